Source: an optimization exercise on an open RTL-to-GDS flow (aim: small area). Production flows keep margins and buffers that such runs may drop.
In this exercise RTL edits were held to simulation tests only and were not proved equivalent to the original.
Order is by start time. A run may have started before the one above it ended, and the first run may already hold edits.
Some runs may be left out. An edit can pass the tests and still lose a function that they never use.
The clock cells of runs 5 to 14 come from the design's own scripts or RTL, not from TritonCTS.
No driver is modelled on the clock port, so clock power and skew are understated where the tree is cut down; a real chip needs a root buffer or a tree.
No activity file was given, so power comes from the tool's default toggle rates.

### design.v
module Adder(
    input  wire [3:0] i_data,
    output wire [3:0] o_data 
);
assign o_data = (i_data > 4'h4) ? (i_data + 4'h3) : i_data;
endmodule
module Bin2bcd_6bit(
    input  wire [5:0] i_data,
    output wire [7:0] o_bcd
);
wire [3:0] o1, o2, o3, o4;
Adder Adder1(
    .i_data ({1'b0, i_data[5:3]}),
    .o_data  (o1)
);
Adder Adder2(
    .i_data ({o1[2:0], i_data[2]}),
    .o_data  (o2)
);
Adder Adder3(
    .i_data ({o2[2:0], i_data[1]}),
    .o_data (o3)
);
assign o_bcd = {1'b0, o1[3], o2[3], o3, i_data[0]};
endmodule
module UniversalCounter#(
    parameter MAX_NUM       =   10,     
    parameter COUNTER_BITS  =   31      
)
(
    input  wire                     clk,           
    input  wire                     rst,          
    input  wire                     en_in,         
    input  wire                     dir_in,         
    input  wire                     loadCmd_in,     
    input  wire [COUNTER_BITS:0]    loadValue_in,
    output reg  [COUNTER_BITS:0]    counter_out,    
    output wire                     tc_out          
);
localparam COUNTER_MODULE   =   MAX_NUM - 1'b1;
always@(posedge clk) begin
    if(rst)
        counter_out <= 'h0;
    else if(loadCmd_in) begin
        if(loadValue_in <= COUNTER_MODULE)
            counter_out <= loadValue_in;
    end else if(en_in) begin
        if(dir_in) begin
            if(counter_out == COUNTER_MODULE)
                counter_out <= 'h0;
            else counter_out <= counter_out + 1'b1;   
        end
        else begin
            if(counter_out == 0)
                counter_out <= COUNTER_MODULE;
            else counter_out <= counter_out - 1'b1;   
        end
    end
end
assign tc_out = en_in & (counter_out == COUNTER_MODULE);
endmodule
module FrequencyDivisionPulse#(
    parameter FREQUENCY_IN       = 100_000_000,
    parameter FREQUENCY_OUT      = 100        
)(
    input   wire        clk,    
    input   wire        rst,    
    output  reg         clk_out 
);
localparam  DIVISION_NUM = (FREQUENCY_IN / FREQUENCY_OUT) - 1'b1;
reg [31:0]  cnt;
always@(posedge clk) begin
    if(rst) begin
        cnt     <= 32'b0;
        clk_out <= 1'b0;
    end
    else if(cnt == DIVISION_NUM) begin
        cnt     <= 32'h0;
        clk_out <= 1'b1;
    end else begin
        cnt     <= cnt + 1'b1;
        clk_out <= 1'b0;
    end
end
endmodule
module FrequencyDivisionSquare #(
    parameter FREQUENCY_IN        = 100_000_000,
    parameter FREQUENCY_OUT       = 100
)
(
    input   wire         clk,
    input   wire         rst,
    output  reg          clk_out
);
    localparam      DIVISION_NUM = FREQUENCY_IN / FREQUENCY_OUT / 2;      
    reg [31:0]      cnt;
    always @(posedge clk) begin
        if(rst) begin
            cnt        <= 32'd0;
            clk_out    <= 1'b0;
        end
        else if(cnt < DIVISION_NUM) begin
            cnt        <= cnt + 1'b1;
        end
        else begin
            cnt        <= 32'h0;
            clk_out    <=  ~clk_out;
        end
    end
endmodule
module AdjustableTimerHMS #(
    parameter FREQUENCY_IN = 1000
)
(
    input  wire       clk,
    input  wire       rst,
    input  wire       en_in,
    input  wire       adjustCmd_in,
    input  wire [7:0] bcdSecond_in,
    input  wire [7:0] bcdMinute_in,
    input  wire [7:0] bcdHour_in,
    output wire [7:0] bcdSecond_out,
    output wire [7:0] bcdMinute_out,
    output wire [7:0] bcdHour_out
);  
wire clk1HzPulse;
FrequencyDivisionPulse #(
    .FREQUENCY_IN    (FREQUENCY_IN),
    .FREQUENCY_OUT   (32'd1)
)
To_1HzPulse_ISR0
(
    .clk     (clk),
    .rst     (rst),
    .clk_out (clk1HzPulse)
);
wire        tc_hour;
wire        tc_min;
wire [31:0] hours;
wire [31:0] minutes;
wire [31:0] seconds;
wire [7:0] hours_bcd;
wire [7:0] minutes_bcd;
wire [7:0] seconds_bcd;
wire [7:0] hourTmp;
wire [7:0] minuteTmp;
wire [7:0] secondTmp;
assign hourTmp   = {1'b0, bcdHour_in[7:4],   3'b0} + {3'b0, bcdHour_in[7:4],   1'b0} + bcdHour_in[3:0];
assign minuteTmp = {1'b0, bcdMinute_in[7:4], 3'b0} + {3'b0, bcdMinute_in[7:4], 1'b0} + bcdMinute_in[3:0];
assign secondTmp = {1'b0, bcdSecond_in[7:4], 3'b0} + {3'b0, bcdSecond_in[7:4], 1'b0} + bcdSecond_in[3:0];
UniversalCounter #(
    .MAX_NUM         (60)
)Counter_ISR0
(
    .clk             (clk),
    .rst             (rst),
    .en_in           (clk1HzPulse & en_in),
    .dir_in          (1'b1),
    .loadCmd_in      (adjustCmd_in),
    .loadValue_in    ({24'h0, secondTmp}),
    .counter_out     (seconds),
    .tc_out          (tc_min)
);
UniversalCounter #(
    .MAX_NUM         (60)
)Counter_ISR1
(
    .clk             (clk),
    .rst             (rst),
    .en_in           (tc_min & en_in),
    .dir_in          (1'b1),
    .loadCmd_in      (adjustCmd_in),
    .loadValue_in    ({24'h0, minuteTmp}),
    .counter_out     (minutes),
    .tc_out          (tc_hour)
);
UniversalCounter #(
    .MAX_NUM         (24)
)Counter_ISR2
(
    .clk             (clk),
    .rst             (rst),
    .en_in           (tc_hour & en_in),
    .dir_in          (1'b1),
    .loadCmd_in      (adjustCmd_in),
    .loadValue_in    ({24'h0, hourTmp}),
    .counter_out     (hours),
    .tc_out          ()
);
Bin2bcd_6bit Bin2bcd_6bit_ISR0
(
    .i_data  (seconds[5:0]),
    .o_bcd   (seconds_bcd)
);
Bin2bcd_6bit Bin2bcd_6bit_ISR1
(
    .i_data  (minutes[5:0]),
    .o_bcd   (minutes_bcd)
);
Bin2bcd_6bit Bin2bcd_6bit_ISR2
(
    .i_data  (hours[5:0]),
    .o_bcd   (hours_bcd)
);
assign bcdHour_out   = hours_bcd;
assign bcdMinute_out = minutes_bcd;
assign bcdSecond_out = seconds_bcd;
endmodule
module ClockWithBtn #(
    parameter FREQUENCY_IN = 1000
)(
    input  wire    clk,
    input  wire    rst,
    input  wire    en_in,
    input  wire    timerSetupBtn_in,
    input  wire    timerSelectBtn_in,
    input  wire    timerUpBtn_in,
    input  wire    timerDownBtn_in,
    output reg [7:0] bcdSecond_out,
    output reg [7:0] bcdMinute_out,
    output reg [7:0] bcdHour_out
);
reg [7:0] hour_setValue;
reg [7:0] minute_setValue;
reg [7:0] second_setValue;
wire [7:0] hours_cnt_bcd;
wire [7:0] minutes_cnt_bcd;
wire [7:0] seconds_cnt_bcd;
reg       setCmd;            
reg [1:0] selectCnt;         
localparam IDLE_STATE    = 3'b001,
           SETTING_STATE = 3'b010,
           END_STATE     = 3'b100;
reg [2:0] state;
always @(posedge clk) begin
    if(rst) begin
        hour_setValue   <= 8'h00;
        minute_setValue <= 8'h00;
        second_setValue <= 8'h00;
        setCmd          <= 1'b0;
        selectCnt       <= 2'h0;
        state           <= IDLE_STATE;
    end
    else begin
        case (state)
            IDLE_STATE:begin
                if(timerSetupBtn_in) begin
                    state <= SETTING_STATE;
                    hour_setValue   <= {1'b0, hours_cnt_bcd[7:4],   3'b0} + {3'b0, hours_cnt_bcd[7:4],   1'b0} + hours_cnt_bcd[3:0];
                    minute_setValue <= {1'b0, minutes_cnt_bcd[7:4], 3'b0} + {3'b0, minutes_cnt_bcd[7:4], 1'b0} + minutes_cnt_bcd[3:0];
                    second_setValue <= {1'b0, seconds_cnt_bcd[7:4], 3'b0} + {3'b0, seconds_cnt_bcd[7:4], 1'b0} + seconds_cnt_bcd[3:0];
                end
            end 
            SETTING_STATE: begin
                if(timerSetupBtn_in) begin
                    setCmd <= 1'b1;
                    state <= END_STATE;
                end
                else if(timerSelectBtn_in) begin
                    if(selectCnt == 2'h2)
                        selectCnt <= 2'h0;
                    else
                        selectCnt <= selectCnt + 1'b1;                    
                end
                else begin
                    if(timerUpBtn_in) begin
                        case (selectCnt)
                            2'h0: begin
                                if(second_setValue == 8'd59)
                                    second_setValue <= 8'd0;
                                else
                                    second_setValue <= second_setValue + 1'b1; 
                            end
                            2'h1: begin
                                if(minute_setValue == 8'd59)
                                    minute_setValue <= 8'd0;
                                else
                                    minute_setValue <= minute_setValue + 1'b1; 
                            end
                            2'h2: begin
                                if(hour_setValue == 8'd23)
                                    hour_setValue <= 8'd0;
                                else
                                    hour_setValue <= hour_setValue + 1'b1;
                            end
                            default: selectCnt <= 2'h0;
                        endcase
                    end
                    else if(timerDownBtn_in) begin
                        case (selectCnt)
                            2'h0: begin
                                if(second_setValue == 8'd0)
                                    second_setValue <= 8'd59;
                                else
                                    second_setValue <= second_setValue - 1'b1; 
                            end
                            2'h1: begin
                                if(minute_setValue == 8'd0)
                                    minute_setValue <= 8'd59;
                                else
                                    minute_setValue <= minute_setValue - 1'b1; 
                            end
                            2'h2: begin
                                if(hour_setValue == 8'd0)
                                    hour_setValue <= 8'd23;
                                else
                                    hour_setValue <= hour_setValue - 1'b1;
                            end
                            default: selectCnt <= 2'h0;
                        endcase                        
                    end
                end
            end
            END_STATE: begin
                setCmd <= 1'b0;
                selectCnt <= 2'h0;
                state <= IDLE_STATE;
            end
            default: state <= IDLE_STATE;
        endcase
    end
end
wire [7:0] secondSet_bcd;
wire [7:0] minuteSet_bcd;
wire [7:0] hourSet_bcd;
Bin2bcd_6bit Bin2bcd_6bit_ISR0
(
    .i_data (second_setValue[5:0]),
    .o_bcd  (secondSet_bcd)
);
Bin2bcd_6bit Bin2bcd_6bit_ISR1
(
    .i_data (minute_setValue[5:0]),
    .o_bcd  (minuteSet_bcd)
);
Bin2bcd_6bit Bin2bcd_6bit_ISR2
(
    .i_data (hour_setValue[5:0]),
    .o_bcd  (hourSet_bcd)
);
wire [7:0] timerHour_bcd;
wire [7:0] timerMinute_bcd;
wire [7:0] timerSecond_bcd;
assign hours_cnt_bcd   = (setCmd) ? hourSet_bcd   : timerHour_bcd;
assign minutes_cnt_bcd = (setCmd) ? minuteSet_bcd : timerMinute_bcd;
assign seconds_cnt_bcd = (setCmd) ? secondSet_bcd : timerSecond_bcd;
AdjustableTimerHMS #(
    .FREQUENCY_IN (FREQUENCY_IN)
)
AdjustableTimerHMS_ISR0
(
    .clk          (clk),
    .rst          (rst),
    .en_in        (en_in),
    .adjustCmd_in (setCmd),
    .bcdSecond_in (secondSet_bcd),
    .bcdMinute_in (minuteSet_bcd),
    .bcdHour_in   (hourSet_bcd),
    .bcdSecond_out(timerSecond_bcd),
    .bcdMinute_out(timerMinute_bcd),
    .bcdHour_out  (timerHour_bcd)
);
reg [7:0] bcdHourTmp;
reg [7:0] bcdMinuteTmp;
reg [7:0] bcdSecondTmp;
always @(*) begin
    if(state == IDLE_STATE) begin
        bcdHourTmp <= hours_cnt_bcd;
        bcdMinuteTmp <= minutes_cnt_bcd;
        bcdSecondTmp <= seconds_cnt_bcd;
    end
    else begin
        bcdHourTmp <= hourSet_bcd;
        bcdMinuteTmp <= minuteSet_bcd;
        bcdSecondTmp <= secondSet_bcd;
    end
end
wire twinklingTime;
FrequencyDivisionSquare #(
    .FREQUENCY_IN  (FREQUENCY_IN),
    .FREQUENCY_OUT (2)
)
FrequencyDivisionSquare_ISR0
(
    .clk     (clk),
    .rst     (rst),
    .clk_out (twinklingTime)
);
always @(*) begin
    if(state == SETTING_STATE) begin
        if(selectCnt == 2'h0) begin
            bcdSecond_out <= (twinklingTime) ? bcdSecondTmp : 8'hFF;
            bcdMinute_out <= bcdMinuteTmp;
            bcdHour_out <= bcdHourTmp;
        end
        else if(selectCnt == 2'h1) begin
            bcdSecond_out <= bcdSecondTmp;
            bcdMinute_out <= (twinklingTime) ? bcdMinuteTmp : 8'hFF;
            bcdHour_out <= bcdHourTmp;
        end
        else if(selectCnt == 2'h2) begin
            bcdSecond_out <= bcdSecondTmp;
            bcdMinute_out <= bcdMinuteTmp;
            bcdHour_out <= (twinklingTime) ? bcdHourTmp : 8'hFF;
        end
        else begin
            bcdSecond_out <= bcdSecondTmp;
            bcdMinute_out <= bcdMinuteTmp;
            bcdHour_out <= bcdHourTmp;
        end
    end
    else begin
        bcdSecond_out <= bcdSecondTmp;
        bcdMinute_out <= bcdMinuteTmp;
        bcdHour_out <= bcdHourTmp;
    end
end
endmodule
### config.mk
export PLATFORM = sky130hd
export DESIGN_NAME = ClockWithBtn
export DESIGN_NICKNAME = ClockWithBtn
export VERILOG_FILES = /design/flow/design.v
export SDC_FILE = /design/flow/constraint.sdc
export NUM_CORES = 4
export LEC_CHECK = 0
export CAP_MARGIN = 20
export CORE_MARGIN = 2
export CORE_UTILIZATION = 40
export PLACE_DENSITY = 0.6
export SLEW_MARGIN = 20
### constraint.sdc
create_clock -name core_clock -period 10.0 [get_ports {clk}]
set_input_delay 2.0000 -clock core_clock [delete_from_list [all_inputs] [get_ports {clk}]]
set_output_delay 2.0000 -clock core_clock [all_outputs]
set_load 0.01 [all_outputs]
### run.sh
#!/bin/bash
# synth_recipe.tcl (not shown) runs the flow's synth.tcl, then flattens the netlist and writes it again
# the make line also repeats each setting of config.mk as NAME=value (left out here)
make -C /OpenROAD-flow-scripts/flow DESIGN_CONFIG=/design/flow/config.mk WORK_HOME=/design/flow/orfs CLKGATE_MAP_FILE= SYNTH_SCRIPT=/design/flow/synth_recipe.tcl finish
==> qor.csv, run 1 <==
stage,metric,value,unit
detailed_routing,Avg WL per Cell,16.02,µm
synth,Synth Area in Simple Gates,25.24,%
clock_network,clock root cell,clkbuf_16,
critical_path,"slowest stage delay, CP",0.59,ns
die,FP Rows,68,
sta,Min Hold Slack,0.4533,ns
synth,Synth Area in XOR/XNOR,6.618,%
global_route,GRT Residual Overflow,0,
critical_path,Reg2Reg Depth,20,
detailed_routing,First-pass DRT Iterations,5,
synth,"EDFF count, synth",0,
sta,Layout Skew,0.01526,ns
synth,Syn Inst Count,1788,
place,routability cong.,0.9068,
critical_path,Reg2Reg Setup Slack,3.90,ns
global_route,met3 Track Usage GR,3.276,%
min_path,Min-Delay Path Class,register to register,
global_route,GR Util met2,33.38,%
final_layout,ANT cells,0,
synth,Synth Area per Inst,7.761,µm²
critical_path,Crit path buffers/inverters,5,
global_route,busiest grt layer,met2,
sta,Final Cycle Share,66.68,%
critical_path,"Req. time, crit path",8.00,ns
sta,Slew @ Worst Pin,1.131,ns
synth,sequential share of the synthesized area,27.70,%
critical_path,critical setup path kind,register to primary output,
die,Die Ht,190.3,µm
die,core area,34370,µm²
flow_run,max-cap violation count,0,
die,total die area,36200,µm²
final_layout,Layout area overhead,9.413,%
global_route,Tot GR Track Use,20.15,%
detailed_routing,Vias per Instance,5.765,
sta,Slew headroom,24.59,%
min_path,number of cells on the worst hold path,1,
power,Sw Share,30.10,%
power,total net switching power,513.8,µW
global_route,grt met1 use,26.98,%
power,Total Power,1707,µW
power,P_int,1193,µW
sta,worst setup margin,3.332,ns
clock_network,CTS tree,built,
sta,setup tns final,0,ns
synth,Synth async-reset ratio,0,%
die,Initial Util,40.37,%
place,"Cell Area, Placed",14600,µm²
synth,Synth Area in Adders,9.143,%
power,Comb power frac,12.9,%
power,worst vdd ir,0.0001180,V
sta,Max Slew Vio Count,0,
place,HPWL Detailed,25240,µm
sta,Fmax achieved,0.1500,GHz
die,# IOs,31,
detailed_routing,drt drc,0,
die,Die W,190.3,µm
final_layout,nets,1890,
critical_path,cell-by-cell trace of the critical path,inv_1 -> ha_1 -> inv_1 -> ha_1 -> xnor2_1 -> ha_1 -> inv_1 -> a31oi_1 -> xnor2_1 -> ha_1 -> inv_1 -> a21boi_0 -> mux2i_1 -> mux2_2 -> nand2_1 -> o211ai_1 -> clkdlybuf4s50_1,
sta,Final Hold Fails,0,
clock_network,CTS Buffer Depth,2,
synth,most used flip-flop cell after synthesis,dfxtp_1,
clock_network,"Reg clk slew, reported paths",0.08,ns
power,clock group share of total power,40.6,%
sta,# setup viols final,0,
synth,"Distinct cells, synth",95,
synth,"FF+latch count, synth",192,
critical_path,Levels on crit path,17,
detailed_routing,final WL,36130,µm
detailed_routing,via count,13000,
final_layout,Fillers,3456,
critical_path,"CP delay by family, top",adder cells,
global_route,initial antenna violation count,1,
outcome,status,no timing/DRC/antenna violations,
synth,Mapped Area,13880,µm²
power,register share of total power,46.5,%
synth,mux contribution to synthesized area,2.416,%
global_route,number of global-route vias before repair,12360,
sta,RSZ-0062 raised after global routing,false,
synth,largest family of logic cells by synthesized area,simple AND/OR/NAND/NOR gates,
clock_network,Worst-Skew Late Latency,0.45,ns
place,port buffer count,30,
critical_path,Worst path slowest cell,clkdlybuf4s50_1,
synth,Synth Area in Compound Gates,23.73,%
clock_network,H-Tree Depth,4,
detailed_routing,Final ANT Viol Nets,0,
clock_network,cts bufs inserted,17,
power,leakage power,0.005745,µW
clock_network,post-cts repair resize count,0,
critical_path,WP data arrival,4.67,ns
clock_network,total clock sinks,192,
final_layout,layout cells sized above 1,6.333,%
critical_path,Setup crit end kind,primary output,
global_route,pin count of the biggest net entering global routing,80,
critical_path,CP Max Fanout,8,
place,Place WS,3.906,ns
clock_network,"Setup Fix Bufs, Post-CTS",0,
synth,Synth warnings,5,
critical_path,CP startpoint kind,register,
clock_network,hold_buf cts,0,
global_route,wire length of the first global-routing pass,60750,µm
power,PD cells,112.4,nW/µm²
sta,minimum clock period,6.668,ns
detailed_routing,initial drt markers,916,
final_layout,final instance area,15180,µm²
worst paths after layout:
path	start	to
setup / recovery	minute_setValue[3]$_SDFFE_PP0P_	bcdMinute_out[2]
hold / removal	FrequencyDivisionSquare_ISR0.cnt[0]$_SDFF_PP0_	FrequencyDivisionSquare_ISR0.cnt[0]$_SDFF_PP0_
setup reg to reg	hour_setValue[4]$_SDFFE_PP0P_	register
hold reg to reg	FrequencyDivisionSquare_ISR0.cnt[0]$_SDFF_PP0_	FrequencyDivisionSquare_ISR0.cnt[0]$_SDFF_PP0_
cell usage after synthesis, drive strengths merged, types with 21 or more instances:
| master | count | area share, % |
|---|---|---|
| a211oi | 42 | 2.5 |
| xor2 | 55 | 3.5 |
| a21oi | 97 | 3.7 |
| mux2i | 21 | 1.6 |
| inv | 87 | 2.4 |
| nand4 | 36 | 1.7 |
| o21ai | 97 | 3.6 |
| dfxtp | 192 | 28 |
| ha | 87 | 7.8 |
| clkbuf | 71 | 1.9 |
| a31oi | 35 | 1.6 |
| a311oi | 33 | 2.4 |
| o211ai | 27 | 1.5 |
| nand3 | 77 | 2.8 |
| xnor2 | 49 | 3.1 |
| nor3 | 53 | 1.9 |
| and3 | 32 | 1.4 |
| nor4 | 44 | 2.0 |
| nor2 | 201 | 5.6 |
| nand2 | 176 | 4.8 |
area by class of cell:
type	instances	area, µm²	area share (%)
Multi-Input combinational cell	1441	9422	62.05
Sequential cell	192	3844	25.32
Tap cell	455	569.3	3.749
Timing Repair Buffer	47	429.2	2.827
Clock buffer	17	425.4	2.802
Inverter	88	331.6	2.184
Clock inverter	15	162.7	1.071
stage by stage:
stage | std cells | util [%]
after CTS | 2255 | 44.17
final | 2255 | 44.17
after detailed placement | 2223 | 42.46
after floorplan | 1811 | -
after global routing | 2255 | 44.17
after global placement | 2222 | 42.43
cells in the final DEF, fill, tap and decap left out, types with 24 or more instances in the layout:
cell type	netlist	final
nor2_1	198	198
nand3_1	77	77
xor2_1	54	54
o211ai_1	27	27
conb_1	1	24
a21oi_1	94	94
a311oi_1	25	25
xnor2_1	49	49
clkdlybuf4s50_1	0	29
inv_1	87	87
dfxtp_1	192	192
nand2_1	176	176
a31oi_1	35	35
a211oi_1	37	37
nand4_1	35	35
ha_1	87	87
and3_1	32	32
nor4_1	43	43
nor3_1	52	52
o21ai_0	89	89
metal layers:
metal / wire length [µm] / vias to the layer above
met1: 17120 / 6154
met4: 549 / 0
met2: 16810 / 294
li1: - / 6510
met3: 1647 / 42
met5: 0 / -
power groups by stage:
stage	Combinational [µW]	Sequential (µW)	Clock, µW
floorplan	163	802	0
global placement	214	811	0
detailed placement	217	812	0
CTS	218	794	712
global route	246	797	741
finish	220	794	693
logic make-up after synthesis:
kind of cell / after synthesis
xor+xnor: 104
simple gates: 719
flops: 192
other cells: 1
fa+ha+maj: 96
mux: 31
buf+inv: 178
compound gates: 467
registers in the layout (all words and copies together) (netlist names):
signal,cells
AdjustableTimerHMS_ISR0.To_1HzPulse_ISR0.cnt,32
minute_setValue,8
AdjustableTimerHMS_ISR0.Counter_ISR0.counter_out,32
second_setValue,8
setCmd,1
FrequencyDivisionSquare_ISR0.cnt,32
state,3
hour_setValue,8
AdjustableTimerHMS_ISR0.Counter_ISR2.counter_out,32
AdjustableTimerHMS_ISR0.Counter_ISR1.counter_out,32
FrequencyDivisionSquare_ISR0.clk_out,1
selectCnt,2
AdjustableTimerHMS_ISR0.To_1HzPulse_ISR0.clk_out,1
==> run 2: changes to the inputs <==
==> design.v (replaced) <==
module ClockWithBtn #(
    parameter FREQUENCY_IN = 1000
)(
    input  wire       clk,
    input  wire       rst,
    input  wire       en_in,
    input  wire       timerSetupBtn_in,
    input  wire       timerSelectBtn_in,
    input  wire       timerUpBtn_in,
    input  wire       timerDownBtn_in,
    output wire [7:0] bcdSecond_out,
    output wire [7:0] bcdMinute_out,
    output wire [7:0] bcdHour_out
);
reg  [9:0] dv;
reg        p;
wire       dv_term = (dv == 10'b0000111111);
wire       dv_clr  = rst | dv_term;
always @(posedge clk) begin
    dv <= dv_clr ? 10'd0 : {~dv[8:0], ~(dv[2] ^ dv[9])};
    p  <= ~rst & dv_term;
end
reg  [8:0] bk;
reg        w;
wire       bk_term = bk[1] & bk[3] & ~bk[4] & bk[5] & bk[7] & ~bk[8];
wire       bk_clr  = rst | bk_term;
always @(posedge clk) begin
    bk <= bk_clr ? 9'd0 : {~bk[7:0], ~(bk[3] ^ bk[8])};
    w  <= ~rst & (w ^ bk_term);
end
reg  act, s1, s0;
wire idle   = ~act & ~s0;
wire setact = act & ~timerSetupBtn_in & ~timerSelectBtn_in;
wire up     = setact & timerUpBtn_in;
wire dn     = setact & ~timerUpBtn_in & timerDownBtn_in;
wire selS   = ~s1 & ~s0;
wire selM   = s0;
wire selH   = s1;
always @(posedge clk) begin
    if (rst) begin
        act <= 1'b0; s1 <= 1'b0; s0 <= 1'b0;
    end else if (act) begin
        if (timerSetupBtn_in) begin
            act <= 1'b0; s1 <= 1'b1; s0 <= 1'b1;
        end else if (timerSelectBtn_in) begin
            s1 <= s0; s0 <= ~s1 & ~s0;
        end
    end else begin
        act <= idle & timerSetupBtn_in;
        s1  <= 1'b0;
        s0  <= 1'b0;
    end
end
reg  [3:0] su_n, mu_n, hu_n;
reg  [2:0] st_n, mt_n;
reg  [1:0] ht_n;
wire [3:0] su = ~su_n, mu = ~mu_n, hu = ~hu_n;
wire [2:0] st = ~st_n, mt = ~mt_n;
wire [1:0] ht = ~ht_n;
wire tick  = p & en_in & idle & ~timerSetupBtn_in;
wire sec59 = (su == 4'd9) & (st == 3'd5);
wire min59 = (mu == 4'd9) & (mt == 3'd5);
wire incS  = tick | (up & selS);
wire decS  = dn & selS;
wire incM  = (tick & sec59) | (up & selM);
wire decM  = dn & selM;
wire incH  = (tick & sec59 & min59) | (up & selH);
wire decH  = dn & selH;
reg [3:0] su_x, mu_x, hu_x;
reg [2:0] st_x, mt_x;
reg [1:0] ht_x;
always @(*) begin
    su_x = su; st_x = st;
    if (incS) begin
        su_x = (su == 4'd9) ? 4'd0 : su + 4'd1;
        if (su == 4'd9) st_x = (st == 3'd5) ? 3'd0 : st + 3'd1;
    end else if (decS) begin
        su_x = (su == 4'd0) ? 4'd9 : su - 4'd1;
        if (su == 4'd0) st_x = (st == 3'd0) ? 3'd5 : st - 3'd1;
    end
    mu_x = mu; mt_x = mt;
    if (incM) begin
        mu_x = (mu == 4'd9) ? 4'd0 : mu + 4'd1;
        if (mu == 4'd9) mt_x = (mt == 3'd5) ? 3'd0 : mt + 3'd1;
    end else if (decM) begin
        mu_x = (mu == 4'd0) ? 4'd9 : mu - 4'd1;
        if (mu == 4'd0) mt_x = (mt == 3'd0) ? 3'd5 : mt - 3'd1;
    end
    hu_x = hu; ht_x = ht;
    if (incH) begin
        if (ht == 2'd2 && hu == 4'd3) begin
            hu_x = 4'd0; ht_x = 2'd0;
        end else if (hu == 4'd9) begin
            hu_x = 4'd0; ht_x = ht + 2'd1;
        end else
            hu_x = hu + 4'd1;
    end else if (decH) begin
        if (ht == 2'd0 && hu == 4'd0) begin
            hu_x = 4'd3; ht_x = 2'd2;
        end else if (hu == 4'd0) begin
            hu_x = 4'd9; ht_x = ht - 2'd1;
        end else
            hu_x = hu - 4'd1;
    end
end
always @(posedge clk) begin
    su_n <= rst ? 4'hF : ~su_x;
    st_n <= rst ? 3'h7 : ~st_x;
    mu_n <= rst ? 4'hF : ~mu_x;
    mt_n <= rst ? 3'h7 : ~mt_x;
    hu_n <= rst ? 4'hF : ~hu_x;
    ht_n <= rst ? 2'h3 : ~ht_x;
end
wire bS = act & selS & ~w;
wire bM = act & selM & ~w;
wire bH = act & selH & ~w;
assign bcdSecond_out = {bS, ~(st_n & {3{~bS}}), ~(su_n & {4{~bS}})};
assign bcdMinute_out = {bM, ~(mt_n & {3{~bM}}), ~(mu_n & {4{~bM}})};
assign bcdHour_out   = {bH, bH, ~(ht_n & {2{~bH}}), ~(hu_n & {4{~bH}})};
endmodule
==> qor.csv, run 2 <==
stage,metric,value,unit
outcome,status,no timing/DRC/antenna violations,
clock_network,"Reg clk slew, reported paths",0.09,ns
synth,cell taking the most area after synthesis,dfxtp_1,
detailed_routing,Vias per Instance,5.244,
final_layout,nets,349,
critical_path,Setup crit end kind,primary output,
critical_path,"CP delay by family, top",simple AND/OR/NAND/NOR gates,
sta,Final Hold Fails,0,
min_path,worst hold endpoint,bk[3]$_SDFF_PP0_,
critical_path,Levels on crit path,4,
synth,Commonest cells post-synth,"nor2_1, dfxtp_1, nand2_1, clkbuf_1, nand3_1",
sta,Slew @ Worst Pin,0.7148,ns
detailed_routing,Avg WL per Cell,13.14,µm
detailed_routing,initial drt markers,138,
sta,Layout Skew,0.009582,ns
detailed_routing,Final ANT Viol Nets,0,
final_layout,Register Area,880.8,µm²
min_path,Min-Delay Path Class,register to register,
global_route,initial antenna violation count,0,
critical_path,CP Max Fanout,20,
final_layout,layout cells sized above 1,8.434,%
sta,Final Cycle Share,44.68,%
place,port buffer count,30,
power,leakage power,0.001328,µW
clock_network,post-cts repair resize count,0,
die,FP Rows,29,
critical_path,worst r2r src,act$_SDFF_PP0_,
detailed_routing,via count,2145,
sta,Max Slew Vio Count,0,
final_layout,Fillers,621,
sta,Slew headroom,52.28,%
clock_network,cts bufs inserted,5,
power,Total Power,375.0,µW
critical_path,Worst path slowest cell,dfxtp_1,
detailed_routing,final WL,5373,µm
critical_path,Reg2Reg Setup Slack,7.76,ns
min_path,hold_sp,bk[2]$_SDFF_PP0_,
clock_network,"Setup Fix Bufs, Post-CTS",0,
die,Die Ht,84.27,µm
synth,Synth Area per Inst,8.105,µm²
critical_path,Crit path buffers/inverters,1,
synth,Synth async-reset ratio,0,%
synth,Synth warnings,1,
detailed_routing,First-pass DRT Iterations,4,
clock_network,CTS Buffer Depth,2,
global_route,Tot GR Track Use,15.46,%
synth,sequential share of the synthesized area,34.17,%
critical_path,cell-by-cell trace of the critical path,nor3b_1 -> nand2b_1 -> nand2_1 -> clkdlybuf4s50_1,
clock_network,Worst-Skew Late Latency,0.30,ns
global_route,GRT Residual Overflow,0,
final_layout,final instance area,2975,µm²
power,PD cells,126.0,nW/µm²
final_layout,area occupied by multi-input gates,1516,µm²
clock_network,clock root cell,clkbuf_8,
clock_network,CTS tree,built,
final_layout,"most common cell after layout, fill and taps aside",nor2_1,
global_route,pin count of the biggest net entering global routing,23,
sta,minimum clock period,4.468,ns
die,total die area,7101,µm²
die,core area,6277,µm²
clock_network,hold_buf cts,0,
critical_path,CP startpoint kind,register,
global_route,number of global-route vias before repair,1997,
critical_path,"slowest stage delay, CP",0.79,ns
synth,Mapped Area,2577,µm²
place,routability cong.,0.8343,
die,# IOs,31,
synth,share of the synthesized area in the top cell type,34.17,%
synth,"EDFF count, synth",0,
critical_path,WP data arrival,2.47,ns
detailed_routing,drt drc,0,
place,"Cell Area, Placed",2854,µm²
sta,RSZ-0062 raised after global routing,false,
power,worst vdd ir,0.0001091,V
synth,most used flip-flop cell after synthesis,dfxtp_1,
synth,most area-consuming cells after synthesis,"dfxtp_1, nor2_1, nand2_1, ha_1, nand3_1",
critical_path,critical setup path kind,register to primary output,
synth,most common cell in the netlist,nor2_1,
synth,Syn Inst Count,318,
die,Die W,84.27,µm
flow_run,max-cap violation count,0,
final_layout,ANT cells,0,
critical_path,Reg2Reg Depth,5,
min_path,number of cells on the worst hold path,1,
sta,setup tns final,0,ns
clock_network,H-Tree Depth,2,
final_layout,most frequent cells in the layout,"nor2_1, dfxtp_1, nand2_1, clkdlybuf4s50_1, nand3_1",
place,HPWL Detailed,3780,µm
sta,# setup viols final,0,
synth,"Distinct cells, synth",60,
final_layout,Layout area overhead,15.44,%
synth,"FF+latch count, synth",44,
die,Initial Util,41.06,%
clock_network,total clock sinks,44,
critical_path,crit path from,act$_SDFF_PP0_,
critical_path,"Req. time, crit path",8.00,ns
global_route,wire length of the first global-routing pass,9280,µm
sta,Fmax achieved,0.2238,GHz
## run 2: cell count changes in the layout (fill, tap and decap cells not counted), sizes merged, moves of 63 or more
cell | before | now
a21oi | 97 | 6
dfxtp | 192 | 44
ha | 87 | 11
inv | 95 | 14
nand2 | 176 | 39
nand3 | 77 | 14
nor2 | 201 | 45
o21ai | 97 | 13
## run 2: routing by layer
metal	GRT usage, %	vias to the layer above	part of all wire [%]
li1	-	1128	-
met1	21.30	979	50
met2	25.54	31	47
met3	2.655	7	3.1
met4	3.079	0	0.82
met5	0	-	0
## run 2: layout make-up
cell class / count / share of cell area, %
clock inverters: 2 / 1.304
well taps: 77 / 3.238
clock buffers: 6 / 2.775
repair buffers: 31 / 10.34
inverters: 14 / 1.766
flip-flops and latches: 44 / 29.60
multi-input cells: 235 / 50.97
## run 2: how the worst max path moves through the flow
| stage | end |
|---|---|
| detailed placement | register |
| CTS | bcdSecond_out[6] |
| finish | bcdSecond_out[6] |
| global route | bcdSecond_out[0] |
| floorplan | register |
| global placement | register |
## run 2: logic make-up after synthesis
kind of cell,count (synthesis),share of synthesized area (%)
AOI/OAI and AO/OA,60,17.19
xor gates and xnor gates,11,3.738
adders and majority gates,11,5.340
buffers and inverters,39,6.990
DFF,44,34.17
muxes,8,3.301
and+or+nand+nor,145,29.27
## run 2: power breakdown
group          switching (µW)  internal [µW]  total, µW  leakage (µW)
registers                8.00            183        191      0.000362
clock network            63.1           81.7        145     0.0000614
logic                    19.2           20.1       39.4      0.000904
## run 2: stage by stage
step / setup WS [ns] / hold slack, ns / util [%] / cells
2_1_floorplan: 6.583 / 0.3682 / - / 318
3_3_place_gp: 5.582 / 0.3719 / 45.47 / 401
3_5_place_dp: 5.533 / 0.3746 / 45.47 / 401
4_1_cts: 5.526 / 0.3888 / 47.40 / 409
5_1_grt: 5.355 / 0.4101 / 47.40 / 409
6_report: 5.532 / 0.3863 / 47.40 / 409
==> run 3: changes to the inputs <==
--- a/design.v
+++ b/design.v
@@ -68,46 +68,45 @@
 wire decH  = dn & selH;
-reg [3:0] su_x, mu_x, hu_x;
-reg [2:0] st_x, mt_x;
-reg [1:0] ht_x;
-always @(*) begin
-    su_x = su; st_x = st;
-    if (incS) begin
-        su_x = (su == 4'd9) ? 4'd0 : su + 4'd1;
-        if (su == 4'd9) st_x = (st == 3'd5) ? 3'd0 : st + 3'd1;
-    end else if (decS) begin
-        su_x = (su == 4'd0) ? 4'd9 : su - 4'd1;
-        if (su == 4'd0) st_x = (st == 3'd0) ? 3'd5 : st - 3'd1;
-    end
-    mu_x = mu; mt_x = mt;
-    if (incM) begin
-        mu_x = (mu == 4'd9) ? 4'd0 : mu + 4'd1;
-        if (mu == 4'd9) mt_x = (mt == 3'd5) ? 3'd0 : mt + 3'd1;
-    end else if (decM) begin
-        mu_x = (mu == 4'd0) ? 4'd9 : mu - 4'd1;
-        if (mu == 4'd0) mt_x = (mt == 3'd0) ? 3'd5 : mt - 3'd1;
-    end
-    hu_x = hu; ht_x = ht;
-    if (incH) begin
-        if (ht == 2'd2 && hu == 4'd3) begin
-            hu_x = 4'd0; ht_x = 2'd0;
-        end else if (hu == 4'd9) begin
-            hu_x = 4'd0; ht_x = ht + 2'd1;
-        end else
-            hu_x = hu + 4'd1;
-    end else if (decH) begin
-        if (ht == 2'd0 && hu == 4'd0) begin
-            hu_x = 4'd3; ht_x = 2'd2;
-        end else if (hu == 4'd0) begin
-            hu_x = 4'd9; ht_x = ht - 2'd1;
-        end else
-            hu_x = hu - 4'd1;
-    end
-end
+wire su9 = su[0] & su[3];
+wire su0 = ~su[0] & ~su[1] & ~su[2] & ~su[3];
+wire mu9 = mu[0] & mu[3];
+wire mu0 = ~mu[0] & ~mu[1] & ~mu[2] & ~mu[3];
+wire hu9 = hu[0] & hu[3];
+wire hu0 = ~hu[0] & ~hu[1] & ~hu[2] & ~hu[3];
+wire h23 = ht[1] & hu[0] & hu[1];
+wire h00 = hu0 & ~ht[0] & ~ht[1];
+wire [3:0] su_t = {
+    incS & su[0] & ((su[1] & su[2]) | su[3]) | decS & ~su[0] & ~su[1] & ~su[2],
+    incS & su[0] & su[1] | decS & ~su[0] & ~su[1] & (su[2] | su[3]),
+    incS & su[0] & ~su[3] | decS & ~su[0] & (su[1] | su[2] | su[3]),
+    incS | decS};
+wire cS = incS & su9, bS_ = decS & su0;
+wire [2:0] st_t = {
+    cS & st[0] & (st[1] | st[2]) | bS_ & ~st[0] & ~st[1],
+    cS & st[0] & ~st[2] | bS_ & ~st[0] & (st[1] | st[2]),
+    cS | bS_};
+wire [3:0] mu_t = {
+    incM & mu[0] & ((mu[1] & mu[2]) | mu[3]) | decM & ~mu[0] & ~mu[1] & ~mu[2],
+    incM & mu[0] & mu[1] | decM & ~mu[0] & ~mu[1] & (mu[2] | mu[3]),
+    incM & mu[0] & ~mu[3] | decM & ~mu[0] & (mu[1] | mu[2] | mu[3]),
+    incM | decM};
+wire cM = incM & mu9, bM_ = decM & mu0;
+wire [2:0] mt_t = {
+    cM & mt[0] & (mt[1] | mt[2]) | bM_ & ~mt[0] & ~mt[1],
+    cM & mt[0] & ~mt[2] | bM_ & ~mt[0] & (mt[1] | mt[2]),
+    cM | bM_};
+wire [3:0] hu_t = {
+    incH & hu[0] & ((hu[1] & hu[2]) | hu[3]) | decH & ~hu[0] & ~hu[1] & ~hu[2] & (hu[3] | ht[0] | ht[1]),
+    incH & hu[0] & hu[1] & ~ht[1] | decH & ~hu[0] & ~hu[1] & (hu[2] | hu[3]),
+    incH & hu[0] & ~hu[3] | decH & ~hu[0] & (hu[1] | hu[2] | hu[3] | (~ht[0] & ~ht[1])),
+    incH | decH};
+wire [1:0] ht_t = {
+    incH & (hu9 & ht[0] | h23) | decH & hu0 & ~ht[0],
+    incH & hu9 | decH & hu0 & (ht[0] | ht[1])};
 always @(posedge clk) begin
-    su_n <= rst ? 4'hF : ~su_x;
-    st_n <= rst ? 3'h7 : ~st_x;
-    mu_n <= rst ? 4'hF : ~mu_x;
-    mt_n <= rst ? 3'h7 : ~mt_x;
-    hu_n <= rst ? 4'hF : ~hu_x;
-    ht_n <= rst ? 2'h3 : ~ht_x;
+    su_n <= rst ? 4'hF : su_n ^ su_t;
+    st_n <= rst ? 3'h7 : st_n ^ st_t;
+    mu_n <= rst ? 4'hF : mu_n ^ mu_t;
+    mt_n <= rst ? 3'h7 : mt_n ^ mt_t;
+    hu_n <= rst ? 4'hF : hu_n ^ hu_t;
+    ht_n <= rst ? 2'h3 : ht_n ^ ht_t;
 end
==> qor.csv, run 3 <==
stage,metric,value,unit
detailed_routing,via count,1934,
critical_path,Reg2Reg Depth,5,
global_route,GRT Residual Overflow,0,
place,HPWL Detailed,3295,µm
final_layout,Largest regs,"dv x10, bk x9",
die,FP Rows,27,
detailed_routing,drt drc,0,
synth,Synth Area per Inst,8.108,µm²
critical_path,"slowest stage delay, CP",0.53,ns
global_route,pin count of the biggest net entering global routing,22,
synth,most area-consuming cells after synthesis,"dfxtp_1, nand2_1, nor2_1, xnor2_1, inv_1",
sta,Layout Skew,0.005931,ns
detailed_routing,Vias per Instance,5.270,
final_layout,most flop-heavy register,dv,
clock_network,post-cts repair resize count,0,
sta,Max Slew Vio Count,0,
final_layout,Fillers,565,
clock_network,cts bufs inserted,5,
critical_path,critical setup path kind,register to primary output,
power,worst vdd ir,0.00008469,V
final_layout,"most common cell after layout, fill and taps aside",dfxtp_1,
critical_path,Setup crit end kind,primary output,
final_layout,nets,301,
sta,RSZ-0062 raised after global routing,false,
sta,setup tns final,0,ns
synth,Mapped Area,2246,µm²
die,# IOs,31,
clock_network,H-Tree Depth,2,
global_route,initial antenna violation count,0,
power,leakage power,0.001137,µW
critical_path,cell-by-cell trace of the critical path,nor2b_1 -> nand2_1 -> nand2_1 -> clkdlybuf4s50_1,
sta,Slew headroom,57.99,%
critical_path,Worst path slowest cell,clkdlybuf4s50_1,
global_route,wire length of the first global-routing pass,8211,µm
critical_path,"CP delay by family, top",simple AND/OR/NAND/NOR gates,
power,PD cells,143.0,nW/µm²
die,Die W,78.93,µm
synth,sequential share of the synthesized area,39.22,%
synth,share of the synthesized area in the top cell type,39.22,%
sta,Fmax achieved,0.2497,GHz
synth,Syn Inst Count,277,
critical_path,cell mode on critical path,nand2_1,
synth,Synth warnings,1,
sta,Slew @ Worst Pin,0.6263,ns
clock_network,CTS tree,built,
synth,"FF+latch count, synth",44,
final_layout,max reg flops,10,
final_layout,Layout area overhead,18.44,%
final_layout,layout cells sized above 1,6.780,%
sta,Final Cycle Share,40.05,%
synth,"Distinct cells, synth",60,
synth,most used flip-flop cell after synthesis,dfxtp_1,
detailed_routing,Final ANT Viol Nets,0,
die,Die Ht,78.93,µm
clock_network,"Setup Fix Bufs, Post-CTS",0,
min_path,Min-Delay Path Class,register to register,
clock_network,"Reg clk slew, reported paths",0.09,ns
critical_path,CP startpoint kind,register,
sta,minimum clock period,4.005,ns
clock_network,hold_buf cts,0,
critical_path,CP Max Fanout,8,
clock_network,CTS Buffer Depth,2,
synth,cell taking the most area after synthesis,dfxtp_1,
detailed_routing,initial drt markers,94,
final_layout,ANT cells,0,
min_path,number of cells on the worst hold path,1,
power,Total Power,380.5,µW
critical_path,WP data arrival,2.00,ns
global_route,number of global-route vias before repair,1803,
detailed_routing,final WL,4784,µm
critical_path,Crit path buffers/inverters,1,
place,port buffer count,30,
detailed_routing,Avg WL per Cell,13.04,µm
sta,Final Hold Fails,0,
clock_network,Worst-Skew Late Latency,0.30,ns
synth,most common cell in the netlist,dfxtp_1,
synth,Synth async-reset ratio,0,%
global_route,Tot GR Track Use,16.64,%
synth,"EDFF count, synth",0,
sta,# setup viols final,0,
die,total die area,6230,µm²
die,Initial Util,41.04,%
flow_run,max-cap violation count,0,
critical_path,"Req. time, crit path",8.00,ns
synth,Commonest cells post-synth,"dfxtp_1, nand2_1, nor2_1, inv_1, clkbuf_1",
outcome,status,no timing/DRC/antenna violations,
clock_network,clock root cell,clkbuf_8,
detailed_routing,First-pass DRT Iterations,4,
place,routability cong.,0.8657,
die,core area,5473,µm²
critical_path,Levels on crit path,4,
clock_network,total clock sinks,44,
final_layout,most frequent cells in the layout,"dfxtp_1, nand2_1, nor2_1, clkdlybuf4s50_1, inv_1",
run 3: cell types whose count changed after synthesis, moves of 4 or more:
cell | before | now
o311ai_1 | 0 | 5
clkbuf_1 | 15 | 11
o21ai_0 | 12 | 2
nand2_1 | 39 | 43
ha_1 | 11 | 0
nor2b_1 | 2 | 6
nor2_1 | 45 | 38
nand3_1 | 14 | 5
run 3: power breakdown:
| group | switching [µW] | internal [µW] | total, µW |
|---|---|---|---|
| Clock | 66.3 | 75.3 | 142 |
| Combinational | 20.9 | 24.2 | 45.1 |
| Sequential | 9.28 | 185 | 194 |
run 3: through the flow:
stage	util [%]	area, µm²	cells	hold slack (ns)	worst slack (ns)
final	48.61	2660	367	0.3860	5.995
after global placement	46.50	2545	359	0.3701	5.864
after CTS	48.61	2660	367	0.3885	5.939
after floorplan	-	2246	277	0.3682	6.596
after detailed placement	46.50	2545	359	0.3711	5.812
after global routing	48.61	2660	367	0.4210	5.790
run 3: cell type report:
| type | instances | area [µm²] | area share, % |
|---|---|---|---|
| inverters | 13 | 48.80 | 1.834 |
| repair buffers | 31 | 307.8 | 11.57 |
| clock buffers | 5 | 68.82 | 2.587 |
| well taps | 72 | 90.09 | 3.387 |
| multi-input cells | 199 | 1217 | 45.77 |
| clock inverters | 3 | 46.29 | 1.740 |
| flip-flops and latches | 44 | 880.8 | 33.11 |
run 3: cells by family (layout without fill, tap and decap cells):
| group | after synthesis | count (layout) | synth area share [%] |
|---|---|---|---|
| and+or+nand+nor | 134 | 134 | 30.81 |
| AOI/OAI and AO/OA | 50 | 50 | 17.33 |
| DFF | 44 | 44 | 39.22 |
| buffers and inverters | 34 | 52 | 6.573 |
| xor gates and xnor gates | 11 | 11 | 4.290 |
| muxes | 4 | 4 | 1.783 |
run 3: routing by layer:
| layer | share of wire (%) | up-vias | GRT usage (%) | wire, µm |
|---|---|---|---|---|
| met4 | 1.4 | 0 | 6.207 | 67 |
| met5 | 0 | - | 0 | 0 |
| li1 | - | 1006 | - | - |
| met2 | 45 | 36 | 26.58 | 2163 |
| met1 | 50 | 885 | 22.22 | 2379 |
| met3 | 3.6 | 7 | 3.409 | 173 |
run 3: path summary, 6_finish.rpt:
kind	startpoint	endpoint	slack [ns]
setup / recovery	act$_SDFF_PP0_	bcdMinute_out[4]	6.00
setup reg to reg	s0$_SDFFE_PP0P_	hu_n[2]$_SDFF_PP1_	7.88
hold / removal	bk[0]$_SDFF_PP0_	bk[1]$_SDFF_PP0_	0.39
hold reg to reg	bk[0]$_SDFF_PP0_	bk[1]$_SDFF_PP0_	0.39
run 3: worst register-to-register path, cell delays in order, from the launching register on:
cell     delay [ns]
dfxtp_1        0.44
nor4b_4        0.39
nand4_2        0.30
o31ai_1        0.55
and4_1         0.25
o21ai_1        0.06
==> run 4: changes to the inputs <==
==> flow/run.sh (new file) <==
#!/bin/bash
# Own layout flow: the standard flow, with two changes:
#  - synthesis maps the logic with an area-oriented ABC script (flow/area.abc);
#    everything else in synthesis is the standard flow's own script (synth_recipe.tcl)
#  - the port buffers are buf_1 cells
# Each tool's output goes to the logs under orfs/logs and to flow_make.log here.
set -euo pipefail
W=$(pwd)
export MY_WORK="$W"
export MY_ABC_SCRIPT="$W/flow/area.abc"
export BUFFER_PORTS_ARGS="-buffer_cell sky130_fd_sc_hd__buf_1"
sed -e "s#SYNTH_SCRIPT=[^ ]*#SYNTH_SCRIPT=$W/flow/my_synth.tcl#" standard.sh > my_standard.sh
grep -q "SYNTH_SCRIPT=$W/flow/my_synth.tcl" my_standard.sh
bash my_standard.sh finish > flow_make.log 2>&1
==> flow/area.abc (new file) <==
strash
 &get -n
 &deepsyn -T 20
 &put
 dch -f
 map -a
 topo
==> flow/my_synth.tcl (new file) <==
# The standard flow's synthesis script (synth_recipe.tcl), with ABC's technology mapping
# run with an area-oriented script and no delay target.
proc abc {args} {
  set i [lsearch -exact $args -script]
  if { $i >= 0 } { set args [lreplace $args $i [expr {$i + 1}] -script $::env(MY_ABC_SCRIPT)] }
  set j [lsearch -exact $args -D]
  if { $j >= 0 } { set args [lreplace $args $j [expr {$j + 1}]] }
  yosys abc {*}$args
}
source $::env(MY_WORK)/synth_recipe.tcl
==> standard.sh (new file) <==
#!/bin/bash
# synth_recipe.tcl (not shown) runs the flow's synth.tcl, then flattens the netlist and writes it again
# the make line also repeats each setting of config.mk as NAME=value (left out here)
make -C /OpenROAD-flow-scripts/flow DESIGN_CONFIG=/design/flow/config.mk WORK_HOME=/design/flow/orfs CLKGATE_MAP_FILE= SYNTH_SCRIPT=/design/flow/synth_recipe.tcl "${@:-finish}"
removed: run.sh
==> qor.csv, run 4 <==
stage,metric,value,unit
power,clock group share of total power,34.9,%
sta,# setup viols final,0,
synth,most area-consuming cells after synthesis,"dfxtp_1, nor2_1, nand2_1, clkinv_1, a21oi_1",
clock_network,hold_buf cts,0,
detailed_routing,Avg WL per Cell,10.22,µm
synth,Synth async-reset ratio,0,%
synth,"EDFF count, synth",0,
final_layout,most frequent cells in the layout,"nor2_1, nand2_1, dfxtp_1, clkinv_1, buf_1",
power,worst vdd ir,0.00008833,V
critical_path,CP Max Fanout,6,
global_route,number of global-route vias before repair,1411,
clock_network,total clock sinks,44,
die,# IOs,31,
place,port buffer count,30,
critical_path,Setup crit end kind,primary output,
synth,Commonest cells post-synth,"nor2_1, nand2_1, dfxtp_1, clkinv_1, a21oi_1",
place,HPWL Detailed,2714,µm
synth,Syn Inst Count,266,
power,PD cells,150.8,nW/µm²
clock_network,H-Tree Depth,2,
synth,sequential share of the synthesized area,47.28,%
synth,share of the synthesized area in the top cell type,47.28,%
outcome,status,no timing/DRC/antenna violations,
final_layout,"Core Util, Final",47.85,%
die,Die W,72.25,µm
sta,Fmax achieved,0.2641,GHz
critical_path,critical setup path kind,register to primary output,
sta,Min Hold Slack,0.3841,ns
min_path,number of cells on the worst hold path,1,
sta,setup tns final,0,ns
power,P_int,245.3,µW
synth,most used flip-flop cell after synthesis,dfxtp_1,
flow_run,max-cap violation count,0,
place,routability cong.,0.7740,
synth,cell taking the most area after synthesis,dfxtp_1,
detailed_routing,drt drc,0,
die,Die Ht,72.25,µm
final_layout,Largest regs,"dv x10, bk x9",
global_route,GRT Residual Overflow,0,
critical_path,Worst path slowest cell,dfxtp_1,
power,register share of total power,58.6,%
sta,RSZ-0062 raised after global routing,false,
clock_network,"Reg clk slew, reported paths",0.08,ns
clock_network,CTS Buffer Depth,2,
die,total die area,5219,µm²
power,Sw Share,23.01,%
clock_network,post-cts repair resize count,0,
critical_path,WP data arrival,1.79,ns
final_layout,layout cells sized above 1,2.658,%
power,Comb power frac,6.5,%
synth,"Distinct cells, synth",17,
critical_path,"Req. time, crit path",8.00,ns
sta,Slew headroom,61.09,%
clock_network,CTS tree,built,
synth,Synth warnings,1,
power,Total Power,318.6,µW
critical_path,cell mode on critical path,clkinv_1,
final_layout,Layout area overhead,13.36,%
clock_network,Worst-Skew Late Latency,0.29,ns
die,Initial Util,42.21,%
global_route,Tot GR Track Use,14.87,%
detailed_routing,Vias per Instance,4.782,
final_layout,max reg flops,10,
sta,Final Cycle Share,37.87,%
sta,Layout Skew,0.006079,ns
critical_path,cell-by-cell trace of the critical path,clkinv_1 -> nor3_1 -> clkinv_1 -> nand2_1 -> buf_1,
power,total net switching power,73.31,µW
min_path,Min-Delay Path Class,register to register,
synth,"FF+latch count, synth",44,
detailed_routing,via count,1688,
sta,minimum clock period,3.787,ns
detailed_routing,initial drt markers,51,
global_route,wire length of the first global-routing pass,6023,µm
detailed_routing,Final ANT Viol Nets,0,
sta,Final Hold Fails,0,
clock_network,"Setup Fix Bufs, Post-CTS",0,
critical_path,Reg2Reg Depth,12,
final_layout,most flop-heavy register,dv,
synth,Synth Area per Inst,7.004,µm²
final_layout,"most common cell after layout, fill and taps aside",nor2_1,
die,core area,4414,µm²
die,FP Rows,24,
critical_path,"slowest stage delay, CP",0.44,ns
final_layout,nets,307,
synth,Mapped Area,1863,µm²
global_route,initial antenna violation count,0,
critical_path,CP startpoint kind,register,
detailed_routing,final WL,3607,µm
global_route,pin count of the biggest net entering global routing,28,
sta,Slew @ Worst Pin,0.5776,ns
power,leakage power,0.0008925,µW
sta,Max Slew Vio Count,0,
final_layout,ANT cells,0,
clock_network,clock root cell,clkbuf_8,
synth,most common cell in the netlist,nor2_1,
detailed_routing,First-pass DRT Iterations,4,
clock_network,cts bufs inserted,5,
run 4: per-layer routing:
| metal | wire length [µm] | vias to the layer above | track usage (%) |
|---|---|---|---|
| met1 | 1760 | 724 | 18.67 |
| met5 | 0 | - | 0 |
| met3 | 163 | 4 | 4.861 |
| met4 | 36 | 0 | 6.080 |
| li1 | - | 935 | - |
| met2 | 1645 | 25 | 23.55 |
run 4: worst paths after layout:
| kind | start | endpoint | slack [ns] |
|---|---|---|---|
| worst max-delay path | s1$_SDFFE_PP0P_ | bcdHour_out[2] | 6.21 |
| worst min-delay path | bk[2]$_SDFF_PP0_ | bk[3]$_SDFF_PP0_ | 0.38 |
| worst max register to register | act$_SDFF_PP0_ | st_n[2]$_SDFF_PP1_ | 7.85 |
| worst min register to register | bk[2]$_SDFF_PP0_ | bk[3]$_SDFF_PP0_ | 0.38 |
run 4: logic make-up after synthesis:
| kind of cell | count (synthesis) | share of synthesized area, % |
|---|---|---|
| DFF | 44 | 47.28 |
| xor gates and xnor gates | 1 | 0.4702 |
| and+or+nand+nor | 115 | 24.92 |
| AOI/OAI and AO/OA | 62 | 17.66 |
| buffers and inverters | 44 | 9.671 |
run 4: layout make-up:
class	instances	area (µm²)
clock inverters	1	7.507
multi-input cells	178	802.0
flip-flops and latches	44	880.8
well taps	52	65.06
clock buffers	7	86.33
repair buffers	31	120.1
fillers	468	2302
inverters	40	150.1
run 4: power groups by stage:
| stage | Combinational (µW) | Sequential, µW | Clock [µW] |
|---|---|---|---|
| 6_report | 20.7 | 187 | 111 |
| 5_1_grt | 23.9 | 188 | 123 |
| 4_1_cts | 21.2 | 187 | 117 |
| 3_5_place_dp | 21.1 | 191 | 0 |
| 3_3_place_gp | 20.7 | 191 | 0 |
| 2_1_floorplan | 13.8 | 190 | 0 |
run 4: worst max-delay path, delay by kind of cell (launching register included):
kind | cells | cell delay [ns]
buf+inv | 3 | 0.58
simple gates | 2 | 0.48
flops | 1 | 0.44
run 4: per-stage QoR:
| stage | cell area, µm² | std cells | worst slack, ns |
|---|---|---|---|
| 2_1_floorplan | 1863 | 266 | 6.484 |
| 3_3_place_gp | 2018 | 345 | 6.210 |
| 3_5_place_dp | 2018 | 345 | 6.157 |
| 4_1_cts | 2112 | 353 | 6.180 |
| 5_1_grt | 2112 | 353 | 6.047 |
| 6_report | 2112 | 353 | 6.213 |
==> run 5: changes to the inputs <==
--- a/design.v
+++ b/design.v
@@ -33,4 +33,2 @@
 wire setact = act & ~timerSetupBtn_in & ~timerSelectBtn_in;
-wire up     = setact & timerUpBtn_in;
-wire dn     = setact & ~timerUpBtn_in & timerDownBtn_in;
 wire selS   = ~s1 & ~s0;
@@ -60,46 +58,40 @@
 wire tick  = p & en_in & idle & ~timerSetupBtn_in;
-wire sec59 = (su == 4'd9) & (st == 3'd5);
-wire min59 = (mu == 4'd9) & (mt == 3'd5);
-wire incS  = tick | (up & selS);
-wire decS  = dn & selS;
-wire incM  = (tick & sec59) | (up & selM);
-wire decM  = dn & selM;
-wire incH  = (tick & sec59 & min59) | (up & selH);
-wire decH  = dn & selH;
-wire su9 = su[0] & su[3];
-wire su0 = ~su[0] & ~su[1] & ~su[2] & ~su[3];
-wire mu9 = mu[0] & mu[3];
-wire mu0 = ~mu[0] & ~mu[1] & ~mu[2] & ~mu[3];
+wire sec59 = su[0] & su[3] & st[0] & st[2];
+wire min59 = mu[0] & mu[3] & mt[0] & mt[2];
+wire btn = setact & (timerUpBtn_in | timerDownBtn_in);
+wire d   = act & ~timerUpBtn_in & timerDownBtn_in;
+wire eS  = tick | (btn & selS);
+wire eM  = (tick & sec59) | (btn & selM);
+wire eH  = (tick & sec59 & min59) | (btn & selH);
+wire [3:0] su_t = {
+    eS & (d ? ~su[0] & ~su[1] & ~su[2] : su[0] & ((su[1] & su[2]) | su[3])),
+    eS & (d ? ~su[0] & ~su[1] & (su[2] | su[3]) : su[0] & su[1]),
+    eS & (d ? ~su[0] & (su[1] | su[2] | su[3]) : su[0] & ~su[3]),
+    eS};
+wire eST = eS & (d ? ~su[0] & ~su[1] & ~su[2] & ~su[3] : su[0] & su[3]);
+wire [2:0] st_t = {
+    eST & (d ? ~st[0] & ~st[1] : st[0] & (st[1] | st[2])),
+    eST & (d ? ~st[0] & (st[1] | st[2]) : st[0] & ~st[2]),
+    eST};
+wire [3:0] mu_t = {
+    eM & (d ? ~mu[0] & ~mu[1] & ~mu[2] : mu[0] & ((mu[1] & mu[2]) | mu[3])),
+    eM & (d ? ~mu[0] & ~mu[1] & (mu[2] | mu[3]) : mu[0] & mu[1]),
+    eM & (d ? ~mu[0] & (mu[1] | mu[2] | mu[3]) : mu[0] & ~mu[3]),
+    eM};
+wire eMT = eM & (d ? ~mu[0] & ~mu[1] & ~mu[2] & ~mu[3] : mu[0] & mu[3]);
+wire [2:0] mt_t = {
+    eMT & (d ? ~mt[0] & ~mt[1] : mt[0] & (mt[1] | mt[2])),
+    eMT & (d ? ~mt[0] & (mt[1] | mt[2]) : mt[0] & ~mt[2]),
+    eMT};
+wire hz = ~ht[0] & ~ht[1];
+wire [3:0] hu_t = {
+    eH & (d ? ~hu[0] & ~hu[1] & ~hu[2] & (hu[3] | ~hz) : hu[0] & ((hu[1] & hu[2]) | hu[3])),
+    eH & (d ? ~hu[0] & ~hu[1] & (hu[2] | hu[3]) : hu[0] & hu[1] & ~ht[1]),
+    eH & (d ? ~hu[0] & (hu[1] | hu[2] | hu[3] | hz) : hu[0] & ~hu[3]),
+    eH};
 wire hu9 = hu[0] & hu[3];
 wire hu0 = ~hu[0] & ~hu[1] & ~hu[2] & ~hu[3];
-wire h23 = ht[1] & hu[0] & hu[1];
-wire h00 = hu0 & ~ht[0] & ~ht[1];
-wire [3:0] su_t = {
-    incS & su[0] & ((su[1] & su[2]) | su[3]) | decS & ~su[0] & ~su[1] & ~su[2],
-    incS & su[0] & su[1] | decS & ~su[0] & ~su[1] & (su[2] | su[3]),
-    incS & su[0] & ~su[3] | decS & ~su[0] & (su[1] | su[2] | su[3]),
-    incS | decS};
-wire cS = incS & su9, bS_ = decS & su0;
-wire [2:0] st_t = {
-    cS & st[0] & (st[1] | st[2]) | bS_ & ~st[0] & ~st[1],
-    cS & st[0] & ~st[2] | bS_ & ~st[0] & (st[1] | st[2]),
-    cS | bS_};
-wire [3:0] mu_t = {
-    incM & mu[0] & ((mu[1] & mu[2]) | mu[3]) | decM & ~mu[0] & ~mu[1] & ~mu[2],
-    incM & mu[0] & mu[1] | decM & ~mu[0] & ~mu[1] & (mu[2] | mu[3]),
-    incM & mu[0] & ~mu[3] | decM & ~mu[0] & (mu[1] | mu[2] | mu[3]),
-    incM | decM};
-wire cM = incM & mu9, bM_ = decM & mu0;
-wire [2:0] mt_t = {
-    cM & mt[0] & (mt[1] | mt[2]) | bM_ & ~mt[0] & ~mt[1],
-    cM & mt[0] & ~mt[2] | bM_ & ~mt[0] & (mt[1] | mt[2]),
-    cM | bM_};
-wire [3:0] hu_t = {
-    incH & hu[0] & ((hu[1] & hu[2]) | hu[3]) | decH & ~hu[0] & ~hu[1] & ~hu[2] & (hu[3] | ht[0] | ht[1]),
-    incH & hu[0] & hu[1] & ~ht[1] | decH & ~hu[0] & ~hu[1] & (hu[2] | hu[3]),
-    incH & hu[0] & ~hu[3] | decH & ~hu[0] & (hu[1] | hu[2] | hu[3] | (~ht[0] & ~ht[1])),
-    incH | decH};
 wire [1:0] ht_t = {
-    incH & (hu9 & ht[0] | h23) | decH & hu0 & ~ht[0],
-    incH & hu9 | decH & hu0 & (ht[0] | ht[1])};
+    eH & (d ? hu0 & ~ht[0] : (hu9 & ht[0]) | (ht[1] & hu[0] & hu[1])),
+    eH & (d ? hu0 & ~hz : hu9)};
 always @(posedge clk) begin
--- a/flow/run.sh
+++ b/flow/run.sh
@@ -1,3 +1,3 @@
 #!/bin/bash
-# Own layout flow: the standard flow, with two changes:
+# Own layout flow: the standard flow, with these changes:
 #  - synthesis maps the logic with an area-oriented ABC script (flow/area.abc);
@@ -5,2 +5,5 @@
 #  - the port buffers are buf_1 cells
+#  - the clock tree is four buffers driven by the clock port, each feeding a
+#    cluster of about a quarter of the flip-flops (flow/cts_hook.tcl); each
+#    is a clkbuf_4, upsized while the estimated slew at its clock pins is high
 # Each tool's output goes to the logs under orfs/logs and to flow_make.log here.
@@ -11,2 +14,7 @@
 export BUFFER_PORTS_ARGS="-buffer_cell sky130_fd_sc_hd__buf_1"
+export PRE_CTS_TCL="$W/flow/cts_hook.tcl"
+export MY_CTS_GROUPS=4
+export MY_CTS_BUF=sky130_fd_sc_hd__clkbuf_4
+export MY_CTS_SIZES="sky130_fd_sc_hd__clkbuf_8 sky130_fd_sc_hd__clkbuf_16"
+export MY_CTS_SLEW=0.11
 sed -e "s#SYNTH_SCRIPT=[^ ]*#SYNTH_SCRIPT=$W/flow/my_synth.tcl#" standard.sh > my_standard.sh
==> flow/cts_hook.tcl (new file) <==
# Clock tree: the clock port drives MY_CTS_GROUPS buffers (MY_CTS_BUF)
# directly, each feeding one cluster of flip-flops (k-means on position).
proc clock_tree_synthesis {args} {
  set ng $::env(MY_CTS_GROUPS)
  set bc $::env(MY_CTS_BUF)
  set bufs {}
  set block [ord::get_db_block]
  set net [$block findNet clk]
  set sinks {}
  foreach it [$net getITerms] {
    if {[$it isInputSignal]} {
      set inst [$it getInst]
      set b [$inst getBBox]
      set x [expr {([$b xMin] + [$b xMax]) / 2.0}]
      set y [expr {([$b yMin] + [$b yMax]) / 2.0}]
      lappend sinks [list $x $y "[$inst getName]/[[$it getMTerm] getName]"]
    }
  }
  set sinks [lsort -real -index 0 $sinks]
  set n [llength $sinks]
  # initial centres: slabs in x
  set cen {}
  for {set g 0} {$g < $ng} {incr g} {
    set s [lindex $sinks [expr {(2 * $g + 1) * $n / (2 * $ng)}]]
    lappend cen [list [lindex $s 0] [lindex $s 1]]
  }
  # balanced k-means: each cluster takes at most ceil(n/ng) sinks
  set cap [expr {($n + $ng - 1) / $ng}]
  for {set it 0} {$it < 30} {incr it} {
    set pairs {}
    set i 0
    foreach s $sinks {
      set g 0
      foreach c $cen {
        set d [expr {abs([lindex $s 0] - [lindex $c 0]) + abs([lindex $s 1] - [lindex $c 1])}]
        lappend pairs [list $d $i $g]
        incr g
      }
      incr i
    }
    set pairs [lsort -real -index 0 $pairs]
    set asg [lrepeat $n -1]
    set cnt [lrepeat $ng 0]
    foreach p $pairs {
      lassign $p d i g
      if {[lindex $asg $i] >= 0 || [lindex $cnt $g] >= $cap} continue
      lset asg $i $g
      lset cnt $g [expr {[lindex $cnt $g] + 1}]
    }
    set newcen {}
    for {set g 0} {$g < $ng} {incr g} {
      set sx 0; set sy 0; set k 0
      for {set i 0} {$i < $n} {incr i} {
        if {[lindex $asg $i] == $g} {
          set s [lindex $sinks $i]
          set sx [expr {$sx + [lindex $s 0]}]; set sy [expr {$sy + [lindex $s 1]}]; incr k
        }
      }
      lappend newcen [list [expr {$sx / $k}] [expr {$sy / $k}]]
    }
    set cen $newcen
  }
  for {set g 0} {$g < $ng} {incr g} {
    set pins {}
    for {set i 0} {$i < $n} {incr i} {
      if {[lindex $asg $i] == $g} { lappend pins [get_pins [lindex [lindex $sinks $i] 2]] }
    }
    set c [lindex $cen $g]
    set buf [insert_buffer -buffer_cell $bc -net clk -load_pins $pins \
      -location [list [expr {[lindex $c 0] / 1000.0}] [expr {[lindex $c 1] / 1000.0}]] \
      -buffer_name clkbuf_$g -net_name clknet_$g]
    lappend bufs $buf
  }
  # upsize a buffer while the estimated slew at its flip-flops' clock pins
  # is above MY_CTS_SLEW (ns)
  set sizes $::env(MY_CTS_SIZES)
  set_propagated_clock [all_clocks]
  estimate_parasitics -placement
  foreach buf $bufs {
    set name [get_full_name $buf]
    foreach size $sizes {
      set worst 0
      foreach pin [get_pins -of_objects [get_nets -of_objects [get_pins $name/X]]] {
        if {[get_full_name $pin] eq "$name/X"} continue
        set worst [expr {max($worst, [get_property $pin slew_max])}]
      }
      puts "clock buffer $name [get_property $buf ref_name] slew $worst"
      if {$worst <= $::env(MY_CTS_SLEW)} break
      replace_cell $buf $size
      estimate_parasitics -placement
    }
  }
}
==> qor.csv, run 5 <==
stage,metric,value,unit
power,Total Power,279.3,µW
clock_network,Worst-Skew Late Latency,0.16,ns
critical_path,critical setup path kind,input port to register,
critical_path,Reg-to-Reg End,hu_n[1]$_SDFF_PP1_,
synth,most area-consuming cells after synthesis,"dfxtp_1, nor2_1, o21ai_0, nand2_1, a21oi_1",
die,Die W,72.89,µm
detailed_routing,initial drt markers,66,
min_path,Min-Delay Path Class,register to register,
synth,Commonest cells post-synth,"nor2_1, dfxtp_1, nand2_1, clkinv_1, o21ai_0",
place,"Cell Area, Placed",2056,µm²
die,core area,4661,µm²
final_layout,most frequent cells in the layout,"nor2_1, dfxtp_1, nand2_1, clkinv_1, o21ai_0",
global_route,Tot GR Track Use,14.45,%
place,routability cong.,0.8245,
detailed_routing,First-pass DRT Iterations,4,
final_layout,Register Area,880.8,µm²
global_route,GRT Residual Overflow,0,
synth,Mapped Area,1898,µm²
sta,minimum clock period,4.198,ns
min_path,worst hold endpoint,bk[3]$_SDFF_PP0_,
final_layout,max reg flops,10,
synth,"EDFF count, synth",0,
power,PD cells,133.1,nW/µm²
sta,Max Slew Vio Count,0,
outcome,status,no timing/DRC/antenna violations,
sta,Slew headroom,54.67,%
synth,most common cell in the netlist,nor2_1,
clock_network,"Reg clk slew, reported paths",0.10,ns
sta,setup tns final,0,ns
global_route,initial antenna violation count,0,
final_layout,"most common cell after layout, fill and taps aside",nor2_1,
final_layout,nets,307,
sta,# setup viols final,0,
die,Die Ht,72.89,µm
detailed_routing,final WL,3775,µm
final_layout,area occupied by multi-input gates,844.6,µm²
final_layout,final instance area,2098,µm²
final_layout,Largest regs,"dv x10, bk x9",
synth,Syn Inst Count,267,
sta,Slew @ Worst Pin,0.6775,ns
final_layout,most flop-heavy register,dv,
power,leakage power,0.0009073,µW
place,HPWL Detailed,2869,µm
die,total die area,5312,µm²
min_path,hold_sp,bk[2]$_SDFF_PP0_,
detailed_routing,drt drc,0,
power,worst vdd ir,0.00008281,V
place,port buffer count,30,
critical_path,Reg2Reg Depth,9,
final_layout,layout cells sized above 1,3.020,%
global_route,wire length of the first global-routing pass,6417,µm
sta,RSZ-0062 raised after global routing,false,
critical_path,worst r2r src,s0$_SDFFE_PP0P_,
critical_path,Reg2Reg Setup Slack,7.30,ns
clock_network,"Setup Fix Bufs, Post-CTS",0,
die,FP Rows,25,
sta,Final Cycle Share,41.98,%
min_path,number of cells on the worst hold path,1,
critical_path,WP data arrival,4.27,ns
detailed_routing,Final ANT Viol Nets,0,
detailed_routing,via count,1724,
clock_network,hold_buf cts,0,
detailed_routing,Avg WL per Cell,10.72,µm
synth,cell taking the most area after synthesis,dfxtp_1,
clock_network,post-cts repair resize count,0,
synth,most used flip-flop cell after synthesis,dfxtp_1,
final_layout,Fillers,491,
synth,"Distinct cells, synth",21,
synth,Synth async-reset ratio,0,%
synth,Synth warnings,1,
sta,Final Hold Fails,0,
synth,"FF+latch count, synth",44,
critical_path,CP startpoint kind,input port,
synth,Synth Area per Inst,7.109,µm²
global_route,pin count of the biggest net entering global routing,25,
critical_path,"Req. time, crit path",10.07,ns
sta,Fmax achieved,0.2382,GHz
synth,sequential share of the synthesized area,46.41,%
critical_path,CP Max Fanout,6,
synth,share of the synthesized area in the top cell type,46.41,%
final_layout,"Core Util, Final",45.02,%
detailed_routing,Vias per Instance,4.898,
critical_path,Setup crit end kind,register,
die,# IOs,31,
critical_path,crit path from,timerSetupBtn_in,
final_layout,Layout area overhead,10.55,%
die,Initial Util,40.72,%
sta,Layout Skew,0.02424,ns
global_route,number of global-route vias before repair,1490,
final_layout,ANT cells,0,
flow_run,max-cap violation count,0,
run 5: worst max-delay path by stage:
stage	slack, ns	depth (start not counted)	endpoint
floorplan	6.03	8	ht_n[1]$_SDFF_PP1_
global placement	5.72	13	mt_n[1]$_SDFF_PP1_
detailed placement	5.66	9	ht_n[1]$_SDFF_PP1_
CTS	5.82	9	ht_n[1]$_SDFF_PP1_
global route	5.48	12	st_n[2]$_SDFF_PP1_
finish	5.80	10	hu_n[1]$_SDFF_PP1_
run 5: cell families after synthesis:
family,after synthesis,share of synthesized area (%)
AOI/OAI and AO/OA,70,19.45
xor gates and xnor gates,3,1.385
buffers and inverters,42,9.097
DFF,44,46.41
and+or+nand+nor,108,23.67
run 5: metrics by stage:
stage | instances | hold WS [ns] | worst slack (ns)
3_5_place_dp | 348 | 0.3751 | 5.661
3_3_place_gp | 348 | 0.3700 | 5.723
5_1_grt | 352 | 0.3927 | 5.481
4_1_cts | 352 | 0.3910 | 5.815
2_1_floorplan | 267 | 0.3682 | 6.034
6_report | 352 | 0.3877 | 5.802
run 5: area by class of cell, clock buffers not listed:
class | instances | area share (%)
sequential | 44 | 41.98
multi-input combinational | 181 | 40.25
inverter | 38 | 6.798
timing repair buffer | 31 | 5.725
tap | 54 | 3.220
run 5: where the power goes:
group	internal, µW	switching (µW)
registers	182	3.88
clock network	27.9	42.4
logic	7.61	15.6
run 5: routing by layer:
metal / global-route usage [%] / up-vias / part of all wire [%]
met4: 1.852 / 0 / 1.1
met3: 1.796 / 3 / 4.6
met1: 19.02 / 751 / 49
met5: 0 / - / 0
met2: 25.96 / 31 / 46
li1: - / 939 / -
run 5: critical path: stages:
cell      delay [ns]
buf_1           0.13
clkinv_1        0.06
nand4_1         0.12
or4_2           0.57
or4_2           0.55
o21ai_0         0.25
o21ai_0         0.19
nor3_1          0.23
a21oi_1         0.09
o21ai_0         0.07
==> run 6: changes to the inputs <==
==> design.v: back to that of run 3 <==
--- a/flow/run.sh
+++ b/flow/run.sh
@@ -2,4 +2,5 @@
 # Own layout flow: the standard flow, with these changes:
-#  - synthesis maps the logic with an area-oriented ABC script (flow/area.abc);
-#    everything else in synthesis is the standard flow's own script (synth_recipe.tcl)
+#  - synthesis maps the logic with several area-oriented ABC scripts
+#    (flow/abc/*.abc) and keeps the smallest result; everything else in
+#    synthesis is the standard flow's own script (synth_recipe.tcl)
 #  - the port buffers are buf_1 cells
@@ -12,3 +13,4 @@
 export MY_WORK="$W"
-export MY_ABC_SCRIPT="$W/flow/area.abc"
+export MY_ABC_DIR="$W/flow/abc"
+export MY_ABC_TMP="$W"
 export BUFFER_PORTS_ARGS="-buffer_cell sky130_fd_sc_hd__buf_1"
@@ -18,3 +20,3 @@
 export MY_CTS_SIZES="sky130_fd_sc_hd__clkbuf_8 sky130_fd_sc_hd__clkbuf_16"
-export MY_CTS_SLEW=0.11
+export MY_CTS_SLEW=0.095
 sed -e "s#SYNTH_SCRIPT=[^ ]*#SYNTH_SCRIPT=$W/flow/my_synth.tcl#" standard.sh > my_standard.sh
==> flow/abc/a_ds.abc (new file) <==
strash
 &get -n
 &deepsyn -T 20
 &put
 dch -f
 map -a
 topo
==> flow/abc/b_m3.abc (new file) <==
strash
 &get -n
 &deepsyn -T 20
 &put
 dch -f
 map -a
 topo
 &get -n
 &nf -R 1000
 &put
==> flow/abc/c_F.abc (new file) <==
strash
 &get -n
 &dc2
 &dch -f
 &nf -R 1000
 &put
==> flow/abc/f_ds30nf.abc (new file) <==
strash
 &get -n
 &deepsyn -T 30 -S 7
 &put
 dch -f
 map -a
 topo
 &get -n
 &nf -R 1000
 &put
==> flow/abc/i_ds20s9.abc (new file) <==
strash
 &get -n
 &deepsyn -T 20 -S 9
 &put
 &dch -f
 &nf -R 1000
 &put
==> flow/my_synth.tcl (replaced) <==
# The standard flow's synthesis script (synth_recipe.tcl), with ABC's technology mapping
# run with several area-oriented scripts (flow/abc/*.abc) and no delay
# target; the smallest result is kept.
proc abc {args} {
  set j [lsearch -exact $args -D]
  if { $j >= 0 } { set args [lreplace $args $j [expr {$j + 1}]] }
  set i [lsearch -exact $args -script]
  if { $i >= 0 } { set args [lreplace $args $i [expr {$i + 1}]] }
  set lib [lindex $args [expr {[lsearch -exact $args -liberty] + 1}]]
  yosys design -save pre_abc
  set best ""
  set best_area 1e18
  foreach s [lsort [glob $::env(MY_ABC_DIR)/*.abc]] {
    yosys design -load pre_abc
    yosys abc {*}$args -script $s
    yosys tee -q -o $::env(MY_ABC_TMP)/abc_stat.txt stat -liberty $lib
    set f [open $::env(MY_ABC_TMP)/abc_stat.txt r]
    set txt [read $f]
    close $f
    regexp {Chip area for module[^:]*: ([0-9.eE+-]+)} $txt -> area
    puts "abc script [file tail $s]: area $area"
    if { $area < $best_area } { set best_area $area; set best $s }
  }
  yosys design -load pre_abc
  puts "abc script chosen: [file tail $best] (area $best_area)"
  yosys abc {*}$args -script $best
}
source $::env(MY_WORK)/synth_recipe.tcl
--- a/config.mk
+++ b/config.mk
@@ -8,5 +8,5 @@
 export CAP_MARGIN = 20
-export CORE_MARGIN = 2
-export CORE_UTILIZATION = 40
-export PLACE_DENSITY = 0.6
+export CORE_AREA = 2.3 2.72 64.86 64.6
+export DIE_AREA = 0 0 67.16 67.16
+export PLACE_DENSITY = 0.85
 export SLEW_MARGIN = 20
removed: flow/area.abc
==> qor.csv, run 6 <==
stage,metric,value,unit
outcome,status,no timing/DRC/antenna violations,
critical_path,worst r2r src,act$_SDFF_PP0_,
final_layout,"most common cell after layout, fill and taps aside",dfxtp_1,
final_layout,ANT cells,0,
sta,setup tns final,0,ns
synth,largest family of logic cells by synthesized area,simple AND/OR/NAND/NOR gates,
synth,mux contribution to synthesized area,0.5435,%
critical_path,CP Max Fanout,6,
global_route,wire length of the first global-routing pass,6092,µm
global_route,GRT Residual Overflow,0,
critical_path,cell-by-cell trace of the critical path,buf_1 -> nand2b_1 -> nor4b_1 -> and3_1 -> and2_0 -> nand3_1 -> a21o_1 -> and2_0 -> a21oi_1 -> o21ai_0,
sta,Final Cycle Share,42.14,%
place,Place WS,5.681,ns
synth,Syn Inst Count,234,
die,FP Rows,22,
synth,Mapped Area,1842,µm²
critical_path,Crit path buffers/inverters,1,
min_path,Min-Delay Path Class,register to register,
final_layout,Final Non-Filler Cells,313,
global_route,initial antenna violation count,0,
detailed_routing,Final ANT Viol Nets,0,
final_layout,max reg flops,10,
min_path,hold_sp,bk[2]$_SDFF_PP0_,
synth,sequential share of the synthesized area,47.83,%
final_layout,"Core Util, Final",54.68,%
critical_path,crit path from,timerSetupBtn_in,
synth,"FF+latch count, synth",44,
final_layout,Layout area overhead,11.14,%
die,Initial Util,49.20,%
min_path,number of cells on the worst hold path,1,
global_route,pin count of the biggest net entering global routing,32,
clock_network,hold_buf cts,0,
synth,Synth async-reset ratio,0,%
sta,Layout Skew,0.01458,ns
clock_network,Worst-Skew Late Latency,0.14,ns
final_layout,Largest regs,"dv x10, bk x9",
die,core area,3744,µm²
detailed_routing,Avg WL per Cell,11.48,µm
clock_network,"Setup Fix Bufs, Post-CTS",0,
critical_path,"CP delay by family, top",simple AND/OR/NAND/NOR gates,
sta,Slew @ Worst Pin,0.8654,ns
synth,Synth Area in XOR/XNOR,0.4755,%
detailed_routing,First-pass DRT Iterations,4,
detailed_routing,via count,1633,
sta,Min Hold Slack,0.3811,ns
place,HPWL Detailed,2562,µm
detailed_routing,initial drt markers,66,
synth,Synth Area per Inst,7.871,µm²
critical_path,cell mode on critical path,and2_0,
synth,most common cell in the netlist,dfxtp_1,
min_path,worst hold endpoint,bk[3]$_SDFF_PP0_,
sta,# setup viols final,0,
critical_path,Reg-to-Reg End,ht_n[0]$_SDFF_PP1_,
synth,Synth Area in Adders,0,%
sta,Fmax achieved,0.2373,GHz
sta,RSZ-0062 raised after global routing,false,
die,# IOs,31,
synth,Synth Area in Compound Gates,20.18,%
die,Die Ht,67.16,µm
final_layout,most flop-heavy register,dv,
clock_network,post-cts repair resize count,0,
critical_path,WP data arrival,4.25,ns
detailed_routing,final WL,3593,µm
synth,cell taking the most area after synthesis,dfxtp_1,
critical_path,"Req. time, crit path",10.04,ns
critical_path,Setup crit end kind,register,
sta,Slew headroom,41.50,%
global_route,number of global-route vias before repair,1400,
place,routability cong.,0.8173,
critical_path,Worst path slowest cell,nor4b_1,
place,dpl cells,309,
critical_path,Reg2Reg Setup Slack,7.40,ns
detailed_routing,drt drc,0,
critical_path,Reg2Reg Depth,9,
die,total die area,4510,µm²
synth,Commonest cells post-synth,"dfxtp_1, nor2_1, nand2_1, a21oi_1, o21ai_0",
sta,worst setup margin,5.786,ns
synth,"Distinct cells, synth",36,
final_layout,nets,274,
power,PD cells,141.1,nW/µm²
critical_path,CP startpoint kind,input port,
place,port buffer count,30,
synth,Synth warnings,1,
synth,share of the synthesized area in the top cell type,47.83,%
sta,Max Slew Vio Count,0,
final_layout,most frequent cells in the layout,"dfxtp_1, nor2_1, nand2_1, buf_1, a21oi_1",
final_layout,layout cells sized above 1,1.887,%
flow_run,max-cap violation count,0,
synth,most area-consuming cells after synthesis,"dfxtp_1, nor2_1, nand2_1, a21oi_1, o21ai_0",
synth,Synth Area in Simple Gates,26.70,%
sta,minimum clock period,4.214,ns
clock_network,"Reg clk slew, reported paths",0.08,ns
die,Die W,67.16,µm
detailed_routing,Vias per Instance,5.217,
critical_path,critical setup path kind,input port to register,
power,worst vdd ir,0.00009954,V
power,leakage power,0.0008622,µW
critical_path,"slowest stage delay, CP",0.77,ns
synth,"EDFF count, synth",0,
global_route,Tot GR Track Use,16.57,%
sta,Final Hold Fails,0,
synth,most used flip-flop cell after synthesis,dfxtp_1,
[run 6: cell count changes after synthesis, moves of 3 or more]
cell,delta
nand3b_1,+3
a21oi_1,-5
clkinv_1,-25
nand2_1,-7
nor2_1,-5
o21ai_0,-13
[run 6: worst max-delay path by stage]
stage                         end  slack [ns]  cells past startpoint
3_5_place_dp   ht_n[0]$_SDFF_PP1_        5.68                     10
5_1_grt        ht_n[0]$_SDFF_PP1_        5.56                     10
2_1_floorplan  ht_n[0]$_SDFF_PP1_        6.08                      9
6_report       ht_n[0]$_SDFF_PP1_        5.79                     10
4_1_cts        ht_n[0]$_SDFF_PP1_        5.85                     10
3_3_place_gp   ht_n[0]$_SDFF_PP1_        5.75                     10
[run 6: cells by family after synthesis]
kind of cell / count (synthesis)
and+or+nand+nor: 108
DFF: 44
AOI/OAI and AO/OA: 63
xor gates and xnor gates: 1
muxes: 1
buffers and inverters: 17
[run 6: per-layer routing]
metal	global-route usage (%)	vias up	wire, µm
li1	-	872	-
met2	29.33	24	1641
met5	0	-	0
met1	22.57	730	1766
met4	2.296	0	61
met3	1.333	7	123
[run 6: metrics by stage]
step / area (µm²) / power, µW
after CTS: 2047 / 291.0
after floorplan: 1842 / 203.1
after global placement: 1992 / 211.0
after detailed placement: 1992 / 211.9
after global routing: 2047 / 304.1
final: 2047 / 288.8
[run 6: report_power, final]
part / internal (µW) / switching (µW)
clock: 36.6 / 44.7
sequential: 182 / 4.98
combinational: 7.37 / 13.0
total: 226 / 62.6
[run 6: final cells by class, clock buffers not listed]
type                       instances  area [µm²]
fill                             379        1697
multi-input combinational        173       882.1
sequential                        44       880.8
timing repair buffer              31       120.1
tap                               48       60.06
inverter                          13       48.80
==> run 7: changes to the inputs <==
--- a/flow/run.sh
+++ b/flow/run.sh
@@ -6,5 +6,5 @@
 #  - the port buffers are buf_1 cells
-#  - the clock tree is four buffers driven by the clock port, each feeding a
-#    cluster of about a quarter of the flip-flops (flow/cts_hook.tcl); each
-#    is a clkbuf_4, upsized while the estimated slew at its clock pins is high
+#  - the clock tree is three buffers driven by the clock port, each feeding a
+#    cluster of about a third of the flip-flops (flow/cts_hook.tcl); each
+#    is a clkbuf_8, upsized while the estimated slew at its clock pins is high
 # Each tool's output goes to the logs under orfs/logs and to flow_make.log here.
@@ -17,6 +17,6 @@
 export PRE_CTS_TCL="$W/flow/cts_hook.tcl"
-export MY_CTS_GROUPS=4
-export MY_CTS_BUF=sky130_fd_sc_hd__clkbuf_4
-export MY_CTS_SIZES="sky130_fd_sc_hd__clkbuf_8 sky130_fd_sc_hd__clkbuf_16"
-export MY_CTS_SLEW=0.095
+export MY_CTS_GROUPS=3
+export MY_CTS_BUF=sky130_fd_sc_hd__clkbuf_8
+export MY_CTS_SIZES="sky130_fd_sc_hd__clkbuf_16"
+export MY_CTS_SLEW=0.10
 sed -e "s#SYNTH_SCRIPT=[^ ]*#SYNTH_SCRIPT=$W/flow/my_synth.tcl#" standard.sh > my_standard.sh
==> qor.csv, run 7 <==
stage,metric,value,unit
outcome,status,no timing/DRC/antenna violations,
detailed_routing,via count,1628,
sta,minimum clock period,4.212,ns
sta,Final Cycle Share,42.12,%
sta,Fmax achieved,0.2374,GHz
global_route,Tot GR Track Use,16.25,%
critical_path,CP Max Fanout,6,
critical_path,CP startpoint kind,input port,
synth,"FF+latch count, synth",44,
sta,Layout Skew,0.009263,ns
synth,Synth Area in Simple Gates,26.70,%
synth,Synth Area per Inst,7.871,µm²
die,FP Rows,22,
global_route,pin count of the biggest net entering global routing,32,
place,port buffer count,30,
detailed_routing,final WL,3540,µm
final_layout,"most common cell after layout, fill and taps aside",dfxtp_1,
detailed_routing,initial drt markers,97,
final_layout,most frequent cells in the layout,"dfxtp_1, nor2_1, nand2_1, buf_1, a21oi_1",
synth,Commonest cells post-synth,"dfxtp_1, nor2_1, nand2_1, a21oi_1, o21ai_0",
power,worst vdd ir,0.0001075,V
power,leakage power,0.0008550,µW
synth,mux contribution to synthesized area,0.5435,%
synth,Mapped Area,1842,µm²
detailed_routing,Avg WL per Cell,11.35,µm
synth,Synth warnings,1,
global_route,wire length of the first global-routing pass,5996,µm
min_path,Min-Delay Path Class,register to register,
global_route,initial antenna violation count,0,
global_route,GRT Residual Overflow,0,
synth,Synth Area in Adders,0,%
detailed_routing,drt drc,0,
place,routability cong.,0.8173,
die,total die area,4510,µm²
sta,Slew @ Worst Pin,0.8644,ns
die,core area,3744,µm²
synth,"EDFF count, synth",0,
synth,share of the synthesized area in the top cell type,47.83,%
final_layout,Largest regs,"dv x10, bk x9",
clock_network,"Reg clk slew, reported paths",0.09,ns
place,HPWL Detailed,2562,µm
detailed_routing,First-pass DRT Iterations,4,
critical_path,"Req. time, crit path",10.04,ns
detailed_routing,Vias per Instance,5.218,
global_route,number of global-route vias before repair,1388,
sta,setup tns final,0,ns
detailed_routing,Final ANT Viol Nets,0,
die,Die Ht,67.16,µm
final_layout,ANT cells,0,
die,Die W,67.16,µm
critical_path,critical setup path kind,input port to register,
sta,Slew headroom,41.56,%
sta,RSZ-0062 raised after global routing,false,
power,Total Power,277.6,µW
synth,largest family of logic cells by synthesized area,simple AND/OR/NAND/NOR gates,
critical_path,WP data arrival,4.26,ns
die,# IOs,31,
synth,Synth Area in Compound Gates,20.18,%
synth,"Distinct cells, synth",36,
synth,Synth Area in XOR/XNOR,0.4755,%
synth,sequential share of the synthesized area,47.83,%
synth,most used flip-flop cell after synthesis,dfxtp_1,
synth,Syn Inst Count,234,
clock_network,"Setup Fix Bufs, Post-CTS",0,
synth,Synth async-reset ratio,0,%
final_layout,most flop-heavy register,dv,
sta,Max Slew Vio Count,0,
critical_path,Setup crit end kind,register,
flow_run,max-cap violation count,0,
clock_network,hold_buf cts,0,
clock_network,Worst-Skew Late Latency,0.15,ns
synth,most area-consuming cells after synthesis,"dfxtp_1, nor2_1, nand2_1, a21oi_1, o21ai_0",
critical_path,Reg2Reg Setup Slack,7.39,ns
final_layout,"Core Util, Final",54.31,%
final_layout,nets,273,
power,PD cells,136.6,nW/µm²
final_layout,Layout area overhead,10.39,%
synth,cell taking the most area after synthesis,dfxtp_1,
synth,most common cell in the netlist,dfxtp_1,
final_layout,max reg flops,10,
final_layout,layout cells sized above 1,1.515,%
die,Initial Util,49.20,%
sta,Final Hold Fails,0,
sta,# setup viols final,0,
clock_network,post-cts repair resize count,0,
final_layout,final instance area,2033,µm²
place,"Cell Area, Placed",1992,µm²
[run 7: cell counts after synthesis]
Identical to the previous run, type by type.
[run 7: routing by layer]
| metal | track usage, % | part of all wire (%) | vias to the layer above |
|---|---|---|---|
| met5 | 0 | 0 | - |
| met1 | 21.84 | 48 | 725 |
| met4 | 1.276 | 0.56 | 0 |
| met3 | 1.500 | 3.8 | 2 |
| met2 | 29.46 | 47 | 29 |
| li1 | - | - | 872 |
[run 7: critical path: stages]
cell,delay (ns)
buf_1,0.11
nand2b_1,0.19
nor4b_1,0.77
and3_1,0.29
and2_0,0.19
nand3_1,0.11
a21o_1,0.18
and2_0,0.18
a21oi_1,0.15
o21ai_0,0.08
[run 7: cells by family after synthesis]
logic type / count (synthesis)
AO/OA/AOI/OAI: 63
XOR/XNOR: 1
buffers and inverters: 17
flip-flops: 44
multiplexers: 1
AND/OR/NAND/NOR: 108
[run 7: where the power goes]
| part | switching [µW] | internal, µW | leakage, µW |
|---|---|---|---|
| clock network | 42.5 | 27.7 | 0.0000216 |
| logic | 13.0 | 7.37 | 0.000471 |
| registers | 4.95 | 182 | 0.000362 |
| total | 60.4 | 217 | 0.000855 |
[run 7: final timing paths]
check / cells past startpoint / end / from
max: 10 / ht_n[0]$_SDFF_PP1_ / timerSetupBtn_in
min: 1 / bk[7]$_SDFF_PP0_ / bk[6]$_SDFF_PP0_
max reg2reg: 9 / ht_n[0]$_SDFF_PP1_ / act$_SDFF_PP0_
min reg2reg: 1 / bk[7]$_SDFF_PP0_ / bk[6]$_SDFF_PP0_
[run 7: cell type report, clock buffers not listed]
type / count / area, µm²
sequential: 44 / 880.8
inverter: 13 / 48.80
fill: 381 / 1710
tap: 48 / 60.06
multi-input combinational: 173 / 882.1
timing repair buffer: 31 / 120.1
[run 7: per-stage QoR]
step / hold WS (ns) / instances / setup WS [ns]
2_1_floorplan: 0.3682 / 234 / 6.084
3_5_place_dp: 0.3773 / 309 / 5.681
4_1_cts: 0.4018 / 312 / 5.854
6_report: 0.3948 / 312 / 5.788
3_3_place_gp: 0.3692 / 309 / 5.750
5_1_grt: 0.4123 / 312 / 5.573
==> run 8: changes to the inputs <==
==> flow/abc/j_ds_nf2.abc (new file) <==
strash
 &get -n
 &deepsyn -T 20
 &put
 dch -f
 map -a
 topo
 &get -n
 &nf -R 1000
 &put
 &get -n
 &dch -f
 &nf -R 1000
 &put
==> flow/abc/k_ds_nf4.abc (new file) <==
strash
 &get -n
 &deepsyn -T 20
 &put
 dch -f
 map -a
 topo
 &get -n
 &nf -R 1000
 &put
 &get -n
 &dch -f
 &nf -R 1000
 &put
 &get -n
 &dch -f
 &nf -R 1000
 &put
 &get -n
 &dch -f
 &nf -R 1000
 &put
==> flow/abc/l_ds_dc2nf.abc (new file) <==
strash
 &get -n
 &deepsyn -T 20
 &put
 dch -f
 map -a
 topo
 &get -n
 &nf -R 1000
 &put
 &get -n
 &dc2
 &dch -f
 &nf -R 1000
 &put
==> qor.csv, run 8 <==
stage,metric,value,unit
detailed_routing,drt drc,0,
final_layout,Register Area,880.8,µm²
final_layout,most flop-heavy register,dv,
detailed_routing,Vias per Instance,5.344,
global_route,number of global-route vias before repair,1436,
final_layout,Largest regs,"dv x10, bk x9",
power,Comb power frac,7.9,%
global_route,wire length of the first global-routing pass,5961,µm
final_layout,max reg flops,10,
final_layout,final instance area,2008,µm²
power,leakage power,0.0008307,µW
sta,Max Slew Vio Count,0,
synth,Synth warnings,1,
sta,Slew headroom,71.84,%
detailed_routing,Avg WL per Cell,11.44,µm
synth,"Distinct cells, synth",30,
sta,Final Hold Fails,0,
synth,Mapped Area,1817,µm²
detailed_routing,Final ANT Viol Nets,0,
die,Initial Util,48.53,%
detailed_routing,via count,1646,
die,Die W,67.16,µm
critical_path,critical setup path kind,input port to register,
synth,Syn Inst Count,230,
synth,Synth Area per Inst,7.899,µm²
power,Sw Share,22.06,%
synth,sequential share of the synthesized area,48.48,%
critical_path,"CP delay by family, top",simple AND/OR/NAND/NOR gates,
final_layout,"most common cell after layout, fill and taps aside",dfxtp_1,
critical_path,cell-by-cell trace of the critical path,buf_1 -> nor3b_1 -> and3b_1 -> and3_1 -> nand4_1 -> clkinv_1 -> a32oi_1 -> a21oi_1 -> o21ai_0,
outcome,status,no timing/DRC/antenna violations,
detailed_routing,initial drt markers,120,
final_layout,most frequent cells in the layout,"dfxtp_1, nand2_1, nor2_1, buf_1, a21oi_1",
clock_network,Worst-Skew Late Latency,0.15,ns
die,# IOs,31,
critical_path,"Req. time, crit path",10.04,ns
die,Die Ht,67.16,µm
power,clock group share of total power,25.0,%
detailed_routing,final WL,3523,µm
sta,Layout Skew,0.005127,ns
synth,most common cell in the netlist,dfxtp_1,
final_layout,nets,269,
synth,Synth async-reset ratio,0,%
sta,# setup viols final,0,
final_layout,layout cells sized above 1,1.538,%
synth,cell taking the most area after synthesis,dfxtp_1,
global_route,Tot GR Track Use,16.17,%
sta,Min Hold Slack,0.3892,ns
global_route,busiest grt layer,met2,
sta,minimum clock period,3.613,ns
final_layout,area occupied by multi-input gates,872.1,µm²
final_layout,Fillers,393,
flow_run,max-cap violation count,0,
min_path,Min-Delay Path Class,register to register,
critical_path,CP startpoint kind,input port,
sta,Slew @ Worst Pin,0.4224,ns
clock_network,post-cts repair resize count,0,
clock_network,hold_buf cts,0,
die,core area,3744,µm²
power,register share of total power,67.1,%
global_route,GRT Residual Overflow,0,
global_route,grt met1 use,20.25,%
global_route,pin count of the biggest net entering global routing,32,
critical_path,Crit path buffers/inverters,2,
critical_path,WP data arrival,3.65,ns
global_route,GR Util met2,31.06,%
global_route,initial antenna violation count,0,
power,PD cells,139.2,nW/µm²
clock_network,"Setup Fix Bufs, Post-CTS",0,
synth,"FF+latch count, synth",44,
place,routability cong.,0.8659,
power,P_int,217.8,µW
place,"Cell Area, Placed",1967,µm²
synth,most area-consuming cells after synthesis,"dfxtp_1, nand2_1, a21oi_1, nor2_1, o21ai_0",
place,HPWL Detailed,2668,µm
place,Place WS,6.223,ns
detailed_routing,First-pass DRT Iterations,4,
synth,share of the synthesized area in the top cell type,48.48,%
sta,RSZ-0062 raised after global routing,false,
critical_path,"slowest stage delay, CP",0.30,ns
die,total die area,4510,µm²
power,total net switching power,61.64,µW
sta,Final Cycle Share,36.13,%
sta,worst setup margin,6.387,ns
synth,Commonest cells post-synth,"dfxtp_1, nand2_1, nor2_1, a21oi_1, o21ai_0",
sta,Fmax achieved,0.2768,GHz
sta,setup tns final,0,ns
critical_path,Worst path slowest cell,and3b_1,
final_layout,ANT cells,0,
critical_path,CP Max Fanout,7,
synth,"EDFF count, synth",0,
place,port buffer count,30,
clock_network,"Reg clk slew, reported paths",0.09,ns
synth,most used flip-flop cell after synthesis,dfxtp_1,
power,worst vdd ir,0.0001628,V
final_layout,Layout area overhead,10.54,%
die,FP Rows,22,
critical_path,Setup crit end kind,register,
global_route,met3 Track Usage GR,1.500,%
[run 8: cell types whose count changed after synthesis, moves of 4 or more]
| cell | previous run | this run |
|---|---|---|
| a21oi_1 | 24 | 28 |
| clkinv_1 | 13 | 9 |
| nand4_1 | 2 | 7 |
| nor2_1 | 41 | 34 |
[run 8: worst paths after layout]
path	startpoint	slack [ns]	cells after the start	to
worst min-delay path	bk[0]$_SDFF_PP0_	0.39	1	bk[1]$_SDFF_PP0_
worst max register to register	su_n[1]$_SDFF_PP1_	7.87	9	ht_n[0]$_SDFF_PP1_
worst min register to register	bk[0]$_SDFF_PP0_	0.39	1	bk[1]$_SDFF_PP0_
worst max-delay path	timerSetupBtn_in	6.39	9	mt_n[1]$_SDFF_PP1_
[run 8: kinds of logic (layout without fill, tap and decap cells)]
group	after synthesis	after routing	share of synthesized area, %
AND/OR/NAND/NOR	112	112	28.58
AO/OA/AOI/OAI	59	59	18.39
buffers and inverters	13	43	3.512
flip-flops	44	44	48.48
XOR/XNOR	1	1	0.4822
multiplexers	1	1	0.5510
[run 8: cell type report, clock buffers not listed]
class                           count  area share (%)
Tap cell                           48           2.991
Inverter                            9           1.682
Multi-Input combinational cell    173           43.43
Sequential cell                    44           43.86
Timing Repair Buffer               31           5.981
[run 8: power by group through the flow]
| stage | combinational, µW | sequential (µW) | clock [µW] |
|---|---|---|---|
| after floorplan | 14.2 | 190 | 0 |
| after global placement | 21.4 | 191 | 0 |
| after detailed placement | 22.4 | 192 | 0 |
| after CTS | 22.4 | 187 | 72.2 |
| after global routing | 25.3 | 188 | 77.8 |
| final | 22.1 | 187 | 69.9 |
[run 8: per-stage QoR]
stage | utilization [%] | power (µW) | cells
finish | 53.64 | 279.4 | 308
global route | 53.64 | 291.6 | 308
CTS | 53.64 | 282.1 | 308
detailed placement | 52.54 | 213.9 | 305
global placement | 52.54 | 212.8 | 305
floorplan | - | 204.5 | 230
[run 8: routing by layer]
layer  part of all wire, %  routed length [µm]  up-vias
li1                      -                   -      871
met1                    46                1616      735
met2                    49                1725       36
met3                   4.6                 161        4
met4                  0.54                  19        0
met5                     0                   0        -
==> run 9: changes to the inputs <==
==> flow/abc/m_ds40_nf2.abc (new file) <==
strash
 &get -n
 &deepsyn -T 40 -S 2
 &put
 dch -f
 map -a
 topo
 &get -n
 &nf -R 1000
 &put
 &get -n
 &dch -f
 &nf -R 1000
 &put
--- a/config.mk
+++ b/config.mk
@@ -7,3 +7,3 @@
 export LEC_CHECK = 0
-export CAP_MARGIN = 20
+export CAP_MARGIN = 0
 export CORE_AREA = 2.3 2.72 64.86 64.6
@@ -11,2 +11,2 @@
 export PLACE_DENSITY = 0.85
-export SLEW_MARGIN = 20
+export SLEW_MARGIN = 0
==> qor.csv, run 9 <==
stage,metric,value,unit
synth,most used flip-flop cell after synthesis,dfxtp_1,
sta,Final Hold Fails,0,
critical_path,worst r2r src,s0$_SDFFE_PP0P_,
critical_path,CP Max Fanout,7,
place,"Cell Area, Placed",1961,µm²
synth,"Distinct cells, synth",30,
critical_path,cell-by-cell trace of the critical path,buf_1 -> nor3b_1 -> and3b_1 -> and3_1 -> nand4_1 -> clkinv_1 -> nand3_1 -> a21boi_0 -> a21oi_1 -> o21ai_0,
place,port buffer count,30,
final_layout,Largest regs,"dv x10, bk x9",
global_route,Tot GR Track Use,15.66,%
flow_run,max-cap violation count,0,
final_layout,layout cells sized above 1,1.533,%
critical_path,Reg2Reg Setup Slack,7.87,ns
die,# IOs,31,
clock_network,post-cts repair resize count,0,
sta,minimum clock period,3.714,ns
critical_path,Reg-to-Reg End,hu_n[2]$_SDFF_PP1_,
power,leakage power,0.0008554,µW
final_layout,Layout area overhead,11.20,%
critical_path,"Req. time, crit path",10.03,ns
min_path,hold_sp,bk[6]$_SDFF_PP0_,
sta,setup tns final,0,ns
sta,Layout Skew,0.01126,ns
critical_path,Setup crit end kind,register,
power,register share of total power,65.2,%
sta,Final Cycle Share,37.14,%
synth,Mapped Area,1810,µm²
sta,# setup viols final,0,
synth,sequential share of the synthesized area,48.65,%
final_layout,final instance area,2013,µm²
critical_path,WP data arrival,3.74,ns
clock_network,"Reg clk slew, reported paths",0.08,ns
synth,"EDFF count, synth",0,
sta,RSZ-0062 raised after global routing,false,
place,routability cong.,0.8109,
power,clock group share of total power,27.3,%
clock_network,hold_buf cts,0,
final_layout,ANT cells,0,
detailed_routing,drt drc,0,
power,Comb power frac,7.6,%
synth,most common cell in the netlist,dfxtp_1,
final_layout,most frequent cells in the layout,"dfxtp_1, nor2_1, nand2_1, a21oi_1, buf_1",
power,Sw Share,21.21,%
synth,"FF+latch count, synth",44,
detailed_routing,initial drt markers,93,
sta,Min Hold Slack,0.3860,ns
synth,share of the synthesized area in the top cell type,48.65,%
place,HPWL Detailed,2516,µm
final_layout,most flop-heavy register,dv,
synth,Synth Area per Inst,7.838,µm²
power,P_int,226.5,µW
clock_network,Worst-Skew Late Latency,0.14,ns
global_route,number of global-route vias before repair,1336,
synth,Commonest cells post-synth,"dfxtp_1, nor2_1, nand2_1, a21oi_1, o21ai_0",
power,Total Power,287.5,µW
die,core area,3744,µm²
synth,Synth async-reset ratio,0,%
sta,Slew @ Worst Pin,0.3343,ns
outcome,status,no timing/DRC/antenna violations,
sta,Fmax achieved,0.2693,GHz
die,Die W,67.16,µm
global_route,initial antenna violation count,0,
sta,Slew headroom,77.51,%
clock_network,"Setup Fix Bufs, Post-CTS",0,
power,worst vdd ir,0.00008656,V
critical_path,critical setup path kind,input port to register,
sta,Max Slew Vio Count,0,
critical_path,Worst path slowest cell,and3b_1,
critical_path,CP startpoint kind,input port,
power,PD cells,142.8,nW/µm²
final_layout,Final Non-Filler Cells,309,
die,Initial Util,48.36,%
die,FP Rows,22,
global_route,pin count of the biggest net entering global routing,34,
min_path,number of cells on the worst hold path,1,
detailed_routing,First-pass DRT Iterations,4,
detailed_routing,Vias per Instance,5.301,
detailed_routing,Avg WL per Cell,11.29,µm
detailed_routing,via count,1638,
final_layout,nets,270,
synth,Syn Inst Count,231,
synth,most area-consuming cells after synthesis,"dfxtp_1, a21oi_1, nor2_1, nand2_1, o21ai_0",
final_layout,max reg flops,10,
critical_path,"slowest stage delay, CP",0.32,ns
global_route,wire length of the first global-routing pass,5747,µm
min_path,Min-Delay Path Class,register to register,
critical_path,Reg2Reg Depth,9,
die,Die Ht,67.16,µm
die,total die area,4510,µm²
detailed_routing,final WL,3489,µm
synth,Synth warnings,1,
min_path,worst hold endpoint,bk[7]$_SDFF_PP0_,
global_route,GRT Residual Overflow,0,
synth,cell taking the most area after synthesis,dfxtp_1,
detailed_routing,Final ANT Viol Nets,0,
place,dpl cells,306,
power,total net switching power,60.99,µW
final_layout,"most common cell after layout, fill and taps aside",dfxtp_1,
run 9: metrics by stage:
stage                     utilization (%)  setup slack, ns
after floorplan                         -            6.522
after global placement              52.37            6.253
after detailed placement            52.37            6.133
after CTS                           53.78            6.310
after global routing                53.78            6.053
final                               53.78            6.286
run 9: area by class of cell, clock buffers not listed:
type	count	area, µm²
inverters	9	33.78
flip-flops and latches	44	880.8
repair buffers	31	120.1
fillers	382	1730
multi-input cells	174	865.8
well taps	48	60.06
run 9: routing by layer:
| metal | wire length [µm] | share of wire [%] | global-route usage, % |
|---|---|---|---|
| met1 | 1690 | 48 | 21.76 |
| met3 | 176 | 5.0 | 1.667 |
| met2 | 1565 | 45 | 26.61 |
| met5 | 0 | 0 | 0 |
| met4 | 57 | 1.6 | 2.806 |
run 9: cells by family (layout without fill, tap and decap cells):
family / count (synthesis) / in the layout / synth area share (%)
AND/OR/NAND/NOR: 109 / 109 / 27.16
AO/OA/AOI/OAI: 63 / 63 / 19.63
flip-flops: 44 / 44 / 48.65
buffers and inverters: 13 / 43 / 3.524
XOR/XNOR: 1 / 1 / 0.4838
multiplexers: 1 / 1 / 0.5529
run 9: worst max path at each step:
stage,start,to,slack [ns],cells after the start
finish,timerSetupBtn_in,mt_n[1]$_SDFF_PP1_,6.29,10
global route,timerSetupBtn_in,mt_n[1]$_SDFF_PP1_,6.05,10
CTS,timerSetupBtn_in,mt_n[1]$_SDFF_PP1_,6.31,10
detailed placement,timerSetupBtn_in,mt_n[1]$_SDFF_PP1_,6.13,10
global placement,timerSetupBtn_in,mt_n[1]$_SDFF_PP1_,6.25,10
floorplan,timerSetupBtn_in,mt_n[1]$_SDFF_PP1_,6.52,9
run 9: critical path: cells and delay by family:
kind	cells	cell delay, ns
AO/OA/AOI/OAI	3	0.38
buffers and inverters	2	0.28
AND/OR/NAND/NOR	5	1.09
run 9: power groups by stage:
stage | Clock [µW] | Combinational, µW | Sequential [µW]
finish | 78.4 | 21.8 | 187
global route | 89.0 | 24.5 | 188
CTS | 81.2 | 22.1 | 187
detailed placement | 0 | 22.1 | 192
global placement | 0 | 21.6 | 191
floorplan | 0 | 14.2 | 190
==> run 10: changes to the inputs <==
--- a/flow/run.sh
+++ b/flow/run.sh
@@ -20,3 +20,3 @@
 export MY_CTS_SIZES="sky130_fd_sc_hd__clkbuf_16"
-export MY_CTS_SLEW=0.10
+export MY_CTS_SLEW=0.11
 sed -e "s#SYNTH_SCRIPT=[^ ]*#SYNTH_SCRIPT=$W/flow/my_synth.tcl#" standard.sh > my_standard.sh
--- a/config.mk
+++ b/config.mk
@@ -7,6 +7,7 @@
 export LEC_CHECK = 0
-export CAP_MARGIN = 0
+export CAP_MARGIN = 20
 export CORE_AREA = 2.3 2.72 64.86 64.6
 export DIE_AREA = 0 0 67.16 67.16
+export GPL_TIMING_DRIVEN = 0
 export PLACE_DENSITY = 0.85
-export SLEW_MARGIN = 0
+export SLEW_MARGIN = 20
==> qor.csv, run 10 <==
stage,metric,value,unit
sta,minimum clock period,3.733,ns
critical_path,CP Max Fanout,7,
final_layout,Layout area overhead,11.89,%
place,port buffer count,30,
synth,"Distinct cells, synth",30,
flow_run,max-cap violation count,0,
clock_network,hold_buf cts,0,
synth,share of the synthesized area in the top cell type,48.65,%
min_path,worst hold endpoint,bk[7]$_SDFF_PP0_,
critical_path,CP startpoint kind,input port,
synth,Synth Area in Simple Gates,27.16,%
power,PD cells,138.5,nW/µm²
sta,RSZ-0062 raised after global routing,false,
critical_path,worst r2r src,s0$_SDFFE_PP0P_,
global_route,number of global-route vias before repair,1306,
die,Initial Util,48.36,%
sta,Fmax achieved,0.2679,GHz
synth,most used flip-flop cell after synthesis,dfxtp_1,
final_layout,"most common cell after layout, fill and taps aside",dfxtp_1,
min_path,Min-Delay Path Class,register to register,
die,core area,3744,µm²
synth,"EDFF count, synth",0,
global_route,wire length of the first global-routing pass,5589,µm
final_layout,layout cells sized above 1,3.030,%
critical_path,critical setup path kind,input port to register,
synth,most common cell in the netlist,dfxtp_1,
detailed_routing,initial drt markers,65,
synth,Synth async-reset ratio,0,%
outcome,status,no timing/DRC/antenna violations,
detailed_routing,Vias per Instance,5.244,
global_route,GRT Residual Overflow,0,
sta,Layout Skew,0.003589,ns
synth,Synth Area in Compound Gates,19.63,%
critical_path,WP data arrival,3.77,ns
final_layout,"Core Util, Final",54.11,%
place,HPWL Detailed,2506,µm
critical_path,"Req. time, crit path",10.04,ns
detailed_routing,Final ANT Viol Nets,0,
power,leakage power,0.0008697,µW
die,FP Rows,22,
final_layout,most flop-heavy register,dv,
synth,largest family of logic cells by synthesized area,simple AND/OR/NAND/NOR gates,
synth,cell taking the most area after synthesis,dfxtp_1,
die,Die W,67.16,µm
critical_path,Reg2Reg Depth,9,
sta,setup tns final,0,ns
final_layout,Final Non-Filler Cells,312,
synth,Commonest cells post-synth,"dfxtp_1, nor2_1, nand2_1, a21oi_1, o21ai_0",
clock_network,"Setup Fix Bufs, Post-CTS",0,
synth,most area-consuming cells after synthesis,"dfxtp_1, a21oi_1, nor2_1, nand2_1, o21ai_0",
min_path,number of cells on the worst hold path,1,
synth,Mapped Area,1810,µm²
sta,Final Cycle Share,37.33,%
detailed_routing,via count,1636,
clock_network,Worst-Skew Late Latency,0.15,ns
detailed_routing,First-pass DRT Iterations,4,
global_route,Tot GR Track Use,15.25,%
final_layout,Largest regs,"dv x10, bk x9",
final_layout,ANT cells,0,
clock_network,post-cts repair resize count,0,
synth,Synth Area in Adders,0,%
power,Total Power,280.6,µW
final_layout,nets,273,
critical_path,crit path from,timerSetupBtn_in,
die,# IOs,31,
sta,Slew @ Worst Pin,0.5986,ns
detailed_routing,Avg WL per Cell,11.07,µm
critical_path,Reg2Reg Setup Slack,7.83,ns
clock_network,"Reg clk slew, reported paths",0.09,ns
synth,mux contribution to synthesized area,0.5529,%
sta,Final Hold Fails,0,
critical_path,Setup crit end kind,register,
die,total die area,4510,µm²
detailed_routing,final WL,3454,µm
min_path,hold_sp,bk[6]$_SDFF_PP0_,
global_route,pin count of the biggest net entering global routing,34,
detailed_routing,drt drc,0,
synth,Syn Inst Count,231,
synth,"FF+latch count, synth",44,
sta,Slew headroom,60.10,%
sta,# setup viols final,0,
die,Die Ht,67.16,µm
synth,Synth Area in XOR/XNOR,0.4838,%
final_layout,max reg flops,10,
synth,Synth warnings,1,
critical_path,Reg-to-Reg End,hu_n[2]$_SDFF_PP1_,
place,routability cong.,0.8379,
synth,sequential share of the synthesized area,48.65,%
sta,Max Slew Vio Count,0,
place,dpl cells,309,
synth,Synth Area per Inst,7.838,µm²
final_layout,most frequent cells in the layout,"dfxtp_1, nor2_1, nand2_1, a21oi_1, buf_1",
power,worst vdd ir,0.0001346,V
global_route,initial antenna violation count,0,
[run 10: cell counts after synthesis]
Identical to the previous run, type by type.
[run 10: critical path, cell delays in order]
cell and delay, ns:
buf_1 0.14, nor3b_1 0.24, and3b_1 0.31, and3_1 0.25, nand4_1 0.23, clkinv_1 0.13
nand3_1 0.07, a21boi_0 0.15, a21oi_1 0.15, o21ai_0 0.09
[run 10: area by class of cell, clock buffers not listed]
type / instances / area [µm²]
Timing Repair Buffer: 30 / 113.9
Multi-Input combinational cell: 174 / 865.8
Inverter: 9 / 33.78
Buffer: 4 / 30.03
Sequential cell: 44 / 880.8
Fill cell: 378 / 1718
Tap cell: 48 / 60.06
[run 10: where the power goes]
group / internal (µW) / switching (µW)
combinational: 8.25 / 14.2
sequential: 182 / 4.95
clock: 27.7 / 43.1
total: 218 / 62.2
[run 10: per-layer routing]
metal  share of wire (%)  track usage, %
met1                  47           21.01
met2                  46           26.61
met3                 5.7           1.667
met4                 1.2           1.786
met5                   0               0
[run 10: cell families (layout without fill, tap and decap cells)]
logic type / count (synthesis) / after routing
XOR/XNOR: 1 / 1
AND/OR/NAND/NOR: 109 / 109
buffers and inverters: 13 / 46
AO/OA/AOI/OAI: 63 / 63
flip-flops: 44 / 44
multiplexers: 1 / 1
[run 10: worst max-delay path by stage]
stage | end | cells past startpoint
finish | mt_n[1]$_SDFF_PP1_ | 10
global route | mt_n[1]$_SDFF_PP1_ | 10
CTS | mt_n[1]$_SDFF_PP1_ | 10
detailed placement | mt_n[1]$_SDFF_PP1_ | 10
global placement | dv[0]$_SDFF_PP0_ | 4
floorplan | mt_n[1]$_SDFF_PP1_ | 9
[run 10: per-stage QoR]
step	worst slack (ns)	hold WS (ns)	cell area, µm²
5_1_grt	6.004	0.3973	2026
2_1_floorplan	6.522	0.3682	1810
3_5_place_dp	6.103	0.3713	1984
4_1_cts	6.264	0.3851	2026
6_report	6.267	0.3860	2026
3_3_place_gp	6.032	0.3697	1983
==> run 11: changes to the inputs <==
--- a/flow/run.sh
+++ b/flow/run.sh
@@ -5,3 +5,4 @@
 #    synthesis is the standard flow's own script (synth_recipe.tcl)
-#  - the port buffers are buf_1 cells
+#  - no buffers are inserted in synthesis for outputs wired straight to a net
+#    (SYNTH_INSBUF=0), and the port buffers are buf_1 cells
 #  - the clock tree is three buffers driven by the clock port, each feeding a
@@ -15,2 +16,3 @@
 export MY_ABC_TMP="$W"
+export SYNTH_INSBUF=0
 export BUFFER_PORTS_ARGS="-buffer_cell sky130_fd_sc_hd__buf_1"
==> qor.csv, run 11 <==
stage,metric,value,unit
critical_path,Reg2Reg Depth,9,
detailed_routing,Avg WL per Cell,11.18,µm
critical_path,CP Max Fanout,6,
critical_path,Setup crit end kind,register,
sta,Final Hold Fails,0,
synth,"FF+latch count, synth",44,
global_route,wire length of the first global-routing pass,5768,µm
die,core area,3744,µm²
synth,cell taking the most area after synthesis,dfxtp_1,
final_layout,Largest regs,"dv x10, bk x9",
die,# IOs,31,
die,Initial Util,47.56,%
final_layout,"Core Util, Final",53.31,%
synth,Synth warnings,1,
critical_path,Worst path slowest cell,nor4_1,
clock_network,"Reg clk slew, reported paths",0.09,ns
power,Sw Share,21.94,%
sta,# setup viols final,0,
synth,"EDFF count, synth",0,
place,"Cell Area, Placed",1954,µm²
critical_path,"slowest stage delay, CP",0.35,ns
global_route,GRT Residual Overflow,0,
sta,RSZ-0062 raised after global routing,false,
detailed_routing,First-pass DRT Iterations,6,
power,total net switching power,61.17,µW
die,total die area,4510,µm²
critical_path,worst r2r src,s0$_SDFFE_PP0P_,
final_layout,nets,269,
min_path,Min-Delay Path Class,register to register,
global_route,Tot GR Track Use,15.46,%
synth,sequential share of the synthesized area,49.47,%
place,Place WS,6.038,ns
clock_network,"Setup Fix Bufs, Post-CTS",0,
detailed_routing,Vias per Instance,5.367,
power,Comb power frac,7.8,%
global_route,initial antenna violation count,0,
synth,most used flip-flop cell after synthesis,dfxtp_1,
detailed_routing,drt drc,0,
power,register share of total power,67.2,%
detailed_routing,Final ANT Viol Nets,0,
die,FP Rows,22,
sta,setup tns final,0,ns
power,PD cells,139.7,nW/µm²
synth,Mapped Area,1780,µm²
detailed_routing,initial drt markers,121,
place,port buffer count,30,
min_path,worst hold endpoint,bk[1]$_SDFF_PP0_,
final_layout,Layout area overhead,12.09,%
detailed_routing,final WL,3442,µm
die,Die Ht,67.16,µm
synth,most area-consuming cells after synthesis,"dfxtp_1, a21oi_1, nor2_1, nand2_1, o21ai_0",
outcome,status,no timing/DRC/antenna violations,
critical_path,Crit path buffers/inverters,1,
critical_path,critical setup path kind,input port to register,
synth,Commonest cells post-synth,"dfxtp_1, nor2_1, nand2_1, a21oi_1, o21ai_0",
power,P_int,217.6,µW
critical_path,CP startpoint kind,input port,
place,routability cong.,0.8096,
synth,Syn Inst Count,227,
synth,"Distinct cells, synth",29,
power,leakage power,0.0008482,µW
clock_network,post-cts repair resize count,0,
critical_path,"CP delay by family, top",simple AND/OR/NAND/NOR gates,
detailed_routing,via count,1653,
global_route,pin count of the biggest net entering global routing,34,
power,clock group share of total power,25.0,%
sta,Min Hold Slack,0.3895,ns
critical_path,Reg-to-Reg End,hu_n[2]$_SDFF_PP1_,
final_layout,most flop-heavy register,dv,
sta,Max Slew Vio Count,0,
sta,minimum clock period,3.785,ns
clock_network,hold_buf cts,0,
sta,worst setup margin,6.215,ns
sta,Slew headroom,59.48,%
final_layout,ANT cells,0,
clock_network,Worst-Skew Late Latency,0.15,ns
flow_run,max-cap violation count,0,
critical_path,"Req. time, crit path",10.04,ns
place,HPWL Detailed,2465,µm
synth,Synth async-reset ratio,0,%
sta,Fmax achieved,0.2642,GHz
final_layout,"most common cell after layout, fill and taps aside",dfxtp_1,
min_path,hold_sp,bk[0]$_SDFF_PP0_,
synth,most common cell in the netlist,dfxtp_1,
global_route,number of global-route vias before repair,1339,
final_layout,final instance area,1996,µm²
synth,share of the synthesized area in the top cell type,49.47,%
critical_path,cell-by-cell trace of the critical path,buf_1 -> nor4_1 -> nand4_1 -> nor4_1 -> a21oi_1 -> or2_0 -> nor2_1 -> a22oi_1 -> a21oi_1 -> o21ai_0,
critical_path,Reg2Reg Setup Slack,7.76,ns
sta,Final Cycle Share,37.85,%
power,worst vdd ir,0.0001345,V
die,Die W,67.16,µm
critical_path,Levels on crit path,10,
synth,Synth Area per Inst,7.843,µm²
final_layout,max reg flops,10,
sta,Slew @ Worst Pin,0.6078,ns
min_path,number of cells on the worst hold path,1,
critical_path,WP data arrival,3.82,ns
final_layout,layout cells sized above 1,1.538,%
final_layout,most frequent cells in the layout,"dfxtp_1, nor2_1, nand2_1, a21oi_1, buf_1",
sta,Layout Skew,0.004879,ns
==> run 11: changes by cell type in the layout (fill, tap and decap cells not counted), sizes merged <==
cell / change
buf: -4
==> run 11: power groups by stage <==
stage	Clock, µW	Combinational [µW]	Sequential (µW)
after floorplan	0	13.4	190
after global placement	0	21.3	191
after detailed placement	0	21.9	191
after CTS	72.2	21.9	187
after global routing	78.8	24.7	189
final	69.7	21.7	187
==> run 11: cells by family after synthesis <==
| kind of cell | after synthesis | synth area share [%] |
|---|---|---|
| buf+inv | 9 | 1.897 |
| flops | 44 | 49.47 |
| mux | 1 | 0.5622 |
| xor+xnor | 1 | 0.4920 |
| simple gates | 109 | 27.62 |
| compound gates | 63 | 19.96 |
==> run 11: per-stage QoR <==
| step | power [µW] | instances |
|---|---|---|
| after detailed placement | 213.3 | 305 |
| after global routing | 292.0 | 308 |
| after floorplan | 203.6 | 227 |
| final | 278.8 | 308 |
| after global placement | 212.6 | 305 |
| after CTS | 281.6 | 308 |
==> run 11: cell type report, clock buffers not listed <==
cell class	instances	area, µm²
fill	371	1748
sequential	44	880.8
multi-input combinational	174	865.8
timing repair buffer	30	113.9
tap	48	60.06
inverter	9	33.78
==> run 11: worst max path at each step <==
stage                         end        startpoint  slack [ns]
3_5_place_dp   hu_n[2]$_SDFF_PP1_  timerSetupBtn_in        6.04
6_report       hu_n[2]$_SDFF_PP1_  timerSetupBtn_in        6.22
3_3_place_gp   hu_n[2]$_SDFF_PP1_  timerSetupBtn_in        6.04
5_1_grt        hu_n[2]$_SDFF_PP1_  timerSetupBtn_in        6.01
4_1_cts        hu_n[2]$_SDFF_PP1_  timerSetupBtn_in        6.20
2_1_floorplan  mt_n[1]$_SDFF_PP1_  timerSetupBtn_in        6.52
==> run 11: per-layer routing <==
| layer | global-route usage (%) | routed length, µm |
|---|---|---|
| met1 | 21.58 | 1655 |
| met2 | 26.98 | 1565 |
| met3 | 1.333 | 194 |
| met4 | 1.531 | 27 |
| met5 | 0 | 0 |
==> run 12: changes to the inputs <==
--- a/flow/run.sh
+++ b/flow/run.sh
@@ -5,4 +5,3 @@
 #    synthesis is the standard flow's own script (synth_recipe.tcl)
-#  - no buffers are inserted in synthesis for outputs wired straight to a net
-#    (SYNTH_INSBUF=0), and the port buffers are buf_1 cells
+#  - the port buffers are buf_1 cells
 #  - the clock tree is three buffers driven by the clock port, each feeding a
@@ -16,3 +15,2 @@
 export MY_ABC_TMP="$W"
-export SYNTH_INSBUF=0
 export BUFFER_PORTS_ARGS="-buffer_cell sky130_fd_sc_hd__buf_1"
--- a/config.mk
+++ b/config.mk
@@ -10,3 +10,2 @@
 export DIE_AREA = 0 0 67.16 67.16
-export GPL_TIMING_DRIVEN = 0
 export PLACE_DENSITY = 0.85
==> qor.csv, run 12 <==
stage,metric,value,unit
outcome,status,no timing/DRC/antenna violations,
detailed_routing,via count,1628,
critical_path,Worst path slowest cell,and3b_1,
global_route,initial antenna violation count,0,
critical_path,"Req. time, crit path",10.03,ns
global_route,met3 Track Usage GR,1.667,%
die,FP Rows,22,
synth,"Distinct cells, synth",30,
clock_network,"Setup Fix Bufs, Post-CTS",0,
final_layout,Layout area overhead,10.57,%
power,leakage power,0.0008503,µW
sta,Final Hold Fails,0,
critical_path,Levels on crit path,10,
final_layout,"most common cell after layout, fill and taps aside",dfxtp_1,
sta,Final Cycle Share,37.17,%
die,Die W,67.16,µm
critical_path,critical setup path kind,input port to register,
synth,"FF+latch count, synth",44,
detailed_routing,Vias per Instance,5.269,
synth,Synth Area in Adders,0,%
clock_network,Worst-Skew Late Latency,0.15,ns
global_route,wire length of the first global-routing pass,5747,µm
synth,most used flip-flop cell after synthesis,dfxtp_1,
final_layout,layout cells sized above 1,1.533,%
synth,sequential share of the synthesized area,48.65,%
synth,largest family of logic cells by synthesized area,simple AND/OR/NAND/NOR gates,
synth,Synth async-reset ratio,0,%
synth,Synth warnings,1,
sta,Slew headroom,77.52,%
sta,Min Hold Slack,0.3860,ns
sta,Fmax achieved,0.2690,GHz
critical_path,CP startpoint kind,input port,
sta,setup tns final,0,ns
synth,most common cell in the netlist,dfxtp_1,
final_layout,Fillers,383,
detailed_routing,initial drt markers,93,
global_route,number of global-route vias before repair,1336,
critical_path,crit path from,timerSetupBtn_in,
critical_path,"CP delay by family, top",simple AND/OR/NAND/NOR gates,
flow_run,max-cap violation count,0,
final_layout,most frequent cells in the layout,"dfxtp_1, nor2_1, nand2_1, a21oi_1, buf_1",
die,Die Ht,67.16,µm
power,worst vdd ir,0.00008653,V
critical_path,Crit path buffers/inverters,2,
synth,"EDFF count, synth",0,
min_path,Min-Delay Path Class,register to register,
global_route,busiest grt layer,met2,
critical_path,worst r2r src,s0$_SDFFE_PP0P_,
critical_path,Reg2Reg Depth,9,
critical_path,Setup crit end kind,register,
place,HPWL Detailed,2516,µm
synth,Synth Area per Inst,7.838,µm²
final_layout,ANT cells,0,
synth,Mapped Area,1810,µm²
global_route,pin count of the biggest net entering global routing,34,
die,total die area,4510,µm²
detailed_routing,Avg WL per Cell,11.30,µm
sta,minimum clock period,3.717,ns
sta,RSZ-0062 raised after global routing,false,
sta,# setup viols final,0,
place,port buffer count,30,
synth,most area-consuming cells after synthesis,"dfxtp_1, a21oi_1, nor2_1, nand2_1, o21ai_0",
global_route,GRT Residual Overflow,0,
final_layout,nets,270,
final_layout,"Core Util, Final",53.48,%
critical_path,Reg2Reg Setup Slack,7.87,ns
synth,Syn Inst Count,231,
final_layout,max reg flops,10,
die,# IOs,31,
critical_path,cell-by-cell trace of the critical path,buf_1 -> nor3b_1 -> and3b_1 -> and3_1 -> nand4_1 -> clkinv_1 -> nand3_1 -> a21boi_0 -> a21oi_1 -> o21ai_0,
clock_network,post-cts repair resize count,0,
synth,Synth Area in XOR/XNOR,0.4838,%
synth,cell taking the most area after synthesis,dfxtp_1,
synth,Synth Area in Compound Gates,19.63,%
global_route,grt met1 use,21.76,%
place,routability cong.,0.8109,
detailed_routing,First-pass DRT Iterations,4,
sta,Slew @ Worst Pin,0.3341,ns
global_route,Tot GR Track Use,15.66,%
critical_path,"slowest stage delay, CP",0.32,ns
detailed_routing,Final ANT Viol Nets,0,
critical_path,Worst setup endpoint,mt_n[1]$_SDFF_PP1_,
critical_path,WP data arrival,3.75,ns
synth,Commonest cells post-synth,"dfxtp_1, nor2_1, nand2_1, a21oi_1, o21ai_0",
sta,Max Slew Vio Count,0,
die,Initial Util,48.36,%
final_layout,Largest regs,"dv x10, bk x9",
detailed_routing,final WL,3491,µm
clock_network,hold_buf cts,0,
synth,Synth Area in Simple Gates,27.16,%
synth,mux contribution to synthesized area,0.5529,%
critical_path,CP Max Fanout,7,
synth,share of the synthesized area in the top cell type,48.65,%
power,PD cells,139.2,nW/µm²
clock_network,"Reg clk slew, reported paths",0.08,ns
detailed_routing,drt drc,0,
die,core area,3744,µm²
sta,Layout Skew,0.01228,ns
critical_path,Reg-to-Reg End,hu_n[2]$_SDFF_PP1_,
global_route,GR Util met2,26.61,%
final_layout,most flop-heavy register,dv,
run 12: power breakdown:
group          total, µW  internal, µW  switching, µW
clock network       69.6          27.7           41.9
logic               21.8          7.75           14.0
registers            187           182           4.96
total                279           218           60.9
run 12: area by class of cell, clock buffers not listed:
cell class / count / area (µm²) / share of cell area, %
multi-input combinational: 174 / 865.8 / 43.25
timing repair buffer: 31 / 120.1 / 6.000
inverter: 9 / 33.78 / 1.688
tap: 48 / 60.06 / 3.000
sequential: 44 / 880.8 / 44.00
run 12: cell families (layout without fill, tap and decap cells):
family,after synthesis,count (layout)
flip-flops,44,44
AND/OR/NAND/NOR,109,109
AO/OA/AOI/OAI,63,63
buffers and inverters,13,43
XOR/XNOR,1,1
multiplexers,1,1
run 12: worst min path at each step:
stage                          start          endpoint  slack, ns  cells after the start
floorplan           bk[0]$_SDFF_PP0_  bk[1]$_SDFF_PP0_       0.37                      1
detailed placement  bk[6]$_SDFF_PP0_  bk[7]$_SDFF_PP0_       0.38                      1
global placement    bk[6]$_SDFF_PP0_  bk[7]$_SDFF_PP0_       0.37                      1
global route        bk[6]$_SDFF_PP0_  bk[7]$_SDFF_PP0_       0.39                      1
CTS                 bk[6]$_SDFF_PP0_  bk[7]$_SDFF_PP0_       0.39                      1
finish              bk[6]$_SDFF_PP0_  bk[7]$_SDFF_PP0_       0.39                      1
run 12: metal layers:
metal  routed length, µm  share of wire [%]
met5                   0                  0
met4                  57                1.6
met3                 172                4.9
met2                1569                 45
met1                1691                 48
run 12: per-stage QoR:
step / setup WS [ns] / total power, µW / cells / instance area [µm²]
after global routing: 6.053 / 293.0 / 309 / 2002
after detailed placement: 6.133 / 213.6 / 306 / 1961
after global placement: 6.253 / 212.9 / 306 / 1961
after CTS: 6.310 / 282.0 / 309 / 2002
after floorplan: 6.522 / 204.4 / 231 / 1810
final: 6.283 / 278.7 / 309 / 2002
==> run 13: changes to the inputs <==
--- a/flow/run.sh
+++ b/flow/run.sh
@@ -5,3 +5,4 @@
 #    synthesis is the standard flow's own script (synth_recipe.tcl)
-#  - the port buffers are buf_1 cells
+#  - no buffers are inserted in synthesis for outputs wired straight to a net
+#    (SYNTH_INSBUF=0), and the port buffers are buf_1 cells
 #  - the clock tree is three buffers driven by the clock port, each feeding a
@@ -15,2 +16,3 @@
 export MY_ABC_TMP="$W"
+export SYNTH_INSBUF=0
 export BUFFER_PORTS_ARGS="-buffer_cell sky130_fd_sc_hd__buf_1"
--- a/config.mk
+++ b/config.mk
@@ -10,3 +10,4 @@
 export DIE_AREA = 0 0 67.16 67.16
-export PLACE_DENSITY = 0.85
+export GPL_TIMING_DRIVEN = 0
+export PLACE_DENSITY = 0.95
 export SLEW_MARGIN = 20
==> qor.csv, run 13 <==
stage,metric,value,unit
global_route,grt met1 use,21.63,%
critical_path,"Req. time, crit path",10.04,ns
sta,Max Slew Vio Count,0,
sta,setup tns final,0,ns
critical_path,crit path from,timerSetupBtn_in,
sta,Fmax achieved,0.2663,GHz
place,routability cong.,0.8474,
final_layout,"Core Util, Final",53.31,%
detailed_routing,via count,1687,
synth,"Distinct cells, synth",29,
sta,Min Hold Slack,0.3888,ns
synth,most used flip-flop cell after synthesis,dfxtp_1,
synth,most common cell in the netlist,dfxtp_1,
synth,"FF+latch count, synth",44,
final_layout,area occupied by multi-input gates,865.8,µm²
flow_run,max-cap violation count,0,
place,dpl cells,305,
power,Sw Share,22.43,%
clock_network,"Reg clk slew, reported paths",0.09,ns
die,Die Ht,67.16,µm
sta,# setup viols final,0,
power,leakage power,0.0008482,µW
sta,Slew headroom,61.11,%
sta,Final Hold Fails,0,
sta,RSZ-0062 raised after global routing,false,
synth,Synth async-reset ratio,0,%
final_layout,most flop-heavy register,dv,
final_layout,ANT cells,0,
power,P_int,217.7,µW
global_route,pin count of the biggest net entering global routing,34,
clock_network,Worst-Skew Late Latency,0.15,ns
critical_path,Setup crit end kind,register,
global_route,number of global-route vias before repair,1382,
detailed_routing,First-pass DRT Iterations,4,
global_route,met3 Track Usage GR,1.667,%
synth,Syn Inst Count,227,
critical_path,CP Max Fanout,7,
global_route,GRT Residual Overflow,0,
final_layout,Final Non-Filler Cells,308,
power,clock group share of total power,25.3,%
sta,Layout Skew,0.006689,ns
final_layout,Fillers,388,
outcome,status,no timing/DRC/antenna violations,
power,PD cells,140.6,nW/µm²
place,HPWL Detailed,2615,µm
die,Initial Util,47.56,%
place,"Cell Area, Placed",1954,µm²
detailed_routing,Final ANT Viol Nets,0,
detailed_routing,drt drc,0,
final_layout,nets,269,
min_path,hold_sp,bk[0]$_SDFF_PP0_,
clock_network,post-cts repair resize count,0,
critical_path,worst r2r src,s0$_SDFFE_PP0P_,
power,total net switching power,62.94,µW
final_layout,"most common cell after layout, fill and taps aside",dfxtp_1,
synth,Mapped Area,1780,µm²
die,# IOs,31,
detailed_routing,final WL,3628,µm
global_route,GR Util met2,27.35,%
synth,"EDFF count, synth",0,
synth,share of the synthesized area in the top cell type,49.47,%
global_route,busiest grt layer,met2,
final_layout,Largest regs,"dv x10, bk x9",
final_layout,Register Area,880.8,µm²
synth,Synth Area per Inst,7.843,µm²
clock_network,"Setup Fix Bufs, Post-CTS",0,
critical_path,critical setup path kind,input port to register,
final_layout,final instance area,1996,µm²
place,port buffer count,30,
critical_path,WP data arrival,3.80,ns
detailed_routing,initial drt markers,160,
sta,Final Cycle Share,37.55,%
power,register share of total power,66.8,%
critical_path,Worst path slowest cell,and3b_1,
min_path,Min-Delay Path Class,register to register,
critical_path,CP startpoint kind,input port,
final_layout,layout cells sized above 1,1.538,%
power,worst vdd ir,0.00006812,V
die,FP Rows,22,
final_layout,Layout area overhead,12.09,%
critical_path,cell-by-cell trace of the critical path,buf_1 -> nor3b_1 -> and3b_1 -> and3_1 -> nand4_1 -> clkinv_1 -> nand3_1 -> a21boi_0 -> a21oi_1 -> o21ai_0,
clock_network,hold_buf cts,0,
synth,sequential share of the synthesized area,49.47,%
synth,most area-consuming cells after synthesis,"dfxtp_1, a21oi_1, nor2_1, nand2_1, o21ai_0",
synth,Synth warnings,1,
critical_path,"slowest stage delay, CP",0.34,ns
final_layout,most frequent cells in the layout,"dfxtp_1, nor2_1, nand2_1, a21oi_1, buf_1",
detailed_routing,Vias per Instance,5.477,
detailed_routing,Avg WL per Cell,11.78,µm
final_layout,max reg flops,10,
global_route,wire length of the first global-routing pass,5858,µm
global_route,Tot GR Track Use,15.97,%
power,Comb power frac,7.8,%
sta,Slew @ Worst Pin,0.5834,ns
synth,Commonest cells post-synth,"dfxtp_1, nor2_1, nand2_1, a21oi_1, o21ai_0",
global_route,initial antenna violation count,0,
synth,cell taking the most area after synthesis,dfxtp_1,
die,total die area,4510,µm²
die,core area,3744,µm²
die,Die W,67.16,µm
sta,minimum clock period,3.755,ns
==> run 13: changes by cell type in the layout (fill, tap and decap cells not counted), sizes merged <==
cell  previous run  this run
buf             31        30
==> run 13: logic make-up (layout without fill, tap and decap cells) <==
family	count (synthesis)	count (layout)	synth area share (%)
buffers and inverters	9	42	1.897
DFF	44	44	49.47
xor gates and xnor gates	1	1	0.4920
muxes	1	1	0.5622
AOI/OAI and AO/OA	63	63	19.96
and+or+nand+nor	109	109	27.62
==> run 13: through the flow <==
stage               setup slack [ns]  power [µW]
finish                         6.245       280.6
global route                   6.022       291.3
CTS                            6.242       281.1
detailed placement             6.088       213.8
global placement               6.088       212.3
floorplan                      6.522       203.6
==> run 13: worst paths after layout <==
check                                     endpoint  slack, ns  cells past startpoint
worst max-delay path            mt_n[1]$_SDFF_PP1_       6.25                     10
worst min-delay path              bk[1]$_SDFF_PP0_       0.39                      1
worst max register to register  hu_n[2]$_SDFF_PP1_       7.80                      9
worst min register to register    bk[1]$_SDFF_PP0_       0.39                      1
==> run 13: power groups by stage <==
stage | clock [µW] | sequential [µW] | combinational (µW)
global route | 77.7 | 188 | 25.1
floorplan | 0 | 190 | 13.4
detailed placement | 0 | 192 | 22.3
finish | 71.1 | 187 | 22.0
CTS | 71.3 | 187 | 22.3
global placement | 0 | 191 | 21.1
==> run 13: layout make-up, clock buffers not listed <==
type | count | share of cell area, %
repair buffers | 30 | 5.705
multi-input cells | 174 | 43.39
well taps | 48 | 3.009
flip-flops and latches | 44 | 44.14
inverters | 9 | 1.693
==> run 13: routing by layer <==
layer,wire length (µm),share of wire [%]
met5,0,0
met4,70,1.9
met3,229,6.3
met2,1580,44
met1,1747,48
==> run 13: worst max-delay path: cells and delay by family <==
kind / cells / cell delay, ns
simple gates: 5 / 1.13
compound gates: 3 / 0.39
buf+inv: 2 / 0.26
==> run 14: changes to the inputs <==
--- a/flow/run.sh
+++ b/flow/run.sh
@@ -7,5 +7,5 @@
 #    (SYNTH_INSBUF=0), and the port buffers are buf_1 cells
-#  - the clock tree is three buffers driven by the clock port, each feeding a
-#    cluster of about a third of the flip-flops (flow/cts_hook.tcl); each
-#    is a clkbuf_8, upsized while the estimated slew at its clock pins is high
+#  - the clock tree is four buffers driven by the clock port, each feeding a
+#    cluster of about a quarter of the flip-flops (flow/cts_hook.tcl); each
+#    is a clkbuf_4, upsized while the estimated slew at its clock pins is high
 # Each tool's output goes to the logs under orfs/logs and to flow_make.log here.
@@ -19,5 +19,5 @@
 export PRE_CTS_TCL="$W/flow/cts_hook.tcl"
-export MY_CTS_GROUPS=3
-export MY_CTS_BUF=sky130_fd_sc_hd__clkbuf_8
-export MY_CTS_SIZES="sky130_fd_sc_hd__clkbuf_16"
+export MY_CTS_GROUPS=4
+export MY_CTS_BUF=sky130_fd_sc_hd__clkbuf_4
+export MY_CTS_SIZES="sky130_fd_sc_hd__clkbuf_8 sky130_fd_sc_hd__clkbuf_16"
 export MY_CTS_SLEW=0.11
==> qor.csv, run 14 <==
stage,metric,value,unit
critical_path,crit path from,timerSetupBtn_in,
critical_path,"CP delay by family, top",simple AND/OR/NAND/NOR gates,
synth,Synth Area per Inst,7.843,µm²
critical_path,cell-by-cell trace of the critical path,buf_1 -> nor3b_1 -> and3b_1 -> and3_1 -> nand4_1 -> clkinv_1 -> nand3_1 -> a21boi_0 -> a21oi_1 -> o21ai_0,
critical_path,CP startpoint kind,input port,
synth,Syn Inst Count,227,
die,total die area,4510,µm²
critical_path,Worst path slowest cell,and3b_1,
final_layout,Layout area overhead,12.16,%
critical_path,CP Max Fanout,7,
die,# IOs,31,
synth,Synth async-reset ratio,0,%
final_layout,final instance area,1997,µm²
synth,"FF+latch count, synth",44,
power,Total Power,281.4,µW
sta,Fmax achieved,0.2672,GHz
sta,Slew headroom,60.65,%
power,P_int,217.9,µW
global_route,GRT Residual Overflow,0,
synth,most used flip-flop cell after synthesis,dfxtp_1,
clock_network,Worst-Skew Late Latency,0.17,ns
critical_path,"slowest stage delay, CP",0.34,ns
detailed_routing,Final ANT Viol Nets,0,
synth,Mapped Area,1780,µm²
global_route,number of global-route vias before repair,1421,
critical_path,worst r2r src,s0$_SDFFE_PP0P_,
place,"Cell Area, Placed",1954,µm²
clock_network,hold_buf cts,0,
final_layout,"Core Util, Final",53.34,%
critical_path,"Req. time, crit path",10.07,ns
synth,sequential share of the synthesized area,49.47,%
final_layout,max reg flops,10,
sta,Final Cycle Share,37.43,%
detailed_routing,final WL,3628,µm
final_layout,nets,270,
flow_run,max-cap violation count,0,
critical_path,WP data arrival,3.81,ns
die,core area,3744,µm²
sta,Slew @ Worst Pin,0.5903,ns
sta,Max Slew Vio Count,0,
final_layout,most frequent cells in the layout,"dfxtp_1, nor2_1, nand2_1, a21oi_1, buf_1",
sta,Final Hold Fails,0,
global_route,initial antenna violation count,0,
power,leakage power,0.0008502,µW
power,clock group share of total power,25.5,%
die,Initial Util,47.56,%
detailed_routing,First-pass DRT Iterations,4,
sta,minimum clock period,3.743,ns
synth,most area-consuming cells after synthesis,"dfxtp_1, a21oi_1, nor2_1, nand2_1, o21ai_0",
synth,share of the synthesized area in the top cell type,49.47,%
power,Sw Share,22.55,%
synth,Commonest cells post-synth,"dfxtp_1, nor2_1, nand2_1, a21oi_1, o21ai_0",
critical_path,Crit path buffers/inverters,2,
synth,Synth warnings,1,
min_path,Min-Delay Path Class,register to register,
critical_path,Setup crit end kind,register,
global_route,pin count of the biggest net entering global routing,34,
clock_network,"Reg clk slew, reported paths",0.11,ns
global_route,Tot GR Track Use,16.21,%
synth,cell taking the most area after synthesis,dfxtp_1,
global_route,wire length of the first global-routing pass,5954,µm
die,Die Ht,67.16,µm
power,register share of total power,66.7,%
power,PD cells,140.9,nW/µm²
clock_network,"Setup Fix Bufs, Post-CTS",0,
detailed_routing,drt drc,0,
detailed_routing,via count,1670,
die,FP Rows,22,
outcome,status,no timing/DRC/antenna violations,
min_path,hold_sp,bk[2]$_SDFF_PP0_,
place,HPWL Detailed,2615,µm
sta,# setup viols final,0,
place,routability cong.,0.8474,
die,Die W,67.16,µm
clock_network,post-cts repair resize count,0,
detailed_routing,Vias per Instance,5.405,
synth,"Distinct cells, synth",29,
sta,RSZ-0062 raised after global routing,false,
final_layout,ANT cells,0,
synth,most common cell in the netlist,dfxtp_1,
power,worst vdd ir,0.00008442,V
final_layout,layout cells sized above 1,1.916,%
final_layout,most flop-heavy register,dv,
critical_path,critical setup path kind,input port to register,
power,total net switching power,63.44,µW
sta,Layout Skew,0.03782,ns
place,port buffer count,30,
sta,setup tns final,0,ns
detailed_routing,initial drt markers,126,
final_layout,Largest regs,"dv x10, bk x9",
detailed_routing,Avg WL per Cell,11.74,µm
final_layout,"most common cell after layout, fill and taps aside",dfxtp_1,
power,Comb power frac,7.8,%
synth,"EDFF count, synth",0,
## run 14: worst reg2reg max path: cells and delay by family, from the launching register on
family / cells / cell delay [ns]
AND/OR/NAND/NOR: 5 / 1.29
flip-flops: 1 / 0.41
AO/OA/AOI/OAI: 4 / 0.40
## run 14: logic make-up (layout without fill, tap and decap cells)
group / after synthesis / after routing / share of synthesized area [%]
muxes: 1 / 1 / 0.5622
DFF: 44 / 44 / 49.47
buffers and inverters: 9 / 43 / 1.897
AOI/OAI and AO/OA: 63 / 63 / 19.96
xor gates and xnor gates: 1 / 1 / 0.4920
and+or+nand+nor: 109 / 109 / 27.62
## run 14: per-stage QoR
step                cells  worst slack, ns  hold WS (ns)
floorplan             227            6.522        0.3682
global placement      305            6.088        0.3710
detailed placement    305            6.088        0.3797
CTS                   309            6.277        0.3435
global route          309            6.040        0.3383
finish                309            6.257        0.3424
## run 14: path summary, 6_finish.rpt
path	depth (start not counted)	endpoint	slack, ns
worst min-delay path	1	bk[3]$_SDFF_PP0_	0.34
worst min register to register	1	bk[3]$_SDFF_PP0_	0.34
worst max register to register	9	hu_n[2]$_SDFF_PP1_	7.75
worst max-delay path	10	mt_n[1]$_SDFF_PP1_	6.26
## run 14: power by group through the flow
stage	Sequential, µW	Clock, µW	Combinational (µW)
after floorplan	190	0	13.4
after global placement	191	0	21.1
after detailed placement	192	0	22.3
after CTS	188	72.3	22.3
after global routing	189	78.3	25.1
final	188	71.8	22.0
## run 14: per-layer routing
layer | vias to the layer above | GRT usage, % | wire [µm]
li1 | 864 | - | -
met1 | 742 | 21.63 | 1691
met2 | 56 | 27.97 | 1625
met3 | 8 | 2.000 | 253
met4 | 0 | 3.827 | 57
met5 | - | 0 | 0
## run 14: cell type report, clock buffers not listed
type | instances | area [µm²]
fillers | 384 | 1747
flip-flops and latches | 44 | 880.8
multi-input cells | 174 | 865.8
repair buffers | 30 | 113.9
well taps | 48 | 60.06
inverters | 9 | 33.78

port drivers added, routing unchanged:
The results above use ideal ports. As a check the final layouts listed here were re-extracted and re-timed, cells and wires unchanged.
Step 1 assumes that a clkbuf_16 drives the clock port and a buf_2 every other input.
Step 2, shift: input delay + t, output delay - t, t = (earliest + latest rising clock arrival at the registers) / 2. This alone moves slack from input paths to output paths.
Three values: no drivers, after step 1, after step 2; two values: the first two.
| run | shift t [ns] | setup WS [ns] | worst hold slack (ns) | slew at the worst register clock pin (ns) | worst data-port slew with drivers (ns) |
|---|---|---|---|---|---|
| run 1 | 0.494 | 3.332 / 3.281 / 3.775 | 0.453 / 0.453 / 0.453 | 0.09 / 0.09 | 0.03 |
| run 2 | 0.322 | 5.532 / 5.506 / 5.498 | 0.386 / 0.386 / 0.386 | 0.09 / 0.09 | 0.03 |
| run 3 | 0.325 | 5.995 / 5.967 / 5.788 | 0.386 / 0.386 / 0.386 | 0.09 / 0.09 | 0.04 |
| run 4 | 0.308 | 6.213 / 6.187 / 6.111 | 0.384 / 0.384 / 0.384 | 0.08 / 0.08 | 0.04 |
| run 5 | 0.194 | 5.802 / 5.829 / 5.635 | 0.388 / 0.388 / 0.388 | 0.10 / 0.10 | 0.03 |
| run 6 | 0.188 | 5.786 / 5.815 / 5.627 | 0.381 / 0.381 / 0.381 | 0.08 / 0.08 | 0.04 |
| run 7 | 0.190 | 5.788 / 5.809 / 5.619 | 0.395 / 0.395 / 0.395 | 0.09 / 0.09 | 0.04 |
| run 8 | 0.185 | 6.387 / 6.397 / 6.212 | 0.389 / 0.389 / 0.389 | 0.09 / 0.09 | 0.03 |
| run 9 | 0.185 | 6.286 / 6.304 / 6.119 | 0.386 / 0.386 / 0.386 | 0.08 / 0.08 | 0.03 |
| run 10 | 0.192 | 6.267 / 6.288 / 6.096 | 0.386 / 0.386 / 0.386 | 0.09 / 0.09 | 0.04 |
| run 11 | 0.189 | 6.215 / 6.237 / 6.049 | 0.390 / 0.390 / 0.390 | 0.09 / 0.09 | 0.03 |
| run 12 | 0.188 | 6.283 / 6.296 / 6.108 | 0.386 / 0.386 / 0.386 | 0.10 / 0.10 | 0.03 |
| run 13 | 0.191 | 6.245 / 6.257 / 6.066 | 0.389 / 0.389 / 0.389 | 0.09 / 0.09 | 0.04 |
| run 14 | 0.197 | 6.257 / 6.270 / 6.073 | 0.342 / 0.342 / 0.342 | 0.11 / 0.11 | 0.04 |
After both steps every run listed still meets setup and hold. The setup slack of run 3, which loses most, moves by -0.028 ns with the drivers and by -0.207 ns with both steps.
